Source: an optimization exercise on an open RTL-to-GDS flow (aim: small area). Production flows keep margins and buffers that such runs may drop.
The RTL was checked by simulation tests, not by an equivalence proof against the original design.
Order is by start time. A run may have started before the one above it ended, and the first run may already hold edits.
Not every run is shown, and edits may drop behaviour that the tests do not exercise.
The flow treats the clock pin as an ideal source, which a real chip does not have.
Power and IR drop assume default switching activity.

$ cat design/flow/run.sh
#!/bin/bash
# synth_recipe.tcl (not shown) runs the flow's synth.tcl, then flattens the netlist and writes it again
# the make line also repeats each setting of config.mk as NAME=value (left out here)
make -C /OpenROAD-flow-scripts/flow DESIGN_CONFIG=/design/flow/config.mk WORK_HOME=/design/flow/orfs CLKGATE_MAP_FILE= SYNTH_SCRIPT=/design/flow/synth_recipe.tcl finish
$ cat design/flow/config.mk
export PLATFORM = sky130hd
export DESIGN_NAME = jtcps1_tilemap
export DESIGN_NICKNAME = jtcps1_tilemap
export VERILOG_FILES = /design/flow/design.v
export SDC_FILE = /design/flow/constraint.sdc
export NUM_CORES = 4
export LEC_CHECK = 0
export CAP_MARGIN = 20
export CORE_MARGIN = 2
export CORE_UTILIZATION = 40
export SLEW_MARGIN = 20
$ cat design/flow/constraint.sdc
create_clock -name core_clock -period 10.0 [get_ports {clk}]
set_input_delay 2.0000 -clock core_clock [delete_from_list [all_inputs] [get_ports {clk}]]
set_output_delay 2.0000 -clock core_clock [all_outputs]
set_load 0.01 [all_outputs]
$ cat design/flow/design.v
`timescale 1ns/1ps
module jtcps1_gfx_mappers(
    input              clk,
    input              rst,
    input      [ 5:0]  game,
    input      [15:0]  bank_offset,
    input      [15:0]  bank_mask,
    input      [ 2:0]  layer,
    input      [ 9:0]  cin,     
    output reg [ 3:0]  offset,
    output reg [ 3:0]  mask,
    output reg         unmapped
);
localparam [2:0] OBJ=3'd0, SCR1=3'd1, SCR2=3'd2, SCR3=3'd3, STARS=3'd4;
reg  [ 3:0]  bank_a, bank_b;
reg          set_used;
wire [15:6] code = cin;
reg last_enable;
wire [3:0] eff_bank = set_used ? bank_b : bank_a;
always @(posedge clk, posedge rst) begin
    if( rst ) begin
        unmapped <= 1'b1;
        offset   <= 4'd0;
        mask     <= 4'd0;
    end else begin
        unmapped <= eff_bank==4'd0;  
        case ( eff_bank )
            4'b0001: { offset, mask } <= { bank_offset[ 3: 0], bank_mask[ 3: 0] };
            4'b0010: { offset, mask } <= { bank_offset[ 7: 4], bank_mask[ 7: 4] };
            4'b0100: { offset, mask } <= { bank_offset[11: 8], bank_mask[11: 8] };
            4'b1000: { offset, mask } <= { bank_offset[15:12], bank_mask[15:12] };
            default: { offset, mask } <= { 4'h0, 4'hf };
        endcase
    end
end
always @(posedge clk, posedge rst) begin
    if( rst ) begin
        bank_a   <= 4'd0;
        bank_b   <= 4'd0;
        set_used <= 1'b0;
    end else begin
        case( game )
            default: begin
                bank_a   <= 4'd1;
                bank_b   <= 4'd0;
                set_used <= 1'b0;
            end
            6'h0: begin  
                bank_a[0] <= (layer==OBJ && code[15:9]<=7'hb) ||
                    (layer==SCR1 && code[15:10]>=7'hc && code[15:10]<=7'hf);
                bank_a[1] <= (layer==SCR2 && code[15:9]>=7'h10 && code[15:9]<=7'h17) ||
                    (layer==SCR3 && code[13:7]>=7'h18 && code[15:14]==2'b00);
                bank_a[2] <= 1'b0;
                bank_a[3] <= 1'b0;
                set_used <= 1'b0;
            end
            6'h1: begin  
                bank_b[0] <= (layer==OBJ && code[15:9]<=7'hb) ||
                    (layer==SCR1 && code[15:10]>=7'hc && code[15:10]<=7'hf) ||
                    (layer==SCR2 && code[15:9]>=7'h10 && code[15:9]<=7'h17) ||
                    (layer==SCR3 && code[13:7]>=7'h18 && code[15:14]==2'b00);
                bank_b[1] <= 1'b0;
                bank_b[2] <= 1'b0;
                bank_b[3] <= 1'b0;
                set_used <= 1'b1;
            end
            6'h2: begin  
                bank_a[0] <= (layer==OBJ && code[15:9]<=7'hb) ||
                    (layer==SCR2 && code[15:9]<=7'hb) ||
                    (layer==SCR3 && code[13:7]>=7'hc && code[13:7]<=7'hf && code[15:14]==2'b00);
                bank_a[1] <= (layer==SCR3 && code[13:7]>=7'h10 && code[13:7]<=7'h13 && code[15:14]==2'b00) ||
                    (layer==SCR1 && code[15:10]>=7'h14 && code[15:10]<=7'h15) ||
                    (layer==OBJ && code[15:9]>=7'h16) ||
                    (layer==SCR2 && code[15:9]>=7'h16);
                bank_a[2] <= 1'b0;
                bank_a[3] <= 1'b0;
                set_used <= 1'b0;
            end
            6'h3: begin  
                bank_b[0] <= (layer==OBJ && code[15:9]<=7'hb) ||
                    (layer==SCR2 && code[15:9]<=7'hb) ||
                    (layer==SCR3 && code[13:7]>=7'hc && code[13:7]<=7'h13 && code[15:14]==2'b00) ||
                    (layer==SCR1 && code[15:10]>=7'h14 && code[15:10]<=7'h15) ||
                    (layer==OBJ && code[15:9]>=7'h16) ||
                    (layer==SCR2 && code[15:9]>=7'h16);
                bank_b[1] <= 1'b0;
                bank_b[2] <= 1'b0;
                bank_b[3] <= 1'b0;
                set_used <= 1'b1;
            end
            6'h4: begin  
                bank_a[0] <= (layer==OBJ) ||
                    (layer==SCR2);
                bank_a[1] <= (layer==OBJ && code[15:9]>=7'h20 && code[15:9]<=7'h3f) ||
                    (layer==SCR1 && code[15:10]>=7'h20 && code[15:10]<=7'h3f) ||
                    (layer==SCR2 && code[15:9]>=7'h20 && code[15:9]<=7'h3f) ||
                    (layer==SCR3 && code[13:7]>=7'h20 && code[13:7]<=7'h3f && code[15:14]==2'b00);
                bank_a[2] <= 1'b0;
                bank_a[3] <= 1'b0;
                set_used <= 1'b0;
            end
            6'h5: begin  
                bank_b[0] <= (layer==SCR1 && code[15:10]<=7'h3) ||
                    (layer==OBJ && code[15:9]>=7'h4);
                bank_b[1] <= (layer==OBJ && code[15:9]>=7'h20 && code[15:9]<=7'h37) ||
                    (layer==SCR2 && code[15:9]>=7'h20 && code[15:9]<=7'h37) ||
                    (layer==SCR3 && code[13:7]>=7'h38 && code[13:7]<=7'h3f && code[15:14]==2'b00);
                bank_b[2] <= 1'b0;
                bank_b[3] <= 1'b0;
                set_used <= 1'b1;
            end
            6'h6: begin  
                bank_a[0] <= (layer==OBJ && code[15:9]<=7'hb) ||
                    (layer==SCR1 && code[15:10]>=7'hc && code[15:10]<=7'hf) ||
                    (layer==SCR2 && code[15:9]>=7'h10 && code[15:9]<=7'h1b) ||
                    (layer==SCR3 && code[13:7]>=7'h1c && code[15:14]==2'b00);
                bank_a[1] <= 1'b0;
                bank_a[2] <= 1'b0;
                bank_a[3] <= 1'b0;
                set_used <= 1'b0;
            end
            6'h7: begin  
                bank_b[1] <= (layer==SCR2 && code[15:9]<=7'h7f) ||
                    (layer==SCR1 && code[15:10]<=7'h7f) ||
                    (layer==SCR3 && code[13:7]<=7'h7f && code[15:14]==2'b00);
                bank_b[0] <= 1'b0;
                bank_b[2] <= 1'b0;
                bank_b[3] <= 1'b0;
                set_used <= 1'b1;
            end
            6'h8: begin  
                bank_a[0] <= (layer==OBJ && code[15:9]<=7'h7) ||
                    (layer==SCR1 && code[15:10]>=7'h8 && code[15:10]<=7'hb) ||
                    (layer==SCR2 && code[15:9]>=7'h10);
                bank_a[1] <= (layer==SCR3 && code[13:7]<=7'h7f && code[15:14]==2'b00) ||
                    (layer==OBJ && code[15:9]>=7'h8 && code[15:9]<=7'hf);
                bank_a[2] <= 1'b0;
                bank_a[3] <= 1'b0;
                set_used <= 1'b0;
            end
            6'h9: begin  
                bank_b[0] <= (layer==OBJ && code[15:9]<=7'h7) ||
                    (layer==SCR1 && code[15:10]>=7'h8 && code[15:10]<=7'hf);
                bank_b[1] <= (layer==SCR2 && code[15:9]>=7'h10);
                bank_b[2] <= (layer==SCR3 && code[13:7]<=7'h7f && code[15:14]==2'b00);
                bank_b[3] <= (layer==OBJ && code[15:9]>=7'h8 && code[15:9]<=7'hf);
                set_used <= 1'b1;
            end
            6'ha: begin  
                bank_a[1] <= (layer==SCR3 && code[13:7]>=7'h20 && code[13:7]<=7'h2f && code[15:14]==2'b00);
                bank_a[2] <= (layer==OBJ && code[15:9]>=7'h8 && code[15:9]<=7'hf);
                bank_a[0] <= (layer==SCR2 && code[15:9]<=7'h7f) ||
                    (layer==SCR1 && code[15:10]<=7'h7f) ||
                    (layer==SCR3 && code[13:7]<=7'h7f && code[15:14]==2'b00) ||
                    (layer==OBJ && code[15:9]<=7'h7);
                bank_a[3] <= 1'b0;
                set_used <= 1'b0;
            end
            6'hb: begin  
                bank_b[0] <= (layer==OBJ);
                bank_b[1] <= (layer==OBJ && code[15:9]>=7'h20 && code[15:9]<=7'h23) ||
                    (layer==SCR2 && code[15:9]>=7'h24 && code[15:9]<=7'h2f) ||
                    (layer==SCR1 && code[15:10]>=7'h30 && code[15:10]<=7'h35) ||
                    (layer==SCR3 && code[13:7]>=7'h36 && code[13:7]<=7'h3f && code[15:14]==2'b00);
                bank_b[2] <= 1'b0;
                bank_b[3] <= 1'b0;
                set_used <= 1'b1;
            end
            6'hc: begin  
                bank_a[0] <= (layer==OBJ);
                bank_a[1] <= (layer==OBJ && code[15:9]>=7'h20 && code[15:9]<=7'h3f);
                bank_a[2] <= (layer==OBJ && code[15:9]>=7'h40 && code[15:9]<=7'h5f) ||
                    (layer==SCR2 && code[15:9]>=7'h10) ||
                    (layer==SCR1 && code[15:10]>=7'h4 && code[15:10]<=7'h7) ||
                    (layer==SCR3 && code[13:7]>=7'h8 && code[13:7]<=7'hf && code[15:14]==2'b00);
                bank_a[3] <= 1'b0;
                set_used <= 1'b0;
            end
            6'hd: begin  
                bank_b[0] <= (layer==OBJ) ||
                    (layer==SCR2);
                bank_b[1] <= (layer==SCR1 && code[15:10]>=7'h20 && code[15:10]<=7'h27) ||
                    (layer==OBJ && code[15:9]>=7'h20 && code[15:9]<=7'h33) ||
                    (layer==SCR2 && code[15:9]>=7'h20 && code[15:9]<=7'h33) ||
                    (layer==SCR3 && code[13:7]>=7'h34 && code[13:7]<=7'h3f && code[15:14]==2'b00);
                bank_b[2] <= 1'b0;
                bank_b[3] <= 1'b0;
                set_used <= 1'b1;
            end
            6'he: begin  
                bank_a[0] <= (layer==OBJ) ||
                    (layer==SCR1 && code[15:10]<=7'h7f);
                bank_a[1] <= (layer==SCR2 && code[15:9]<=7'h7f) ||
                    (layer==SCR3 && code[13:7]<=7'h7f && code[15:14]==2'b00);
                bank_a[2] <= 1'b0;
                bank_a[3] <= 1'b0;
                set_used <= 1'b0;
            end
            6'hf: begin  
                bank_b[0] <= (layer==OBJ) ||
                    (layer==SCR1 && code[15:10]<=7'h7f);
                bank_b[1] <= (layer==SCR2 && code[15:9]<=7'h7f) ||
                    (layer==SCR3 && code[13:7]<=7'h7f && code[15:14]==2'b00);
                bank_b[2] <= 1'b0;
                bank_b[3] <= 1'b0;
                set_used <= 1'b1;
            end
            6'h10: begin  
                bank_a[0] <= (layer==SCR1 && code[15:10]<=7'h3) ||
                    (layer==OBJ && code[15:9]>=7'h4) ||
                    (layer==SCR2 && code[15:9]>=7'h4);
                bank_a[1] <= (layer==OBJ && code[15:9]>=7'h20 && code[15:9]<=7'h3f) ||
                    (layer==SCR2 && code[15:9]>=7'h20 && code[15:9]<=7'h3f);
                bank_a[2] <= (layer==OBJ && code[15:9]>=7'h40 && code[15:9]<=7'h59) ||
                    (layer==SCR2 && code[15:9]>=7'h40 && code[15:9]<=7'h59) ||
                    (layer==SCR3 && code[13:7]>=7'h5a && code[13:7]<=7'h5f && code[15:14]==2'b00);
                bank_a[3] <= 1'b0;
                set_used <= 1'b0;
            end
            6'h11: begin  
                bank_b[0] <= (layer==OBJ && code[15:9]<=7'hf) ||
                    (layer==SCR1 && code[15:10]>=7'h10 && code[15:10]<=7'h13) ||
                    (layer==SCR2 && code[15:9]>=7'h14 && code[15:9]<=7'h1b) ||
                    (layer==SCR3 && code[13:7]>=7'h1c && code[15:14]==2'b00);
                bank_b[1] <= 1'b0;
                bank_b[2] <= 1'b0;
                bank_b[3] <= 1'b0;
                set_used <= 1'b1;
            end
            6'h12: begin  
                bank_a[0] <= (layer==OBJ && code[15:9]<=7'hf) ||
                    (layer==SCR2 && code[15:9]<=7'hf) ||
                    (layer==SCR1 && code[15:10]>=7'h10 && code[15:10]<=7'h11) ||
                    (layer==OBJ && code[15:9]>=7'h12 && code[15:9]<=7'h19) ||
                    (layer==SCR2 && code[15:9]>=7'h12 && code[15:9]<=7'h19) ||
                    (layer==SCR3 && code[13:7]>=7'h1a && code[15:14]==2'b00);
                bank_a[1] <= 1'b0;
                bank_a[2] <= 1'b0;
                bank_a[3] <= 1'b0;
                set_used <= 1'b0;
            end
            6'h13: begin  
                bank_b[0] <= (layer==SCR1 && code[15:10]<=7'h2) ||
                    (layer==SCR2 && code[15:9]>=7'h3 && code[15:9]<=7'he) ||
                    (layer==SCR3 && code[13:7]>=7'hf && code[13:7]<=7'h12 && code[15:14]==2'b00) ||
                    (layer==OBJ && code[15:9]>=7'h13);
                bank_b[1] <= (layer==OBJ && code[15:9]>=7'h20 && code[15:9]<=7'h29) ||
                    (layer==SCR2 && code[15:9]>=7'h2a && code[15:9]<=7'h2d) ||
                    (layer==SCR3 && code[13:7]>=7'h2e && code[13:7]<=7'h2f && code[15:14]==2'b00);
                bank_b[2] <= 1'b0;
                bank_b[3] <= 1'b0;
                set_used <= 1'b1;
            end
            6'h14: begin  
                bank_a[0] <= (layer==OBJ) ||
                    (layer==SCR2);
                bank_a[1] <= (layer==OBJ && code[15:9]>=7'h20 && code[15:9]<=7'h27) ||
                    (layer==SCR2 && code[15:9]>=7'h20 && code[15:9]<=7'h27) ||
                    (layer==SCR1 && code[15:10]>=7'h28 && code[15:10]<=7'h2f) ||
                    (layer==SCR3 && code[13:7]>=7'h30 && code[13:7]<=7'h3f && code[15:14]==2'b00);
                bank_a[2] <= 1'b0;
                bank_a[3] <= 1'b0;
                set_used <= 1'b0;
            end
            6'h15: begin  
                bank_b[0] <= (layer==SCR1 && code[15:10]<=7'h3) ||
                    (layer==OBJ && code[15:9]>=7'h4 && code[15:9]<=7'h17) ||
                    (layer==SCR2 && code[15:9]>=7'h4 && code[15:9]<=7'h17) ||
                    (layer==SCR3 && code[13:7]>=7'h18 && code[15:14]==2'b00);
                bank_b[1] <= 1'b0;
                bank_b[2] <= 1'b0;
                bank_b[3] <= 1'b0;
                set_used <= 1'b1;
            end
            6'h16: begin  
                bank_a[0] <= (layer==OBJ && code[15:9]<=7'hb) ||
                    (layer==SCR1 && code[15:10]>=7'h1c) ||
                    (layer==SCR3 && code[13:7]>=7'hc && code[13:7]<=7'hf && code[15:14]==2'b00) ||
                    (layer==SCR2 && code[15:9]>=7'h10 && code[15:9]<=7'h1b);
                bank_a[1] <= 1'b0;
                bank_a[2] <= 1'b0;
                bank_a[3] <= 1'b0;
                set_used <= 1'b0;
            end
            6'h17: begin  
                bank_b[0] <= (layer==SCR1 && code[15:10]<=7'h3) ||
                    (layer==OBJ && code[15:9]>=7'h4);
                bank_b[1] <= (layer==OBJ && code[15:9]>=7'h20 && code[15:9]<=7'h36) ||
                    (layer==SCR2 && code[15:9]>=7'h20 && code[15:9]<=7'h36) ||
                    (layer==SCR3 && code[13:7]>=7'h37 && code[13:7]<=7'h3f && code[15:14]==2'b00);
                bank_b[2] <= 1'b0;
                bank_b[3] <= 1'b0;
                set_used <= 1'b1;
            end
            6'h18: begin  
                bank_a[0] <= (layer==OBJ && code[15:9]<=7'h1b) ||
                    (layer==SCR2 && code[15:9]<=7'h1b) ||
                    (layer==SCR3 && code[13:7]>=7'h1c && code[13:7]<=7'h1d && code[15:14]==2'b00) ||
                    (layer==SCR1 && code[15:10]>=7'h1e);
                bank_a[1] <= 1'b0;
                bank_a[2] <= 1'b0;
                bank_a[3] <= 1'b0;
                set_used <= 1'b0;
            end
            6'h19: begin  
                bank_b[0] <= (layer==SCR1 && code[15:10]<=7'h1) ||
                    (layer==SCR3 && code[13:7]>=7'h2 && code[13:7]<=7'h7 && code[15:14]==2'b00) ||
                    (layer==OBJ && code[15:9]>=7'h8) ||
                    (layer==SCR2 && code[15:9]>=7'h8);
                bank_b[1] <= 1'b0;
                bank_b[2] <= 1'b0;
                bank_b[3] <= 1'b0;
                set_used <= 1'b1;
            end
            6'h1a: begin  
                bank_a[0] <= (layer==OBJ && code[15:9]<=7'hf) ||
                    (layer==SCR1 && code[15:10]<=7'hf) ||
                    (layer==SCR2 && code[15:9]<=7'hf) ||
                    (layer==SCR3 && code[13:7]<=7'hf && code[15:14]==2'b00);
                bank_a[1] <= 1'b0;
                bank_a[2] <= 1'b0;
                bank_a[3] <= 1'b0;
                set_used <= 1'b0;
            end
            6'h1b: begin  
                bank_b[0] <= (layer==OBJ) ||
                    (layer==SCR2) ||
                    (layer==SCR1) ||
                    (layer==SCR3 && code[15:14]==2'b00);
                bank_b[1] <= (layer==OBJ && code[15:9]>=7'h20 && code[15:9]<=7'h3f) ||
                    (layer==SCR2 && code[15:9]>=7'h20 && code[15:9]<=7'h3f) ||
                    (layer==SCR1 && code[15:10]>=7'h20 && code[15:10]<=7'h3f) ||
                    (layer==SCR3 && code[13:7]>=7'h20 && code[13:7]<=7'h3f && code[15:14]==2'b00);
                bank_b[2] <= (layer==OBJ && code[15:9]>=7'h40 && code[15:9]<=7'h5f) ||
                    (layer==SCR2 && code[15:9]>=7'h40 && code[15:9]<=7'h5f) ||
                    (layer==SCR1 && code[15:10]>=7'h40 && code[15:10]<=7'h5f) ||
                    (layer==SCR3 && code[13:7]>=7'h40 && code[13:7]<=7'h5f && code[15:14]==2'b00);
                bank_b[3] <= (layer==OBJ && code[15:9]>=7'h60 && code[15:9]<=7'h7f) ||
                    (layer==SCR2 && code[15:9]>=7'h60 && code[15:9]<=7'h7f) ||
                    (layer==SCR1 && code[15:10]>=7'h60 && code[15:10]<=7'h7f) ||
                    (layer==SCR3 && code[13:7]>=7'h60 && code[13:7]<=7'h7f && code[15:14]==2'b00);
                set_used <= 1'b1;
            end
            6'h1c: begin  
                bank_a[0] <= (layer==OBJ && code[15:9]<=7'hf);
                bank_a[1] <= (layer==OBJ && code[15:9]>=7'h10 && code[15:9]<=7'h14) ||
                    (layer==SCR1 && code[15:10]>=7'h15 && code[15:10]<=7'h1b) ||
                    (layer==SCR3 && code[13:7]>=7'h1c && code[15:14]==2'b00);
                bank_a[2] <= (layer==SCR3 && code[13:7]<=7'hf && code[15:14]==2'b00) ||
                    (layer==SCR2 && code[15:9]>=7'ha && code[15:9]<=7'hf);
                bank_a[3] <= (layer==SCR2 && code[15:9]>=7'h10) ||
                    (layer==OBJ && code[15:9]>=7'h15);
                set_used <= 1'b0;
            end
            6'h1d: begin  
                bank_b[0] <= (layer==OBJ && code[15:9]<=7'h14) ||
                    (layer==SCR1 && code[15:10]>=7'h15 && code[15:10]<=7'h1b) ||
                    (layer==SCR3 && code[13:7]>=7'h1c && code[15:14]==2'b00);
                bank_b[1] <= (layer==SCR3 && code[13:7]<=7'hf && code[15:14]==2'b00) ||
                    (layer==SCR2 && code[15:9]>=7'ha) ||
                    (layer==OBJ && code[15:9]>=7'h15);
                bank_b[2] <= 1'b0;
                bank_b[3] <= 1'b0;
                set_used <= 1'b1;
            end
            6'h1e: begin  
                bank_a[0] <= (layer==OBJ && code[15:9]<=7'h10) ||
                    (layer==SCR1 && code[15:10]>=7'h11 && code[15:10]<=7'h12) ||
                    (layer==SCR3 && code[13:7]>=7'h13 && code[13:7]<=7'h17 && code[15:14]==2'b00) ||
                    (layer==SCR2 && code[15:9]>=7'h18);
                bank_a[1] <= 1'b0;
                bank_a[2] <= 1'b0;
                bank_a[3] <= 1'b0;
                set_used <= 1'b0;
            end
            6'h1f: begin  
                bank_b[0] <= (layer==OBJ);
                bank_b[1] <= (layer==OBJ && code[15:9]>=7'h20 && code[15:9]<=7'h3f);
                bank_b[2] <= (layer==OBJ && code[15:9]>=7'h40 && code[15:9]<=7'h47) ||
                    (layer==SCR3 && code[13:7]>=7'h8 && code[13:7]<=7'hf && code[15:14]==2'b00) ||
                    (layer==SCR1 && code[15:10]>=7'h10 && code[15:10]<=7'h13) ||
                    (layer==SCR2 && code[15:9]>=7'h14);
                bank_b[3] <= 1'b0;
                set_used <= 1'b1;
            end
            6'h20: begin  
                bank_a[0] <= (layer==OBJ && code[15:9]<=7'h7f) ||
                    (layer==SCR2 && code[15:9]<=7'h7f) ||
                    (layer==SCR1 && code[15:10]<=7'h7f) ||
                    (layer==SCR3 && code[13:7]<=7'h7f && code[15:14]==2'b00);
                bank_a[1] <= 1'b0;
                bank_a[2] <= 1'b0;
                bank_a[3] <= 1'b0;
                set_used <= 1'b0;
            end
            6'h21: begin  
                bank_b[0] <= (layer==OBJ && code[15:9]<=7'hf);
                bank_b[1] <= (layer==OBJ && code[15:9]>=7'h10 && code[15:9]<=7'h13) ||
                    (layer==SCR2 && code[15:9]>=7'h10);
                bank_b[2] <= (layer==SCR3 && code[13:7]<=7'hf && code[15:14]==2'b00);
                bank_b[3] <= (layer==SCR3 && code[13:7]>=7'h10 && code[15:14]==2'b00) ||
                    (layer==SCR1 && code[15:10]>=7'h1c);
                set_used <= 1'b1;
            end
            6'h22: begin  
                bank_a[0] <= (layer==OBJ && code[15:9]<=7'h13) ||
                    (layer==SCR2 && code[15:9]>=7'h10);
                bank_a[1] <= (layer==SCR3 && code[15:14]==2'b00) ||
                    (layer==SCR1 && code[15:10]>=7'h1c);
                bank_a[2] <= 1'b0;
                bank_a[3] <= 1'b0;
                set_used <= 1'b0;
            end
            6'h23: begin  
                bank_b[0] <= (layer==OBJ);
                bank_b[1] <= (layer==OBJ && code[15:9]>=7'h20 && code[15:9]<=7'h3f);
                bank_b[2] <= (layer==OBJ && code[15:9]>=7'h40 && code[15:9]<=7'h47) ||
                    (layer==SCR3 && code[13:7]>=7'h8 && code[13:7]<=7'hf && code[15:14]==2'b00) ||
                    (layer==SCR1 && code[15:10]>=7'h10 && code[15:10]<=7'h13) ||
                    (layer==SCR2 && code[15:9]>=7'h14);
                bank_b[3] <= 1'b0;
                set_used <= 1'b1;
            end
            6'h24: begin  
                bank_a[0] <= (layer==OBJ && code[15:9]<=7'hf);
                bank_a[1] <= (layer==OBJ && code[15:9]>=7'h10 && code[15:9]<=7'h17) ||
                    (layer==SCR1 && code[15:10]>=7'h18);
                bank_a[2] <= (layer==SCR3 && code[13:7]<=7'hf && code[15:14]==2'b00);
                bank_a[3] <= (layer==SCR2 && code[15:9]>=7'h10);
                set_used <= 1'b0;
            end
            6'h25: begin  
                bank_b[0] <= (layer==OBJ) ||
                    (layer==SCR2) ||
                    (layer==SCR1) ||
                    (layer==SCR3 && code[15:14]==2'b00);
                bank_b[1] <= (layer==OBJ && code[15:9]>=7'h20 && code[15:9]<=7'h3f) ||
                    (layer==SCR2 && code[15:9]>=7'h20 && code[15:9]<=7'h3f) ||
                    (layer==SCR1 && code[15:10]>=7'h20 && code[15:10]<=7'h3f) ||
                    (layer==SCR3 && code[13:7]>=7'h20 && code[13:7]<=7'h3f && code[15:14]==2'b00);
                bank_b[2] <= 1'b0;
                bank_b[3] <= 1'b0;
                set_used <= 1'b1;
            end
            6'h26: begin  
                bank_a[0] <= (layer==SCR1 && code[15:10]<=7'h3) ||
                    (layer==SCR3 && code[13:7]>=7'h4 && code[13:7]<=7'hf && code[15:14]==2'b00) ||
                    (layer==OBJ && code[15:9]>=7'h10) ||
                    (layer==SCR2 && code[15:9]>=7'h10);
                bank_a[1] <= (layer==OBJ && code[15:9]>=7'h20 && code[15:9]<=7'h3f) ||
                    (layer==SCR2 && code[15:9]>=7'h20 && code[15:9]<=7'h3f);
                bank_a[2] <= 1'b0;
                bank_a[3] <= 1'b0;
                set_used <= 1'b0;
            end
            6'h27: begin  
                bank_b[0] <= (layer==OBJ && code[15:9]<=7'hf) ||
                    (layer==SCR2 && code[15:9]<=7'hf) ||
                    (layer==SCR1 && code[15:10]<=7'hf) ||
                    (layer==SCR3 && code[13:7]<=7'hf && code[15:14]==2'b00);
                bank_b[1] <= (layer==OBJ && code[15:9]>=7'h10) ||
                    (layer==SCR2 && code[15:9]>=7'h10) ||
                    (layer==SCR1 && code[15:10]>=7'h10) ||
                    (layer==SCR3 && code[13:7]>=7'h10 && code[15:14]==2'b00);
                bank_b[2] <= 1'b0;
                bank_b[3] <= 1'b0;
                set_used <= 1'b1;
            end
            6'h28: begin  
                bank_a[0] <= (layer==OBJ) ||
                    (layer==SCR2) ||
                    (layer==SCR1) ||
                    (layer==SCR3 && code[15:14]==2'b00);
                bank_a[1] <= 1'b0;
                bank_a[2] <= 1'b0;
                bank_a[3] <= 1'b0;
                set_used <= 1'b0;
            end
            6'h29: begin  
                bank_b[0] <= (layer==OBJ && code[15:9]<=7'h13) ||
                    (layer==SCR3 && code[13:7]>=7'h14 && code[13:7]<=7'h1b && code[15:14]==2'b00) ||
                    (layer==SCR1 && code[15:10]>=7'h1c);
                bank_b[1] <= (layer==SCR2 && code[15:9]<=7'hf);
                bank_b[2] <= 1'b0;
                bank_b[3] <= 1'b0;
                set_used <= 1'b1;
            end
            6'h2a: begin  
                bank_a[0] <= (layer==OBJ && code[15:9]<=7'h7) ||
                    (layer==SCR3 && code[13:7]>=7'h8 && code[13:7]<=7'hf && code[15:14]==2'b00) ||
                    (layer==SCR1 && code[15:10]>=7'h10 && code[15:10]<=7'h11) ||
                    (layer==SCR2 && code[15:9]>=7'h12);
                bank_a[1] <= 1'b0;
                bank_a[2] <= 1'b0;
                bank_a[3] <= 1'b0;
                set_used <= 1'b0;
            end
        endcase
    end
end
endmodule
`timescale 1ns/1ps
module jtcps1_tilemap(
    input              rst,
    input              clk,
    input              flip,
    input      [ 8:0]  vrender,  
    input      [ 2:0]  size,     
    input      [15:0]  hpos,
    input      [15:0]  vpos,
    input              start,
    input              stop,
    output reg         done,
    input      [ 5:0]  game,
    input      [15:0]  bank_offset,
    input      [15:0]  bank_mask,
    output reg [ 7:0]  tile_addr,
    input      [15:0]  tile_data,
    output reg [19:0]  rom_addr,     
    output reg         rom_half,     
    input      [31:0]  rom_data,
    output reg         rom_cs,
    input              rom_ok,
    output reg [ 8:0]  buf_addr,
    output reg [10:0]  buf_data,
    output reg         buf_wr
);
reg [10:0] vn;
reg [10:0] hn;
reg [31:0] pxl_data;
reg [ 5:0] st;
reg [15:0] code;
reg  [ 2:0] layer;
reg  [ 3:0] offset, mask;
reg         unmapped;
wire [ 3:0] pre_offset1, pre_mask1;
wire [ 3:0] pre_offset2, pre_mask2;
wire [ 3:0] pre_offset3, pre_mask3;
wire        pre_unmapped1;
wire        pre_unmapped2;
wire        pre_unmapped3;
always @(*) begin
    case(size)
        3'b1:  begin
            layer  = 3'b001;
        end
        3'b10: begin
            layer  = 3'b010;
        end
        3'b100: begin
            layer  = 3'b011;
        end
        default: begin
            layer  = 3'b000;
        end
    endcase
end
reg [9:0] mapper_in;
jtcps1_gfx_mappers u_mapper1(
    .clk        ( clk             ),
    .rst        ( rst             ),
    .game       ( game            ),
    .bank_offset( bank_offset     ),
    .bank_mask  ( bank_mask       ),
    .layer      ( 3'd1            ),
    .cin        ( mapper_in       ),     
    .offset     ( pre_offset1     ),
    .mask       ( pre_mask1       ),
    .unmapped   ( pre_unmapped1   )
);
jtcps1_gfx_mappers u_mapper2(
    .clk        ( clk             ),
    .rst        ( rst             ),
    .game       ( game            ),
    .bank_offset( bank_offset     ),
    .bank_mask  ( bank_mask       ),
    .layer      ( 3'd2            ),
    .cin        ( mapper_in       ),     
    .offset     ( pre_offset2     ),
    .mask       ( pre_mask2       ),
    .unmapped   ( pre_unmapped2   )
);
jtcps1_gfx_mappers u_mapper3(
    .clk        ( clk             ),
    .rst        ( rst             ),
    .game       ( game            ),
    .bank_offset( bank_offset     ),
    .bank_mask  ( bank_mask       ),
    .layer      ( 3'd3            ),
    .cin        ( mapper_in       ),     
    .offset     ( pre_offset3     ),
    .mask       ( pre_mask3       ),
    .unmapped   ( pre_unmapped3   )
);
reg  [1:0] group;
reg        vflip;
reg        hflip;
reg  [4:0] pal;
reg [19:0] rom_pre_addr, rom_masked_addr, rom_offset_addr;
always @(*) begin
    case (size)
        3'b001: rom_pre_addr = { 1'b0, code, vn[2:0] ^ {3{vflip}} };
        3'b010: rom_pre_addr = { code, vn[3:0] ^{4{vflip}} };
        default: rom_pre_addr = { code[13:0], vn[4:0] ^{5{vflip}}, hflip };  
    endcase
    rom_masked_addr = { mask, ~16'h0 } & rom_pre_addr;
    rom_offset_addr = { offset, 16'h0} | rom_masked_addr;
end
function [3:0] colour;
    input [31:0] c;
    input        flip;
    colour = flip ? { c[24], c[16], c[ 8], c[0] } : 
                    { c[31], c[23], c[15], c[7] };
endfunction
wire [10:0] hn0  = size[0] ? 11'h38 : (size[1] ? 11'h30 : 11'h20 );
wire [ 8:0] buf0 = size[0] ?  9'h38 : (size[1] ?  9'h30 :  9'h20 );
always @(posedge clk or posedge rst) begin
    if(rst) begin
        rom_cs          <= 1'b0;
        done            <= 1'b0;
        st              <= 6'd0;
        rom_addr        <= 23'd0;
        rom_half        <= 1'b0;
        code            <= 16'd0;
        buf_addr        <= 9'd0;
        buf_wr          <= 1'b0;
        buf_data        <= 11'd0;
    end else begin
        st <= st+6'd1;
        case( st ) 
            0: begin
                rom_cs   <= 1'b0;
                /*verilator lint_off WIDTH*/
                vn       <= vpos + {7'd0, vrender ^ { 1'b0, {8{flip}}} };
                /*verilator lint_on WIDTH*/
                buf_addr <= buf0+9'h1ff- (
                    size[0] ? {2'b0, hpos[2:0]} : (size[1] ? {1'b0,hpos[3:0]} : hpos[4:0]) );
                buf_wr    <= 1'b0;
                done      <= 1'b0;
                tile_addr <= size[0] ? 8'd0 : (size[1] ? (8'h80+{1'b0,hpos[9:4],1'b0}) : 8'd226 );
                if(!start) begin
                    st   <= 0;
                end
            end
            1: tile_addr[0] <= 1'b1;
            2: begin
                mapper_in    <= tile_data[15:6];
                code         <= tile_data;
            end
            3: begin  
                hflip   <= tile_data[5];
                group   <= tile_data[8:7];
                vflip   <= tile_data[6];
                pal     <= tile_data[4:0];
                st      <= 49;
            end
            50: begin
                offset   <= size==3'd1 ? pre_offset1   : ( size==3'd2 ? pre_offset2   : pre_offset3    );
                mask     <= size==3'd1 ? pre_mask1     : ( size==3'd2 ? pre_mask2     : pre_mask3      );
                unmapped <= size==3'd1 ? pre_unmapped1 : ( size==3'd2 ? pre_unmapped2 : pre_unmapped3  );
                st       <= 4;
            end
            4: begin
                rom_half <= hflip;
                rom_addr <= rom_offset_addr;
                rom_cs   <= 1'b1;
                tile_addr<= tile_addr+8'd1;
            end
            6: if(rom_ok) begin
                pxl_data  <= rom_data;    
                if(!size[0]) rom_half <= ~rom_half;  
            end else st<=6;
            7,8,9,10,    11,12,13,14, 
            16,17,18,19, 20,21,22,23,
            25,26,27,28, 29,30,31,32,
            34,35,36,37, 38,39,40,41: begin
                buf_wr   <= 1'b1;
                buf_addr <= buf_addr+9'd1;
                buf_data <= { group, pal, unmapped ? 4'hf : colour(pxl_data, hflip) };
                pxl_data <= hflip ? pxl_data>>1 : pxl_data<<1;
            end
            15: begin
                buf_wr <= 1'b0;
                if( size[0]  ) begin
                    st <= 6'd1;  
                end else if(rom_ok) begin
                    pxl_data <= rom_data;
                    if(size[2]  ) begin
                        rom_half <= ~rom_half;
                        rom_addr[0] <= ~rom_addr[0];
                    end else rom_cs <= 1'b0;  
                end else st<=st;
            end
            24: begin
                buf_wr <= 1'b0;
                if( size[1]   ) begin
                    st <= 1;  
                end else if(rom_ok) begin
                    pxl_data <= rom_data;
                    rom_half <= ~rom_half;
                end else st<=st;
            end
            33: begin
                if(rom_ok) begin
                    pxl_data <= rom_data;
                    rom_half <= ~rom_half;
                end else st<=st;
            end
            42: begin
                buf_wr <= 1'b0;
                rom_cs <= 1'b0;
                st     <= 6'd1;  
            end
        endcase
        if( stop || buf_addr == 9'd447 ) begin
            buf_addr<= 9'd0;
            buf_wr  <= 1'b0;
            done    <= 1'b1;
            st      <= 6'd0;
        end
    end
end
endmodule
==> results of run 1 <==
## kinds of logic after synthesis
kind of cell	Yosys count	synth area share (%)
AOI/OAI and AO/OA	386	22.6
xor gates and xnor gates	28	2.11
adders and majority gates	12	1.36
buffers and inverters	126	4.95
DFF	188	43.6
muxes	67	6.04
and+or+nand+nor	434	19.3
## layer usage
metal	vias to the layer above	GRT usage (%)	wire [um]
li1	4902	-	-
met5	-	0	0
met2	535	37.6	16700
met4	0	6.98	730
met1	5163	33.0	15500
met3	56	3.94	2880
## layout by cell type, fill, tap and decap left out, types with 11 or more instances in the layout
cell type,Yosys,layout
clkbuf_16,0,17
nor3_1,18,18
nand2b_1,17,17
mux2i_1,42,42
ha_1,11,11
nand3b_1,13,13
nand3_1,51,51
buf_4,6,22
nand2_1,110,110
nor4_1,11,11
nor2_1,101,99
mux2_2,25,25
a211oi_1,15,14
o21ai_0,60,60
o22ai_1,17,17
dfrtp_1,113,113
inv_1,27,26
edfxtp_1,72,72
clkdlybuf4s50_1,0,166
a22oi_1,67,67
nor2b_1,19,19
xnor2_1,12,12
xor2_1,16,16
a31oi_1,25,25
or3_1,12,12
or2_2,11,11
a21oi_1,84,84
## power by group
group	internal, mW	switching [mW]
Clock	0.333	0.330
Combinational	0.363	0.386
Sequential	0.960	0.131
Total	1.66	0.848
## flip-flops by register name, summed over array words and instances, names as in the netlist, 6 cells and up
signal,flops
buf_data,11
tile_addr,8
mapper_in,9
code,16
buf_addr,9
pxl_data,32
rom_addr,20
st,6
## worst max-delay path, cell delays in order
cell	delay, ns
clkdlybuf4s50_1	0.45
buf_4	0.38
nor2b_1	0.83
nand3_1	0.13
a2111oi_0	0.48
a41oi_1	0.12
a41oi_1	0.31
## cell type report
type | count | area share [%]
well taps | 384 | 3.41
clock buffers | 17 | 3.02
multi-input cells | 927 | 42.8
clock inverters | 15 | 1.11
repair buffers | 188 | 13.0
inverters | 28 | 0.763
diodes | 1 | 0.0177
flip-flops and latches | 188 | 35.9
## worst paths after layout
path / endpoint / slack, ns / cells after the start
setup / recovery: u_mapper2.bank_b[0] / 5.61 / 7
hold / removal: buf_data[7] / 0.48 / 1
setup reg to reg: pxl_data[2] / 6.91 / 6
hold reg to reg: buf_data[7] / 0.48 / 1
max in group asynchronous: u_mapper3.mask[0] / 6.41 / 3
min in group asynchronous: buf_data[1] / 2.25 / 2
## stage by stage
step,cells,setup WS [ns],util [%],power (mW)
final,1748,5.61,49.3,2.50
after global routing,1747,5.49,49.3,2.65
after CTS,1747,5.71,49.2,2.52
after detailed placement,1715,5.23,47.2,1.86
after global placement,1715,5.20,47.2,1.85
after floorplan,1241,4.54,-,1.51
==> results.sh, run 1 <==
export IMPL_grtUsageTotal_pct=23.6
export IMPL_synth_area_sq_mm=0.0116
export IMPL_ctsResizeCount=0
export IMPL_ir_drop_mv=0.131
export IMPL_synth_top_area_share_pct=24.3
export IMPL_core_sq_mm=0.0286
export IMPL_nNetsFinal=1498
export IMPL_drt_iter0_markers=1328
export IMPL_final_area_sq_mm=0.0141
export IMPL_max_freq_ghz=0.228
export IMPL_synthTopCellsByArea="dfrtp_1 24%, edfxtp_1 19%, a22oi_1 4.3%"
export IMPL_status="finished clean"
export IMPL_start_util_pct=40.6
export IMPL_grt_pass1_vias=10192
export IMPL_avgSynthCellArea_sq_um=9.37
export IMPL_dr_pass1_iters=5
export IMPL_report_final_slew_viol_count=0
export IMPL_cts_clk_slew_worst_paths_ns=0.08
export IMPL_die_x_um=174
export IMPL_crit_arrival_ns=4.72
export IMPL_required_ns=10.33
export IMPL_synthCells=1241
export IMPL_wl_um=35900
export IMPL_post_route_drc_count=0
export IMPL_boundaryPins=188
export IMPL_cts_buffers=17
export IMPL_area_growth_pct=21.3
export IMPL_clkLatencyLatePin_ns=0.44
export IMPL_ys_ff_latch=188
export IMPL_synth_common_cells="113 x dfrtp_1, 110 x nand2_1, 101 x nor2_1"
export IMPL_synth_area_leader_cell="dfrtp_1"
export IMPL_min_period_ns=4.39
export IMPL_placed_area_sq_mm=0.0135
export IMPL_critical_path_class="in2reg"
export IMPL_final_setup_tns_ns=0
export IMPL_dp_hpwl_um=25400
export IMPL_worstHoldPathType="reg2reg"
export IMPL_setup_viol=0
export IMPL_startpoint_type="input port"
export IMPL_htree_levels=4
export IMPL_hold_ws_ns=0.482
export IMPL_layout_drive_gt1_share_pct=8.44
export IMPL_ys_seq_area_share_pct=43.6
export IMPL_nFillCells=2636
export IMPL_period_share_pct=43.9
export IMPL_cts_hold_buf=0
export IMPL_worstHoldStart="pal[3]"
export IMPL_cp_startpoint="game[2]"
export IMPL_tritoncts="yes"
export IMPL_cts_setup_buffers=0
export IMPL_cts_root_buf="clkbuf_16"
export IMPL_yosysMostFrequentCell="dfrtp_1"
export IMPL_dieArea_sq_mm=0.0304
export IMPL_clock_sinks=188
export IMPL_antenna_found_initial=1
export IMPL_power_density_mw_per_mm2=178
export IMPL_max_slew_worst_pin_slew_ns=0.992
export IMPL_fp_dieH_um=174
export IMPL_synth_edff_count=72
export IMPL_r2r_start="st[1]"
export IMPL_clock_tree_buffer_depth=2
export IMPL_grt_remaining_overflow=0
export IMPL_multiInputGateArea_sq_mm=0.00603
export IMPL_grt_pass1_wl_um=57200
export IMPL_grt_setup_unrepaired="no"
export IMPL_io_buffer_count=166
export IMPL_grt_max_degree=78
export IMPL_via_per_inst=6.10
export IMPL_avgRoutedWirePerCell_um=20.5
export IMPL_yosys_most_used_dff="dfrtp_1"
export IMPL_ys_warn_count=2
export IMPL_slew_headroom_pct=33.4
export IMPL_crit_path_end_kind="flip-flop"
export IMPL_cp_max_fo=40
export IMPL_vias=10656
export IMPL_num_rows=62
export IMPL_skew_ns=0.0143
export IMPL_synth_cell_types=94
export IMPL_async_flop_share_pct=61.7
export IMPL_ant_nets=0
export IMPL_gp_congestion=1.02
export IMPL_hold_violations=0
export IMPL_ff_latch_area_sq_mm=0.00507
export IMPL_power_leakage_nw=5.24
export IMPL_max_cap_viol_count=0
==> run 2: changes to the inputs <==
==> design/flow/design.v (replaced) <==
`timescale 1ns/1ps
module jtcps1_gfx_mappers(
    input      [ 5:0]  game,
    input      [ 2:0]  size,
    input      [15:6]  code,
    output reg [ 3:0]  bank
);
wire s1 = size[0];
wire s2 = size[1];
wire s3 = size[2];
always @(*) begin
    case( game )
        6'h0: begin
            bank[0] = (s1 && code[15:10]>=7'hc && code[15:10]<=7'hf);
            bank[1] = (s2 && code[15:9]>=7'h10 && code[15:9]<=7'h17) ||
                (s3 && code[13:7]>=7'h18 && code[15:14]==2'b00);
            bank[2] = 1'b0;
            bank[3] = 1'b0;
        end
        6'h1: begin
            bank[0] = (s1 && code[15:10]>=7'hc && code[15:10]<=7'hf) ||
                (s2 && code[15:9]>=7'h10 && code[15:9]<=7'h17) ||
                (s3 && code[13:7]>=7'h18 && code[15:14]==2'b00);
            bank[1] = 1'b0;
            bank[2] = 1'b0;
            bank[3] = 1'b0;
        end
        6'h2: begin
            bank[0] = (s2 && code[15:9]<=7'hb) ||
                (s3 && code[13:7]>=7'hc && code[13:7]<=7'hf && code[15:14]==2'b00);
            bank[1] = (s3 && code[13:7]>=7'h10 && code[13:7]<=7'h13 && code[15:14]==2'b00) ||
                (s1 && code[15:10]>=7'h14 && code[15:10]<=7'h15) ||
                (s2 && code[15:9]>=7'h16);
            bank[2] = 1'b0;
            bank[3] = 1'b0;
        end
        6'h3: begin
            bank[0] = (s2 && code[15:9]<=7'hb) ||
                (s3 && code[13:7]>=7'hc && code[13:7]<=7'h13 && code[15:14]==2'b00) ||
                (s1 && code[15:10]>=7'h14 && code[15:10]<=7'h15) ||
                (s2 && code[15:9]>=7'h16);
            bank[1] = 1'b0;
            bank[2] = 1'b0;
            bank[3] = 1'b0;
        end
        6'h4: begin
            bank[0] = (s2);
            bank[1] = (s1 && code[15:10]>=7'h20 && code[15:10]<=7'h3f) ||
                (s2 && code[15:9]>=7'h20 && code[15:9]<=7'h3f) ||
                (s3 && code[13:7]>=7'h20 && code[13:7]<=7'h3f && code[15:14]==2'b00);
            bank[2] = 1'b0;
            bank[3] = 1'b0;
        end
        6'h5: begin
            bank[0] = (s1 && code[15:10]<=7'h3);
            bank[1] = (s2 && code[15:9]>=7'h20 && code[15:9]<=7'h37) ||
                (s3 && code[13:7]>=7'h38 && code[13:7]<=7'h3f && code[15:14]==2'b00);
            bank[2] = 1'b0;
            bank[3] = 1'b0;
        end
        6'h6: begin
            bank[0] = (s1 && code[15:10]>=7'hc && code[15:10]<=7'hf) ||
                (s2 && code[15:9]>=7'h10 && code[15:9]<=7'h1b) ||
                (s3 && code[13:7]>=7'h1c && code[15:14]==2'b00);
            bank[1] = 1'b0;
            bank[2] = 1'b0;
            bank[3] = 1'b0;
        end
        6'h7: begin
            bank[0] = 1'b0;
            bank[1] = (s2 && code[15:9]<=7'h7f) ||
                (s1 && code[15:10]<=7'h7f) ||
                (s3 && code[13:7]<=7'h7f && code[15:14]==2'b00);
            bank[2] = 1'b0;
            bank[3] = 1'b0;
        end
        6'h8: begin
            bank[0] = (s1 && code[15:10]>=7'h8 && code[15:10]<=7'hb) ||
                (s2 && code[15:9]>=7'h10);
            bank[1] = (s3 && code[13:7]<=7'h7f && code[15:14]==2'b00);
            bank[2] = 1'b0;
            bank[3] = 1'b0;
        end
        6'h9: begin
            bank[0] = (s1 && code[15:10]>=7'h8 && code[15:10]<=7'hf);
            bank[1] = (s2 && code[15:9]>=7'h10);
            bank[2] = (s3 && code[13:7]<=7'h7f && code[15:14]==2'b00);
            bank[3] = 1'b0;
        end
        6'ha: begin
            bank[0] = (s2 && code[15:9]<=7'h7f) ||
                (s1 && code[15:10]<=7'h7f) ||
                (s3 && code[13:7]<=7'h7f && code[15:14]==2'b00);
            bank[1] = (s3 && code[13:7]>=7'h20 && code[13:7]<=7'h2f && code[15:14]==2'b00);
            bank[2] = 1'b0;
            bank[3] = 1'b0;
        end
        6'hb: begin
            bank[0] = 1'b0;
            bank[1] = (s2 && code[15:9]>=7'h24 && code[15:9]<=7'h2f) ||
                (s1 && code[15:10]>=7'h30 && code[15:10]<=7'h35) ||
                (s3 && code[13:7]>=7'h36 && code[13:7]<=7'h3f && code[15:14]==2'b00);
            bank[2] = 1'b0;
            bank[3] = 1'b0;
        end
        6'hc: begin
            bank[0] = 1'b0;
            bank[1] = 1'b0;
            bank[2] = (s2 && code[15:9]>=7'h10) ||
                (s1 && code[15:10]>=7'h4 && code[15:10]<=7'h7) ||
                (s3 && code[13:7]>=7'h8 && code[13:7]<=7'hf && code[15:14]==2'b00);
            bank[3] = 1'b0;
        end
        6'hd: begin
            bank[0] = (s2);
            bank[1] = (s1 && code[15:10]>=7'h20 && code[15:10]<=7'h27) ||
                (s2 && code[15:9]>=7'h20 && code[15:9]<=7'h33) ||
                (s3 && code[13:7]>=7'h34 && code[13:7]<=7'h3f && code[15:14]==2'b00);
            bank[2] = 1'b0;
            bank[3] = 1'b0;
        end
        6'he: begin
            bank[0] = (s1 && code[15:10]<=7'h7f);
            bank[1] = (s2 && code[15:9]<=7'h7f) ||
                (s3 && code[13:7]<=7'h7f && code[15:14]==2'b00);
            bank[2] = 1'b0;
            bank[3] = 1'b0;
        end
        6'hf: begin
            bank[0] = (s1 && code[15:10]<=7'h7f);
            bank[1] = (s2 && code[15:9]<=7'h7f) ||
                (s3 && code[13:7]<=7'h7f && code[15:14]==2'b00);
            bank[2] = 1'b0;
            bank[3] = 1'b0;
        end
        6'h10: begin
            bank[0] = (s1 && code[15:10]<=7'h3) ||
                (s2 && code[15:9]>=7'h4);
            bank[1] = (s2 && code[15:9]>=7'h20 && code[15:9]<=7'h3f);
            bank[2] = (s2 && code[15:9]>=7'h40 && code[15:9]<=7'h59) ||
                (s3 && code[13:7]>=7'h5a && code[13:7]<=7'h5f && code[15:14]==2'b00);
            bank[3] = 1'b0;
        end
        6'h11: begin
            bank[0] = (s1 && code[15:10]>=7'h10 && code[15:10]<=7'h13) ||
                (s2 && code[15:9]>=7'h14 && code[15:9]<=7'h1b) ||
                (s3 && code[13:7]>=7'h1c && code[15:14]==2'b00);
            bank[1] = 1'b0;
            bank[2] = 1'b0;
            bank[3] = 1'b0;
        end
        6'h12: begin
            bank[0] = (s2 && code[15:9]<=7'hf) ||
                (s1 && code[15:10]>=7'h10 && code[15:10]<=7'h11) ||
                (s2 && code[15:9]>=7'h12 && code[15:9]<=7'h19) ||
                (s3 && code[13:7]>=7'h1a && code[15:14]==2'b00);
            bank[1] = 1'b0;
            bank[2] = 1'b0;
            bank[3] = 1'b0;
        end
        6'h13: begin
            bank[0] = (s1 && code[15:10]<=7'h2) ||
                (s2 && code[15:9]>=7'h3 && code[15:9]<=7'he) ||
                (s3 && code[13:7]>=7'hf && code[13:7]<=7'h12 && code[15:14]==2'b00);
            bank[1] = (s2 && code[15:9]>=7'h2a && code[15:9]<=7'h2d) ||
                (s3 && code[13:7]>=7'h2e && code[13:7]<=7'h2f && code[15:14]==2'b00);
            bank[2] = 1'b0;
            bank[3] = 1'b0;
        end
        6'h14: begin
            bank[0] = (s2);
            bank[1] = (s2 && code[15:9]>=7'h20 && code[15:9]<=7'h27) ||
                (s1 && code[15:10]>=7'h28 && code[15:10]<=7'h2f) ||
                (s3 && code[13:7]>=7'h30 && code[13:7]<=7'h3f && code[15:14]==2'b00);
            bank[2] = 1'b0;
            bank[3] = 1'b0;
        end
        6'h15: begin
            bank[0] = (s1 && code[15:10]<=7'h3) ||
                (s2 && code[15:9]>=7'h4 && code[15:9]<=7'h17) ||
                (s3 && code[13:7]>=7'h18 && code[15:14]==2'b00);
            bank[1] = 1'b0;
            bank[2] = 1'b0;
            bank[3] = 1'b0;
        end
        6'h16: begin
            bank[0] = (s1 && code[15:10]>=7'h1c) ||
                (s3 && code[13:7]>=7'hc && code[13:7]<=7'hf && code[15:14]==2'b00) ||
                (s2 && code[15:9]>=7'h10 && code[15:9]<=7'h1b);
            bank[1] = 1'b0;
            bank[2] = 1'b0;
            bank[3] = 1'b0;
        end
        6'h17: begin
            bank[0] = (s1 && code[15:10]<=7'h3);
            bank[1] = (s2 && code[15:9]>=7'h20 && code[15:9]<=7'h36) ||
                (s3 && code[13:7]>=7'h37 && code[13:7]<=7'h3f && code[15:14]==2'b00);
            bank[2] = 1'b0;
            bank[3] = 1'b0;
        end
        6'h18: begin
            bank[0] = (s2 && code[15:9]<=7'h1b) ||
                (s3 && code[13:7]>=7'h1c && code[13:7]<=7'h1d && code[15:14]==2'b00) ||
                (s1 && code[15:10]>=7'h1e);
            bank[1] = 1'b0;
            bank[2] = 1'b0;
            bank[3] = 1'b0;
        end
        6'h19: begin
            bank[0] = (s1 && code[15:10]<=7'h1) ||
                (s3 && code[13:7]>=7'h2 && code[13:7]<=7'h7 && code[15:14]==2'b00) ||
                (s2 && code[15:9]>=7'h8);
            bank[1] = 1'b0;
            bank[2] = 1'b0;
            bank[3] = 1'b0;
        end
        6'h1a: begin
            bank[0] = (s1 && code[15:10]<=7'hf) ||
                (s2 && code[15:9]<=7'hf) ||
                (s3 && code[13:7]<=7'hf && code[15:14]==2'b00);
            bank[1] = 1'b0;
            bank[2] = 1'b0;
            bank[3] = 1'b0;
        end
        6'h1b: begin
            bank[0] = (s2) ||
                (s1) ||
                (s3 && code[15:14]==2'b00);
            bank[1] = (s2 && code[15:9]>=7'h20 && code[15:9]<=7'h3f) ||
                (s1 && code[15:10]>=7'h20 && code[15:10]<=7'h3f) ||
                (s3 && code[13:7]>=7'h20 && code[13:7]<=7'h3f && code[15:14]==2'b00);
            bank[2] = (s2 && code[15:9]>=7'h40 && code[15:9]<=7'h5f) ||
                (s1 && code[15:10]>=7'h40 && code[15:10]<=7'h5f) ||
                (s3 && code[13:7]>=7'h40 && code[13:7]<=7'h5f && code[15:14]==2'b00);
            bank[3] = (s2 && code[15:9]>=7'h60 && code[15:9]<=7'h7f) ||
                (s1 && code[15:10]>=7'h60 && code[15:10]<=7'h7f) ||
                (s3 && code[13:7]>=7'h60 && code[13:7]<=7'h7f && code[15:14]==2'b00);
        end
        6'h1c: begin
            bank[0] = 1'b0;
            bank[1] = (s1 && code[15:10]>=7'h15 && code[15:10]<=7'h1b) ||
                (s3 && code[13:7]>=7'h1c && code[15:14]==2'b00);
            bank[2] = (s3 && code[13:7]<=7'hf && code[15:14]==2'b00) ||
                (s2 && code[15:9]>=7'ha && code[15:9]<=7'hf);
            bank[3] = (s2 && code[15:9]>=7'h10);
        end
        6'h1d: begin
            bank[0] = (s1 && code[15:10]>=7'h15 && code[15:10]<=7'h1b) ||
                (s3 && code[13:7]>=7'h1c && code[15:14]==2'b00);
            bank[1] = (s3 && code[13:7]<=7'hf && code[15:14]==2'b00) ||
                (s2 && code[15:9]>=7'ha);
            bank[2] = 1'b0;
            bank[3] = 1'b0;
        end
        6'h1e: begin
            bank[0] = (s1 && code[15:10]>=7'h11 && code[15:10]<=7'h12) ||
                (s3 && code[13:7]>=7'h13 && code[13:7]<=7'h17 && code[15:14]==2'b00) ||
                (s2 && code[15:9]>=7'h18);
            bank[1] = 1'b0;
            bank[2] = 1'b0;
            bank[3] = 1'b0;
        end
        6'h1f: begin
            bank[0] = 1'b0;
            bank[1] = 1'b0;
            bank[2] = (s3 && code[13:7]>=7'h8 && code[13:7]<=7'hf && code[15:14]==2'b00) ||
                (s1 && code[15:10]>=7'h10 && code[15:10]<=7'h13) ||
                (s2 && code[15:9]>=7'h14);
            bank[3] = 1'b0;
        end
        6'h20: begin
            bank[0] = (s2 && code[15:9]<=7'h7f) ||
                (s1 && code[15:10]<=7'h7f) ||
                (s3 && code[13:7]<=7'h7f && code[15:14]==2'b00);
            bank[1] = 1'b0;
            bank[2] = 1'b0;
            bank[3] = 1'b0;
        end
        6'h21: begin
            bank[0] = 1'b0;
            bank[1] = (s2 && code[15:9]>=7'h10);
            bank[2] = (s3 && code[13:7]<=7'hf && code[15:14]==2'b00);
            bank[3] = (s3 && code[13:7]>=7'h10 && code[15:14]==2'b00) ||
                (s1 && code[15:10]>=7'h1c);
        end
        6'h22: begin
            bank[0] = (s2 && code[15:9]>=7'h10);
            bank[1] = (s3 && code[15:14]==2'b00) ||
                (s1 && code[15:10]>=7'h1c);
            bank[2] = 1'b0;
            bank[3] = 1'b0;
        end
        6'h23: begin
            bank[0] = 1'b0;
            bank[1] = 1'b0;
            bank[2] = (s3 && code[13:7]>=7'h8 && code[13:7]<=7'hf && code[15:14]==2'b00) ||
                (s1 && code[15:10]>=7'h10 && code[15:10]<=7'h13) ||
                (s2 && code[15:9]>=7'h14);
            bank[3] = 1'b0;
        end
        6'h24: begin
            bank[0] = 1'b0;
            bank[1] = (s1 && code[15:10]>=7'h18);
            bank[2] = (s3 && code[13:7]<=7'hf && code[15:14]==2'b00);
            bank[3] = (s2 && code[15:9]>=7'h10);
        end
        6'h25: begin
            bank[0] = (s2) ||
                (s1) ||
                (s3 && code[15:14]==2'b00);
            bank[1] = (s2 && code[15:9]>=7'h20 && code[15:9]<=7'h3f) ||
                (s1 && code[15:10]>=7'h20 && code[15:10]<=7'h3f) ||
                (s3 && code[13:7]>=7'h20 && code[13:7]<=7'h3f && code[15:14]==2'b00);
            bank[2] = 1'b0;
            bank[3] = 1'b0;
        end
        6'h26: begin
            bank[0] = (s1 && code[15:10]<=7'h3) ||
                (s3 && code[13:7]>=7'h4 && code[13:7]<=7'hf && code[15:14]==2'b00) ||
                (s2 && code[15:9]>=7'h10);
            bank[1] = (s2 && code[15:9]>=7'h20 && code[15:9]<=7'h3f);
            bank[2] = 1'b0;
            bank[3] = 1'b0;
        end
        6'h27: begin
            bank[0] = (s2 && code[15:9]<=7'hf) ||
                (s1 && code[15:10]<=7'hf) ||
                (s3 && code[13:7]<=7'hf && code[15:14]==2'b00);
            bank[1] = (s2 && code[15:9]>=7'h10) ||
                (s1 && code[15:10]>=7'h10) ||
                (s3 && code[13:7]>=7'h10 && code[15:14]==2'b00);
            bank[2] = 1'b0;
            bank[3] = 1'b0;
        end
        6'h28: begin
            bank[0] = (s2) ||
                (s1) ||
                (s3 && code[15:14]==2'b00);
            bank[1] = 1'b0;
            bank[2] = 1'b0;
            bank[3] = 1'b0;
        end
        6'h29: begin
            bank[0] = (s3 && code[13:7]>=7'h14 && code[13:7]<=7'h1b && code[15:14]==2'b00) ||
                (s1 && code[15:10]>=7'h1c);
            bank[1] = (s2 && code[15:9]<=7'hf);
            bank[2] = 1'b0;
            bank[3] = 1'b0;
        end
        6'h2a: begin
            bank[0] = (s3 && code[13:7]>=7'h8 && code[13:7]<=7'hf && code[15:14]==2'b00) ||
                (s1 && code[15:10]>=7'h10 && code[15:10]<=7'h11) ||
                (s2 && code[15:9]>=7'h12);
            bank[1] = 1'b0;
            bank[2] = 1'b0;
            bank[3] = 1'b0;
        end
        default: bank = 4'd1;
    endcase
end
endmodule
`timescale 1ns/1ps
module jtcps1_tilemap(
    input              rst,
    input              clk,
    input              flip,
    input      [ 8:0]  vrender,  
    input      [ 2:0]  size,     
    input      [15:0]  hpos,
    input      [15:0]  vpos,
    input              start,
    input              stop,
    output reg         done,
    input      [ 5:0]  game,
    input      [15:0]  bank_offset,
    input      [15:0]  bank_mask,
    output reg [ 7:0]  tile_addr,
    input      [15:0]  tile_data,
    output reg [19:0]  rom_addr,     
    output reg         rom_half,     
    input      [31:0]  rom_data,
    output reg         rom_cs,
    input              rom_ok,
    output reg [ 8:0]  buf_addr,
    output reg [10:0]  buf_data,
    output reg         buf_wr
);
localparam [5:0] IDLE = 6'd0,
                 S1   = 6'd1,   
                 S2   = 6'd2,   
                 S3   = 6'd3,   
                 SW0  = 6'd4,   
                 SW1  = 6'd5,   
                 S4   = 6'd6,   
                 S5   = 6'd7,   
                 W0   = 6'd8,   
                 W1   = 6'd9,   
                 W2   = 6'd10,  
                 W3   = 6'd11,  
                 WE   = 6'd12;  
reg [ 5:0] st;
reg [15:0] code;
reg [31:0] pxl_data;
reg  [1:0] group;
reg        vflip;
reg        hflip;
reg  [4:0] pal;
wire       pixel = st[5];
wire [2:0] pcnt  = st[2:0];
wire [1:0] blk   = st[4:3];
wire [3:0] bank;
jtcps1_gfx_mappers u_mapper(
    .game       ( game            ),
    .size       ( size            ),
    .code       ( code[15:6]      ),
    .bank       ( bank            )
);
reg  [3:0] offset, mask;
wire       unmapped = bank==4'd0;
always @(*) begin
    case( bank )
        4'b0001: { offset, mask } = { bank_offset[ 3: 0], bank_mask[ 3: 0] };
        4'b0010: { offset, mask } = { bank_offset[ 7: 4], bank_mask[ 7: 4] };
        4'b0100: { offset, mask } = { bank_offset[11: 8], bank_mask[11: 8] };
        4'b1000: { offset, mask } = { bank_offset[15:12], bank_mask[15:12] };
        default: { offset, mask } = { 4'h0, 4'hf };
    endcase
end
wire [4:0] vn = vpos[4:0] + (vrender[4:0] ^ {5{flip}});
wire [4:0] vf = vn ^ {5{vflip}};
reg [19:0] rom_pre_addr, rom_offset_addr;
always @(*) begin
    case (size)
        3'b001:  rom_pre_addr = { 1'b0, code, vf[2:0] };
        3'b010:  rom_pre_addr = { code, vf[3:0] };
        default: rom_pre_addr = { code[13:0], vf, hflip };  
    endcase
    rom_offset_addr = { offset | (mask & rom_pre_addr[19:16]), rom_pre_addr[15:0] };
end
wire [2:0] pidx = pcnt ^ {3{~hflip}};
wire [3:0] colour = { pxl_data[{2'd3,pidx}], pxl_data[{2'd2,pidx}],
                      pxl_data[{2'd1,pidx}], pxl_data[{2'd0,pidx}] };
wire [8:0] buf0 = size[0] ? { 6'b000110, ~hpos[2:0] } :
                  size[1] ? { 5'b00010,  ~hpos[3:0] } :
                            { 4'b0000,   ~hpos[4:0] };
wire [7:0] tile0 = size[0] ? 8'd0 : (size[1] ? { 1'b1, hpos[9:4], 1'b0 } : 8'd226 );
wire finish = stop || buf_addr == 9'd447;
always @(posedge clk) begin
    if( !rst ) begin
        case( st )
            IDLE: tile_addr <= tile0;
            S1:   tile_addr[0] <= 1'b1;
            S4:   tile_addr <= { tile_addr[7:1] + 7'd1, 1'b0 };
            default:;
        endcase
    end
end
always @(posedge clk) begin
    if( st==S2 ) code <= tile_data;
    if( st==S3 ) begin
        hflip   <= tile_data[5];
        group   <= tile_data[8:7];
        vflip   <= tile_data[6];
        pal     <= tile_data[4:0];
    end
    if( !pixel ) pxl_data <= rom_data;
end
always @(posedge clk or posedge rst) begin
    if(rst) begin
        rom_cs          <= 1'b0;
        done            <= 1'b0;
        st              <= IDLE;
        rom_addr        <= 20'd0;
        rom_half        <= 1'b0;
        buf_addr        <= 9'd0;
        buf_wr          <= 1'b0;
        buf_data        <= 11'd0;
    end else begin
        done   <= finish;
        buf_wr <= !finish && (pixel || st==W3);
        if( pixel ) begin
            st <= pcnt==3'd7 ? W1 + {4'd0, blk} : st + 6'd1;
            buf_addr <= buf_addr+9'd1;
            buf_data <= { group, pal, unmapped ? 4'hf : colour };
        end else begin
            case( st )
                IDLE: begin
                    rom_cs   <= 1'b0;
                    buf_addr <= buf0;
                    if( start ) st <= S1;
                end
                S1:  st <= S2;
                S2:  st <= S3;
                S3:  st <= SW0;
                SW0: st <= SW1;
                SW1: st <= S4;
                S4: begin
                    st       <= S5;
                    rom_half <= hflip;
                    rom_addr <= rom_offset_addr;
                    rom_cs   <= 1'b1;
                end
                S5: st <= W0;
                W0: if(rom_ok) begin
                    st <= 6'b100000;
                    if(!size[0]) rom_half <= ~rom_half;
                end
                W1: begin
                    if( size[0] ) begin
                        st <= S1;
                    end else if(rom_ok) begin
                        st <= 6'b101000;
                        if(size[2]) begin
                            rom_half <= ~rom_half;
                            rom_addr[0] <= ~rom_addr[0];
                        end else rom_cs <= 1'b0;
                    end
                end
                W2: begin
                    if( size[1] ) begin
                        st <= S1;
                    end else if(rom_ok) begin
                        st <= 6'b110000;
                        rom_half <= ~rom_half;
                    end
                end
                W3: if(rom_ok) begin
                    st <= 6'b111000;
                    rom_half <= ~rom_half;
                end
                WE: begin
                    rom_cs <= 1'b0;
                    st     <= S1;
                end
                default: st <= IDLE;
            endcase
        end
        if( finish ) begin
            buf_addr<= 9'd0;
            st      <= IDLE;
        end
    end
end
endmodule
==> run 2 against run 1 <==
Still clean on timing, DRC and antenna. Via count shrank 31%. Maximum frequency shrank 24%. Clock skew grew 0.0017 ns. Area after synthesis shrank 33%. Sequential share of layout area shrank 4.3 points. Global-route usage grew 3.3 points. Final cell count shrank 29%. Critical path type unchanged. Largest cell class unchanged. Highest routed layer unchanged.
==> results.sh, run 2 <==
export IMPL_biggestRegsByFlops="pxl_data x32, rom_addr x20, code x16"
export IMPL_cp_max_fo=23
export IMPL_layout_drive_gt1_share_pct=8.41
export IMPL_grt_util_met3_pct=6.64
export IMPL_nNetsFinal=1111
export IMPL_max_slew_worst_pin_slew_ns=1.07
export IMPL_place_ws_ns=3.80
export IMPL_final_setup_tns_ns=0
export IMPL_vias=7333
export IMPL_dp_cells=1203
export IMPL_synth_edff_count=65
export IMPL_async_flop_share_pct=43.5
export IMPL_yosysMostFrequentCell="nor2_1"
export IMPL_ys_seq_area_share_pct=41.4
export IMPL_slew_headroom_pct=27.8
export IMPL_gp_congestion=0.969
export IMPL_rrSetupSlack_ns=5.75
export IMPL_final_cells=1235
export IMPL_crit_arrival_ns=6.10
export IMPL_cts_clk_slew_worst_paths_ns=0.06
export IMPL_drt_iter0_markers=565
export IMPL_synthTopCellsByArea="edfxtp_1 25%, dfrtp_1 16%, nor2_1 4.0%"
export IMPL_ir_drop_mv=0.136
export IMPL_final_util_pct=53.7
export IMPL_grt_use_met1_pct=37.4
export IMPL_antenna_found_initial=0
export IMPL_synth_common_cells="83 x nor2_1, 65 x edfxtp_1, 65 x nand2_1"
export IMPL_synth_area_leader_cell="edfxtp_1"
export IMPL_fp_dieH_um=143
export IMPL_dp_hpwl_um=18700
export IMPL_path_cells="clkdlybuf4s50_1 -> nor4b_2 -> nand2_1 -> o31a_1 -> o311ai_1 -> nand3_1 -> nor4_4 -> nand3b_1 -> a221oi_1 -> o22ai_1"
export IMPL_via_per_inst=5.94
export IMPL_cts_hold_buf=0
export IMPL_grt_pass1_vias=7268
export IMPL_max_stage_delay_ns=0.85
export IMPL_boundaryPins=188
export IMPL_ant_nets=0
export IMPL_num_rows=50
export IMPL_cts_root_buf="clkbuf_16"
export IMPL_final_common_cell="clkdlybuf4s50_1"
export IMPL_hold_ws_ns=0.475
export IMPL_power_leakage_nw=3.71
export IMPL_max_cap_viol_count=0
export IMPL_setup_viol=0
export IMPL_grt_setup_unrepaired="no"
export IMPL_status="finished clean"
export IMPL_ys_warn_count=2
export IMPL_largest_reg_flops=32
export IMPL_crit_path_end_kind="flip-flop"
export IMPL_ys_ff_latch=115
export IMPL_startpoint_type="input port"
export IMPL_critical_path_class="in2reg"
export IMPL_max_freq_ghz=0.172
export IMPL_nFillCells=1707
export IMPL_dr_pass1_iters=5
export IMPL_avgRoutedWirePerCell_um=21.7
export IMPL_tritoncts="yes"
export IMPL_htree_levels=4
export IMPL_grtUsageMet2_pct=41.5
export IMPL_setup_slack_ns=4.20
export IMPL_power_density_mw_per_mm2=191
export IMPL_ctsResizeCount=0
export IMPL_grt_max_degree=52
export IMPL_final_cell_mix="166 x clkdlybuf4s50_1, 83 x nor2_1, 65 x nand2_1, 65 x edfxtp_1, 50 x dfrtp_1"
export IMPL_grt_busiest_layer="met2"
export IMPL_post_route_drc_count=0
export IMPL_synth_area_sq_mm=0.00774
export IMPL_hold_violations=0
export IMPL_grt_remaining_overflow=0
export IMPL_core_sq_mm=0.0188
export IMPL_clock_sinks=115
export IMPL_top_register="pxl_data"
export IMPL_min_period_ns=5.80
export IMPL_grtUsageTotal_pct=26.9
export IMPL_clkLatencyLatePin_ns=0.42
export IMPL_skew_ns=0.0160
export IMPL_cts_buffers=17
export IMPL_start_util_pct=41.1
export IMPL_required_ns=10.29
export IMPL_io_buffer_count=166
export IMPL_cts_setup_buffers=0
export IMPL_synthCells=838
export IMPL_dieArea_sq_mm=0.0205
export IMPL_yosys_most_used_dff="edfxtp_1"
export IMPL_report_final_slew_viol_count=0
export IMPL_worstHoldPathType="reg2reg"
export IMPL_avgSynthCellArea_sq_um=9.24
export IMPL_wl_um=26800
export IMPL_clock_tree_buffer_depth=2
export IMPL_area_growth_pct=30.6
export IMPL_slowest_stage="nor4_4"
export IMPL_synth_cell_types=86
export IMPL_synth_top_area_share_pct=25.2
export IMPL_die_x_um=143
export IMPL_grt_pass1_wl_um=42300
export IMPL_period_share_pct=58.0
export IMPL_num_antenna_cells=0
-- run 2: changes by cell type after synthesis, moves of 14 or more --
cell     delta
dfrtp_1    -63
a22oi_1    -47
nand2_1    -45
a21oi_1    -40
mux2i_1    -34
nand3_1    -26
o21ai_0    -26
nor2_1     -18
mux2_2     -14
-- run 2: power by group --
group	switching (mW)	leakage (nW)	total, mW	internal, mW
logic	0.322	2.21	0.628	0.305
clock network	0.256	0.284	0.610	0.354
registers	0.0994	1.21	0.690	0.591
total	0.678	3.71	1.93	1.25
-- run 2: worst paths after layout --
check | start | end | cells past startpoint
worst max register to register | code[14] | rom_addr[18] | 9
min in group asynchronous | rst | buf_wr | 3
worst max-delay path | game[3] | rom_addr[18] | 10
worst min register to register | pal[3] | buf_data[7] | 1
worst min-delay path | pal[3] | buf_data[7] | 1
max in group asynchronous | rst | rom_addr[5] | 3
-- run 2: cell families after synthesis --
family | count (synthesis) | share of synthesized area, %
XOR/XNOR | 34 | 3.85
AO/OA/AOI/OAI | 232 | 20.4
multiplexers | 27 | 4.96
buffers and inverters | 94 | 5.01
adder cells (fa/ha/maj) | 13 | 2.20
flip-flops | 115 | 41.4
AND/OR/NAND/NOR | 323 | 22.2
-- run 2: metal layers --
layer | wire, um | part of all wire [%]
met1 | 11900 | 44
met3 | 2120 | 7.9
met5 | 0 | 0
met4 | 416 | 1.6
met2 | 12400 | 46
-- run 2: worst max-delay path: cells and delay by family --
kind,cells,cell delay (ns)
AOI/OAI and AO/OA,4,1.01
buffers and inverters,1,0.81
and+or+nand+nor,5,2.27
-- run 2: layout make-up --
type	count	area, sq um	share of cell area (%)
Tap cell	260	325	3.22
Clock inverter	15	165	1.63
Inverter	20	75.1	0.742
Timing Repair Buffer	179	1760	17.4
Multi-Input combinational cell	629	4160	41.2
Clock buffer	17	425	4.21
Sequential cell	115	3200	31.7
-- run 2: stage by stage --
step                      power, mW  area [sq um]
after floorplan                1.04          7740
after global placement         1.32          9530
after detailed placement       1.32          9530
after CTS                      1.94         10100
after global routing           2.03         10100
final                          1.93         10100
==> run 3: changes to the inputs <==
==> design/flow/flow/run.sh (new file) <==
#!/bin/bash
# Own layout flow: the standard ORFS flow (standard.sh, unchanged synthesis)
# with smaller port buffers and a clock tree without dummy loads.
set -euo pipefail
# buffer every input and output port with the smallest buffer
export BUFFER_PORTS_ARGS="-buffer_cell sky130_fd_sc_hd__buf_1"
# clock tree: clkbuf_8 leaves on larger clusters, no dummy loads
export CTS_ARGS="-sink_clustering_enable -repair_clock_nets -dont_use_dummy_load -buf_list sky130_fd_sc_hd__clkbuf_8 -sink_clustering_size 30 -sink_clustering_max_diameter 100"
bash standard.sh > flow_make.log 2>&1
==> design/flow/standard.sh (new file) <==
#!/bin/bash
# synth_recipe.tcl (not shown) runs the flow's synth.tcl, then flattens the netlist and writes it again
# the make line also repeats each setting of config.mk as NAME=value (left out here)
make -C /OpenROAD-flow-scripts/flow DESIGN_CONFIG=/design/flow/config.mk WORK_HOME=/design/flow/orfs CLKGATE_MAP_FILE= SYNTH_SCRIPT=/design/flow/synth_recipe.tcl "${@:-finish}"
removed: design/flow/run.sh
==> run 3 against run 2 <==
Combinational power fell by 12%. Core utilization fell by 7.2 points. Clock skew rose by 0.018 ns. Global-route usage fell by 2.5 points. Sequential share of layout area rose by 4.9 points. Still clean on timing, DRC and antenna. Clock power fell by 49%.
==> results.sh, run 3 <==
export IMPL_status="finished clean"
export IMPL_top_register="pxl_data"
export IMPL_slew_headroom_pct=30.9
export IMPL_wl_um=24900
export IMPL_drt_iter0_markers=799
export IMPL_report_final_slew_viol_count=0
export IMPL_skew_ns=0.0344
export IMPL_final_cell_mix="166 x buf_1, 83 x nor2_1, 65 x nand2_1, 65 x edfxtp_1, 50 x dfrtp_1"
export IMPL_ctsResizeCount=0
export IMPL_rrSetupSlack_ns=5.57
export IMPL_crit_arrival_ns=5.67
export IMPL_dp_cells=1208
export IMPL_crit_end="rom_addr[18]"
export IMPL_cts_hold_buf=0
export IMPL_power_density_mw_per_mm2=175
export IMPL_period_share_pct=53.6
export IMPL_avgSynthCellArea_sq_um=9.24
export IMPL_reg2reg_to="rom_addr[18]"
export IMPL_biggestRegsByFlops="pxl_data x32, rom_addr x20, code x16"
export IMPL_cts_clk_slew_worst_paths_ns=0.07
export IMPL_dp_hpwl_um=17500
export IMPL_grt_remaining_overflow=0
export IMPL_start_util_pct=41.1
export IMPL_boundaryPins=188
export IMPL_largest_reg_flops=32
export IMPL_grtUsageTotal_pct=24.3
export IMPL_final_util_pct=46.5
export IMPL_async_flop_share_pct=43.5
export IMPL_synth_cell_types=86
export IMPL_clkLatencyLatePin_ns=0.46
export IMPL_startpoint_type="input port"
export IMPL_clock_sinks=115
export IMPL_synth_edff_count=65
export IMPL_crit_path_end_kind="flip-flop"
export IMPL_synthTopCellsByArea="edfxtp_1 25%, dfrtp_1 16%, nor2_1 4.0%"
export IMPL_dr_pass1_iters=5
export IMPL_yosys_most_used_dff="edfxtp_1"
export IMPL_place_ws_ns=4.27
export IMPL_synth_area_leader_cell="edfxtp_1"
export IMPL_r2r_start="code[15]"
export IMPL_hold_violations=0
export IMPL_synth_area_sq_mm=0.00774
export IMPL_die_x_um=143
export IMPL_num_rows=50
export IMPL_setup_viol=0
export IMPL_cp_startpoint="game[2]"
export IMPL_cp_max_fo=21
export IMPL_area_growth_pct=13.1
export IMPL_clock_tree_buffer_depth=2
export IMPL_min_period_ns=5.36
export IMPL_tritoncts="yes"
export IMPL_post_route_drc_count=0
export IMPL_ir_drop_mv=0.108
export IMPL_max_slew_worst_pin_slew_ns=1.02
export IMPL_setup_slack_ns=4.64
export IMPL_ys_seq_area_share_pct=41.4
export IMPL_fp_dieH_um=143
export IMPL_via_per_inst=5.93
export IMPL_cts_root_buf="clkbuf_8"
export IMPL_gp_congestion=0.988
export IMPL_ant_nets=0
export IMPL_yosysMostFrequentCell="nor2_1"
export IMPL_ys_ff_latch=115
export IMPL_grt_pass1_vias=6722
export IMPL_avgRoutedWirePerCell_um=20.3
export IMPL_layout_drive_gt1_share_pct=7.46
export IMPL_antenna_found_initial=0
export IMPL_ys_warn_count=2
export IMPL_synth_top_area_share_pct=25.2
export IMPL_nNetsFinal=1116
export IMPL_worstHoldPathType="reg2reg"
export IMPL_grt_pass1_wl_um=38300
export IMPL_core_sq_mm=0.0188
export IMPL_final_cells=1225
export IMPL_synth_common_cells="83 x nor2_1, 65 x edfxtp_1, 65 x nand2_1"
export IMPL_max_cap_viol_count=0
export IMPL_critical_path_class="in2reg"
export IMPL_cts_setup_buffers=0
export IMPL_required_ns=10.30
export IMPL_final_common_cell="buf_1"
export IMPL_cts_buffers=17
export IMPL_max_freq_ghz=0.186
export IMPL_synthCells=838
export IMPL_power_leakage_nw=3.12
export IMPL_htree_levels=4
export IMPL_hold_ws_ns=0.474
export IMPL_num_antenna_cells=0
export IMPL_grt_setup_unrepaired="no"
export IMPL_dieArea_sq_mm=0.0205
export IMPL_final_setup_tns_ns=0
export IMPL_io_buffer_count=166
export IMPL_worstRegToRegCells=9
export IMPL_vias=7262
export IMPL_grt_max_degree=46
-- run 3: how the worst min path moves through the flow --
stage          cells after the start            to  slack (ns)      from
2_1_floorplan                      1  buf_data[10]        0.45  group[1]
3_3_place_gp                       1   buf_data[5]        0.45    pal[1]
3_5_place_dp                       1   buf_data[5]        0.46    pal[1]
4_1_cts                            1   buf_data[5]        0.48    pal[1]
5_1_grt                            1   buf_data[9]        0.50  group[0]
6_report                           1   buf_data[9]        0.47  group[0]
-- run 3: stage by stage --
stage	power, mW	area (sq um)
floorplan	1.04	7740
global route	1.62	8760
detailed placement	1.22	8520
global placement	1.23	8520
finish	1.53	8760
CTS	1.54	8760
-- run 3: logic make-up after synthesis --
kind of cell    after synthesis  synth area share [%]
buf+inv                      94                  5.01
flops                       115                  41.4
xor+xnor                     34                  3.85
simple gates                323                  22.2
fa+ha+maj                    13                  2.20
mux                          27                  4.96
compound gates              232                  20.4
-- run 3: area by class of cell --
type	instances	area, sq um
clock buffers	17	234
fillers	1889	10100
inverters	20	75.1
multi-input cells	629	4160
flip-flops and latches	115	3200
well taps	260	325
repair buffers	184	758
-- run 3: routing by layer --
layer  part of all wire [%]  up-vias  GRT usage, %  wire length, um
met5                      0        -             0                0
met4                    2.4        0          8.34              586
li1                       -     3415             -                -
met2                     44      376          36.0            11000
met3                    8.4       52          5.80             2080
met1                     45     3419          34.9            11300
-- run 3: worst max-delay path, stage by stage --
cell and delay [ns]:
buf_1 0.60, and4bb_1 0.37, a32o_1 0.30, o32ai_1 0.17
o21ai_0 0.18, or4_4 0.47, nor4_4 0.76, nand3b_1 0.30
a221oi_1 0.36, o22ai_1 0.14
-- run 3: power breakdown --
part | total (mW) | switching, mW | internal, mW
combinational | 0.550 | 0.334 | 0.216
clock | 0.312 | 0.163 | 0.148
sequential | 0.670 | 0.0794 | 0.591
==> run 4: changes to the inputs <==
==> design/flow/flow/run.sh (replaced) <==
#!/bin/bash
set -euo pipefail
export BUFFER_PORTS_ARGS="-buffer_cell sky130_fd_sc_hd__buf_1"
export CTS_ARGS="-repair_clock_nets -dont_use_dummy_load -buf_list sky130_fd_sc_hd__clkbuf_16"
bash standard.sh > flow_make.log 2>&1
--- a/design/flow/config.mk
+++ b/design/flow/config.mk
@@ -7,5 +7,6 @@
 export LEC_CHECK = 0
 export CAP_MARGIN = 20
 export CORE_MARGIN = 2
-export CORE_UTILIZATION = 40
+export CORE_UTILIZATION = 60
+export GPL_TIMING_DRIVEN = 0
 export SLEW_MARGIN = 20
==> run 4 against run 3 <==
Clock-buffer cell count stayed put. Clock skew is 0.0076 ns lower. Register-to-register slack better by 0.54 ns. Synthesized cell count stayed put. Highest routed layer unchanged.
==> results.sh, run 4 <==
export IMPL_status="finished clean"
export IMPL_combPwrFrac_pct=34.1
export IMPL_rrSetupSlack_ns=6.11
export IMPL_grtUsageTotal_pct=36.8
export IMPL_ys_ff_latch=115
export IMPL_period_share_pct=53.2
export IMPL_tritoncts="yes"
export IMPL_core_sq_mm=0.0126
export IMPL_min_period_ns=5.32
export IMPL_final_cell_mix="169 x buf_1, 83 x nor2_1, 65 x nand2_1, 65 x edfxtp_1, 50 x dfrtp_1"
export IMPL_met3_length_um=3240
export IMPL_cts_buffers=17
export IMPL_cts_root_buf="clkbuf_16"
export IMPL_async_flop_share_pct=43.5
export IMPL_grt_setup_unrepaired="no"
export IMPL_biggestRegsByFlops="pxl_data x32, rom_addr x20, code x16"
export IMPL_wl_um=25300
export IMPL_ctsResizeCount=0
export IMPL_cts_clk_slew_worst_paths_ns=0.06
export IMPL_skew_ns=0.0268
export IMPL_boundaryPins=188
export IMPL_dr_wl_met2_um=11000
export IMPL_vias=7839
export IMPL_synth_area_leader_cell="edfxtp_1"
export IMPL_ir_drop_mv=0.170
export IMPL_fp_dieH_um=118
export IMPL_final_common_cell="buf_1"
export IMPL_die_x_um=118
export IMPL_grt_pass1_vias=7219
export IMPL_setup_viol=0
export IMPL_p_switching_mw=0.615
export IMPL_ant_nets=0
export IMPL_clock_tree_buffer_depth=2
export IMPL_hold_ws_ns=0.463
export IMPL_synthCells=838
export IMPL_nNetsFinal=1169
export IMPL_cp_max_fo=10
export IMPL_grt_pass1_wl_um=39700
export IMPL_avgRoutedWirePerCell_um=21.3
export IMPL_max_freq_ghz=0.188
export IMPL_max_cap_viol_count=0
export IMPL_ys_seq_area_share_pct=41.4
export IMPL_synth_cell_types=86
export IMPL_critical_path_class="in2reg"
export IMPL_synth_area_sq_mm=0.00774
export IMPL_yosysMostFrequentCell="nor2_1"
export IMPL_via_per_inst=6.59
export IMPL_max_slew_worst_pin_slew_ns=1.14
export IMPL_pwr_share_seq_pct=38.2
export IMPL_area_growth_pct=16.3
export IMPL_top_register="pxl_data"
export IMPL_dp_hpwl_um=18400
export IMPL_clkLatencyLatePin_ns=0.43
export IMPL_power_density_mw_per_mm2=191
export IMPL_cts_hold_buf=0
export IMPL_num_rows=41
export IMPL_p_int_mw=1.10
export IMPL_synth_edff_count=65
export IMPL_grt_max_degree=52
export IMPL_slew_headroom_pct=24.0
export IMPL_layout_drive_gt1_share_pct=7.47
export IMPL_drt_met1_wl_um=10300
export IMPL_crit_arrival_ns=5.60
export IMPL_crit_path_end_kind="flip-flop"
export IMPL_ys_warn_count=2
export IMPL_yosys_most_used_dff="edfxtp_1"
export IMPL_top_layer="met4"
export IMPL_cts_setup_buffers=0
export IMPL_startpoint_type="input port"
export IMPL_htree_levels=4
export IMPL_dr_pass1_iters=6
export IMPL_io_buffer_count=163
export IMPL_synth_common_cells="83 x nor2_1, 65 x edfxtp_1, 65 x nand2_1"
export IMPL_largest_reg_flops=32
export IMPL_clock_sinks=115
export IMPL_dieArea_sq_mm=0.0138
export IMPL_grt_remaining_overflow=0
export IMPL_required_ns=10.28
export IMPL_power_leakage_nw=3.26
export IMPL_final_setup_tns_ns=0
export IMPL_worstHoldPathType="reg2reg"
export IMPL_gp_congestion=1.12
export IMPL_avgSynthCellArea_sq_um=9.24
export IMPL_hold_violations=0
export IMPL_antenna_found_initial=0
export IMPL_start_util_pct=61.4
export IMPL_synth_top_area_share_pct=25.2
export IMPL_drt_iter0_markers=1018
export IMPL_report_final_slew_viol_count=0
export IMPL_post_route_drc_count=0
export IMPL_synthTopCellsByArea="edfxtp_1 25%, dfrtp_1 16%, nor2_1 4.0%"
export IMPL_num_antenna_cells=0
export IMPL_clockPowerShare_pct=27.7
export IMPL_swShare_pct=35.8
run 4: cell families (layout without fill, tap and decap cells):
| family | after synthesis | count (layout) | share of synthesized area (%) |
|---|---|---|---|
| flip-flops | 115 | 115 | 41.4 |
| AO/OA/AOI/OAI | 232 | 232 | 20.4 |
| buffers and inverters | 94 | 274 | 5.01 |
| adder cells (fa/ha/maj) | 13 | 13 | 2.20 |
| XOR/XNOR | 34 | 34 | 3.85 |
| multiplexers | 27 | 27 | 4.96 |
| AND/OR/NAND/NOR | 323 | 323 | 22.2 |
run 4: routing by layer:
metal	track usage, %	vias to the layer above
li1	-	3523
met2	52.7	545
met5	0	-
met1	51.6	3688
met3	12.4	83
met4	14.6	0
run 4: through the flow:
stage / cells / util (%) / setup slack (ns) / total power, mW / area, sq um
floorplan: 838 / - / 5.66 / 1.04 / 7740
global placement: 1173 / 67.9 / 4.44 / 1.22 / 8570
detailed placement: 1173 / 67.9 / 4.54 / 1.23 / 8570
global route: 1190 / 71.4 / 4.55 / 1.80 / 9010
finish: 1190 / 71.4 / 4.68 / 1.72 / 9010
CTS: 1190 / 71.3 / 4.96 / 1.70 / 9000
run 4: worst paths after layout:
kind,start,end,cells past startpoint
min in group asynchronous,rst,buf_addr[5],2
max reg2reg,code[14],rom_addr[16],11
min reg2reg,pal[3],buf_data[7],1
max in group asynchronous,rst,rom_addr[5],2
max,size[2],rom_addr[16],13
min,pal[3],buf_data[7],1
run 4: layout make-up:
type,instances,area (sq um)
Fill cell,1011,3610
Multi-Input combinational cell,629,4160
Inverter,20,77.6
Tap cell,172,215
Buffer,74,313
Timing Repair Buffer,163,612
Clock buffer,17,425
Sequential cell,115,3200
run 4: power by group through the flow:
stage	Clock (mW)	Combinational [mW]	Sequential, mW
3_3_place_gp	0	0.560	0.657
3_5_place_dp	0	0.568	0.660
2_1_floorplan	0	0.373	0.671
5_1_grt	0.497	0.639	0.665
6_report	0.475	0.587	0.656
4_1_cts	0.475	0.573	0.654
run 4: worst max-delay path, cell delays in order:
cell       delay (ns)
buf_1            0.08
buf_2            0.24
nor3b_1          0.72
clkbuf_1         0.54
o21ai_0          0.19
o22ai_1          0.31
a2bb2oi_1        0.13
nand4_1          0.20
or2_2            0.14
clkbuf_1         0.32
o22ai_1          0.17
a211oi_1         0.38
o32ai_1          0.16
==> run 5: changes to the inputs <==
==> design/flow/flow/run.sh (replaced) <==
#!/bin/bash
# Own layout flow: the standard ORFS flow (standard.sh, unchanged synthesis)
# with smaller port buffers and a clock tree without dummy loads.
set -euo pipefail
export BUFFER_PORTS_ARGS="-buffer_cell sky130_fd_sc_hd__buf_1"
export CTS_ARGS="-sink_clustering_enable -repair_clock_nets -dont_use_dummy_load -buf_list sky130_fd_sc_hd__clkbuf_8 -sink_clustering_size 50 -sink_clustering_max_diameter 300"
bash standard.sh > flow_make.log 2>&1
--- a/design/flow/config.mk
+++ b/design/flow/config.mk
@@ -7,6 +7,6 @@
 export LEC_CHECK = 0
 export CAP_MARGIN = 20
 export CORE_MARGIN = 2
-export CORE_UTILIZATION = 60
+export CORE_UTILIZATION = 40
 export GPL_TIMING_DRIVEN = 0
 export SLEW_MARGIN = 20
==> run 5 against run 4 <==
Highest routed layer unchanged. Clock-buffer cell count stayed put. Synthesized cell count stayed put. Register-to-register slack better by 0.02 ns. Core utilization is 24 points lower. Clock power is 35% lower. Sequential cell count is the same. Wire length increased by 6.7%. Global-route usage is 10 points lower.
==> results.sh, run 5 <==
export IMPL_top_register="pxl_data"
export IMPL_layout_drive_gt1_share_pct=7.76
export IMPL_max_cap_viol_count=0
export IMPL_synth_edff_count=65
export IMPL_hold_violations=0
export IMPL_dieArea_sq_mm=0.0205
export IMPL_tritoncts="yes"
export IMPL_cts_setup_buffers=0
export IMPL_slew_headroom_pct=32.3
export IMPL_crit_path_end_kind="flip-flop"
export IMPL_clock_tree_buffer_depth=2
export IMPL_max_freq_ghz=0.189
export IMPL_cts_clk_slew_worst_paths_ns=0.06
export IMPL_synthCells=838
export IMPL_yosysMostFrequentCell="nor2_1"
export IMPL_ys_ff_latch=115
export IMPL_cts_buffers=17
export IMPL_cts_hold_buf=0
export IMPL_startpoint_type="input port"
export IMPL_worstHoldPathType="reg2reg"
export IMPL_gp_congestion=0.984
export IMPL_report_final_slew_viol_count=0
export IMPL_wl_um=27000
export IMPL_ir_drop_mv=0.103
export IMPL_ys_warn_count=2
export IMPL_synth_cell_types=86
export IMPL_boundaryPins=188
export IMPL_grt_setup_unrepaired="no"
export IMPL_grt_pass1_wl_um=41100
export IMPL_num_rows=50
export IMPL_synth_common_cells="83 x nor2_1, 65 x edfxtp_1, 65 x nand2_1"
export IMPL_vias=7543
export IMPL_grt_max_degree=52
export IMPL_start_util_pct=41.1
export IMPL_post_route_drc_count=0
export IMPL_period_share_pct=52.8
export IMPL_area_growth_pct=15.5
export IMPL_final_setup_tns_ns=0
export IMPL_cts_root_buf="clkbuf_8"
export IMPL_ant_nets=0
export IMPL_cp_num_buf_inv=4
export IMPL_critPathTopFamily="compound AO/OA/AOI/OAI gates"
export IMPL_dp_hpwl_um=20300
export IMPL_avgSynthCellArea_sq_um=9.24
export IMPL_synthTopCellsByArea="edfxtp_1 25%, dfrtp_1 16%, nor2_1 4.0%"
export IMPL_synth_area_sq_mm=0.00774
export IMPL_grt_remaining_overflow=0
export IMPL_dr_pass1_iters=5
export IMPL_cp_max_fo=10
export IMPL_antenna_found_initial=0
export IMPL_fp_dieH_um=143
export IMPL_ctsResizeCount=0
export IMPL_ys_seq_area_share_pct=41.4
export IMPL_crit_arrival_ns=5.57
export IMPL_path_cells="buf_1 -> buf_2 -> nor3b_1 -> clkbuf_1 -> o21ai_0 -> o22ai_1 -> a2bb2oi_1 -> nand4_1 -> or2_2 -> clkbuf_1 -> o22ai_1 -> a211o_1 -> a31oi_1"
export IMPL_clkLatencyLatePin_ns=0.44
export IMPL_slowest_stage="clkbuf_1"
export IMPL_required_ns=10.29
export IMPL_largest_reg_flops=32
export IMPL_min_period_ns=5.28
export IMPL_yosys_most_used_dff="edfxtp_1"
export IMPL_final_util_pct=47.5
export IMPL_max_stage_delay_ns=0.59
export IMPL_drt_iter0_markers=718
export IMPL_num_antenna_cells=0
export IMPL_async_flop_share_pct=43.5
export IMPL_htree_levels=4
export IMPL_die_x_um=143
export IMPL_synth_top_area_share_pct=25.2
export IMPL_synth_area_leader_cell="edfxtp_1"
export IMPL_grt_pass1_vias=7259
export IMPL_nNetsFinal=1169
export IMPL_via_per_inst=5.90
export IMPL_final_common_cell="buf_1"
export IMPL_max_slew_worst_pin_slew_ns=1.00
export IMPL_grtUsageTotal_pct=26.4
export IMPL_setup_viol=0
export IMPL_power_leakage_nw=3.18
export IMPL_skew_ns=0.0316
export IMPL_biggestRegsByFlops="pxl_data x32, rom_addr x20, code x16"
export IMPL_avgRoutedWirePerCell_um=21.2
export IMPL_power_density_mw_per_mm2=174
export IMPL_status="finished clean"
export IMPL_io_buffer_count=163
export IMPL_critical_path_class="in2reg"
export IMPL_rrSetupSlack_ns=6.13
export IMPL_core_sq_mm=0.0188
export IMPL_final_cell_mix="169 x buf_1, 83 x nor2_1, 65 x nand2_1, 65 x edfxtp_1, 50 x dfrtp_1"
export IMPL_clock_sinks=115
-- run 5: cell counts after synthesis --
Identical to the previous run, type by type.
-- run 5: report_power, final --
part | internal (mW) | switching [mW]
clock | 0.149 | 0.162
sequential | 0.591 | 0.0664
combinational | 0.221 | 0.368
total | 0.960 | 0.597
-- run 5: final cells by class --
cell class / instances / area (sq um)
buffer: 74 / 313
clock buffer: 17 / 234
fill: 1853 / 9890
inverter: 20 / 77.6
multi-input combinational: 629 / 4180
sequential: 115 / 3200
tap: 260 / 325
timing repair buffer: 163 / 612
-- run 5: worst register-to-register path, delay by kind of cell (launching register included) --
kind                   cells  cell delay, ns
DFF                        1            0.49
and+or+nand+nor            3            0.93
buffers and inverters      2            0.92
AOI/OAI and AO/OA          6            1.41
-- run 5: worst paths after layout --
| path | from | end | cells past startpoint |
|---|---|---|---|
| setup / recovery | size[2] | rom_addr[19] | 13 |
| hold / removal | pal[3] | buf_data[7] | 1 |
| setup reg to reg | code[14] | rom_addr[19] | 11 |
| hold reg to reg | pal[3] | buf_data[7] | 1 |
| max in group asynchronous | rst | rom_addr[5] | 2 |
| min in group asynchronous | rst | rom_cs | 2 |
-- run 5: logic make-up (layout without fill, tap and decap cells) --
logic type | Yosys count | in the layout | share of synthesized area [%]
AOI/OAI and AO/OA | 232 | 232 | 20.4
xor gates and xnor gates | 34 | 34 | 3.85
adders and majority gates | 13 | 13 | 2.20
buffers and inverters | 94 | 274 | 5.01
DFF | 115 | 115 | 41.4
muxes | 27 | 27 | 4.96
and+or+nand+nor | 323 | 323 | 22.2
-- run 5: stage by stage --
stage | cell area (sq um) | std cells | power, mW | hold WS (ns) | setup WS (ns)
finish | 8940 | 1278 | 1.56 | 0.468 | 4.72
detailed placement | 8700 | 1261 | 1.25 | 0.462 | 4.46
CTS | 8940 | 1278 | 1.56 | 0.473 | 4.89
global placement | 8680 | 1261 | 1.24 | 0.456 | 4.38
floorplan | 7740 | 838 | 1.04 | 0.454 | 5.66
global route | 8940 | 1278 | 1.65 | 0.482 | 4.68
-- run 5: routing by layer --
layer	vias to the layer above	wire (um)	global-route usage [%]
met2	378	12000	40.3
met5	-	0	0
met1	3578	11900	36.2
li1	3523	-	-
met3	64	2390	6.27
met4	0	769	10.1
==> run 6: changes to the inputs <==
==> design/flow/design.v (replaced) <==
`timescale 1ns/1ps
module jtcps1_gfx_mappers(
    input  [5:0] game,
    input  [2:0] size,
    input  [15:6] code,
    input  [15:0] bank_offset,
    input  [15:0] bank_mask,
    output [3:0] offset,
    output [3:0] mask,
    output unmapped
);
wire new_n61;
wire new_n62;
wire new_n63;
wire new_n64;
wire new_n65;
wire new_n66;
wire new_n67;
wire new_n68;
wire new_n69;
wire new_n70;
wire new_n71;
wire new_n72;
wire new_n73;
wire new_n74;
wire new_n75;
wire new_n76;
wire new_n77;
wire new_n78;
wire new_n79;
wire new_n80;
wire new_n81;
wire new_n82;
wire new_n83;
wire new_n84;
wire new_n85;
wire new_n86;
wire new_n87;
wire new_n88;
wire new_n89;
wire new_n90;
wire new_n91;
wire new_n92;
wire new_n93;
wire new_n94;
wire new_n95;
wire new_n96;
wire new_n97;
wire new_n98;
wire new_n99;
wire new_n100;
wire new_n101;
wire new_n102;
wire new_n103;
wire new_n104;
wire new_n105;
wire new_n106;
wire new_n107;
wire new_n108;
wire new_n109;
wire new_n110;
wire new_n111;
wire new_n112;
wire new_n113;
wire new_n114;
wire new_n115;
wire new_n116;
wire new_n117;
wire new_n118;
wire new_n119;
wire new_n120;
wire new_n121;
wire new_n122;
wire new_n123;
wire new_n124;
wire new_n125;
wire new_n126;
wire new_n127;
wire new_n128;
wire new_n129;
wire new_n130;
wire new_n131;
wire new_n132;
wire new_n133;
wire new_n134;
wire new_n135;
wire new_n136;
wire new_n137;
wire new_n138;
wire new_n139;
wire new_n140;
wire new_n141;
wire new_n142;
wire new_n143;
wire new_n144;
wire new_n145;
wire new_n146;
wire new_n147;
wire new_n148;
wire new_n149;
wire new_n150;
wire new_n151;
wire new_n152;
wire new_n153;
wire new_n154;
wire new_n155;
wire new_n156;
wire new_n157;
wire new_n158;
wire new_n159;
wire new_n160;
wire new_n161;
wire new_n162;
wire new_n163;
wire new_n164;
wire new_n165;
wire new_n166;
wire new_n167;
wire new_n168;
wire new_n169;
wire new_n170;
wire new_n171;
wire new_n172;
wire new_n173;
wire new_n174;
wire new_n175;
wire new_n176;
wire new_n177;
wire new_n178;
wire new_n179;
wire new_n180;
wire new_n181;
wire new_n182;
wire new_n183;
wire new_n184;
wire new_n185;
wire new_n186;
wire new_n187;
wire new_n188;
wire new_n189;
wire new_n190;
wire new_n191;
wire new_n192;
wire new_n193;
wire new_n194;
wire new_n195;
wire new_n196;
wire new_n197;
wire new_n198;
wire new_n199;
wire new_n200;
wire new_n201;
wire new_n202;
wire new_n203;
wire new_n204;
wire new_n205;
wire new_n206;
wire new_n207;
wire new_n208;
wire new_n209;
wire new_n210;
wire new_n211;
wire new_n212;
wire new_n213;
wire new_n214;
wire new_n215;
wire new_n216;
wire new_n217;
wire new_n218;
wire new_n219;
wire new_n220;
wire new_n221;
wire new_n222;
wire new_n223;
wire new_n224;
wire new_n225;
wire new_n226;
wire new_n227;
wire new_n228;
wire new_n229;
wire new_n230;
wire new_n231;
wire new_n232;
wire new_n233;
wire new_n234;
wire new_n235;
wire new_n236;
wire new_n237;
wire new_n238;
wire new_n239;
wire new_n240;
wire new_n241;
wire new_n242;
wire new_n243;
wire new_n244;
wire new_n245;
wire new_n246;
wire new_n247;
wire new_n248;
wire new_n249;
wire new_n250;
wire new_n251;
wire new_n252;
wire new_n253;
wire new_n254;
wire new_n255;
wire new_n256;
wire new_n257;
wire new_n258;
wire new_n259;
wire new_n260;
wire new_n261;
wire new_n262;
wire new_n263;
wire new_n264;
wire new_n265;
wire new_n266;
wire new_n267;
wire new_n268;
wire new_n269;
wire new_n270;
wire new_n271;
wire new_n272;
wire new_n273;
wire new_n274;
wire new_n275;
wire new_n276;
wire new_n277;
wire new_n278;
wire new_n279;
wire new_n280;
wire new_n281;
wire new_n282;
wire new_n283;
wire new_n284;
wire new_n285;
wire new_n286;
wire new_n287;
wire new_n288;
wire new_n289;
wire new_n290;
wire new_n291;
wire new_n292;
wire new_n293;
wire new_n294;
wire new_n295;
wire new_n296;
wire new_n297;
wire new_n298;
wire new_n299;
wire new_n300;
wire new_n301;
wire new_n302;
wire new_n303;
wire new_n304;
wire new_n305;
wire new_n306;
wire new_n307;
wire new_n308;
wire new_n309;
wire new_n310;
wire new_n311;
wire new_n312;
wire new_n313;
wire new_n314;
wire new_n315;
wire new_n316;
wire new_n317;
wire new_n318;
wire new_n319;
wire new_n320;
wire new_n321;
wire new_n322;
wire new_n323;
wire new_n324;
wire new_n325;
wire new_n326;
wire new_n327;
wire new_n328;
wire new_n329;
wire new_n330;
wire new_n331;
wire new_n332;
wire new_n333;
wire new_n334;
wire new_n335;
wire new_n336;
wire new_n337;
wire new_n338;
wire new_n339;
wire new_n340;
wire new_n341;
wire new_n342;
wire new_n343;
wire new_n344;
wire new_n345;
wire new_n346;
wire new_n347;
wire new_n348;
wire new_n349;
wire new_n350;
wire new_n351;
wire new_n352;
wire new_n353;
wire new_n354;
wire new_n355;
wire new_n356;
wire new_n357;
wire new_n358;
wire new_n359;
wire new_n360;
wire new_n361;
wire new_n362;
wire new_n363;
wire new_n364;
wire new_n365;
wire new_n366;
wire new_n367;
wire new_n368;
wire new_n369;
wire new_n370;
wire new_n371;
wire new_n372;
wire new_n373;
wire new_n374;
wire new_n375;
wire new_n376;
wire new_n377;
wire new_n378;
wire new_n379;
wire new_n380;
wire new_n381;
wire new_n382;
wire new_n383;
wire new_n384;
wire new_n385;
wire new_n386;
wire new_n387;
wire new_n388;
wire new_n389;
wire new_n390;
wire new_n391;
wire new_n392;
wire new_n393;
wire new_n394;
wire new_n395;
wire new_n396;
wire new_n397;
wire new_n398;
wire new_n399;
wire new_n400;
wire new_n401;
wire new_n402;
wire new_n403;
wire new_n404;
wire new_n405;
wire new_n406;
wire new_n407;
wire new_n408;
wire new_n409;
wire new_n410;
wire new_n411;
wire new_n412;
wire new_n413;
wire new_n414;
wire new_n415;
wire new_n416;
wire new_n417;
wire new_n418;
wire new_n419;
wire new_n420;
wire new_n421;
wire new_n422;
wire new_n423;
wire new_n424;
wire new_n425;
wire new_n426;
wire new_n427;
wire new_n428;
wire new_n429;
wire new_n430;
wire new_n431;
wire new_n432;
wire new_n433;
wire new_n434;
wire new_n435;
wire new_n436;
wire new_n437;
wire new_n438;
wire new_n439;
wire new_n440;
wire new_n441;
wire new_n443;
wire new_n444;
wire new_n445;
wire new_n446;
wire new_n447;
wire new_n448;
wire new_n450;
wire new_n451;
wire new_n452;
wire new_n453;
wire new_n454;
wire new_n455;
wire new_n457;
wire new_n458;
wire new_n459;
wire new_n460;
wire new_n461;
wire new_n462;
wire new_n464;
wire new_n465;
wire new_n466;
wire new_n467;
wire new_n468;
wire new_n469;
wire new_n470;
wire new_n471;
wire new_n472;
wire new_n474;
wire new_n475;
wire new_n476;
wire new_n477;
wire new_n478;
wire new_n479;
wire new_n480;
wire new_n482;
wire new_n483;
wire new_n484;
wire new_n485;
wire new_n486;
wire new_n487;
wire new_n488;
wire new_n490;
wire new_n491;
wire new_n492;
wire new_n493;
wire new_n494;
wire new_n495;
wire new_n496;
assign new_n61 = game[0] & ~game[3] ;
assign new_n62 = game[2] & game[4] ;
assign new_n63 = ~size[0] & ~size[2] ;
assign new_n64 = ~code[14] & ~code[15] ;
assign new_n65 = code[12] & code[13] ;
assign new_n66 = new_n64 & ~new_n65;
assign new_n67 = new_n63 & ~new_n66;
assign new_n68 = ~code[12] & ~code[13] ;
assign new_n69 = size[0] & code[14] ;
assign new_n70 = ~code[15] & new_n69;
assign new_n71 = new_n68 & new_n70;
assign new_n72 = size[2] & ~code[15] ;
assign new_n73 = ~code[14] & new_n72;
assign new_n74 = new_n68 & new_n73;
assign new_n75 = code[11] & new_n74;
assign new_n76 = ~new_n71 & ~new_n75;
assign new_n77 = code[10] & code[11] ;
assign new_n78 = ~code[10] & ~code[11] ;
assign new_n79 = ~new_n77 & ~new_n78;
assign new_n80 = ~new_n76 & new_n79;
assign new_n81 = ~new_n67 & ~new_n80;
assign new_n82 = ~code[11] & new_n68;
assign new_n83 = ~new_n63 & ~new_n73;
assign new_n84 = ~new_n82 & ~new_n83;
assign new_n85 = new_n81 & new_n84;
assign new_n86 = new_n62 & new_n85;
assign new_n87 = new_n61 & ~new_n86;
assign new_n88 = code[11] & code[12] ;
assign new_n89 = code[13] & new_n69;
assign new_n90 = new_n88 & new_n89;
assign new_n91 = ~code[13] & new_n64;
assign new_n92 = new_n63 & new_n91;
assign new_n93 = size[0] & code[15] ;
assign new_n94 = ~game[0] & game[3] ;
assign new_n95 = ~new_n93 & new_n94;
assign new_n96 = ~new_n92 & new_n95;
assign new_n97 = ~new_n90 & new_n96;
assign new_n98 = new_n63 & ~new_n91;
assign new_n99 = new_n64 & ~new_n88;
assign new_n100 = new_n98 & new_n99;
assign new_n101 = code[9] & new_n77;
assign new_n102 = ~code[8] & new_n101;
assign new_n103 = new_n74 & new_n102;
assign new_n104 = ~new_n100 & ~new_n103;
assign new_n105 = new_n97 & new_n104;
assign new_n106 = ~code[12] & code[13] ;
assign new_n107 = code[12] & ~code[13] ;
assign new_n108 = ~new_n78 & new_n107;
assign new_n109 = ~new_n106 & ~new_n108;
assign new_n110 = new_n70 & ~new_n109;
assign new_n111 = new_n68 & ~new_n101;
assign new_n112 = new_n73 & ~new_n111;
assign new_n113 = game[3] & ~new_n112;
assign new_n114 = ~new_n110 & new_n113;
assign new_n115 = new_n62 & ~new_n114;
assign new_n116 = game[0] & new_n115;
assign new_n117 = ~game[3] & ~game[5] ;
assign new_n118 = game[2] & new_n117;
assign new_n119 = game[2] & ~game[4] ;
assign new_n120 = game[0] & new_n119;
assign new_n121 = ~new_n118 & ~new_n120;
assign new_n122 = new_n63 & ~new_n121;
assign new_n123 = ~game[2] & game[4] ;
assign new_n124 = size[0] & new_n64;
assign new_n125 = new_n68 & new_n124;
assign new_n126 = ~code[11] & ~code[12] ;
assign new_n127 = new_n63 & ~new_n126;
assign new_n128 = ~new_n125 & ~new_n127;
assign new_n129 = game[0] & code[11] ;
assign new_n130 = ~code[12] & new_n129;
assign new_n131 = ~new_n128 & ~new_n130;
assign new_n132 = ~code[8] & ~code[9] ;
assign new_n133 = game[3] & new_n78;
assign new_n134 = ~new_n132 & new_n133;
assign new_n135 = new_n74 & new_n134;
assign new_n136 = ~new_n94 & ~new_n98;
assign new_n137 = ~new_n135 & new_n136;
assign new_n138 = ~new_n131 & new_n137;
assign new_n139 = new_n123 & ~new_n138;
assign new_n140 = ~new_n122 & ~new_n139;
assign new_n141 = ~new_n116 & new_n140;
assign new_n142 = ~new_n105 & ~new_n141;
assign new_n143 = ~new_n87 & new_n142;
assign new_n144 = ~game[1] & ~new_n143;
assign new_n145 = new_n100 & ~new_n126;
assign new_n146 = ~new_n71 & ~new_n145;
assign new_n147 = code[10] & new_n63;
assign new_n148 = new_n146 & ~new_n147;
assign new_n149 = new_n85 & ~new_n92;
assign new_n150 = ~code[11] & ~new_n147;
assign new_n151 = ~new_n149 & ~new_n150;
assign new_n152 = ~new_n148 & ~new_n151;
assign new_n153 = ~code[11] & new_n74;
assign new_n154 = code[10] & new_n153;
assign new_n155 = ~new_n67 & ~new_n154;
assign new_n156 = ~new_n152 & new_n155;
assign new_n157 = game[3] & game[5] ;
assign new_n158 = ~new_n156 & new_n157;
assign new_n159 = new_n77 & ~new_n132;
assign new_n160 = new_n68 & ~new_n159;
assign new_n161 = new_n73 & ~new_n160;
assign new_n162 = ~game[2] & ~new_n92;
assign new_n163 = ~new_n161 & new_n162;
assign new_n164 = ~new_n152 & new_n163;
assign new_n165 = code[7] & code[8] ;
assign new_n166 = ~code[9] & ~code[10] ;
assign new_n167 = new_n75 & new_n166;
assign new_n168 = ~new_n165 & ~new_n167;
assign new_n169 = code[9] & code[10] ;
assign new_n170 = new_n153 & new_n169;
assign new_n171 = new_n165 & ~new_n170;
assign new_n172 = ~new_n168 & ~new_n171;
assign new_n173 = game[2] & ~new_n81;
assign new_n174 = ~new_n172 & new_n173;
assign new_n175 = game[3] & ~new_n174;
assign new_n176 = ~code[12] & new_n70;
assign new_n177 = ~new_n89 & ~new_n93;
assign new_n178 = ~new_n176 & ~new_n177;
assign new_n179 = game[2] & ~game[3] ;
assign new_n180 = ~new_n100 & new_n179;
assign new_n181 = ~new_n178 & new_n180;
assign new_n182 = ~new_n170 & new_n181;
assign new_n183 = ~game[0] & game[4] ;
assign new_n184 = ~new_n182 & new_n183;
assign new_n185 = ~new_n175 & new_n184;
assign new_n186 = ~new_n164 & new_n185;
assign new_n187 = ~new_n124 & ~new_n153;
assign new_n188 = ~new_n117 & ~new_n187;
assign new_n189 = ~new_n92 & ~new_n170;
assign new_n190 = ~new_n188 & new_n189;
assign new_n191 = ~game[2] & ~game[4] ;
assign new_n192 = new_n117 & new_n191;
assign new_n193 = ~new_n88 & new_n192;
assign new_n194 = game[2] & game[5] ;
assign new_n195 = game[0] & new_n194;
assign new_n196 = game[3] & ~game[5] ;
assign new_n197 = ~game[2] & new_n196;
assign new_n198 = ~game[0] & new_n197;
assign new_n199 = ~new_n195 & ~new_n198;
assign new_n200 = ~new_n193 & new_n199;
assign new_n201 = ~new_n190 & ~new_n200;
assign new_n202 = new_n153 & ~new_n166;
assign new_n203 = ~new_n125 & ~new_n202;
assign new_n204 = new_n194 & ~new_n203;
assign new_n205 = game[1] & ~new_n204;
assign new_n206 = ~new_n201 & new_n205;
assign new_n207 = ~new_n186 & new_n206;
assign new_n208 = ~new_n158 & new_n207;
assign new_n209 = ~new_n144 & ~new_n208;
assign new_n210 = new_n77 & new_n98;
assign new_n211 = ~code[11] & new_n107;
assign new_n212 = new_n70 & new_n211;
assign new_n213 = game[1] & ~new_n67;
assign new_n214 = ~new_n212 & new_n213;
assign new_n215 = ~new_n210 & new_n214;
assign new_n216 = ~new_n167 & new_n215;
assign new_n217 = new_n192 & ~new_n216;
assign new_n218 = ~game[1] & ~new_n149;
assign new_n219 = new_n217 & ~new_n218;
assign new_n220 = game[0] & new_n219;
assign new_n221 = ~size[0] & ~new_n64;
assign new_n222 = game[5] & ~new_n221;
assign new_n223 = code[13] & new_n124;
assign new_n224 = ~game[3] & code[12] ;
assign new_n225 = game[3] & ~code[12] ;
assign new_n226 = ~new_n224 & ~new_n225;
assign new_n227 = new_n223 & ~new_n226;
assign new_n228 = ~new_n222 & ~new_n227;
assign new_n229 = new_n98 & ~new_n217;
assign new_n230 = new_n228 & ~new_n229;
assign new_n231 = ~game[0] & ~game[1] ;
assign new_n232 = new_n191 & new_n231;
assign new_n233 = ~new_n217 & ~new_n232;
assign new_n234 = ~new_n230 & ~new_n233;
assign new_n235 = ~game[0] & new_n98;
assign new_n236 = ~game[3] & new_n235;
assign new_n237 = ~game[3] & ~game[4] ;
assign new_n238 = ~new_n73 & ~new_n178;
assign new_n239 = game[0] & ~new_n153;
assign new_n240 = ~new_n238 & new_n239;
assign new_n241 = ~new_n112 & ~new_n167;
assign new_n242 = new_n240 & new_n241;
assign new_n243 = game[0] & game[1] ;
assign new_n244 = new_n191 & ~new_n243;
assign new_n245 = ~new_n242 & new_n244;
assign new_n246 = ~new_n237 & ~new_n245;
assign new_n247 = ~new_n236 & ~new_n246;
assign new_n248 = game[5] & ~new_n247;
assign new_n249 = game[0] & ~game[1] ;
assign new_n250 = ~game[3] & new_n123;
assign new_n251 = new_n249 & new_n250;
assign new_n252 = game[1] & ~game[4] ;
assign new_n253 = ~game[0] & new_n252;
assign new_n254 = new_n118 & new_n253;
assign new_n255 = ~new_n251 & ~new_n254;
assign new_n256 = ~game[2] & ~new_n146;
assign new_n257 = ~new_n100 & new_n228;
assign new_n258 = game[2] & ~new_n257;
assign new_n259 = ~new_n112 & ~new_n258;
assign new_n260 = ~new_n256 & new_n259;
assign new_n261 = ~new_n255 & ~new_n260;
assign new_n262 = new_n123 & new_n243;
assign new_n263 = ~new_n77 & new_n125;
assign new_n264 = new_n126 & ~new_n169;
assign new_n265 = new_n92 & ~new_n264;
assign new_n266 = ~new_n263 & ~new_n265;
assign new_n267 = new_n88 & new_n169;
assign new_n268 = ~new_n266 & ~new_n267;
assign new_n269 = ~new_n172 & ~new_n268;
assign new_n270 = new_n262 & ~new_n269;
assign new_n271 = size[2] & new_n221;
assign new_n272 = game[3] & size[0] ;
assign new_n273 = new_n252 & ~new_n272;
assign new_n274 = game[2] & ~new_n273;
assign new_n275 = ~new_n198 & ~new_n274;
assign new_n276 = ~game[5] & ~new_n125;
assign new_n277 = new_n61 & ~new_n276;
assign new_n278 = ~new_n252 & ~new_n277;
assign new_n279 = ~new_n275 & ~new_n278;
assign new_n280 = new_n196 & new_n262;
assign new_n281 = new_n191 & new_n196;
assign new_n282 = new_n249 & new_n281;
assign new_n283 = new_n223 & new_n282;
assign new_n284 = ~new_n280 & ~new_n283;
assign new_n285 = ~new_n279 & new_n284;
assign new_n286 = ~new_n271 & ~new_n285;
assign new_n287 = ~new_n270 & ~new_n286;
assign new_n288 = ~new_n261 & new_n287;
assign new_n289 = ~new_n248 & new_n288;
assign new_n290 = ~new_n234 & new_n289;
assign new_n291 = ~new_n220 & new_n290;
assign new_n292 = ~new_n209 & new_n291;
assign new_n293 = new_n201 & ~new_n240;
assign new_n294 = ~game[4] & ~new_n271;
assign new_n295 = ~new_n293 & new_n294;
assign new_n296 = new_n73 & new_n107;
assign new_n297 = code[11] & new_n296;
assign new_n298 = code[9] & new_n297;
assign new_n299 = new_n165 & new_n298;
assign new_n300 = code[10] & new_n297;
assign new_n301 = code[14] & ~code[15] ;
assign new_n302 = new_n63 & new_n301;
assign new_n303 = ~new_n65 & new_n302;
assign new_n304 = code[13] & new_n101;
assign new_n305 = new_n303 & ~new_n304;
assign new_n306 = ~new_n300 & ~new_n305;
assign new_n307 = ~new_n299 & new_n306;
assign new_n308 = ~game[5] & ~new_n307;
assign new_n309 = ~new_n295 & ~new_n308;
assign new_n310 = code[8] & new_n298;
assign new_n311 = ~new_n88 & new_n93;
assign new_n312 = ~size[0] & ~code[15] ;
assign new_n313 = ~new_n126 & new_n312;
assign new_n314 = ~new_n311 & ~new_n313;
assign new_n315 = ~code[13] & code[14] ;
assign new_n316 = ~new_n314 & new_n315;
assign new_n317 = ~new_n300 & ~new_n316;
assign new_n318 = ~new_n310 & new_n317;
assign new_n319 = new_n197 & ~new_n318;
assign new_n320 = ~new_n179 & ~new_n319;
assign new_n321 = ~new_n309 & ~new_n320;
assign new_n322 = new_n243 & ~new_n321;
assign new_n323 = game[5] & new_n191;
assign new_n324 = ~game[3] & new_n323;
assign new_n325 = game[1] & new_n324;
assign new_n326 = ~new_n238 & new_n325;
assign new_n327 = game[1] & ~new_n211;
assign new_n328 = new_n73 & new_n281;
assign new_n329 = ~new_n327 & new_n328;
assign new_n330 = ~game[0] & ~new_n329;
assign new_n331 = ~new_n326 & new_n330;
assign new_n332 = ~new_n219 & new_n331;
assign new_n333 = ~code[14] & new_n93;
assign new_n334 = ~code[13] & new_n333;
assign new_n335 = ~new_n298 & ~new_n334;
assign new_n336 = game[3] & ~new_n335;
assign new_n337 = game[3] & code[11] ;
assign new_n338 = code[13] & new_n337;
assign new_n339 = new_n303 & ~new_n338;
assign new_n340 = ~new_n300 & ~new_n339;
assign new_n341 = ~new_n336 & new_n340;
assign new_n342 = ~game[5] & new_n119;
assign new_n343 = ~new_n341 & new_n342;
assign new_n344 = new_n63 & ~new_n109;
assign new_n345 = ~new_n153 & ~new_n344;
assign new_n346 = game[4] & ~new_n345;
assign new_n347 = ~new_n98 & ~new_n346;
assign new_n348 = game[2] & new_n196;
assign new_n349 = game[4] & new_n348;
assign new_n350 = ~new_n324 & ~new_n349;
assign new_n351 = ~new_n281 & new_n350;
assign new_n352 = ~new_n347 & ~new_n351;
assign new_n353 = new_n249 & ~new_n352;
assign new_n354 = ~new_n343 & new_n353;
assign new_n355 = ~new_n332 & ~new_n354;
assign new_n356 = ~new_n322 & new_n355;
assign new_n357 = new_n249 & new_n323;
assign new_n358 = new_n92 & new_n357;
assign new_n359 = ~game[5] & new_n231;
assign new_n360 = new_n115 & new_n359;
assign new_n361 = ~new_n358 & ~new_n360;
assign new_n362 = code[13] & new_n333;
assign new_n363 = new_n68 & new_n302;
assign new_n364 = ~game[3] & ~new_n363;
assign new_n365 = ~new_n362 & new_n364;
assign new_n366 = ~new_n297 & new_n365;
assign new_n367 = ~new_n361 & ~new_n366;
assign new_n368 = new_n194 & new_n237;
assign new_n369 = ~game[0] & ~new_n98;
assign new_n370 = new_n368 & ~new_n369;
assign new_n371 = new_n117 & new_n231;
assign new_n372 = new_n119 & new_n371;
assign new_n373 = ~new_n280 & ~new_n372;
assign new_n374 = ~new_n370 & new_n373;
assign new_n375 = ~new_n93 & ~new_n302;
assign new_n376 = ~new_n296 & new_n375;
assign new_n377 = ~new_n374 & ~new_n376;
assign new_n378 = ~new_n349 & ~new_n368;
assign new_n379 = new_n231 & ~new_n378;
assign new_n380 = ~game[3] & new_n357;
assign new_n381 = ~new_n379 & ~new_n380;
assign new_n382 = ~new_n177 & new_n179;
assign new_n383 = ~new_n381 & new_n382;
assign new_n384 = code[8] & new_n169;
assign new_n385 = new_n73 & new_n384;
assign new_n386 = ~new_n302 & ~new_n385;
assign new_n387 = ~game[5] & new_n107;
assign new_n388 = new_n79 & new_n387;
assign new_n389 = new_n262 & new_n388;
assign new_n390 = ~new_n386 & new_n389;
assign new_n391 = new_n123 & new_n371;
assign new_n392 = new_n302 & new_n391;
assign new_n393 = new_n252 & new_n348;
assign new_n394 = ~new_n83 & new_n393;
assign new_n395 = ~new_n392 & ~new_n394;
assign new_n396 = ~new_n390 & new_n395;
assign new_n397 = ~new_n383 & new_n396;
assign new_n398 = ~new_n377 & new_n397;
assign new_n399 = ~new_n367 & new_n398;
assign new_n400 = ~new_n356 & new_n399;
assign new_n401 = new_n107 & new_n124;
assign new_n402 = ~new_n154 & ~new_n401;
assign new_n403 = new_n347 & new_n402;
assign new_n404 = game[4] & ~new_n92;
assign new_n405 = new_n231 & new_n348;
assign new_n406 = ~new_n404 & new_n405;
assign new_n407 = ~new_n403 & new_n406;
assign new_n408 = new_n82 & ~new_n381;
assign new_n409 = code[13] & new_n280;
assign new_n410 = ~new_n282 & ~new_n409;
assign new_n411 = ~new_n408 & new_n410;
assign new_n412 = new_n73 & ~new_n411;
assign new_n413 = code[15] & new_n63;
assign new_n414 = code[13] & new_n72;
assign new_n415 = new_n159 & new_n414;
assign new_n416 = ~new_n413 & ~new_n415;
assign new_n417 = new_n65 & ~new_n78;
assign new_n418 = ~code[14] & ~new_n417;
assign new_n419 = new_n391 & new_n418;
assign new_n420 = ~new_n416 & new_n419;
assign new_n421 = new_n146 & new_n155;
assign new_n422 = new_n243 & ~new_n350;
assign new_n423 = ~new_n421 & new_n422;
assign new_n424 = ~new_n420 & ~new_n423;
assign new_n425 = ~new_n412 & new_n424;
assign new_n426 = ~new_n407 & new_n425;
assign new_n427 = ~new_n235 & ~new_n240;
assign new_n428 = ~new_n381 & ~new_n427;
assign new_n429 = new_n280 & new_n413;
assign new_n430 = ~new_n428 & ~new_n429;
assign new_n431 = new_n426 & new_n430;
assign new_n432 = new_n400 & new_n431;
assign new_n433 = ~new_n292 & new_n432;
assign new_n434 = bank_offset[0] & new_n433;
assign new_n435 = bank_offset[12] & new_n428;
assign new_n436 = ~new_n434 & ~new_n435;
assign new_n437 = new_n292 & ~new_n426;
assign new_n438 = bank_offset[8] & new_n437;
assign new_n439 = new_n292 & ~new_n400;
assign new_n440 = bank_offset[4] & new_n439;
assign new_n441 = ~new_n438 & ~new_n440;
assign offset[0] = ~new_n436 | ~new_n441;
assign new_n443 = bank_offset[5] & new_n439;
assign new_n444 = bank_offset[13] & new_n428;
assign new_n445 = ~new_n443 & ~new_n444;
assign new_n446 = bank_offset[1] & new_n433;
assign new_n447 = bank_offset[9] & new_n437;
assign new_n448 = ~new_n446 & ~new_n447;
assign offset[1] = ~new_n445 | ~new_n448;
assign new_n450 = bank_offset[2] & new_n433;
assign new_n451 = bank_offset[14] & new_n428;
assign new_n452 = ~new_n450 & ~new_n451;
assign new_n453 = bank_offset[6] & new_n439;
assign new_n454 = bank_offset[10] & new_n437;
assign new_n455 = ~new_n453 & ~new_n454;
assign offset[2] = ~new_n452 | ~new_n455;
assign new_n457 = bank_offset[7] & new_n439;
assign new_n458 = bank_offset[15] & new_n428;
assign new_n459 = ~new_n457 & ~new_n458;
assign new_n460 = bank_offset[3] & new_n433;
assign new_n461 = bank_offset[11] & new_n437;
assign new_n462 = ~new_n460 & ~new_n461;
assign offset[3] = ~new_n459 | ~new_n462;
assign new_n464 = ~new_n428 & ~new_n437;
assign new_n465 = ~new_n439 & new_n464;
assign new_n466 = ~bank_mask[0] & new_n433;
assign new_n467 = new_n465 & ~new_n466;
assign new_n468 = bank_mask[4] & new_n439;
assign new_n469 = bank_mask[8] & new_n437;
assign new_n470 = bank_mask[12] & new_n428;
assign new_n471 = ~new_n469 & ~new_n470;
assign new_n472 = ~new_n468 & new_n471;
assign mask[0] = new_n467 | ~new_n472;
assign new_n474 = ~bank_mask[1] & new_n433;
assign new_n475 = new_n465 & ~new_n474;
assign new_n476 = bank_mask[5] & new_n439;
assign new_n477 = bank_mask[13] & new_n428;
assign new_n478 = bank_mask[9] & new_n437;
assign new_n479 = ~new_n477 & ~new_n478;
assign new_n480 = ~new_n476 & new_n479;
assign mask[1] = new_n475 | ~new_n480;
assign new_n482 = ~bank_mask[2] & new_n433;
assign new_n483 = new_n465 & ~new_n482;
assign new_n484 = bank_mask[6] & new_n439;
assign new_n485 = bank_mask[10] & new_n437;
assign new_n486 = bank_mask[14] & new_n428;
assign new_n487 = ~new_n485 & ~new_n486;
assign new_n488 = ~new_n484 & new_n487;
assign mask[2] = new_n483 | ~new_n488;
assign new_n490 = ~bank_mask[3] & new_n433;
assign new_n491 = new_n465 & ~new_n490;
assign new_n492 = bank_mask[7] & new_n439;
assign new_n493 = bank_mask[15] & new_n428;
assign new_n494 = bank_mask[11] & new_n437;
assign new_n495 = ~new_n493 & ~new_n494;
assign new_n496 = ~new_n492 & new_n495;
assign mask[3] = new_n491 | ~new_n496;
assign unmapped = new_n292 & new_n432;
endmodule
`timescale 1ns/1ps
module jtcps1_tilemap(
    input              rst,
    input              clk,
    input              flip,
    input      [ 8:0]  vrender,  
    input      [ 2:0]  size,     
    input      [15:0]  hpos,
    input      [15:0]  vpos,
    input              start,
    input              stop,
    output reg         done,
    input      [ 5:0]  game,
    input      [15:0]  bank_offset,
    input      [15:0]  bank_mask,
    output reg [ 7:0]  tile_addr,
    input      [15:0]  tile_data,
    output reg [19:0]  rom_addr,     
    output reg         rom_half,     
    input      [31:0]  rom_data,
    output reg         rom_cs,
    input              rom_ok,
    output reg [ 8:0]  buf_addr,
    output reg [10:0]  buf_data,
    output reg         buf_wr
);
localparam [5:0] IDLE = 6'd0,
                 S1   = 6'd1,   
                 S2   = 6'd2,   
                 S3   = 6'd3,   
                 SW0  = 6'd4,   
                 SW1  = 6'd5,   
                 S4   = 6'd6,   
                 S5   = 6'd7,   
                 W0   = 6'd8,   
                 W1   = 6'd9,   
                 W2   = 6'd10,  
                 W3   = 6'd11,  
                 WE   = 6'd12;  
reg [ 5:0] st;
reg [15:0] code;
reg [31:0] pxl_data;
reg  [1:0] group;
reg        vflip;
reg        hflip;
reg  [4:0] pal;
wire       pixel = st[5];
wire [2:0] pcnt  = st[2:0];
wire [1:0] blk   = st[4:3];
wire [3:0] offset, mask;
wire       unmapped;
jtcps1_gfx_mappers u_mapper(
    .game       ( game            ),
    .size       ( size            ),
    .code       ( code[15:6]      ),
    .bank_offset( bank_offset     ),
    .bank_mask  ( bank_mask       ),
    .offset     ( offset          ),
    .mask       ( mask            ),
    .unmapped   ( unmapped        )
);
wire [4:0] vn = vpos[4:0] + (vrender[4:0] ^ {5{flip}});
wire [4:0] vf = vn ^ {5{vflip}};
reg [19:0] rom_pre_addr, rom_offset_addr;
always @(*) begin
    case (size)
        3'b001:  rom_pre_addr = { 1'b0, code, vf[2:0] };
        3'b010:  rom_pre_addr = { code, vf[3:0] };
        default: rom_pre_addr = { code[13:0], vf, hflip };  
    endcase
    rom_offset_addr = { offset | (mask & rom_pre_addr[19:16]), rom_pre_addr[15:0] };
end
wire [2:0] pidx = pcnt ^ {3{~hflip}};
wire [3:0] colour = { pxl_data[{2'd3,pidx}], pxl_data[{2'd2,pidx}],
                      pxl_data[{2'd1,pidx}], pxl_data[{2'd0,pidx}] };
wire [8:0] buf0 = size[0] ? { 6'b000110, ~hpos[2:0] } :
                  size[1] ? { 5'b00010,  ~hpos[3:0] } :
                            { 4'b0000,   ~hpos[4:0] };
wire [7:0] tile0 = size[0] ? 8'd0 : (size[1] ? { 1'b1, hpos[9:4], 1'b0 } : 8'd226 );
wire finish = stop || buf_addr == 9'd447;
always @(posedge clk) begin
    if( !rst ) begin
        case( st )
            IDLE: tile_addr <= tile0;
            S1:   tile_addr[0] <= 1'b1;
            S4:   tile_addr <= { tile_addr[7:1] + 7'd1, 1'b0 };
            default:;
        endcase
    end
end
always @(posedge clk) begin
    if( st==S2 ) code <= tile_data;
    if( st==S3 ) begin
        hflip   <= tile_data[5];
        group   <= tile_data[8:7];
        vflip   <= tile_data[6];
        pal     <= tile_data[4:0];
    end
    if( !pixel ) pxl_data <= rom_data;
end
always @(posedge clk or posedge rst) begin
    if(rst) begin
        rom_cs          <= 1'b0;
        done            <= 1'b0;
        st              <= IDLE;
        rom_addr        <= 20'd0;
        rom_half        <= 1'b0;
        buf_addr        <= 9'd0;
        buf_wr          <= 1'b0;
        buf_data        <= 11'd0;
    end else begin
        done   <= finish;
        buf_wr <= !finish && (pixel || st==W3);
        if( pixel ) begin
            st <= pcnt==3'd7 ? W1 + {4'd0, blk} : st + 6'd1;
            buf_addr <= buf_addr+9'd1;
            buf_data <= { group, pal, unmapped ? 4'hf : colour };
        end else begin
            case( st )
                IDLE: begin
                    rom_cs   <= 1'b0;
                    buf_addr <= buf0;
                    if( start ) st <= S1;
                end
                S1:  st <= S2;
                S2:  st <= S3;
                S3:  st <= SW0;
                SW0: st <= SW1;
                SW1: st <= S4;
                S4: begin
                    st       <= S5;
                    rom_half <= hflip;
                    rom_addr <= rom_offset_addr;
                    rom_cs   <= 1'b1;
                end
                S5: st <= W0;
                W0: if(rom_ok) begin
                    st <= 6'b100000;
                    if(!size[0]) rom_half <= ~rom_half;
                end
                W1: begin
                    if( size[0] ) begin
                        st <= S1;
                    end else if(rom_ok) begin
                        st <= 6'b101000;
                        if(size[2]) begin
                            rom_half <= ~rom_half;
                            rom_addr[0] <= ~rom_addr[0];
                        end else rom_cs <= 1'b0;
                    end
                end
                W2: begin
                    if( size[1] ) begin
                        st <= S1;
                    end else if(rom_ok) begin
                        st <= 6'b110000;
                        rom_half <= ~rom_half;
                    end
                end
                W3: if(rom_ok) begin
                    st <= 6'b111000;
                    rom_half <= ~rom_half;
                end
                WE: begin
                    rom_cs <= 1'b0;
                    st     <= S1;
                end
                default: st <= IDLE;
            endcase
        end
        if( finish ) begin
            buf_addr<= 9'd0;
            st      <= IDLE;
        end
    end
end
endmodule
==> design/flow/flow/run.sh (replaced) <==
#!/bin/bash
# Own layout flow: the standard ORFS flow (standard.sh, unchanged synthesis)
# with smaller port buffers and a clock tree without dummy loads.
set -euo pipefail
# buffer every input and output port with the smallest buffer
export BUFFER_PORTS_ARGS="-buffer_cell sky130_fd_sc_hd__buf_1"
# clock tree: clkbuf_8 leaves on larger clusters, no dummy loads
export CTS_ARGS="-sink_clustering_enable -repair_clock_nets -dont_use_dummy_load -buf_list sky130_fd_sc_hd__clkbuf_8 -sink_clustering_size 30 -sink_clustering_max_diameter 100"
bash standard.sh > flow_make.log 2>&1
--- a/design/flow/config.mk
+++ b/design/flow/config.mk
@@ -7,6 +7,5 @@
 export LEC_CHECK = 0
 export CAP_MARGIN = 20
 export CORE_MARGIN = 2
-export CORE_UTILIZATION = 40
-export GPL_TIMING_DRIVEN = 0
+export CORE_UTILIZATION = 65
 export SLEW_MARGIN = 20
==> run 6 against run 5 <==
Still clean. Wire length is 1.7% lower. Total power is 2.6% lower. Sequential cell count stayed put. Clock-buffer cell count stayed put. Synthesized cell count is 6.6% lower. Core utilization is 27 points higher. Via count is 3.9% higher. Sequential power is 3.8% higher. Critical path type unchanged. Highest routed layer unchanged.
==> results.sh, run 6 <==
export IMPL_required_ns=10.35
export IMPL_power_leakage_nw=3.13
export IMPL_dr_pass1_iters=10
export IMPL_wl_um=26600
export IMPL_ys_seq_area_share_pct=43.2
export IMPL_yosysMostFrequentCell="nand2_1"
export IMPL_setup_slack_ns=4.93
export IMPL_area_growth_pct=12.6
export IMPL_critical_path_class="in2reg"
export IMPL_grt_pass1_vias=7568
export IMPL_via_per_inst=7.36
export IMPL_die_x_um=111
export IMPL_synthCells=783
export IMPL_grt_max_degree=51
export IMPL_htree_levels=4
export IMPL_cp_max_fo=13
export IMPL_grt_pass1_wl_um=41300
export IMPL_top_layer="met4"
export IMPL_cts_hold_buf=0
export IMPL_p_total_mw=1.52
export IMPL_avgSynthCellArea_sq_um=9.48
export IMPL_ys_ff_latch=115
export IMPL_grt_setup_unrepaired="no"
export IMPL_p_int_mw=0.924
export IMPL_tritoncts="yes"
export IMPL_yosys_most_used_dff="edfxtp_1"
export IMPL_synth_edff_count=65
export IMPL_biggestRegsByFlops="pxl_data x32, rom_addr x20, code x16"
export IMPL_start_util_pct=65.8
export IMPL_status="finished clean"
export IMPL_gp_congestion=1.05
export IMPL_synth_cell_types=80
export IMPL_hold_violations=0
export IMPL_cp_startpoint="size[2]"
export IMPL_final_cell_mix="166 x buf_1, 77 x nand2_1, 65 x nor2_1, 65 x edfxtp_1, 50 x dfrtp_1"
export IMPL_vias=7840
export IMPL_cts_buffers=17
export IMPL_crit_arrival_ns=5.41
export IMPL_fp_dieH_um=111
export IMPL_ant_nets=0
export IMPL_dr_wl_met2_um=12400
export IMPL_cts_clk_slew_worst_paths_ns=0.05
export IMPL_pwr_share_seq_pct=45.0
export IMPL_ctsResizeCount=0
export IMPL_setup_viol=0
export IMPL_report_final_slew_viol_count=0
export IMPL_crit_path_end_kind="flip-flop"
export IMPL_final_common_cell="buf_1"
export IMPL_io_buffer_count=166
export IMPL_async_flop_share_pct=43.5
export IMPL_avgRoutedWirePerCell_um=25.0
export IMPL_hold_ws_ns=0.497
export IMPL_nFillCells=750
export IMPL_core_sq_mm=0.0113
export IMPL_dieArea_sq_mm=0.0123
export IMPL_num_rows=39
export IMPL_antenna_found_initial=1
export IMPL_largest_reg_flops=32
export IMPL_nNetsFinal=1075
export IMPL_synth_common_cells="77 x nand2_1, 66 x nor2_1, 65 x edfxtp_1"
export IMPL_met3_length_um=3360
export IMPL_drt_met1_wl_um=9300
export IMPL_max_slew_worst_pin_slew_ns=0.985
export IMPL_period_share_pct=50.7
export IMPL_swShare_pct=39.0
export IMPL_max_cap_viol_count=0
export IMPL_slew_headroom_pct=33.8
export IMPL_layout_drive_gt1_share_pct=6.94
export IMPL_clockPowerShare_pct=20.8
export IMPL_power_density_mw_per_mm2=181
export IMPL_grt_remaining_overflow=0
export IMPL_clock_sinks=115
export IMPL_ys_warn_count=1
export IMPL_post_route_drc_count=0
export IMPL_p_switching_mw=0.591
export IMPL_startpoint_type="input port"
export IMPL_final_setup_tns_ns=0
export IMPL_num_antenna_cells=0
export IMPL_ir_drop_mv=0.208
export IMPL_dp_hpwl_um=17500
export IMPL_cts_root_buf="clkbuf_8"
export IMPL_clock_tree_buffer_depth=2
export IMPL_synth_area_sq_mm=0.00742
export IMPL_top_register="pxl_data"
export IMPL_clkLatencyLatePin_ns=0.46
export IMPL_boundaryPins=188
export IMPL_drt_iter0_markers=1389
export IMPL_worstHoldStart="rom_addr[14]"
export IMPL_r2r_start="code[11]"
export IMPL_min_period_ns=5.07
export IMPL_synthTopCellsByArea="edfxtp_1 26%, dfrtp_1 17%, nand2_1 3.9%"
export IMPL_cts_setup_buffers=0
export IMPL_synth_top_area_share_pct=26.3
export IMPL_combPwrFrac_pct=34.2
export IMPL_place_ws_ns=4.24
export IMPL_synth_area_leader_cell="edfxtp_1"
export IMPL_grtUsageTotal_pct=43.1
export IMPL_worstHoldPathType="reg2reg"
export IMPL_skew_ns=0.0246
export IMPL_max_freq_ghz=0.197
run 6: changes by cell type after synthesis, moves of 8 or more:
cell / previous run / this run
o22ai_1: 14 / 5
buf_2: 22 / 11
nand3_1: 25 / 33
a221o_1: 1 / 14
nand2_1: 65 / 77
a21oi_1: 44 / 36
nor2b_1: 17 / 8
nor2_1: 83 / 66
run 6: critical path, stage by stage:
cell	delay, ns
buf_1	0.50
or3b_1	0.43
a21oi_1	0.47
nand2b_1	0.22
o311ai_1	0.14
a221oi_2	0.39
o211ai_1	0.16
a211oi_2	0.61
a221o_1	0.27
o21ai_1	0.08
a21oi_1	0.15
run 6: metal layers:
metal	vias up	track usage, %
met5	-	0
met4	0	22.2
met3	170	11.5
met2	766	70.5
met1	3663	52.7
li1	3241	-
run 6: metrics by stage:
stage	area, sq um	std cells	utilization [%]
finish	8360	1065	74.2
global route	8360	1065	74.2
CTS	8340	1065	73.9
detailed placement	8100	1048	71.9
global placement	8100	1048	71.9
floorplan	7420	783	-
run 6: cell type report:
cell class,instances,area [sq um],area share [%]
clock buffer,17,234,2.80
inverter,29,109,1.30
multi-input combinational,583,3920,46.9
sequential,115,3200,38.3
tap,143,179,2.14
timing repair buffer,178,713,8.53
run 6: cells by family (layout without fill, tap and decap cells):
| group | count (synthesis) | after routing | share of synthesized area [%] |
|---|---|---|---|
| and+or+nand+nor | 287 | 287 | 19.3 |
| AOI/OAI and AO/OA | 220 | 220 | 21.3 |
| DFF | 115 | 115 | 43.2 |
| buffers and inverters | 85 | 224 | 4.48 |
| xor gates and xnor gates | 35 | 35 | 4.13 |
| muxes | 26 | 26 | 4.99 |
| adders and majority gates | 15 | 15 | 2.63 |
run 6: path summary, 6_finish.rpt:
check	slack, ns	cells past startpoint	end
setup reg to reg	5.93	11	rom_addr[16]
setup / recovery	4.93	11	rom_addr[16]
max in group asynchronous	7.68	3	buf_data[7]
hold / removal	0.50	2	rom_addr[14]
min in group asynchronous	1.81	3	rom_addr[19]
hold reg to reg	0.50	2	rom_addr[14]
run 6: power by group through the flow:
stage	clock (mW)	combinational, mW	sequential (mW)
global route	0.329	0.559	0.684
floorplan	0	0.347	0.648
global placement	0	0.464	0.670
detailed placement	0	0.486	0.678
CTS	0.313	0.504	0.672
finish	0.316	0.518	0.682
==> run 7: changes to the inputs <==
--- a/design/flow/config.mk
+++ b/design/flow/config.mk
@@ -7,5 +7,5 @@
 export LEC_CHECK = 0
 export CAP_MARGIN = 20
 export CORE_MARGIN = 2
-export CORE_UTILIZATION = 65
+export CORE_UTILIZATION = 40
 export SLEW_MARGIN = 20
==> run 7 against run 6 <==
Critical endpoint is now rom_addr[19]. Final cell count is 8.4% higher. Maximum frequency is essentially flat. First-iteration DRC count is 53% lower. Via count fell by 13%. Core utilization fell by 27 points. Still clean. Largest cell class unchanged.
==> results.sh, run 7 <==
export IMPL_critical_path_class="in2reg"
export IMPL_fp_dieH_um=140
export IMPL_gp_congestion=0.975
export IMPL_dr_wl_met2_um=9910
export IMPL_yosys_most_used_dff="edfxtp_1"
export IMPL_worstRegToRegCells=12
export IMPL_ctsResizeCount=0
export IMPL_swShare_pct=36.7
export IMPL_via_per_inst=5.90
export IMPL_layout_drive_gt1_share_pct=7.14
export IMPL_skew_ns=0.0315
export IMPL_dr_pass1_iters=5
export IMPL_core_sq_mm=0.0181
export IMPL_avgSynthCellArea_sq_um=9.48
export IMPL_biggestRegsByFlops="pxl_data x32, rom_addr x20, code x16"
export IMPL_yosysMostFrequentCell="nand2_1"
export IMPL_setup_slack_ns=4.94
export IMPL_num_antenna_cells=0
export IMPL_synth_area_sq_mm=0.00742
export IMPL_grtUsageTotal_pct=23.1
export IMPL_slew_headroom_pct=31.7
export IMPL_min_path_cells=1
export IMPL_top_layer="met4"
export IMPL_vias=6803
export IMPL_cts_clk_slew_worst_paths_ns=0.06
export IMPL_crit_path_end_kind="flip-flop"
export IMPL_die_x_um=140
export IMPL_final_setup_tns_ns=0
export IMPL_placed_area_sq_mm=0.00824
export IMPL_grt_setup_unrepaired="no"
export IMPL_reg2reg_to="rom_addr[19]"
export IMPL_r2r_start="code[11]"
export IMPL_dieArea_sq_mm=0.0197
export IMPL_cp_max_fo=29
export IMPL_multiInputGateArea_sq_mm=0.00390
export IMPL_clock_tree_buffer_depth=2
export IMPL_hold_violations=0
export IMPL_drt_met1_wl_um=9940
export IMPL_num_rows=49
export IMPL_synth_common_cells="77 x nand2_1, 66 x nor2_1, 65 x edfxtp_1"
export IMPL_grt_max_degree=42
export IMPL_synth_edff_count=65
export IMPL_antenna_found_initial=0
export IMPL_max_cap_viol_count=0
export IMPL_period_share_pct=50.6
export IMPL_synth_area_leader_cell="edfxtp_1"
export IMPL_clkLatencyLatePin_ns=0.45
export IMPL_async_flop_share_pct=43.5
export IMPL_io_buffer_count=166
export IMPL_synth_cell_types=80
export IMPL_ir_drop_mv=0.0767
export IMPL_clockPowerShare_pct=21.0
export IMPL_max_freq_ghz=0.197
export IMPL_boundaryPins=188
export IMPL_avgRoutedWirePerCell_um=19.6
export IMPL_max_slew_worst_pin_slew_ns=1.02
export IMPL_final_cell_mix="166 x buf_1, 77 x nand2_1, 65 x nor2_1, 65 x edfxtp_1, 50 x dfrtp_1"
export IMPL_ff_latch_area_sq_mm=0.00320
export IMPL_start_util_pct=41.0
export IMPL_grt_remaining_overflow=0
export IMPL_status="finished clean"
export IMPL_top_register="pxl_data"
export IMPL_synthCells=783
export IMPL_setup_viol=0
export IMPL_cts_setup_buffers=0
export IMPL_tritoncts="yes"
export IMPL_pwr_share_seq_pct=45.6
export IMPL_combPwrFrac_pct=33.4
export IMPL_largest_reg_flops=32
export IMPL_power_density_mw_per_mm2=173
export IMPL_clock_sinks=115
export IMPL_post_route_drc_count=0
export IMPL_htree_levels=4
export IMPL_nFillCells=1784
export IMPL_area_growth_pct=14.1
export IMPL_dp_hpwl_um=16300
export IMPL_cts_root_buf="clkbuf_8"
export IMPL_grt_pass1_vias=6521
export IMPL_wl_um=22600
export IMPL_synth_top_area_share_pct=26.3
export IMPL_p_int_mw=0.925
export IMPL_ant_nets=0
export IMPL_ys_seq_area_share_pct=43.2
export IMPL_rrSetupSlack_ns=6.10
export IMPL_min_period_ns=5.06
export IMPL_p_switching_mw=0.537
export IMPL_hold_ws_ns=0.470
export IMPL_crit_arrival_ns=5.36
export IMPL_whs_endpoint="buf_data[6]"
export IMPL_required_ns=10.29
export IMPL_cts_hold_buf=0
export IMPL_worstHoldStart="pal[2]"
export IMPL_place_ws_ns=4.59
export IMPL_cts_buffers=17
export IMPL_worstHoldPathType="reg2reg"
export IMPL_ys_ff_latch=115
export IMPL_startpoint_type="input port"
export IMPL_report_final_slew_viol_count=0
export IMPL_synthTopCellsByArea="edfxtp_1 26%, dfrtp_1 17%, nand2_1 3.9%"
export IMPL_met3_length_um=2160
export IMPL_drt_iter0_markers=659
export IMPL_final_area_sq_mm=0.00847
export IMPL_ys_warn_count=1
export IMPL_final_common_cell="buf_1"
export IMPL_grt_pass1_wl_um=35700
export IMPL_power_leakage_nw=3.14
export IMPL_nNetsFinal=1078
[run 7: cell counts after synthesis]
Identical to the previous run, type by type.
[run 7: routing by layer]
| layer | track usage, % | vias up |
|---|---|---|
| li1 | - | 3236 |
| met1 | 32.2 | 3133 |
| met2 | 34.1 | 382 |
| met3 | 6.67 | 52 |
| met4 | 8.93 | 0 |
| met5 | 0 | - |
[run 7: worst max-delay path by stage]
stage | start | slack [ns] | end | cells past startpoint
floorplan | size[0] | 5.58 | rom_addr[19] | 11
global placement | size[0] | 4.30 | rom_addr[16] | 13
detailed placement | size[0] | 4.59 | rom_addr[19] | 13
CTS | size[0] | 5.03 | rom_addr[19] | 13
global route | size[0] | 4.75 | rom_addr[19] | 13
finish | size[0] | 4.94 | rom_addr[19] | 13
[run 7: stage by stage]
stage	utilization (%)	total power [mW]	cells
5_1_grt	46.8	1.56	1154
4_1_cts	46.8	1.47	1154
6_report	46.8	1.46	1154
3_3_place_gp	45.5	1.16	1137
3_5_place_dp	45.5	1.16	1137
2_1_floorplan	-	0.995	783
[run 7: kinds of logic (layout without fill, tap and decap cells)]
kind of cell | count (synthesis) | in the layout | share of synthesized area (%)
buf+inv | 85 | 227 | 4.48
simple gates | 287 | 287 | 19.3
fa+ha+maj | 15 | 15 | 2.63
flops | 115 | 115 | 43.2
compound gates | 220 | 220 | 21.3
xor+xnor | 35 | 35 | 4.13
mux | 26 | 26 | 4.99
[run 7: layout make-up]
type	count	share of cell area, %
Inverter	29	1.29
Tap cell	229	3.38
Sequential cell	115	37.8
Clock buffer	17	2.76
Multi-Input combinational cell	583	46.1
Timing Repair Buffer	181	8.69
[run 7: power groups by stage]
stage / registers, mW / logic (mW) / clock network (mW)
final: 0.667 / 0.488 / 0.307
after global routing: 0.677 / 0.549 / 0.337
after CTS: 0.665 / 0.488 / 0.318
after detailed placement: 0.673 / 0.486 / 0
after global placement: 0.673 / 0.489 / 0
after floorplan: 0.648 / 0.347 / 0
[run 7: worst max-delay path, stage by stage]
cell and delay, ns:
buf_1 0.07, buf_4 0.22, nor2_1 0.62, buf_4 0.30, a32o_1 0.29, a21oi_1 0.10, a21o_1 0.18, a2111o_1 0.47
a31oi_4 0.23, nor2_2 0.12, a221o_1 0.34, o41ai_2 0.33, a31oi_1 0.06
==> run 8: changes to the inputs <==
==> design/flow/flow/run.sh (replaced) <==
#!/bin/bash
# Own layout flow: the standard ORFS flow (standard.sh, unchanged synthesis)
# with smaller port buffers, synthesis buffers removed before placement and a
# clock tree without dummy loads.
set -euo pipefail
export BUFFER_PORTS_ARGS="-buffer_cell sky130_fd_sc_hd__buf_1"
export REMOVE_ABC_BUFFERS=1
export CTS_ARGS="-sink_clustering_enable -repair_clock_nets -dont_use_dummy_load -buf_list sky130_fd_sc_hd__clkbuf_8"
bash standard.sh > flow_make.log 2>&1
--- a/design/flow/config.mk
+++ b/design/flow/config.mk
@@ -8,4 +8,5 @@
 export CAP_MARGIN = 20
 export CORE_MARGIN = 2
 export CORE_UTILIZATION = 40
+export GPL_TIMING_DRIVEN = 0
 export SLEW_MARGIN = 20
==> run 8 against run 7 <==
Register-to-register slack lost 0.08 ns. Clock skew is essentially flat. Sequential cell count is the same. Final cell count shrank 0.95%. Non-clock buffer count shrank 11. Clock power is essentially flat. Die area is the same. Critical path type unchanged. Critical endpoint is now rom_addr[16].
==> results.sh, run 8 <==
export IMPL_clockPowerShare_pct=21.0
export IMPL_async_flop_share_pct=43.5
export IMPL_nNetsFinal=1067
export IMPL_synthCells=783
export IMPL_avgSynthCellArea_sq_um=9.48
export IMPL_min_period_ns=5.29
export IMPL_largest_reg_flops=32
export IMPL_dp_hpwl_um=15800
export IMPL_core_sq_mm=0.0181
export IMPL_slew_headroom_pct=29.7
export IMPL_max_cap_viol_count=0
export IMPL_synth_area_leader_cell="edfxtp_1"
export IMPL_status="finished clean"
export IMPL_antenna_found_initial=0
export IMPL_power_density_mw_per_mm2=172
export IMPL_whs_endpoint="buf_data[9]"
export IMPL_num_antenna_cells=0
export IMPL_p_int_mw=0.921
export IMPL_synth_common_cells="77 x nand2_1, 66 x nor2_1, 65 x edfxtp_1"
export IMPL_max_freq_ghz=0.189
export IMPL_synthTopCellsByArea="edfxtp_1 26%, dfrtp_1 17%, nand2_1 3.9%"
export IMPL_min_path_cells=1
export IMPL_p_total_mw=1.45
export IMPL_hold_violations=0
export IMPL_io_buffer_count=166
export IMPL_layout_drive_gt1_share_pct=6.89
export IMPL_ir_drop_mv=0.113
export IMPL_hold_ws_ns=0.457
export IMPL_setup_viol=0
export IMPL_rrSetupSlack_ns=6.02
export IMPL_required_ns=10.33
export IMPL_ys_seq_area_share_pct=43.2
export IMPL_num_rows=49
export IMPL_biggestRegsByFlops="pxl_data x32, rom_addr x20, code x16"
export IMPL_skew_ns=0.0313
export IMPL_reg2reg_to="rom_addr[16]"
export IMPL_nFillCells=1745
export IMPL_r2r_start="code[15]"
export IMPL_slowest_stage="nor3b_2"
export IMPL_dieArea_sq_mm=0.0197
export IMPL_avgRoutedWirePerCell_um=19.2
export IMPL_area_growth_pct=13.6
export IMPL_report_final_slew_viol_count=0
export IMPL_drt_iter0_markers=686
export IMPL_power_leakage_nw=3.10
export IMPL_clkLatencyLatePin_ns=0.43
export IMPL_cts_hold_buf=0
export IMPL_clock_tree_buffer_depth=2
export IMPL_startpoint_type="input port"
export IMPL_top_register="pxl_data"
export IMPL_grt_pass1_wl_um=34300
export IMPL_worstHoldPathType="reg2reg"
export IMPL_die_x_um=140
export IMPL_period_share_pct=52.9
export IMPL_synth_cell_types=80
export IMPL_via_per_inst=5.99
export IMPL_grt_max_degree=52
export IMPL_cp_max_fo=13
export IMPL_pwr_share_seq_pct=45.9
export IMPL_cts_root_buf="clkbuf_8"
export IMPL_yosysMostFrequentCell="nand2_1"
export IMPL_synth_edff_count=65
export IMPL_grt_setup_unrepaired="no"
export IMPL_max_stage_delay_ns=0.72
export IMPL_worstHoldStart="group[0]"
export IMPL_ctsResizeCount=0
export IMPL_boundaryPins=188
export IMPL_combPwrFrac_pct=33.1
export IMPL_dr_pass1_iters=5
export IMPL_grtUsageTotal_pct=22.1
export IMPL_synth_top_area_share_pct=26.3
export IMPL_final_common_cell="buf_1"
export IMPL_swShare_pct=36.5
export IMPL_p_switching_mw=0.531
export IMPL_cts_buffers=17
export IMPL_grt_remaining_overflow=0
export IMPL_multiInputGateArea_sq_mm=0.00393
export IMPL_synth_area_sq_mm=0.00742
export IMPL_grt_pass1_vias=6359
export IMPL_fp_dieH_um=140
export IMPL_crit_arrival_ns=5.62
export IMPL_wl_um=22000
export IMPL_start_util_pct=41.0
export IMPL_max_slew_worst_pin_slew_ns=1.05
export IMPL_final_setup_tns_ns=0
export IMPL_path_cells="buf_1 -> nor3b_2 -> and3_1 -> o21ai_0 -> a21oi_1 -> o21ai_0 -> a221o_1 -> a211oi_2 -> a221o_1 -> o21ai_1 -> a21oi_1"
export IMPL_ff_latch_area_sq_mm=0.00320
export IMPL_ys_ff_latch=115
export IMPL_post_route_drc_count=0
export IMPL_ys_warn_count=1
export IMPL_crit_path_end_kind="flip-flop"
export IMPL_vias=6850
export IMPL_critical_path_class="in2reg"
export IMPL_ant_nets=0
export IMPL_worstRegToRegCells=10
export IMPL_cts_clk_slew_worst_paths_ns=0.07
export IMPL_htree_levels=4
export IMPL_yosys_most_used_dff="edfxtp_1"
export IMPL_final_cell_mix="165 x buf_1, 77 x nand2_1, 65 x edfxtp_1"
export IMPL_cts_setup_buffers=0
export IMPL_gp_congestion=0.967
export IMPL_tritoncts="yes"
export IMPL_cp_startpoint="size[2]"
export IMPL_clock_sinks=115
-- run 8: cells by family after synthesis --
kind of cell | count (synthesis) | share of synthesized area (%)
buf+inv | 85 | 4.48
simple gates | 287 | 19.3
flops | 115 | 43.2
compound gates | 220 | 21.3
mux | 26 | 4.99
xor+xnor | 35 | 4.13
fa+ha+maj | 15 | 2.63
-- run 8: cell type report --
type                    instances  area share [%]
repair buffers                170            7.94
clock buffers                  17            2.77
well taps                     229            3.40
flip-flops and latches        115            38.0
multi-input cells             583            46.5
inverters                      29            1.34
-- run 8: stage by stage --
step,setup WS (ns),cell area [sq um],util [%],cells
floorplan,5.17,7200,-,727
global placement,3.00,8110,44.8,1122
detailed placement,4.20,8200,45.3,1126
finish,4.71,8430,46.6,1143
CTS,4.65,8430,46.6,1143
global route,4.56,8430,46.6,1143
-- run 8: worst max path at each step --
stage / to / slack [ns] / depth (start not counted)
after CTS: buf_data[2] / 4.65 / 9
final: rom_addr[16] / 4.71 / 11
after global placement: rom_addr[19] / 3.00 / 8
after detailed placement: buf_data[2] / 4.20 / 9
after floorplan: rom_addr[19] / 5.17 / 10
after global routing: rom_addr[16] / 4.56 / 11
-- run 8: worst max-delay path, delay by kind of cell --
family,cells,cell delay [ns]
AOI/OAI and AO/OA,8,2.05
buffers and inverters,1,0.48
and+or+nand+nor,2,1.06
-- run 8: routing by layer --
| layer | GRT usage [%] | share of wire (%) |
|---|---|---|
| met4 | 6.70 | 2.2 |
| met1 | 30.4 | 43 |
| met2 | 33.6 | 45 |
| met5 | 0 | 0 |
| met3 | 7.01 | 9.9 |
-- run 8: power by group through the flow --
stage / Sequential [mW] / Combinational [mW] / Clock [mW]
finish: 0.667 / 0.480 / 0.305
global route: 0.678 / 0.533 / 0.334
CTS: 0.665 / 0.479 / 0.314
detailed placement: 0.673 / 0.477 / 0
global placement: 0.673 / 0.472 / 0
floorplan: 0.668 / 0.310 / 0
==> run 9: changes to the inputs <==
--- a/design/flow/design.v
+++ b/design/flow/design.v
@@ -942,41 +942,51 @@
 wire [4:0] vf = vn ^ {5{vflip}};
 reg [19:0] rom_pre_addr, rom_offset_addr;
 always @(*) begin
-    case (size)
-        3'b001:  rom_pre_addr = { 1'b0, code, vf[2:0] };
-        3'b010:  rom_pre_addr = { code, vf[3:0] };
-        default: rom_pre_addr = { code[13:0], vf, hflip };  
-    endcase
+    rom_pre_addr = ( {20{size[0]}} & { 1'b0, code, vf[2:0] } ) |
+                   ( {20{size[1]}} & { code, vf[3:0] } ) |
+                   ( {20{size[2]}} & { code[13:0], vf, hflip } );
     rom_offset_addr = { offset | (mask & rom_pre_addr[19:16]), rom_pre_addr[15:0] };
 end
 wire [2:0] pidx = pcnt ^ {3{~hflip}};
 wire [3:0] colour = { pxl_data[{2'd3,pidx}], pxl_data[{2'd2,pidx}],
                       pxl_data[{2'd1,pidx}], pxl_data[{2'd0,pidx}] };
-wire [8:0] buf0 = size[0] ? { 6'b000110, ~hpos[2:0] } :
-                  size[1] ? { 5'b00010,  ~hpos[3:0] } :
-                            { 4'b0000,   ~hpos[4:0] };
-wire [7:0] tile0 = size[0] ? 8'd0 : (size[1] ? { 1'b1, hpos[9:4], 1'b0 } : 8'd226 );
+wire [8:0] buf0 = ( {9{size[0]}} & { 6'b000110, ~hpos[2:0] } ) |
+                  ( {9{size[1]}} & { 5'b00010,  ~hpos[3:0] } ) |
+                  ( {9{size[2]}} & { 4'b0000,   ~hpos[4:0] } );
+wire [7:0] tile0 = ( {8{size[1]}} & { 1'b1, hpos[9:4], 1'b0 } ) |
+                   ( {8{size[2]}} & 8'd226 );
 wire finish = stop || buf_addr == 9'd447;
+wire np     = ~st[5];
+wire lo     = np & ~st[3] & ~st[2];    
+wire s_idle = lo & ~st[1] & ~st[0];
+wire s_1    = lo & ~st[1] &  st[0];
+wire s_2    = lo &  st[1] & ~st[0];
+wire s_3    = lo &  st[1] &  st[0];
+wire s_4    = np & ~st[3] & st[2] & st[1] & ~st[0];
+wire s_w    = np &  st[3] & ~st[2];    
+wire s_w0   = s_w & ~st[1] & ~st[0];
+wire s_w1   = s_w & ~st[1] &  st[0];
+wire s_w2   = s_w &  st[1] & ~st[0];
+wire s_w3   = s_w &  st[1] &  st[0];
+wire s_we   = np &  st[3] &  st[2];
 always @(posedge clk) begin
     if( !rst ) begin
-        case( st )
-            IDLE: tile_addr <= tile0;
-            S1:   tile_addr[0] <= 1'b1;
-            S4:   tile_addr <= { tile_addr[7:1] + 7'd1, 1'b0 };
-            default:;
-        endcase
+        if( s_idle ) tile_addr <= tile0;
+        if( s_1    ) tile_addr[0] <= 1'b1;
+        if( s_4    ) tile_addr <= { tile_addr[7:1] + 7'd1, 1'b0 };
     end
 end
 always @(posedge clk) begin
-    if( st==S2 ) code <= tile_data;
-    if( st==S3 ) begin
+    if( s_2 ) code <= tile_data;
+    if( s_3 ) begin
         hflip   <= tile_data[5];
         group   <= tile_data[8:7];
         vflip   <= tile_data[6];
         pal     <= tile_data[4:0];
     end
-    if( !pixel ) pxl_data <= rom_data;
+    if( np ) pxl_data <= rom_data;
 end
+wire w_end = (s_w1 & size[0]) | (s_w2 & size[1]);
 always @(posedge clk or posedge rst) begin
     if(rst) begin
         rom_cs          <= 1'b0;
@@ -989,68 +999,38 @@
         buf_data        <= 11'd0;
     end else begin
         done   <= finish;
-        buf_wr <= !finish && (pixel || st==W3);
-        if( pixel ) begin
-            st <= pcnt==3'd7 ? W1 + {4'd0, blk} : st + 6'd1;
-            buf_addr <= buf_addr+9'd1;
-            buf_data <= { group, pal, unmapped ? 4'hf : colour };
+        buf_wr <= !finish && (pixel || s_w3);
+        if( finish ) begin
+            st <= IDLE;
+        end else if( pixel ) begin
+            st <= pcnt==3'd7 ? { 3'b001, {1'b0,blk} + 3'd1 } : { st[5:3], pcnt + 3'd1 };
+        end else if( s_idle ) begin
+            if( start ) st <= S1;
+        end else if( s_w ) begin
+            if( w_end ) st <= S1;
+            else if( rom_ok ) st <= { 1'b1, st[1:0], 3'b000 };
+        end else if( s_we ) begin
+            st <= S1;
         end else begin
-            case( st )
-                IDLE: begin
-                    rom_cs   <= 1'b0;
-                    buf_addr <= buf0;
-                    if( start ) st <= S1;
-                end
-                S1:  st <= S2;
-                S2:  st <= S3;
-                S3:  st <= SW0;
-                SW0: st <= SW1;
-                SW1: st <= S4;
-                S4: begin
-                    st       <= S5;
-                    rom_half <= hflip;
-                    rom_addr <= rom_offset_addr;
-                    rom_cs   <= 1'b1;
-                end
-                S5: st <= W0;
-                W0: if(rom_ok) begin
-                    st <= 6'b100000;
-                    if(!size[0]) rom_half <= ~rom_half;
-                end
-                W1: begin
-                    if( size[0] ) begin
-                        st <= S1;
-                    end else if(rom_ok) begin
-                        st <= 6'b101000;
-                        if(size[2]) begin
-                            rom_half <= ~rom_half;
-                            rom_addr[0] <= ~rom_addr[0];
-                        end else rom_cs <= 1'b0;
-                    end
-                end
-                W2: begin
-                    if( size[1] ) begin
-                        st <= S1;
-                    end else if(rom_ok) begin
-                        st <= 6'b110000;
-                        rom_half <= ~rom_half;
-                    end
-                end
-                W3: if(rom_ok) begin
-                    st <= 6'b111000;
-                    rom_half <= ~rom_half;
-                end
-                WE: begin
-                    rom_cs <= 1'b0;
-                    st     <= S1;
-                end
-                default: st <= IDLE;
-            endcase
+            st <= st + 6'd1;  
         end
-        if( finish ) begin
-            buf_addr<= 9'd0;
-            st      <= IDLE;
+        if( finish )
+            buf_addr <= 9'd0;
+        else if( pixel )
+            buf_addr <= buf_addr + 9'd1;
+        else if( s_idle )
+            buf_addr <= buf0;
+        if( pixel ) buf_data <= { group, pal, unmapped ? 4'hf : colour };
+        if( s_idle | s_we | (s_w1 & size[1] & rom_ok) ) rom_cs <= 1'b0;
+        if( s_4 ) rom_cs <= 1'b1;
+        if( s_4 ) begin
+            rom_half <= hflip;
+            rom_addr <= rom_offset_addr;
         end
+        if( rom_ok && ( (s_w0 & ~size[0]) | ((s_w1 | s_w2) & size[2]) | s_w3 ) )
+            rom_half <= ~rom_half;
+        if( rom_ok && s_w1 && size[2] )
+            rom_addr[0] <= ~rom_addr[0];
     end
 end
 endmodule
==> run 9 against run 8 <==
Combinational power fell by 61%. Clock power barely moved. Core utilization fell by 0.22 points. Largest cell class unchanged. Highest routed layer unchanged.
==> results.sh, run 9 <==
export IMPL_status="finished clean"
export IMPL_report_final_slew_viol_count=0
export IMPL_core_sq_mm=0.0181
export IMPL_vias=6721
export IMPL_layout_drive_gt1_share_pct=8.99
export IMPL_ys_warn_count=1
export IMPL_min_path_cells=1
export IMPL_clock_tree_buffer_depth=2
export IMPL_p_total_mw=1.04
export IMPL_critical_path_class="in2reg"
export IMPL_ctsResizeCount=0
export IMPL_via_per_inst=6.00
export IMPL_dr_pass1_iters=5
export IMPL_ys_ff_latch=115
export IMPL_ys_seq_area_share_pct=42.9
export IMPL_synth_edff_count=65
export IMPL_grtUsageTotal_pct=22.3
export IMPL_grt_max_degree=51
export IMPL_cts_root_buf="clkbuf_8"
export IMPL_startpoint_type="input port"
export IMPL_grt_pass1_vias=6361
export IMPL_crit_arrival_ns=5.34
export IMPL_biggestRegsByFlops="pxl_data x32, rom_addr x20, code x16"
export IMPL_cp_max_fo=36
export IMPL_whs_endpoint="buf_data[7]"
export IMPL_synth_area_sq_mm=0.00747
export IMPL_clock_sinks=115
export IMPL_final_common_cell="buf_1"
export IMPL_worstHoldStart="pal[3]"
export IMPL_ant_nets=0
export IMPL_slew_headroom_pct=24.8
export IMPL_crit_path_end_kind="flip-flop"
export IMPL_boundaryPins=188
export IMPL_avgRoutedWirePerCell_um=19.7
export IMPL_synthTopCellsByArea="edfxtp_1 26%, dfrtp_1 17%, nor2_1 3.7%"
export IMPL_required_ns=10.26
export IMPL_final_setup_tns_ns=0
export IMPL_htree_levels=4
export IMPL_hold_violations=0
export IMPL_async_flop_share_pct=43.5
export IMPL_cts_buffers=17
export IMPL_synth_area_leader_cell="edfxtp_1"
export IMPL_max_freq_ghz=0.197
export IMPL_period_share_pct=50.8
export IMPL_nNetsFinal=1041
export IMPL_dp_hpwl_um=16000
export IMPL_rrSetupSlack_ns=6.11
export IMPL_yosysMostFrequentCell="nor2_1"
export IMPL_ir_drop_mv=0.107
export IMPL_cts_hold_buf=0
export IMPL_num_rows=49
export IMPL_cts_clk_slew_worst_paths_ns=0.05
export IMPL_power_leakage_nw=3.01
export IMPL_start_util_pct=41.2
export IMPL_largest_reg_flops=32
export IMPL_tritoncts="yes"
export IMPL_area_growth_pct=12.7
export IMPL_synth_common_cells="74 x nor2_1, 65 x edfxtp_1, 50 x dfrtp_1"
export IMPL_avgSynthCellArea_sq_um=9.74
export IMPL_cts_setup_buffers=0
export IMPL_drt_iter0_markers=594
export IMPL_worstRegToRegCells=9
export IMPL_dieArea_sq_mm=0.0198
export IMPL_power_density_mw_per_mm2=123
export IMPL_r2r_start="code[11]"
export IMPL_synth_cell_types=94
export IMPL_antenna_found_initial=0
export IMPL_worstHoldPathType="reg2reg"
export IMPL_clkLatencyLatePin_ns=0.44
export IMPL_setup_viol=0
export IMPL_skew_ns=0.0256
export IMPL_fp_dieH_um=141
export IMPL_min_period_ns=5.08
export IMPL_max_cap_viol_count=0
export IMPL_top_register="pxl_data"
export IMPL_synth_top_area_share_pct=26.1
export IMPL_reg2reg_to="buf_data[1]"
export IMPL_grt_pass1_wl_um=34700
export IMPL_yosys_most_used_dff="edfxtp_1"
export IMPL_wl_um=22000
export IMPL_grt_remaining_overflow=0
export IMPL_grt_setup_unrepaired="no"
export IMPL_synthCells=767
export IMPL_final_cell_mix="161 x buf_1, 74 x nor2_1, 65 x edfxtp_1"
export IMPL_die_x_um=141
export IMPL_gp_congestion=0.983
export IMPL_max_slew_worst_pin_slew_ns=1.13
export IMPL_post_route_drc_count=0
export IMPL_io_buffer_count=166
[run 9: changes by cell type after synthesis, sizes merged, moves of 7 or more]
cell / previous run / this run
a21oi: 36 / 45
a221o: 14 / 1
a222oi: 2 / 15
a22oi: 14 / 6
a31oi: 20 / 10
and2: 13 / 5
buf: 15 / 28
nand2: 77 / 47
nor2: 67 / 75
nor3: 28 / 21
[run 9: logic make-up after synthesis]
family                     count (synthesis)  share of synthesized area, %
AOI/OAI and AO/OA                        235                          23.1
muxes                                     22                          4.44
adders and majority gates                 13                          2.28
and+or+nand+nor                          263                          18.5
xor gates and xnor gates                  32                          3.75
DFF                                      115                          42.9
buffers and inverters                     87                          4.99
[run 9: layout make-up]
| cell class | count | area [sq um] |
|---|---|---|
| Antenna cell | 1 | 2.50 |
| Timing Repair Buffer | 170 | 692 |
| Clock buffer | 17 | 234 |
| Tap cell | 229 | 287 |
| Fill cell | 1771 | 9730 |
| Multi-Input combinational cell | 565 | 3910 |
| Inverter | 23 | 90.1 |
| Sequential cell | 115 | 3200 |
[run 9: through the flow]
| step | util, % | setup WS, ns | hold slack [ns] | std cells | cell area (sq um) |
|---|---|---|---|---|---|
| 2_1_floorplan | - | 5.78 | 0.454 | 703 | 7180 |
| 6_report | 46.4 | 4.92 | 0.471 | 1120 | 8420 |
| 3_5_place_dp | 45.1 | 4.59 | 0.464 | 1102 | 8180 |
| 4_1_cts | 46.4 | 5.05 | 0.474 | 1119 | 8420 |
| 5_1_grt | 46.4 | 4.77 | 0.492 | 1119 | 8420 |
| 3_3_place_gp | 44.6 | 3.47 | 0.456 | 1098 | 8090 |
[run 9: where the power goes]
part	switching (mW)	internal [mW]
registers	0.0203	0.527
clock network	0.155	0.148
logic	0.112	0.0753
[run 9: worst max path at each step]
stage,depth (start not counted),startpoint,to
final,9,size[0],buf_data[1]
after floorplan,9,size[2],rom_addr[16]
after detailed placement,9,size[0],buf_data[3]
after global routing,9,size[0],buf_data[1]
after CTS,9,size[0],buf_data[1]
after global placement,10,size[2],rom_addr[19]
[run 9: critical path, stage by stage]
cell      delay (ns)
buf_2           0.32
nor2_1          0.77
a32oi_1         0.18
a311o_1         0.37
a211oi_2        0.31
o311ai_2        0.21
a32o_2          0.37
a41oi_1         0.65
a21oi_1         0.13
[run 9: routing by layer]
metal | vias up | share of wire, % | GRT usage, %
met5 | - | 0 | 0
met4 | 0 | 2.0 | 7.68
met3 | 34 | 9.2 | 7.07
met2 | 323 | 46 | 34.6
met1 | 3165 | 43 | 29.6
li1 | 3199 | - | -
==> run 10: too many edits to list; what changed since run 9 <==
design/flow/design.v: 1036 -> 3511 lines; modules unchanged: 0
  jtcps1_tilemap: edited, 156 -> 3510 lines, shown in part
  removed: jtcps1_gfx_mappers
  code outside the modules changed too, not shown
==> module jtcps1_tilemap as of run 10, first 93 of 3510 lines <==
module jtcps1_tilemap(rst, clk, flip, vrender, size, hpos, vpos, start, stop, done, game, bank_offset, bank_mask, tile_addr, tile_data, rom_addr, rom_half, rom_data, rom_cs, rom_ok, buf_addr
, buf_data, buf_wr);
  input rst;
  wire rst;
  input clk;
  wire clk;
  input flip;
  wire flip;
  input [8:0] vrender;
  wire [8:0] vrender;
  input [2:0] size;
  wire [2:0] size;
  input [15:0] hpos;
  wire [15:0] hpos;
  input [15:0] vpos;
  wire [15:0] vpos;
  input start;
  wire start;
  input stop;
  wire stop;
  output done;
  reg done;
  input [5:0] game;
  wire [5:0] game;
  input [15:0] bank_offset;
  wire [15:0] bank_offset;
  input [15:0] bank_mask;
  wire [15:0] bank_mask;
  output [7:0] tile_addr;
  reg [7:0] tile_addr;
  input [15:0] tile_data;
  wire [15:0] tile_data;
  output [19:0] rom_addr;
  reg [19:0] rom_addr;
  output rom_half;
  reg rom_half;
  input [31:0] rom_data;
  wire [31:0] rom_data;
  output rom_cs;
  reg rom_cs;
  input rom_ok;
  wire rom_ok;
  output [8:0] buf_addr;
  reg [8:0] buf_addr;
  output [10:0] buf_data;
  reg [10:0] buf_data;
  output buf_wr;
  reg buf_wr;
  wire [8:0] _0000_;
  wire _0001_;
  wire _0002_;
  wire _0003_;
  wire [5:0] _0004_;
  wire _0005_;
  wire _0006_;
  wire _0007_;
  wire _0008_;
  wire _0009_;
  wire _0010_;
  wire _0011_;
  wire _0012_;
  wire _0013_;
  wire _0014_;
  wire _0015_;
  wire _0016_;
  wire _0017_;
  wire _0018_;
  wire _0019_;
  wire _0020_;
  wire _0021_;
  wire _0022_;
  wire _0023_;
  wire _0024_;
  wire _0025_;
  wire _0026_;
  wire _0027_;
  wire _0028_;
  wire _0029_;
  wire _0030_;
  wire _0031_;
  wire _0032_;
  wire _0033_;
  wire _0034_;
  wire _0035_;
  wire _0036_;
  wire _0037_;
  wire _0038_;
  wire _0039_;
  wire _0040_;
  wire _0041_;
  wire _0042_;
  wire _0043_;
  wire _0044_;
==> run 10 against run 9 <==
Via count fell by 0.98%. Clock power rose by 1%. Final area fell by 2.5%. Total power rose by 44%. Sequential power rose by 28%. Maximum frequency fell by 7.8%. Synthesized cell count fell by 3.1%. Sequential cell count did not move. Worst hold slack got worse by 0.0050 ns. Clock-buffer cell count did not move. Critical path depth rose by 1. Still clean. Clock skew rose by 0.0023 ns.
==> results.sh, run 10 <==
export IMPL_status="finished clean"
export IMPL_final_common_cell="buf_1"
export IMPL_dp_hpwl_um=15900
export IMPL_final_setup_tns_ns=0
export IMPL_yosys_most_used_dff="edfxtp_1"
export IMPL_crit_path_end_kind="flip-flop"
export IMPL_combPwrFrac_pct=32.8
export IMPL_grt_max_degree=51
export IMPL_cp_max_fo=24
export IMPL_worstHoldPathType="reg2reg"
export IMPL_setup_viol=0
export IMPL_die_x_um=139
export IMPL_yosysMostFrequentCell="nand2_1"
export IMPL_clockPowerShare_pct=20.5
export IMPL_worstRegToRegCells=11
export IMPL_layout_drive_gt1_share_pct=7.01
export IMPL_p_switching_mw=0.549
export IMPL_core_sq_mm=0.0179
export IMPL_boundaryPins=188
export IMPL_skew_ns=0.0278
export IMPL_slowest_stage="nor3b_1"
export IMPL_start_util_pct=40.6
export IMPL_cts_setup_buffers=0
export IMPL_top_register="pxl_data"
export IMPL_wl_um=22500
export IMPL_synth_area_leader_cell="edfxtp_1"
export IMPL_p_int_mw=0.948
export IMPL_path_cells="buf_1 -> nor3b_1 -> or4b_1 -> o211ai_2 -> nor3b_2 -> a221oi_1 -> o311ai_2 -> nor2_1 -> a31oi_1 -> a21oi_1"
export IMPL_ys_seq_area_share_pct=44.0
export IMPL_report_final_slew_viol_count=0
export IMPL_max_slew_worst_pin_slew_ns=1.08
export IMPL_dp_cells=1082
export IMPL_power_density_mw_per_mm2=182
export IMPL_area_growth_pct=12.9
export IMPL_ys_ff_latch=115
export IMPL_gp_congestion=0.976
export IMPL_synthTopCellsByArea="edfxtp_1 27%, dfrtp_1 17%, ha_1 3.8%"
export IMPL_htree_levels=4
export IMPL_avgRoutedWirePerCell_um=20.5
export IMPL_ir_drop_mv=0.119
export IMPL_clock_tree_buffer_depth=2
export IMPL_nFillCells=1785
export IMPL_post_route_drc_count=0
export IMPL_final_cells=1099
export IMPL_clkLatencyLatePin_ns=0.43
export IMPL_synth_cell_types=81
export IMPL_power_leakage_nw=3.07
export IMPL_grt_pass1_wl_um=35600
export IMPL_biggestRegsByFlops="pxl_data x32, rom_addr x20, code x16"
export IMPL_hold_violations=0
export IMPL_tritoncts="yes"
export IMPL_cts_root_buf="clkbuf_8"
export IMPL_dr_pass1_iters=6
export IMPL_pwr_share_seq_pct=46.7
export IMPL_clock_sinks=115
export IMPL_final_cell_mix="161 x buf_1, 65 x nand2_1, 65 x edfxtp_1"
export IMPL_max_freq_ghz=0.182
export IMPL_cts_buffers=17
export IMPL_num_rows=49
export IMPL_largest_reg_flops=32
export IMPL_cp_depth=10
export IMPL_synth_top_area_share_pct=26.8
export IMPL_num_antenna_cells=0
export IMPL_max_cap_viol_count=0
export IMPL_required_ns=10.28
export IMPL_antenna_found_initial=0
export IMPL_ctsResizeCount=0
export IMPL_max_stage_delay_ns=0.85
export IMPL_async_flop_share_pct=43.5
export IMPL_critical_path_class="in2reg"
export IMPL_synthCells=743
export IMPL_ant_nets=0
export IMPL_swShare_pct=36.7
export IMPL_via_per_inst=6.06
export IMPL_synth_edff_count=65
export IMPL_synth_area_sq_mm=0.00727
export IMPL_slew_headroom_pct=28.1
export IMPL_ys_warn_count=1
export IMPL_cts_clk_slew_worst_paths_ns=0.06
export IMPL_grt_remaining_overflow=0
export IMPL_period_share_pct=55.0
export IMPL_dieArea_sq_mm=0.0193
export IMPL_crit_arrival_ns=5.78
export IMPL_critPathTopFamily="compound AO/OA/AOI/OAI gates"
export IMPL_grt_setup_unrepaired="no"
export IMPL_synth_common_cells="66 x nand2_1, 65 x edfxtp_1, 51 x a21oi_1"
export IMPL_startpoint_type="input port"
export IMPL_min_period_ns=5.50
export IMPL_nNetsFinal=1030
export IMPL_fp_dieH_um=139
export IMPL_grt_pass1_vias=6425
export IMPL_drt_iter0_markers=638
export IMPL_vias=6655
export IMPL_avgSynthCellArea_sq_um=9.79
export IMPL_grtUsageTotal_pct=23.3
export IMPL_cp_num_buf_inv=1
export IMPL_io_buffer_count=166
export IMPL_cts_hold_buf=0
export IMPL_min_path_cells=1
## run 10: changes by cell type in the layout (fill, tap and decap cells not counted), sizes merged, moves of 6 or more
cell     change
nor2        -26
nand2       +19
ha          +10
inv          +9
nand3        -9
xor2         -9
a211oi       -7
a31oi        +7
a21oi        +6
and2         +6
o2111ai      -6
## run 10: stage by stage
step | area (sq um) | total power, mW | setup slack (ns) | hold slack, ns | util (%)
finish | 8210 | 1.50 | 4.50 | 0.466 | 45.9
detailed placement | 7980 | 1.20 | 4.20 | 0.466 | 44.6
CTS | 8210 | 1.51 | 4.66 | 0.475 | 45.9
global placement | 7930 | 1.19 | 2.68 | 0.454 | 44.3
global route | 8210 | 1.60 | 4.23 | 0.493 | 45.9
floorplan | 7020 | 0.993 | 5.44 | 0.454 | -
## run 10: final cells by class
class,count,area (sq um),share of cell area (%)
Multi-Input combinational cell,540,3710,45.2
Sequential cell,115,3200,39.0
Timing Repair Buffer,167,657,8.00
Tap cell,229,287,3.49
Clock buffer,17,234,2.85
Inverter,31,119,1.45
## run 10: kinds of logic (layout without fill, tap and decap cells)
logic type,after synthesis,after routing,share of synthesized area [%]
and+or+nand+nor,247,247,17.6
AOI/OAI and AO/OA,224,224,21.9
DFF,115,115,44.0
buffers and inverters,88,215,5.06
muxes,27,27,5.26
adders and majority gates,22,22,3.78
xor gates and xnor gates,20,20,2.41
## run 10: routing by layer
metal / share of wire (%) / vias up / global-route usage [%]
met3: 8.5 / 59 / 6.77
li1: - / 3112 / -
met1: 43 / 3156 / 31.2
met4: 2.7 / 0 / 8.93
met5: 0 / - / 0
met2: 46 / 328 / 35.9
## run 10: path summary, 6_finish.rpt
check                         start           end  slack (ns)
max reg2reg                code[10]  rom_addr[17]        5.74
min reg2reg                rom_half      rom_half        0.47
max in group asynchronous       rst   rom_addr[9]        7.79
min                        rom_half      rom_half        0.47
max                         game[2]   buf_data[2]        4.50
min in group asynchronous       rst        buf_wr        1.71
## run 10: power groups by stage
stage / combinational, mW / sequential, mW / clock (mW)
global placement: 0.488 / 0.704 / 0
finish: 0.490 / 0.700 / 0.307
CTS: 0.495 / 0.700 / 0.317
detailed placement: 0.493 / 0.708 / 0
floorplan: 0.281 / 0.712 / 0
global route: 0.550 / 0.713 / 0.338
==> run 11: changes to the inputs <==
==> design/flow/flow/run.sh (replaced) <==
#!/bin/bash
# Own layout flow: the standard ORFS flow (standard.sh, unchanged synthesis)
# with smaller port buffers, synthesis buffers removed before placement, a
# clock tree without dummy loads, and gates on paths with slack downsized after
# global routing.
set -euo pipefail
export BUFFER_PORTS_ARGS="-buffer_cell sky130_fd_sc_hd__buf_1"
export REMOVE_ABC_BUFFERS=1
export CTS_ARGS="-sink_clustering_enable -repair_clock_nets -dont_use_dummy_load -buf_list sky130_fd_sc_hd__clkbuf_8"
export RECOVER_POWER=100
bash standard.sh > flow_make.log 2>&1
==> run 11 against run 10 <==
Now fails the layout checks on capacitance limit, slew limit. Register-to-register slack got worse by 0.44 ns. Sequential share of layout area rose by 0.077 points. Non-clock buffer count did not move. Combinational power barely moved. Sequential cell count did not move. Maximum frequency fell by 20%. Core utilization fell by 0.091 points. Sequential power barely moved. Clock skew rose by 0.0021 ns. Critical path depth did not move. Critical endpoint is now rom_addr[19]. Highest routed layer unchanged.
==> results.sh, run 11 <==
export IMPL_status="complete, but fails checks"
export IMPL_so_faults="capacitance limit, slew limit"
export IMPL_boundaryPins=188
export IMPL_skew_ns=0.0300
export IMPL_core_sq_mm=0.0179
export IMPL_synth_area_leader_cell="edfxtp_1"
export IMPL_layout_drive_gt1_share_pct=6.21
export IMPL_nFillCells=1791
export IMPL_dr_pass1_iters=6
export IMPL_grt_pass1_vias=6425
export IMPL_htree_levels=4
export IMPL_yosys_most_used_dff="edfxtp_1"
export IMPL_cts_root_buf="clkbuf_8"
export IMPL_tritoncts="yes"
export IMPL_biggestRegsByFlops="pxl_data x32, rom_addr x20, code x16"
export IMPL_grt_max_degree=51
export IMPL_critical_path_class="in2reg"
export IMPL_report_final_slew_viol_count=98
export IMPL_antenna_found_initial=0
export IMPL_synth_cell_types=81
export IMPL_synth_common_cells="66 x nand2_1, 65 x edfxtp_1, 51 x a21oi_1"
export IMPL_top_register="pxl_data"
export IMPL_period_share_pct=69.2
export IMPL_place_ws_ns=4.20
export IMPL_crit_arrival_ns=7.26
export IMPL_final_setup_tns_ns=0
export IMPL_avgSynthCellArea_sq_um=9.79
export IMPL_fp_dieH_um=139
export IMPL_synth_top_area_share_pct=26.8
export IMPL_setup_slack_ns=3.08
export IMPL_num_rows=49
export IMPL_grt_remaining_overflow=0
export IMPL_startpoint_type="input port"
export IMPL_cts_clk_slew_worst_paths_ns=0.06
export IMPL_power_density_mw_per_mm2=183
export IMPL_ant_nets=0
export IMPL_grt_setup_unrepaired="no"
export IMPL_ys_seq_area_share_pct=44.0
export IMPL_area_growth_pct=12.7
export IMPL_dieArea_sq_mm=0.0193
export IMPL_cts_hold_buf=0
export IMPL_crit_path_end_kind="flip-flop"
export IMPL_synth_edff_count=65
export IMPL_nNetsFinal=1030
export IMPL_synth_area_sq_mm=0.00727
export IMPL_final_area_sq_mm=0.00820
export IMPL_largest_reg_flops=32
export IMPL_ys_warn_count=1
export IMPL_avgRoutedWirePerCell_um=20.5
export IMPL_hold_violations=0
export IMPL_final_cell_mix="161 x buf_1, 66 x nand2_1, 65 x edfxtp_1"
export IMPL_clkLatencyLatePin_ns=0.44
export IMPL_ctsResizeCount=0
export IMPL_max_slew_worst_pin_slew_ns=2.49
export IMPL_placed_area_sq_mm=0.00798
export IMPL_grtUsageTotal_pct=23.3
export IMPL_ys_ff_latch=115
export IMPL_cts_setup_buffers=0
export IMPL_dp_hpwl_um=15900
export IMPL_cts_buffers=17
export IMPL_required_ns=10.34
export IMPL_clock_sinks=115
export IMPL_slew_headroom_pct=-66.9
export IMPL_met3_length_um=1800
export IMPL_dp_cells=1082
export IMPL_num_antenna_cells=0
export IMPL_die_x_um=139
export IMPL_gp_congestion=0.976
export IMPL_grt_pass1_wl_um=35600
export IMPL_post_route_drc_count=0
export IMPL_yosysMostFrequentCell="nand2_1"
export IMPL_via_per_inst=6.12
export IMPL_dr_wl_met2_um=10400
export IMPL_top_layer="met4"
export IMPL_vias=6725
export IMPL_power_leakage_nw=3.06
export IMPL_async_flop_share_pct=43.5
export IMPL_setup_viol=0
export IMPL_final_common_cell="buf_1"
export IMPL_ir_drop_mv=0.119
export IMPL_max_freq_ghz=0.145
export IMPL_max_cap_viol_count=3
export IMPL_synthTopCellsByArea="edfxtp_1 27%, dfrtp_1 17%, ha_1 3.8%"
export IMPL_start_util_pct=40.6
export IMPL_wl_um=22500
export IMPL_drt_met1_wl_um=9800
export IMPL_clock_tree_buffer_depth=2
export IMPL_synthCells=743
export IMPL_cp_max_fo=34
export IMPL_worstHoldPathType="reg2reg"
export IMPL_io_buffer_count=166
export IMPL_min_period_ns=6.92
export IMPL_drt_iter0_markers=590
export IMPL_final_cells=1099
run 11: cell counts after synthesis:
No cell type changed its count.
run 11: path summary, 6_finish.rpt:
kind | start | to | slack [ns] | depth (start not counted)
min reg2reg | rom_half | rom_half | 0.47 | 1
max | size[0] | rom_addr[19] | 3.08 | 10
max in group asynchronous | rst | rom_addr[9] | 6.58 | 2
max reg2reg | code[13] | rom_addr[19] | 5.30 | 9
min | rom_half | rom_half | 0.47 | 1
min in group asynchronous | rst | buf_addr[1] | 2.26 | 2
run 11: routing by layer:
metal	GRT usage, %	up-vias
met5	0	-
met4	8.93	0
met3	6.77	58
met2	35.9	342
met1	31.2	3209
li1	-	3116
run 11: where the power goes:
| group | internal, mW | switching [mW] | leakage, nW |
|---|---|---|---|
| Clock | 0.149 | 0.160 | 0.122 |
| Sequential | 0.606 | 0.0943 | 1.25 |
| Combinational | 0.193 | 0.297 | 1.69 |
run 11: layout make-up:
class / instances / area, sq um / share of cell area (%)
Multi-Input combinational cell: 540 / 3700 / 45.2
Sequential cell: 115 / 3200 / 39.1
Timing Repair Buffer: 167 / 654 / 7.98
Tap cell: 229 / 287 / 3.50
Clock buffer: 17 / 234 / 2.85
Inverter: 31 / 118 / 1.43
run 11: metrics by stage:
stage          total power [mW]  util, %  hold WS, ns
3_3_place_gp               1.19     44.3        0.454
5_1_grt                    1.60     45.8        0.493
3_5_place_dp               1.20     44.6        0.466
6_report                   1.50     45.8        0.466
2_1_floorplan             0.993        -        0.454
4_1_cts                    1.51     45.9        0.475
run 11: logic make-up after synthesis:
group,share of synthesized area [%]
flip-flops,44.0
adder cells (fa/ha/maj),3.78
XOR/XNOR,2.41
AO/OA/AOI/OAI,21.9
multiplexers,5.26
buffers and inverters,5.06
AND/OR/NAND/NOR,17.6
run 11: critical path, stage by stage:
cell and delay, ns:
clkbuf_1 1.23, nor2_1 0.73, nand4_1 0.42, o2111ai_1 0.15
o21ai_0 0.30, nor4b_1 0.14, o32ai_1 1.25, a211oi_2 0.29
a2111o_1 0.49, a31oi_1 0.22
==> run 12: changes to the inputs <==
==> design/flow/flow/run.sh (replaced) <==
#!/bin/bash
# Own layout flow: the standard ORFS flow (standard.sh, unchanged synthesis)
# with smaller port buffers, synthesis buffers removed before placement, and a
# clock tree whose last level is one clock buffer per cluster of flip-flops
# (flow/clock_leaves.tcl, run just before clock_tree_synthesis, which then
# builds the tree from the clock port to those buffers).
set -euo pipefail
HERE=$(cd "$(dirname "$0")"; pwd)
export BUFFER_PORTS_ARGS="-buffer_cell sky130_fd_sc_hd__buf_1"
export REMOVE_ABC_BUFFERS=1
export PRE_CTS_TCL="$HERE/clock_leaves.tcl"
export LEAF_K=10
export CTS_ARGS="-clk_nets clk -sink_clustering_enable -repair_clock_nets -dont_use_dummy_load -buf_list sky130_fd_sc_hd__clkbuf_8"
bash standard.sh > flow_make.log 2>&1
==> design/flow/flow/clock_leaves.tcl (new file) <==
# Pre-CTS: group the flip-flops into K clusters (k-means on their placed
# locations) and give each cluster its own clock buffer at the cluster centre;
# clock_tree_synthesis then builds the tree from the clock port to these
# buffers.
set K [expr {[info exists ::env(LEAF_K)] ? $::env(LEAF_K) : 10}]
set LEAF sky130_fd_sc_hd__clkbuf_8
set db [ord::get_db]; set block [[$db getChip] getBlock]
set bnet [$block findNet clk]
set its {}; set xs {}; set ys {}
foreach it [$bnet getITerms] {
  set b [[$it getInst] getBBox]
  lappend its $it; lappend xs [expr {([$b xMin]+[$b xMax])/2}]; lappend ys [expr {([$b yMin]+[$b yMax])/2}]
}
set N [llength $its]
set idx [lsort -integer -indices $xs]
set cx {}; set cy {}
for {set c 0} {$c < $K} {incr c} { set j [lindex $idx [expr {int(($c+0.5)*$N/$K)}]]; lappend cx [lindex $xs $j]; lappend cy [lindex $ys $j] }
for {set iter 0} {$iter < 100} {incr iter} {
  set asg {}
  for {set i 0} {$i < $N} {incr i} {
    set best 0; set bd 1e30
    for {set c 0} {$c < $K} {incr c} {
      set d [expr {abs([lindex $xs $i]-[lindex $cx $c]) + abs([lindex $ys $i]-[lindex $cy $c])}]
      if {$d < $bd} {set bd $d; set best $c}
    }
    lappend asg $best
  }
  for {set c 0} {$c < $K} {incr c} { set sx($c) 0.0; set sy($c) 0.0; set cnt($c) 0 }
  for {set i 0} {$i < $N} {incr i} { set c [lindex $asg $i]; set sx($c) [expr {$sx($c)+[lindex $xs $i]}]; set sy($c) [expr {$sy($c)+[lindex $ys $i]}]; incr cnt($c) }
  set cx {}; set cy {}
  for {set c 0} {$c < $K} {incr c} { set m [expr {max($cnt($c),1)}]; lappend cx [expr {$sx($c)/$m}]; lappend cy [expr {$sy($c)/$m}] }
}
for {set c 0} {$c < $K} {incr c} {
  if {$cnt($c) == 0} continue
  set net($c) [odb::dbNet_create $block clknet_leaf_$c]
  $net($c) setSigType CLOCK
  set inst [odb::dbInst_create $block [$db findMaster $LEAF] clkbuf_leaf_$c]
  $inst setLocation [expr {int([lindex $cx $c])}] [expr {int([lindex $cy $c])}]
  $inst setPlacementStatus PLACED
  [$inst findITerm X] connect $net($c)
  [$inst findITerm A] connect $bnet
  puts "clock leaf $c: $cnt($c) flip-flops"
}
for {set i 0} {$i < $N} {incr i} { set it [lindex $its $i]; $it disconnect; $it connect $net([lindex $asg $i]) }
==> run 12 against run 11 <==
The run now finishes clean. Area after synthesis did not move. Final cell count is 0.36% lower. Clock power decreased by 13%. First-iteration DRC count rose by 4.9%. Via count shrank 1.3%. Die area unchanged. Critical endpoint is now buf_data[2].
==> results.sh, run 12 <==
export IMPL_dp_cells=1082
export IMPL_report_final_slew_viol_count=0
export IMPL_crit_arrival_ns=5.75
export IMPL_ctsResizeCount=0
export IMPL_p_total_mw=1.46
export IMPL_dieArea_sq_mm=0.0193
export IMPL_clkLatencyLatePin_ns=0.46
export IMPL_grt_setup_unrepaired="no"
export IMPL_post_route_drc_count=0
export IMPL_synthTopCellsByArea="edfxtp_1 27%, dfrtp_1 17%, ha_1 3.8%"
export IMPL_boundaryPins=188
export IMPL_synth_top_area_share_pct=26.8
export IMPL_synth_area_leader_cell="edfxtp_1"
export IMPL_grt_pass1_vias=6367
export IMPL_crit_path_end_kind="flip-flop"
export IMPL_synth_edff_count=65
export IMPL_cts_hold_buf=0
export IMPL_biggestRegsByFlops="pxl_data x32, rom_addr x20, code x16"
export IMPL_crit_end="buf_data[2]"
export IMPL_area_growth_pct=12.2
export IMPL_power_leakage_nw=3.05
export IMPL_grt_pass1_wl_um=35400
export IMPL_dr_pass1_iters=5
export IMPL_slew_headroom_pct=29.5
export IMPL_ant_nets=0
export IMPL_core_sq_mm=0.0179
export IMPL_yosys_most_used_dff="edfxtp_1"
export IMPL_num_rows=49
export IMPL_hold_violations=0
export IMPL_critical_path_class="in2reg"
export IMPL_synth_cell_types=81
export IMPL_num_antenna_cells=0
export IMPL_worstRegToRegCells=11
export IMPL_cp_startpoint="game[2]"
export IMPL_layout_drive_gt1_share_pct=6.58
export IMPL_final_util_pct=45.6
export IMPL_ir_drop_mv=0.121
export IMPL_power_density_mw_per_mm2=179
export IMPL_antenna_found_initial=0
export IMPL_cts_buffers=3
export IMPL_synthCells=743
export IMPL_max_slew_worst_pin_slew_ns=1.06
export IMPL_grt_remaining_overflow=0
export IMPL_grtUsageTotal_pct=22.6
export IMPL_top_register="pxl_data"
export IMPL_reg2reg_to="rom_addr[17]"
export IMPL_min_period_ns=5.46
export IMPL_async_flop_share_pct=43.5
export IMPL_max_stage_delay_ns=0.85
export IMPL_final_cell_mix="161 x buf_1, 65 x nand2_1, 65 x edfxtp_1"
export IMPL_path_cells="buf_1 -> nor3b_1 -> or4b_1 -> o211ai_2 -> nor3b_2 -> a221oi_1 -> o311ai_2 -> nor2_1 -> a31oi_1 -> a21oi_1"
export IMPL_synth_area_sq_mm=0.00727
export IMPL_ys_seq_area_share_pct=44.0
export IMPL_cts_setup_buffers=0
export IMPL_period_share_pct=54.6
export IMPL_grt_max_degree=51
export IMPL_fp_dieH_um=139
export IMPL_tritoncts="yes"
export IMPL_io_buffer_count=166
export IMPL_nFillCells=1779
export IMPL_via_per_inst=6.06
export IMPL_rrSetupSlack_ns=5.76
export IMPL_max_cap_viol_count=0
export IMPL_required_ns=10.28
export IMPL_critPathTopFamily="simple AND/OR/NAND/NOR gates"
export IMPL_avgSynthCellArea_sq_um=9.79
export IMPL_dp_hpwl_um=15900
export IMPL_setup_viol=0
export IMPL_status="finished clean"
export IMPL_die_x_um=139
export IMPL_cts_clk_slew_worst_paths_ns=0.08
export IMPL_r2r_start="code[10]"
export IMPL_final_common_cell="buf_1"
export IMPL_cp_num_buf_inv=1
export IMPL_ys_ff_latch=115
export IMPL_slowest_stage="nor3b_1"
export IMPL_synth_common_cells="66 x nand2_1, 65 x edfxtp_1, 51 x a21oi_1"
export IMPL_yosysMostFrequentCell="nand2_1"
export IMPL_startpoint_type="input port"
export IMPL_drt_iter0_markers=619
export IMPL_nNetsFinal=1026
export IMPL_worstHoldPathType="reg2reg"
export IMPL_avgRoutedWirePerCell_um=20.4
export IMPL_final_setup_tns_ns=0
export IMPL_gp_congestion=0.976
export IMPL_ys_warn_count=1
export IMPL_max_freq_ghz=0.183
export IMPL_wl_um=22300
export IMPL_cp_max_fo=24
export IMPL_cp_depth=10
export IMPL_skew_ns=0.0303
export IMPL_vias=6638
export IMPL_final_cells=1095
export IMPL_largest_reg_flops=32
export IMPL_start_util_pct=40.6
==> run 12: cell counts after synthesis <==
No cell type changed its count.
==> run 12: area by class of cell, without the clock buffers <==
type                    count  area (sq um)  area share, %
flip-flops and latches    115          3200           39.3
plain buffers              10           138           1.69
inverters                  31           119           1.46
repair buffers            167           657           8.05
well taps                 229           287           3.51
multi-input cells         540          3710           45.5
==> run 12: worst min path at each step <==
stage                         to         start  slack (ns)  cells past startpoint
floorplan           buf_data[10]      group[1]        0.45                      1
global placement        rom_half      rom_half        0.45                      1
detailed placement      rom_half      rom_half        0.47                      1
CTS                     rom_half      rom_half        0.47                      1
global route        rom_addr[15]  rom_addr[15]        0.50                      2
finish                  rom_half      rom_half        0.47                      1
==> run 12: layer usage <==
metal	wire length, um	vias up	share of wire, %	track usage, %
met5	0	-	0	0
met3	1730	61	7.8	5.11
li1	-	3107	-	-
met4	594	0	2.7	6.91
met2	10200	328	46	35.9
met1	9810	3142	44	31.1
==> run 12: where the power goes <==
group	leakage [nW]	switching (mW)	total, mW	internal [mW]
Combinational	1.71	0.296	0.490	0.194
Clock	0.0935	0.153	0.269	0.117
Sequential	1.25	0.0940	0.698	0.604
Total	3.05	0.543	1.46	0.915
==> run 12: metrics by stage <==
step                      hold slack [ns]  setup slack, ns  instance area, sq um
after detailed placement            0.466             4.20                  7980
after CTS                           0.475             4.66                  8160
after global placement              0.454             2.68                  7930
after floorplan                     0.454             5.44                  7020
after global routing                0.502             4.23                  8160
final                               0.466             4.54                  8160
==> run 12: cells by family after synthesis <==
| kind of cell | Yosys count | synth area share (%) |
|---|---|---|
| AOI/OAI and AO/OA | 224 | 21.9 |
| xor gates and xnor gates | 20 | 2.41 |
| muxes | 27 | 5.26 |
| buffers and inverters | 88 | 5.06 |
| DFF | 115 | 44.0 |
| adders and majority gates | 22 | 3.78 |
| and+or+nand+nor | 247 | 17.6 |
==> run 12: worst reg2reg max path: cells and delay by family (launching register included) <==
family          cells  cell delay (ns)
simple gates        2             0.44
compound gates      7             2.38
fa+ha+maj           1             0.28
buf+inv             1             0.25
flops               1             0.79
==> run 13: changes to the inputs <==
--- a/design/flow/flow/run.sh
+++ b/design/flow/flow/run.sh
@@ -9,6 +9,6 @@
 export BUFFER_PORTS_ARGS="-buffer_cell sky130_fd_sc_hd__buf_1"
 export REMOVE_ABC_BUFFERS=1
 export PRE_CTS_TCL="$HERE/clock_leaves.tcl"
-export LEAF_K=10
+export LEAF_K=12
 export CTS_ARGS="-clk_nets clk -sink_clustering_enable -repair_clock_nets -dont_use_dummy_load -buf_list sky130_fd_sc_hd__clkbuf_8"
 bash standard.sh > flow_make.log 2>&1
--- a/design/flow/flow/clock_leaves.tcl
+++ b/design/flow/flow/clock_leaves.tcl
@@ -2,7 +2,7 @@
 # locations) and give each cluster its own clock buffer at the cluster centre;
 # clock_tree_synthesis then builds the tree from the clock port to these
 # buffers.
-set K [expr {[info exists ::env(LEAF_K)] ? $::env(LEAF_K) : 10}]
+set K [expr {[info exists ::env(LEAF_K)] ? $::env(LEAF_K) : 12}]
 set LEAF sky130_fd_sc_hd__clkbuf_8
 set db [ord::get_db]; set block [[$db getChip] getBlock]
 set bnet [$block findNet clk]
==> run 13 against run 12 <==
Largest cell class unchanged. First-iteration DRC count fell by 12%. Die area stayed put. Largest power group unchanged. Critical path type unchanged. Still clean on timing, DRC and antenna. Maximum frequency rose by 0.62%. Register-to-register slack improved by 0.05 ns.
==> results.sh, run 13 <==
export IMPL_status="finished clean"
export IMPL_max_freq_ghz=0.184
export IMPL_min_period_ns=5.43
export IMPL_num_antenna_cells=0
export IMPL_vias=6654
export IMPL_worstRegToRegCells=11
export IMPL_synth_area_sq_mm=0.00727
export IMPL_max_slew_worst_pin_slew_ns=1.07
export IMPL_post_route_drc_count=0
export IMPL_setup_viol=0
export IMPL_max_stage_delay_ns=0.84
export IMPL_layout_drive_gt1_share_pct=6.80
export IMPL_ir_drop_mv=0.116
export IMPL_grtUsageTotal_pct=22.8
export IMPL_crit_path_end_kind="flip-flop"
export IMPL_ctsResizeCount=0
export IMPL_synth_edff_count=65
export IMPL_grt_pass1_wl_um=35600
export IMPL_largest_reg_flops=32
export IMPL_cp_depth=10
export IMPL_grt_remaining_overflow=0
export IMPL_startpoint_type="input port"
export IMPL_power_leakage_nw=3.06
export IMPL_final_cells=1097
export IMPL_nNetsFinal=1028
export IMPL_yosysMostFrequentCell="nand2_1"
export IMPL_ys_warn_count=1
export IMPL_via_per_inst=6.07
export IMPL_synthTopCellsByArea="edfxtp_1 27%, dfrtp_1 17%, ha_1 3.8%"
export IMPL_max_cap_viol_count=0
export IMPL_async_flop_share_pct=43.5
export IMPL_cp_max_fo=24
export IMPL_ant_nets=0
export IMPL_top_register="pxl_data"
export IMPL_final_cell_mix="161 x buf_1, 65 x nand2_1, 65 x edfxtp_1"
export IMPL_antenna_found_initial=0
export IMPL_drt_iter0_markers=543
export IMPL_min_path_cells=1
export IMPL_dieArea_sq_mm=0.0193
export IMPL_report_final_slew_viol_count=0
export IMPL_synth_cell_types=81
export IMPL_yosys_most_used_dff="edfxtp_1"
export IMPL_grt_setup_unrepaired="no"
export IMPL_io_buffer_count=166
export IMPL_hold_ws_ns=0.467
export IMPL_cts_setup_buffers=0
export IMPL_crit_arrival_ns=5.77
export IMPL_synth_area_leader_cell="edfxtp_1"
export IMPL_rrSetupSlack_ns=5.81
export IMPL_gp_congestion=0.976
export IMPL_ys_ff_latch=115
export IMPL_final_common_cell="buf_1"
export IMPL_hold_violations=0
export IMPL_required_ns=10.34
export IMPL_cts_clk_slew_worst_paths_ns=0.08
export IMPL_cts_buffers=3
export IMPL_cts_hold_buf=0
export IMPL_avgSynthCellArea_sq_um=9.79
export IMPL_power_density_mw_per_mm2=181
export IMPL_dp_hpwl_um=15900
export IMPL_area_growth_pct=12.6
export IMPL_cp_num_buf_inv=1
export IMPL_tritoncts="yes"
export IMPL_critPathTopFamily="compound AO/OA/AOI/OAI gates"
export IMPL_path_cells="buf_1 -> nor3b_1 -> or4b_1 -> o211ai_2 -> nor3b_2 -> a221oi_1 -> o311ai_2 -> a211oi_2 -> a2111o_1 -> a31oi_1"
export IMPL_nFillCells=1784
export IMPL_grt_pass1_vias=6386
export IMPL_slowest_stage="nor3b_1"
export IMPL_slew_headroom_pct=28.9
export IMPL_die_x_um=139
export IMPL_final_setup_tns_ns=0
export IMPL_num_rows=49
export IMPL_wl_um=22600
export IMPL_final_util_pct=45.7
export IMPL_skew_ns=0.0617
export IMPL_boundaryPins=188
export IMPL_grt_max_degree=51
export IMPL_core_sq_mm=0.0179
export IMPL_biggestRegsByFlops="pxl_data x32, rom_addr x20, code x16"
export IMPL_period_share_pct=54.3
export IMPL_dp_cells=1082
export IMPL_synthCells=743
export IMPL_critical_path_class="in2reg"
export IMPL_start_util_pct=40.6
export IMPL_synth_common_cells="66 x nand2_1, 65 x edfxtp_1, 51 x a21oi_1"
export IMPL_ys_seq_area_share_pct=44.0
export IMPL_fp_dieH_um=139
export IMPL_synth_top_area_share_pct=26.8
export IMPL_clkLatencyLatePin_ns=0.48
export IMPL_avgRoutedWirePerCell_um=20.6
export IMPL_dr_pass1_iters=5
export IMPL_worstHoldPathType="reg2reg"
==> run 13: kinds of logic after synthesis <==
| group | share of synthesized area (%) |
|---|---|
| muxes | 5.26 |
| DFF | 44.0 |
| AOI/OAI and AO/OA | 21.9 |
| adders and majority gates | 3.78 |
| xor gates and xnor gates | 2.41 |
| and+or+nand+nor | 17.6 |
| buffers and inverters | 5.06 |
==> run 13: cell type report, without the clock buffers <==
cell class / count / area [sq um] / share of cell area (%)
Inverter: 31 / 119 / 1.45
Timing Repair Buffer: 167 / 657 / 8.02
Multi-Input combinational cell: 540 / 3710 / 45.4
Tap cell: 229 / 287 / 3.50
Sequential cell: 115 / 3200 / 39.1
Buffer: 12 / 165 / 2.02
==> run 13: per-stage QoR <==
step,instance area (sq um),total power [mW],setup WS [ns]
after CTS,8190,1.50,4.70
after floorplan,7020,0.993,5.44
after global placement,7930,1.19,2.68
after detailed placement,7980,1.20,4.20
final,8190,1.49,4.57
after global routing,8190,1.58,4.26
==> run 13: worst reg2reg max path, stage by stage, from the launching register on <==
cell,delay (ns)
edfxtp_1,0.78
inv_1,0.25
ha_1,0.28
or3b_1,0.35
a211o_1,0.31
nand4_1,0.09
o2111ai_1,0.16
a311oi_1,0.55
o32ai_2,0.34
and3_1,0.36
a2111o_1,0.43
a31oi_1,0.18
==> run 13: final timing paths <==
path	from	to
max reg2reg	code[10]	rom_addr[16]
max in group asynchronous	rst	rom_addr[16]
min in group asynchronous	rst	buf_wr
max	game[2]	rom_addr[16]
min	pal[3]	buf_data[7]
min reg2reg	pal[3]	buf_data[7]
==> run 13: power breakdown <==
| part | leakage [nW] | switching, mW | total (mW) | internal [mW] |
|---|---|---|---|---|
| sequential | 1.25 | 0.0946 | 0.699 | 0.604 |
| clock | 0.108 | 0.162 | 0.295 | 0.133 |
| combinational | 1.71 | 0.297 | 0.491 | 0.194 |
| total | 3.06 | 0.553 | 1.49 | 0.932 |
==> run 13: routing by layer <==
metal / up-vias / global-route usage, % / wire length, um
li1: 3110 / - / -
met1: 3112 / 30.8 / 9610
met2: 371 / 36.2 / 10300
met3: 61 / 5.73 / 2030
met4: 0 / 7.50 / 685
met5: - / 0 / 0
==> run 14: changes to the inputs <==
--- a/design/flow/flow/run.sh
+++ b/design/flow/flow/run.sh
@@ -9,6 +9,6 @@
 export BUFFER_PORTS_ARGS="-buffer_cell sky130_fd_sc_hd__buf_1"
 export REMOVE_ABC_BUFFERS=1
 export PRE_CTS_TCL="$HERE/clock_leaves.tcl"
-export LEAF_K=12
+export LEAF_K=11
 export CTS_ARGS="-clk_nets clk -sink_clustering_enable -repair_clock_nets -dont_use_dummy_load -buf_list sky130_fd_sc_hd__clkbuf_8"
 bash standard.sh > flow_make.log 2>&1
--- a/design/flow/flow/clock_leaves.tcl
+++ b/design/flow/flow/clock_leaves.tcl
@@ -2,7 +2,7 @@
 # locations) and give each cluster its own clock buffer at the cluster centre;
 # clock_tree_synthesis then builds the tree from the clock port to these
 # buffers.
-set K [expr {[info exists ::env(LEAF_K)] ? $::env(LEAF_K) : 12}]
+set K [expr {[info exists ::env(LEAF_K)] ? $::env(LEAF_K) : 11}]
 set LEAF sky130_fd_sc_hd__clkbuf_8
 set db [ord::get_db]; set block [[$db getChip] getBlock]
 set bnet [$block findNet clk]
==> run 14 against run 13 <==
Still clean on timing, DRC and antenna. Worst hold slack better by 0.00085 ns. Wire length decreased by 0.80%. Sequential cell count unchanged. Area after synthesis is the same. Critical path depth unchanged. Clock power is 5% lower. First-iteration DRC count up 5.0%. Sequential share of layout area rose by 0.066 points. Synthesized cell count unchanged. Maximum frequency fell by 0.64%. Die area stayed put. Via count about the same. Highest routed layer unchanged.
==> results.sh, run 14 <==
export IMPL_place_ws_ns=4.20
export IMPL_core_sq_mm=0.0179
export IMPL_synth_edff_count=65
export IMPL_grt_pass1_vias=6408
export IMPL_yosys_most_used_dff="edfxtp_1"
export IMPL_grtUsageTotal_pct=22.7
export IMPL_min_path_cells=1
export IMPL_tritoncts="yes"
export IMPL_ctsResizeCount=0
export IMPL_final_common_cell="buf_1"
export IMPL_rrSetupSlack_ns=5.71
export IMPL_synthTopCellsByArea="edfxtp_1 27%, dfrtp_1 17%, ha_1 3.8%"
export IMPL_report_final_slew_viol_count=0
export IMPL_ir_drop_mv=0.121
export IMPL_period_share_pct=54.7
export IMPL_nFillCells=1785
export IMPL_synth_area_leader_cell="edfxtp_1"
export IMPL_ant_nets=0
export IMPL_whs_endpoint="rom_half"
export IMPL_cp_max_fo=24
export IMPL_cts_hold_buf=0
export IMPL_max_cap_viol_count=0
export IMPL_worstHoldStart="rom_half"
export IMPL_slowest_stage="nor3b_1"
export IMPL_hold_violations=0
export IMPL_skew_ns=0.0273
export IMPL_start_util_pct=40.6
export IMPL_power_leakage_nw=3.05
export IMPL_vias=6660
export IMPL_combPwrFrac_pct=33.4
export IMPL_top_register="pxl_data"
export IMPL_antenna_found_initial=0
export IMPL_grt_remaining_overflow=0
export IMPL_clkLatencyLatePin_ns=0.46
export IMPL_synth_common_cells="66 x nand2_1, 65 x edfxtp_1, 51 x a21oi_1"
export IMPL_synth_area_sq_mm=0.00727
export IMPL_wl_um=22400
export IMPL_grt_max_degree=51
export IMPL_area_growth_pct=12.4
export IMPL_worstRegToRegCells=11
export IMPL_p_total_mw=1.47
export IMPL_min_period_ns=5.47
export IMPL_synth_top_area_share_pct=26.8
export IMPL_dp_hpwl_um=15900
export IMPL_post_route_drc_count=0
export IMPL_startpoint_type="input port"
export IMPL_final_setup_tns_ns=0
export IMPL_cp_depth=10
export IMPL_clockPowerShare_pct=19.0
export IMPL_critical_path_class="in2reg"
export IMPL_ys_ff_latch=115
export IMPL_largest_reg_flops=32
export IMPL_die_x_um=139
export IMPL_num_rows=49
export IMPL_cts_buffers=3
export IMPL_critPathTopFamily="simple AND/OR/NAND/NOR gates"
export IMPL_final_cell_mix="161 x buf_1, 65 x nand2_1, 65 x edfxtp_1"
export IMPL_dr_pass1_iters=5
export IMPL_crit_arrival_ns=5.77
export IMPL_slew_headroom_pct=27.2
export IMPL_via_per_inst=6.08
export IMPL_crit_path_end_kind="flip-flop"
export IMPL_grt_pass1_wl_um=35500
export IMPL_boundaryPins=188
export IMPL_synthCells=743
export IMPL_nNetsFinal=1027
export IMPL_avgRoutedWirePerCell_um=20.5
export IMPL_p_int_mw=0.924
export IMPL_power_density_mw_per_mm2=180
export IMPL_yosysMostFrequentCell="nand2_1"
export IMPL_setup_viol=0
export IMPL_io_buffer_count=166
export IMPL_swShare_pct=37.1
export IMPL_cp_num_buf_inv=1
export IMPL_biggestRegsByFlops="pxl_data x32, rom_addr x20, code x16"
export IMPL_max_freq_ghz=0.183
export IMPL_drt_iter0_markers=570
export IMPL_setup_slack_ns=4.53
export IMPL_layout_drive_gt1_share_pct=6.69
export IMPL_fp_dieH_um=139
export IMPL_grt_setup_unrepaired="no"
export IMPL_max_slew_worst_pin_slew_ns=1.09
export IMPL_max_stage_delay_ns=0.86
export IMPL_ys_seq_area_share_pct=44.0
export IMPL_cts_setup_buffers=0
export IMPL_num_antenna_cells=0
export IMPL_async_flop_share_pct=43.5
export IMPL_dieArea_sq_mm=0.0193
export IMPL_path_cells="buf_1 -> nor3b_1 -> or4b_1 -> o211ai_2 -> nor3b_2 -> a221oi_1 -> o311ai_2 -> nor2_1 -> a31oi_1 -> a21oi_1"
export IMPL_cts_clk_slew_worst_paths_ns=0.07
export IMPL_reg2reg_to="rom_addr[17]"
export IMPL_avgSynthCellArea_sq_um=9.79
export IMPL_pwr_share_seq_pct=47.6
export IMPL_ys_warn_count=1
export IMPL_status="finished clean"
export IMPL_worstHoldPathType="reg2reg"
export IMPL_r2r_start="code[10]"
export IMPL_p_switching_mw=0.545
export IMPL_synth_cell_types=81
export IMPL_gp_congestion=0.976
export IMPL_required_ns=10.30
[run 14: changes by cell type in the layout (fill, tap and decap cells not counted)]
cell,previous run,this run
clkbuf_8,15,14
[run 14: worst reg2reg max path, delay by kind of cell (launching register included)]
kind,cells,cell delay [ns]
AO/OA/AOI/OAI,7,2.42
flip-flops,1,0.79
AND/OR/NAND/NOR,2,0.44
adder cells (fa/ha/maj),1,0.28
buffers and inverters,1,0.25
[run 14: cells by family after synthesis]
| family | count (synthesis) | synth area share, % |
|---|---|---|
| AND/OR/NAND/NOR | 247 | 17.6 |
| AO/OA/AOI/OAI | 224 | 21.9 |
| flip-flops | 115 | 44.0 |
| buffers and inverters | 88 | 5.06 |
| multiplexers | 27 | 5.26 |
| adder cells (fa/ha/maj) | 22 | 3.78 |
| XOR/XNOR | 20 | 2.41 |
[run 14: how the worst max path moves through the flow]
stage,startpoint,endpoint
final,game[2],buf_data[2]
after global routing,size[0],rom_addr[19]
after CTS,game[2],buf_data[2]
after detailed placement,game[2],buf_data[2]
after global placement,size[2],rom_addr[16]
after floorplan,size[0],rom_addr[16]
[run 14: metrics by stage]
stage               instance area, sq um  hold slack, ns  cells  utilization, %
global placement                    7930           0.454   1081            44.3
detailed placement                  7980           0.466   1082            44.6
finish                              8170           0.468   1096            45.7
CTS                                 8170           0.476   1096            45.6
global route                        8170           0.505   1096            45.7
floorplan                           7020           0.454    686               -
[run 14: power by group through the flow]
stage	combinational [mW]	clock (mW)	sequential (mW)
6_report	0.490	0.280	0.699
5_1_grt	0.550	0.308	0.712
4_1_cts	0.495	0.290	0.699
3_5_place_dp	0.493	0	0.708
3_3_place_gp	0.488	0	0.704
2_1_floorplan	0.281	0	0.712
[run 14: per-layer routing]
| layer | part of all wire, % | up-vias | global-route usage, % |
|---|---|---|---|
| met3 | 9.0 | 54 | 5.04 |
| met5 | 0 | - | 0 |
| met4 | 2.8 | 0 | 7.55 |
| met1 | 42 | 3133 | 30.9 |
| li1 | - | 3103 | - |
| met2 | 46 | 370 | 36.2 |
[run 14: layout make-up, without the clock buffers]
type                            instances  area (sq um)  share of cell area, %
Inverter                               31           119                   1.45
Buffer                                 11           151                   1.85
Sequential cell                       115          3200                   39.2
Tap cell                              229           287                   3.51
Multi-Input combinational cell        540          3710                   45.5
Timing Repair Buffer                  167           657                   8.04

-- afterwards: timing with drivers on the ports --
Ports are ideal in the flow. The routed layouts listed here were re-timed in OpenROAD. Step 1 assumes that a clkbuf_16 drives the clock port and a buf_2 every other input. Step 2 times the ports against the registers' clock, not the clock port: input delays grow and output delays shrink by t, the midpoint of the rising clock arrivals with the driver on. Three values: ideal, step 1, step 2; two values: the first two.
| run | t (ns) | setup WS [ns] | clock arrival spread, ns | cell pins on the clock port's net |
|---|---|---|---|---|
| run 1 | 0.478 | 5.611 / 5.636 / 5.157 | 0.016 / 0.015 | 1 |
| run 2 | 0.456 | 4.196 / 4.204 / 3.749 | 0.017 / 0.017 | 1 |
| run 3 | 0.474 | 4.636 / 4.649 / 4.175 | 0.050 / 0.049 | 1 |
| run 4 | 0.457 | 4.679 / 4.697 / 4.241 | 0.027 / 0.027 | 1 |
| run 5 | 0.460 | 4.720 / 4.736 / 4.276 | 0.048 / 0.048 | 1 |
| run 6 | 0.477 | 4.934 / 4.950 / 4.473 | 0.043 / 0.043 | 1 |
| run 7 | 0.463 | 4.936 / 4.952 / 4.490 | 0.045 / 0.045 | 1 |
| run 8 | 0.456 | 4.715 / 4.728 / 4.272 | 0.037 / 0.036 | 1 |
| run 9 | 0.459 | 4.925 / 4.941 / 4.482 | 0.029 / 0.029 | 1 |
| run 10 | 0.461 | 4.495 / 4.513 / 4.053 | 0.031 / 0.031 | 1 |
| run 11 | 0.461 | 3.083 / 3.085 / 2.624 | 0.032 / 0.032 | 1 |
| run 12 | 0.477 | 4.536 / 4.551 / 4.074 | 0.030 / 0.031 | 1 |
| run 13 | 0.494 | 4.570 / 4.589 / 4.095 | 0.061 / 0.061 | 1 |
| run 14 | 0.487 | 4.535 / 4.553 / 4.066 | 0.027 / 0.028 | 1 |
For run 13, which loses most, drivers alone change the setup slack by +0.019 ns; drivers and shift together by -0.475 ns.
